Context: an optimization exercise on an open-source flow, tuned for small area and a short achievable clock period. The choices shown serve that exercise and are no tape-out recipe. In this exercise RTL edits were held to simulation tests only and were not proved equivalent to the original. The runs stand in the order in which they began. Some may have run side by side, so a run need not build on the results above it, and the first need not be the original design. Not every run is shown, and edits may drop behaviour that the tests do not exercise.

$ cat flow/config.mk
export PLATFORM = sky130hd
export DESIGN_NAME = div_top
export DESIGN_NICKNAME = div_top
export VERILOG_FILES = /design/flow/design.v
export SDC_FILE = /design/flow/constraint.sdc
export NUM_CORES = 4
export LEC_CHECK = 0
export CAP_MARGIN = 20
export CORE_MARGIN = 2
export CORE_UTILIZATION = 50
export CTS_CLUSTER_DIAMETER = 50
export CTS_CLUSTER_SIZE = 15
export SLEW_MARGIN = 20
$ cat flow/constraint.sdc
create_clock -name core_clock -period 110.0 [get_ports {clk}]
set_input_delay 22.0000 -clock core_clock [delete_from_list [all_inputs] [get_ports {clk}]]
set_output_delay 22.0000 -clock core_clock [all_outputs]
set_load 0.01 [all_outputs]
$ cat flow/design.v
module div_top
(
    input             clk,
    input      [31:0] x,
    input      [31:0] y,
    output reg [31:0] q,
    output reg [31:0] r
);
reg  [31:0] x_r;
reg  [31:0] y_r;
wire [31:0] q_w;
wire [31:0] r_w;
nrda_div #(.WIDTH(32)) u_div (
    .x(x_r),
    .y(y_r),
    .r(r_w),
    .q(q_w)
);
always @(posedge clk) begin
    x_r <= x;
    y_r <= y;
    q   <= q_w;
    r   <= r_w;
end
endmodule

module nrda_div
#(
    parameter WIDTH=32
)
(
    input [WIDTH-1:0] x,
    input [WIDTH-1:0] y,
    output reg [WIDTH-1:0] r,
    output reg [WIDTH-1:0] q
);
reg [2*WIDTH:0] A; 
reg [2*WIDTH-1:0] D;
integer i;
always @(x or y) begin
    A = x[WIDTH-1] ? {{(WIDTH+1){1'b0}},~x+1'b1} : {{(WIDTH+1){1'b0}},x};
    D = y[WIDTH-1] ? {~y+1'b1,{WIDTH{1'b0}}} : {y,{WIDTH{1'b0}}};
    for(i = 0; i < WIDTH; i = i + 1) begin
        if(A[2*WIDTH]==1'b1) begin
            A = A << 1;
            A = A + D;
        end
        else begin
            A = A << 1;
            A = A - D;
        end
        if(A[2*WIDTH]==1'b1) begin
            A[0] = 1'b0;
        end
        else begin
            A[0] = 1'b1;
        end
    end
    r = A[2*WIDTH-1:WIDTH];
    q = A[WIDTH-1:0];
    if(r[WIDTH-1]==1'b1) begin
        r = y[WIDTH-1] ? (r+(~y+1'b1)) : (r+y);
    end
    r = x[WIDTH-1] ? (~r+1'b1) : r;
    q = x[WIDTH-1]^y[WIDTH-1] ? (~q+1'b1) : q;
end
endmodule
$ cat flow/run.sh
#!/bin/bash
# synth_recipe.tcl (not shown) runs the flow's synth.tcl, then flattens the netlist and writes it again
# the make line also repeats each setting of config.mk as NAME=value (left out here)
make -C /OpenROAD-flow-scripts/flow DESIGN_CONFIG=/design/flow/config.mk WORK_HOME=/design/flow/orfs CLKGATE_MAP_FILE= SYNTH_SCRIPT=/design/flow/synth_recipe.tcl finish
==> flow_metrics.py, run 1 <==
metrics = {
    "sta": {
        "period_share_pct": 97.8,
        "maxSlewViolCount": 0,
        "fin_crit_ps": 107560,
        "setup_violations": 0,
        "worst_pin_slew_ps": 1130,
        "skew_ps": 45.4,
        "hold_viol": 0,
        "fmax_ghz": 0.00930,
        "slew_headroom_pct": 24.2,
        "final.setup.tns_ps": 0,
    },
    "setup_path": {
        "cp_num_buf_inv": 96,
        "cp_common_cell": "buf_4",
        "critPathLaunchType": "flip-flop",
        "r2r.worst_path.cells": 582,
        "endpoint_kind": "flip-flop",
        "worstPathArrival_ps": 108020,
        "crit_path_end": "r[31]",
        "slowest_stage": "or4_1",
        "critPathRequiredTime_ps": 110450,
        "cpPeakStageDelay_ps": 550,
        "regToRegSetupSlack_ps": 2440,
        "cp_max_fo": 19,
        "rr_endpoint": "r[31]",
        "cp_top_family": "compound AO/OA/AOI/OAI gates",
        "r2r-start": "x_r[5]",
        "path_class": "flip-flop to flip-flop",
        "cp-startpoint": "x_r[5]",
        "critical_path_depth": 582,
    },
    "synth": {
        "synthFlopType": "dfxtp_1",
        "synth_edf_count": 0,
        "netlist_area_mm2": 0.0667,
        "synth_seq_area_share_pct": 3.84,
        "syn_inst": 9372,
        "ys_ff_latch": 128,
        "yosys_warnings": 2,
        "synth.distinct_cells": 100,
        "syn_avg_cell_area_um2": 7.11,
        "async_reset_ff_share_pct": 0,
    },
    "global_route": {
        "grt_use_met3_pct": 13.6,
        "grtUsageMet1_pct": 52.0,
        "grt_busiest_layer": "met2",
        "grt_pass1_vias": 87300,
        "grt_util_all_layers_pct": 49.6,
        "antenna_found_initial": 26,
        "grtUsageMet2_pct": 78.1,
        "grt_pass1_wl_mm": 511,
        "grt_max_degree": 40,
        "gr-total-overflow": 0,
    },
    "floorplanning": {
        "top_level_ports": 129,
        "die_area_mm2": 0.136,
        "core_mm2": 0.132,
        "die_x_um": 369,
        "die_h_um": 369,
        "start_util_pct": 50.5,
        "num_rows": 133,
    },
    "finish": {
        "final_core_util_pct": 75.1,
        "drive_gt1_share_pct": 31.8,
        "area_growth_pct": 48.7,
        "most-common-layout-cells": "buf_4 (3511), xnor2_1 (1526), ha_1 (1021), nor2_1 (1008), a21oi_1 (872)",
        "layout_commonest_cell": "buf_4",
        "fin_nets": 13900,
        "stdcell_count": 14500,
    },
    "route": {
        "drtAntennaViolNets": 0,
        "first_pass_iters": 8,
        "drc": 0,
        "vias": 87500,
        "via_per_inst": 6.03,
        "wl_mm": 356,
        "drt-wirelength-per-cell_um": 24.5,
        "drt_iter0_markers": 8682,
    },
    "placement": {
        "dp_hpwl_mm": 271,
        "placedCellCount": 14400,
        "gp_congestion": 1.09,
        "io_buffers": 128,
    },
    "cts": {
        "cts_tree": "done",
        "clkSinkCount": 128,
        "clock_path_buffers": 2,
        "ctsHtreeMaxLevel": 4,
        "cts_buffers": 17,
        "insertion_delay_ps": 600,
        "hold_buffers": 0,
        "cts.clk_slew.worst_paths_ps": 80,
        "cts_root_buf": "clkbuf_16",
    },
    "min_path": {
        "hold_path.startpoint": "x_r[31]",
        "hold_depth": 3,
        "min_to": "r[1]",
        "hold_class": "flip-flop to flip-flop",
    },
    "job": {
        "max-cap-violations": 0,
    },
    "outcome": {
        "status": "no timing/DRC/antenna violations",
    },
}
==> synth_stat cells, drive strengths merged (20+ instances only) <==
cell type | count | share of area, %
a31oi | 85 | 0.80
o41ai | 21 | 0.34
a211oi | 84 | 0.95
a2111oi | 31 | 0.41
dfxtp | 128 | 3.8
clkbuf | 275 | 1.5
o2111ai | 20 | 0.26
mux2i | 96 | 1.4
o31ai | 64 | 0.76
or2 | 38 | 0.36
nand3 | 163 | 1.2
nand2b | 159 | 1.5
ha | 1030 | 19
or3 | 41 | 0.38
a31o | 21 | 0.28
nand2 | 839 | 4.7
o211ai | 41 | 0.46
nor4 | 34 | 0.33
a21boi | 24 | 0.27
inv | 329 | 1.9
nor2 | 1014 | 5.7
and2 | 53 | 0.50
o21bai | 191 | 2.2
nor3 | 127 | 0.96
nand4 | 66 | 0.64
fa | 32 | 0.96
a21o | 356 | 4.0
xnor2 | 1589 | 21
o21a | 186 | 2.1
nor2b | 110 | 1.0
xor2 | 299 | 4.0
buf | 63 | 0.38
or4 | 39 | 0.44
o21ai | 450 | 3.4
a21oi | 941 | 7.1
and3 | 68 | 0.64
==> flip-flops by register name, indices dropped and copies added (netlist names) <==
register / count
q: 32
r: 32
x_r: 32
y_r: 32
==> worst max-delay path by stage <==
stage          cells after the start     to  slack [ps]
3_3_place_gp                     558  r[31]       -2290
2_1_floorplan                    531  r[31]          40
==> final cells by class <==
cell class                      count  area (µm²)
Fill cell                       10500       32900
Inverter                          334        1250
Clock buffer                       17         425
Sequential cell                   128        2570
Timing Repair Buffer             3691       28600
Tap cell                         1755        2200
Multi-Input combinational cell   8572       63900
Antenna cell                       14        35.0
Clock inverter                     15         195
==> cell families after synthesis <==
family / count (synthesis) / synth area share, %
simple gates: 2808 / 19.2
compound gates: 2695 / 25.7
xor+xnor: 1907 / 25.6
fa+ha+maj: 1062 / 20.3
buf+inv: 672 / 3.81
flops: 128 / 3.84
mux: 100 / 1.51
==> through the flow <==
stage / hold WS (ps) / area, µm² / setup slack, ps
6_report: 829 / 99100 / 2440
5_1_grt: 845 / 99100 / -1950
4_1_cts: 815 / 97200 / 6.77
3_5_place_dp: 808 / 95900 / -5430
3_3_place_gp: 785 / 95900 / -2290
2_1_floorplan: 677 / 66700 / 36.2
==> what timing repair did <==
item | in CTS | in global routing
endpoints found under the hold margin | 0 | 0
endpoints found under the setup margin | 64 | 64
cloned | 0 | 3
buffers inserted | 29 | 57
resized for setup | 91 | 308
pin swaps | 35 | 198
==> routing by layer <==
metal,part of all wire (%),up-vias
li1,-,39800
met4,13,16
met2,42,5069
met3,11,2249
met1,34,40400
met5,0.059,-
Power of run 1 is not shown: the default activity estimate is doubtful for this run.
==> inputs of run 2 (changes only) <==
==> flow/design.v (replaced) <==
module div_top
(
    input             clk,
    input      [31:0] x,
    input      [31:0] y,
    output reg [31:0] q,
    output reg [31:0] r
);
reg  [31:0] x_r;
reg  [31:0] y_r;
wire [31:0] q_w;
wire [31:0] r_w;
nrda_div #(.WIDTH(32)) u_div (
    .x(x_r),
    .y(y_r),
    .r(r_w),
    .q(q_w)
);
always @(posedge clk) begin
    x_r <= x;
    y_r <= y;
    q   <= q_w;
    r   <= r_w;
end
endmodule

module nrda_div
#(
    parameter WIDTH=32
)
(
    input [WIDTH-1:0] x,
    input [WIDTH-1:0] y,
    output reg [WIDTH-1:0] r,
    output reg [WIDTH-1:0] q
);
localparam W  = WIDTH;
localparam NS = WIDTH/2;      
localparam RW = WIDTH+1;      
localparam AW = WIDTH+3;      
localparam SW = clog2(WIDTH);
function integer clog2;
    input integer v;
    integer u;
    begin
        clog2 = 0;
        for (u = v - 1; u > 0; u = u >> 1)
            clog2 = clog2 + 1;
    end
endfunction
function [3:0] sel;           
    input [6:0] e;
    input [2:0] di;
    integer m2, m1, m0, mm1, es;
    begin
        case (di)
        3'd0: begin m2 = 12; m1 = 4; m0 = -4;  mm1 = -13; end
        3'd1: begin m2 = 14; m1 = 4; m0 = -6;  mm1 = -15; end
        3'd2: begin m2 = 15; m1 = 4; m0 = -6;  mm1 = -16; end
        3'd3: begin m2 = 16; m1 = 4; m0 = -6;  mm1 = -18; end
        3'd4: begin m2 = 18; m1 = 6; m0 = -8;  mm1 = -20; end
        3'd5: begin m2 = 20; m1 = 6; m0 = -8;  mm1 = -20; end
        3'd6: begin m2 = 20; m1 = 8; m0 = -8;  mm1 = -22; end
        default: begin m2 = 24; m1 = 8; m0 = -8;  mm1 = -24; end
        endcase
        es = e[6] ? {25'h1ffffff, e} : {25'h0, e};
        if (es >= m2)       sel = 4'b1000;
        else if (es >= m1)  sel = 4'b0100;
        else if (es >= m0)  sel = 4'b0000;
        else if (es >= mm1) sel = 4'b0010;
        else                sel = 4'b0001;
    end
endfunction
wire xs = x[W-1];
wire ys = y[W-1];
wire yz = ~|y;
reg  [W-1:0]   yv_ [0:SW];
reg  [2*W-1:0] xv [0:SW];
reg  [SW-1:0]  s;
integer k;
always @(*) begin
    yv_[0] = y;
    xv[0] = {{W{xs}}, x};
    for (k = 0; k < SW; k = k + 1) begin
        s[SW-1-k] = ~|((yv_[k] ^ {W{ys}}) >> (W - (1 << (SW-1-k)))) & ~yz;
        yv_[k+1] = s[SW-1-k] ? yv_[k] << (1 << (SW-1-k)) : yv_[k];
        xv[k+1] = s[SW-1-k] ? xv[k] << (1 << (SW-1-k)) : xv[k];
    end
end
wire [RW-1:0]  yv = {ys, yv_[SW]};        
wire [2*W-1:0] xn = xv[SW];               
wire [RW-1:0]  ya = ys ? ~yv : yv;        
wire [2:0] di = ya[W-1] ? ya[W-2:W-4] : 3'b000;
wire signed [2:0] w0t = xn[2*W-1:2*W-3];   
wire q0p = di[2] ? (w0t >= 3'sd3) : (w0t >= 3'sd2);
wire q0n = di[2] ? (w0t == -3'sd4) : (w0t <= -3'sd3);
wire q0i = ys ? q0n : q0p;                
wire [AW-1:0] D1 = {{(AW-RW){yv[RW-1]}}, yv};
wire [AW-1:0] D2 = {{(AW-RW-1){yv[RW-1]}}, yv, 1'b0};
reg [RW-1:0] S [0:NS];
reg [RW-1:0] C [0:NS];
reg [NS-1:0] dp1, dp2, dn1, dn2;
reg [AW-1:0] A, B, M;
reg [6:0] est;
reg [3:0] qd;
reg inv, one, two;
integer j;
always @(*) begin
    S[0] = {xn[2*W-1], xn[2*W-1:W]};
    C[0] = (q0p | q0n) ? (q0i ? ~yv : yv) : {RW{1'b0}};
    for (j = 1; j <= NS; j = j + 1) begin
        A = {S[j-1], xn[W-2*j+1 -: 2]};
        B = {C[j-1], (j == 1) ? {q0i, q0i} : 2'b00};
        est = A[AW-1:AW-7] + B[AW-1:AW-7];
        qd = sel(est, di);
        inv = ys ? (qd[1] | qd[0]) : (qd[3] | qd[2]);
        one = qd[2] | qd[1];
        two = qd[3] | qd[0];
        dp2[NS-j] = two & inv;  dp1[NS-j] = one & inv;
        dn2[NS-j] = two & ~inv; dn1[NS-j] = one & ~inv;
        M = ({AW{two}} & D2 | {AW{one}} & D1) ^ {AW{inv}};
        S[j] = A ^ B ^ M;
        C[j] = {((A & B) | (A & M) | (B & M)), (inv | ((j == 1) & q0i))};
    end
end
wire [RW-1:0] rf = S[NS] + C[NS];
wire rneg = rf[RW-1];
wire rnz = |rf;
wire corr = xs ? (~rneg & rnz) : rneg;
wire sub = xs ^ ys;                       
wire [RW-1:0] rc = S[NS] + C[NS] + (sub ? ~yv : yv) + sub;
wire [RW-1:0] rr = corr ? rc : rf;
wire [RW-1:0] rs = (rr >> s) | (rr[RW-1] ? ~({RW{1'b1}} >> s) : {RW{1'b0}});
wire [2:0] e0 = {dp2[0], dp1[0]} - {dn2[0], dn1[0]} +
                (corr ? (sub ? 3'd1 : 3'd7) : 3'd0);
reg [W-1:0] P, N;
integer t;
always @(*) begin
    for (t = 1; t < NS; t = t + 1) begin
        P[2*t+1] = dp2[t]; P[2*t] = dp1[t];
        N[2*t+1] = dn2[t]; N[2*t] = dn1[t];
    end
    P[1:0] = e0[2] ? 2'b00 : e0[1:0];
    N[1:0] = e0[2] ? -e0[1:0] : 2'b00;
    if (yz) begin
        P = {{(W-1){1'b0}}, xs};
        N = {{(W-1){1'b0}}, ~xs};
    end
end
always @(*) begin
    r = rs[W-1:0];
    q = P - N;
end
endmodule
==> run 2 against run 1 <==
Synthesized area is 29% lower. Die area fell by 29%. Global-route usage fell by 11 points. Cell area shrank 49%. Clock skew grew 3.9 ps. Flip-flop and latch count unchanged. Routed wire length is 46% lower. Hold slack better by 130 ps. Fmax up 24%. First-iteration DRC count decreased by 44%. Sequential share of layout area grew 2.5 points. Synthesized cell count decreased by 38%. Critical path type unchanged.
==> flow_metrics.py, run 2 <==
metrics = {
    "finish": {
        "most-common-layout-cells": "xnor2_1 (570), fa_1 (499), inv_1 (479), ha_1 (431), nand2_1 (426)",
        "area_growth_pct": 7.44,
        "drive_gt1_share_pct": 6.18,
        "fin_nets": 6696,
        "layout_commonest_cell": "xnor2_1",
    },
    "setup_path": {
        "r2r-start": "y_r[31]",
        "cp_top_family": "compound AO/OA/AOI/OAI gates",
        "endpoint_kind": "flip-flop",
        "cpPeakStageDelay_ps": 920,
        "path_class": "flip-flop to flip-flop",
        "critPathLaunchType": "flip-flop",
        "cp_common_cell": "inv_1",
        "critPathRequiredTime_ps": 110360,
        "slowest_stage": "mux2i_4",
        "worstPathArrival_ps": 87330,
        "cp-startpoint": "y_r[31]",
        "cp_num_buf_inv": 55,
        "cp_max_fo": 52,
    },
    "route": {
        "drtAntennaViolNets": 0,
        "via_per_inst": 6.39,
        "first_pass_iters": 10,
        "drt-wirelength-per-cell_um": 27.3,
        "drc": 0,
        "wl_mm": 190,
        "vias": 44500,
        "drt_iter0_markers": 4879,
    },
    "global_route": {
        "grt_max_degree": 83,
        "grt_pass1_wl_mm": 284,
        "grt_pass1_vias": 43400,
        "gr-total-overflow": 0,
        "antenna_found_initial": 6,
        "grt_util_all_layers_pct": 38.9,
    },
    "cts": {
        "cts_root_buf": "clkbuf_16",
        "cts_resized": 0,
        "postCtsSetupBuffers": 0,
        "hold_buffers": 0,
        "insertion_delay_ps": 540,
        "clock_path_buffers": 2,
        "ctsHtreeMaxLevel": 4,
        "clkSinkCount": 128,
        "cts.clk_slew.worst_paths_ps": 110,
        "cts_tree": "done",
        "cts_buffers": 17,
    },
    "floorplanning": {
        "die_x_um": 311,
        "core_mm2": 0.0932,
        "die_area_mm2": 0.0965,
        "start_util_pct": 50.4,
        "top_level_ports": 129,
        "num_rows": 112,
        "die_h_um": 311,
    },
    "synth": {
        "yosys-top-cells-count": "xnor2_1 (571), fa_1 (499), inv_1 (479)",
        "synth_edf_count": 0,
        "synthFlopType": "dfxtp_1",
        "netlist_area_mm2": 0.0470,
        "async_reset_ff_share_pct": 0,
        "synth.top_cell.area_share_pct": 21.3,
        "ys_top_cells_by_area": "fa_1 (21%), ha_1 (11%), xnor2_1 (11%), dfxtp_1 (5.5%), a22oi_1 (5.0%)",
        "syn_inst": 5814,
        "syn_avg_cell_area_um2": 8.08,
        "yosys.cell_count.top_type": "xnor2_1",
        "synth_seq_area_share_pct": 5.45,
        "synth.distinct_cells": 118,
        "ys_ff_latch": 128,
        "yosys_warnings": 6,
        "synth_top_area_cell": "fa_1",
    },
    "placement": {
        "io_buffers": 128,
        "gp_congestion": 1.02,
        "dp_hpwl_mm": 143,
    },
    "min_path": {
        "hold_path.startpoint": "x_r[31]",
        "hold_class": "flip-flop to flip-flop",
    },
    "sta": {
        "fmax_ghz": 0.0115,
        "slew_headroom_pct": 23.4,
        "setup_violations": 0,
        "maxSlewViolCount": 0,
        "period_share_pct": 79.1,
        "skew_ps": 49.3,
        "fin_crit_ps": 86970,
        "worst_pin_slew_ps": 1150,
        "hold_viol": 0,
        "final.setup.tns_ps": 0,
        "rsz0062_at_grt": "no",
    },
    "job": {
        "max-cap-violations": 0,
    },
    "outcome": {
        "status": "no timing/DRC/antenna violations",
    },
}
run 2: final cells by class:
class | instances | area [µm²]
diodes | 1 | 2.50
clock buffers | 17 | 425
clock inverters | 14 | 195
multi-input cells | 4796 | 41500
well taps | 1254 | 1570
fillers | 8937 | 42700
repair buffers | 271 | 2370
flip-flops and latches | 128 | 2560
inverters | 487 | 1830
run 2: kinds of logic after synthesis:
group	Yosys count	share of synthesized area [%]
xor+xnor	725	13.6
other cells	2	0.0160
flops	128	5.45
mux	200	4.46
compound gates	1652	23.6
buf+inv	925	7.56
fa+ha+maj	930	32.7
simple gates	1252	12.6
run 2: worst paths after layout:
check,slack (ps),cells after the start,to
max,23030,341,q[28]
min reg2reg,960,4,q[0]
min,960,4,q[0]
max reg2reg,23030,341,q[28]
run 2: through the flow:
step                utilization, %  instances  area, µm²  setup slack [ps]  hold WS [ps]
floorplan                        -       5849      47100             32020           841
global placement              53.5       6934      49800             25840           986
detailed placement            53.5       6935      49800             24280           963
CTS                           54.2       6966      50500             24170           943
global route                  54.2       6967      50500             16750          1030
finish                        54.2       6968      50500             23030           958
run 2: worst register-to-register path: cells and delay by family (launching register included):
kind                       cells  cell delay, ps
xor gates and xnor gates      34            9540
muxes                         12            5820
AOI/OAI and AO/OA            110           25770
and+or+nand+nor               67           14050
adders and majority gates     63           21480
DFF                            1             310
buffers and inverters         55            9830
run 2: routing by layer:
layer  up-vias  share of wire (%)  track usage, %
met1     21600                 39            49.6
li1      20000                  -               -
met2      2356                 44            59.8
met4         6                6.7            22.3
met3       548                 10            9.84
met5         -              0.022               0
Power of run 2 is left out: the tool's default activity adds up to more than one toggle a clock period on the data nets, which glitch-free logic cannot reach.
==> inputs of run 3 (changes only) <==
--- a/flow/config.mk
+++ b/flow/config.mk
@@ -8,6 +8,7 @@
 export CAP_MARGIN = 20
 export CORE_MARGIN = 2
-export CORE_UTILIZATION = 50
+export CORE_UTILIZATION = 70
 export CTS_CLUSTER_DIAMETER = 50
 export CTS_CLUSTER_SIZE = 15
+export PLACE_DENSITY = 0.8
 export SLEW_MARGIN = 20
==> run 3 against run 2 <==
Final cell count shrank 5.4%. Utilization grew 21 points. Fmax grew 0.28%. Routed wire length shrank 6.3%. Die area shrank 28%. Hold slack gained 29 ps. Still clean on timing, DRC and antenna. Via count grew 3.8%. Clock skew grew 12 ps. Cell area shrank 1.0%. Count of clock-buffer cells in the layout is the same.
==> flow_metrics.py, run 3 <==
metrics = {
    "min_path": {
        "hold_class": "flip-flop to flip-flop",
        "hold_path.startpoint": "x_r[31]",
        "hold_depth": 4,
        "min_to": "q[0]",
    },
    "finish": {
        "area_growth_pct": 6.31,
        "stdcell_area_mm2": 0.0500,
        "drive_gt1_share_pct": 6.07,
        "fin_nets": 6698,
        "fillCellCount": 5261,
        "layout_commonest_cell": "xnor2_1",
        "most-common-layout-cells": "xnor2_1 (571), fa_1 (499), inv_1 (479), ha_1 (431), nand2_1 (430)",
        "final_core_util_pct": 74.8,
    },
    "global_route": {
        "grt_pass1_vias": 44600,
        "antenna_found_initial": 9,
        "gr-total-overflow": 0,
        "grt_use_met3_pct": 18.6,
        "grt_busiest_layer": "met2",
        "grt_pass1_wl_mm": 269,
        "grtUsageMet2_pct": 73.8,
        "grt_max_degree": 93,
        "grt_util_all_layers_pct": 50.8,
        "grtUsageMet1_pct": 61.6,
    },
    "cts": {
        "cts_resized": 0,
        "cts.clk_slew.worst_paths_ps": 100,
        "clkSinkCount": 128,
        "clock_path_buffers": 2,
        "cts_tree": "done",
        "postCtsSetupBuffers": 0,
        "insertion_delay_ps": 520,
        "ctsHtreeMaxLevel": 4,
        "cts_buffers": 17,
        "cts_root_buf": "clkbuf_16",
        "hold_buffers": 0,
    },
    "route": {
        "wl_mm": 178,
        "vias": 46200,
        "drt-wirelength-per-cell_um": 27.1,
        "drtAntennaViolNets": 0,
        "drt_iter0_markers": 6860,
        "first_pass_iters": 7,
        "drc": 0,
        "via_per_inst": 7.01,
    },
    "synth": {
        "yosys_warnings": 6,
        "synthFlopType": "dfxtp_1",
        "netlist_area_mm2": 0.0470,
        "syn_avg_cell_area_um2": 8.08,
        "synth_top_area_cell": "fa_1",
        "yosys-top-cells-count": "xnor2_1 (571), fa_1 (499), inv_1 (479)",
        "synth.top_cell.area_share_pct": 21.3,
        "synth_edf_count": 0,
        "ys_top_cells_by_area": "fa_1 (21%), ha_1 (11%), xnor2_1 (11%), dfxtp_1 (5.5%), a22oi_1 (5.0%)",
        "async_reset_ff_share_pct": 0,
        "ys_ff_latch": 128,
        "synth_seq_area_share_pct": 5.45,
        "syn_inst": 5814,
        "synth.distinct_cells": 118,
        "yosys.cell_count.top_type": "xnor2_1",
    },
    "sta": {
        "maxSlewViolCount": 0,
        "skew_ps": 61.4,
        "fmax_ghz": 0.0115,
        "whs_ps": 987,
        "hold_viol": 0,
        "rsz0062_at_grt": "no",
        "worst_pin_slew_ps": 1230,
        "period_share_pct": 78.8,
        "slew_headroom_pct": 17.8,
        "fin_crit_ps": 86730,
        "final.setup.tns_ps": 0,
        "setup_violations": 0,
    },
    "setup_path": {
        "path_class": "flip-flop to flip-flop",
        "worstPathArrival_ps": 87070,
        "r2r.worst_path.cells": 335,
        "endpoint_kind": "flip-flop",
        "slowest_stage": "a21oi_2",
        "r2r-start": "y_r[31]",
        "regToRegSetupSlack_ps": 23270,
        "cpPeakStageDelay_ps": 1010,
        "critPathRequiredTime_ps": 110340,
        "cp-startpoint": "y_r[31]",
        "rr_endpoint": "q[28]",
        "critPathLaunchType": "flip-flop",
        "cp_common_cell": "inv_1",
        "cp_max_fo": 81,
    },
    "outcome": {
        "status": "no timing/DRC/antenna violations",
    },
    "placement": {
        "dpl_cell_area_mm2": 0.0493,
        "dp_hpwl_mm": 134,
        "io_buffers": 128,
        "gp_congestion": 1.05,
    },
    "floorplanning": {
        "start_util_pct": 70.4,
        "die_h_um": 263,
        "top_level_ports": 129,
        "die_x_um": 263,
        "num_rows": 95,
        "core_mm2": 0.0668,
        "die_area_mm2": 0.0692,
    },
    "job": {
        "max-cap-violations": 0,
    },
}
run 3: changes by cell type in the layout (fill, tap and decap cells not counted), sizes merged:
cell	change
buf	+1
inv	-1
bufinv	-2
clkinv	+5
clkbuf	+1
diode	+2
clkinvlp	-1
run 3: cell families (layout without fill, tap and decap cells):
family          after synthesis  count (layout)  share of synthesized area (%)
compound gates             1652            1652                           23.6
xor+xnor                    725             725                           13.6
fa+ha+maj                   930             930                           32.7
buf+inv                     925             792                           7.56
flops                       128             128                           5.45
mux                         200             200                           4.46
other cells                   2              40                         0.0160
simple gates               1252            1252                           12.6
run 3: area by class of cell:
cell class,count,area (µm²),share of cell area (%)
multi-input cells,4796,41500,83.0
flip-flops and latches,128,2560,5.13
repair buffers,273,2390,4.77
inverters,487,1830,3.66
well taps,873,1090,2.19
clock buffers,17,425,0.851
clock inverters,15,195,0.391
diodes,3,7.51,0.0150
run 3: per-stage QoR:
stage / instances / setup slack [ps]
after floorplan: 5849 / 32020
after global routing: 6589 / 17540
after detailed placement: 6555 / 25300
after global placement: 6555 / 27660
after CTS: 6587 / 25010
final: 6592 / 23270
run 3: how the worst max path moves through the flow:
stage,endpoint,slack (ps),depth (start not counted)
floorplan,q[31],32020,354
global placement,q[28],27660,333
detailed placement,q[28],25300,328
CTS,q[28],25010,328
global route,q[28],17540,340
finish,q[28],23270,335
run 3: per-layer routing:
metal  routed length, µm  up-vias
met2               72800     3504
met3               26600      962
li1                    -    20000
met5                  45        -
met4               17200        6
met1               61800    21700
run 3: critical path, delay by kind of cell (launching register included):
family,cells,cell delay (ps)
compound gates,109,26640
xor+xnor,34,9540
fa+ha+maj,62,21180
buf+inv,55,10220
flops,1,320
mux,9,4070
simple gates,66,14200
Power of run 3 is left out for the same reason.
==> inputs of run 4 (changes only) <==
==> flow/flow/run.sh (new file) <==
#!/bin/bash
set -euo pipefail
bash standard.sh SETUP_SLACK_MARGIN=40 finish > standard_flow.log 2>&1
==> flow/standard.sh (new file) <==
#!/bin/bash
# synth_recipe.tcl (not shown) runs the flow's synth.tcl, then flattens the netlist and writes it again
# the make line also repeats each setting of config.mk as NAME=value (left out here)
make -C /OpenROAD-flow-scripts/flow DESIGN_CONFIG=/design/flow/config.mk WORK_HOME=/design/flow/orfs CLKGATE_MAP_FILE= SYNTH_SCRIPT=/design/flow/synth_recipe.tcl "${@:-finish}"
--- a/flow/config.mk
+++ b/flow/config.mk
@@ -8,7 +8,6 @@
 export CAP_MARGIN = 20
 export CORE_MARGIN = 2
-export CORE_UTILIZATION = 70
+export CORE_UTILIZATION = 50
 export CTS_CLUSTER_DIAMETER = 50
 export CTS_CLUSTER_SIZE = 15
-export PLACE_DENSITY = 0.8
 export SLEW_MARGIN = 20
removed: flow/run.sh
==> run 4 against run 3 <==
Flip-flop and latch count unchanged. Critical path depth increased by 13. Hold slack better by 2.8 ps. Die area grew 39%. Setup slack better by 18000 ps. First-iteration DRC count down 9.2%. Utilization is 10 points lower. Final cell count rose by 14%. Count of clock-buffer cells in the layout did not move. Synthesized area did not move. Critical endpoint is now q[24]. Highest routed layer unchanged.
==> flow_metrics.py, run 4 <==
metrics = {
    "outcome": {
        "status": "no timing/DRC/antenna violations",
    },
    "cts": {
        "hold_buffers": 0,
        "cts_buffers": 17,
        "insertion_delay_ps": 530,
        "ctsHtreeMaxLevel": 4,
        "clkSinkCount": 128,
        "clock_path_buffers": 2,
        "cts.clk_slew.worst_paths_ps": 110,
        "cts_tree": "done",
        "cts_root_buf": "clkbuf_16",
    },
    "synth": {
        "synthFlopType": "dfxtp_1",
        "ys_ff_latch": 128,
        "yosys-top-cells-count": "xnor2_1 (571), fa_1 (499), inv_1 (479)",
        "syn_inst": 5814,
        "synth_seq_area_share_pct": 5.45,
        "synth.distinct_cells": 118,
        "synth_edf_count": 0,
        "yosys_warnings": 6,
        "synth_top_area_cell": "fa_1",
        "netlist_area_mm2": 0.0470,
        "syn_avg_cell_area_um2": 8.08,
        "async_reset_ff_share_pct": 0,
        "yosys.cell_count.top_type": "xnor2_1",
        "synth.top_cell.area_share_pct": 21.3,
        "ys_top_cells_by_area": "fa_1 (21%), ha_1 (11%), xnor2_1 (11%), dfxtp_1 (5.5%), a22oi_1 (5.0%)",
    },
    "sta": {
        "setup_ws_ps": 41700,
        "slew_headroom_pct": 19.4,
        "hold_viol": 0,
        "skew_ps": 44.7,
        "maxSlewViolCount": 0,
        "final.setup.tns_ps": 0,
        "fin_crit_ps": 68300,
        "fmax_ghz": 0.0146,
        "worst_pin_slew_ps": 1200,
        "rsz0062_at_grt": "yes",
        "setup_violations": 0,
        "period_share_pct": 62.1,
    },
    "floorplanning": {
        "core_mm2": 0.0932,
        "die_x_um": 311,
        "die_h_um": 311,
        "die_area_mm2": 0.0965,
        "num_rows": 112,
        "top_level_ports": 129,
        "start_util_pct": 50.4,
    },
    "setup_path": {
        "cp_max_fo": 18,
        "critPathRequiredTime_ps": 110330,
        "slowest_stage": "fa_2",
        "critPathLaunchType": "flip-flop",
        "cpPeakStageDelay_ps": 590,
        "endpoint_kind": "flip-flop",
        "rr_endpoint": "q[24]",
        "r2r-start": "y_r[31]",
        "regToRegSetupSlack_ps": 41700,
        "cp_common_cell": "inv_1",
        "path_class": "flip-flop to flip-flop",
        "r2r.worst_path.cells": 348,
        "worstPathArrival_ps": 68630,
    },
    "route": {
        "drt_iter0_markers": 6231,
        "first_pass_iters": 8,
        "vias": 48800,
        "wl_mm": 214,
        "drt-wirelength-per-cell_um": 28.6,
        "via_per_inst": 6.52,
        "drtAntennaViolNets": 0,
        "drc": 0,
    },
    "finish": {
        "layout_commonest_cell": "xnor2_1",
        "area_growth_pct": 27.6,
        "stdcell_area_mm2": 0.0600,
        "drive_gt1_share_pct": 21.9,
        "fin_nets": 7208,
        "fillCellCount": 7839,
        "multi_input_area_mm2": 0.0454,
        "most-common-layout-cells": "xnor2_1 (499), buf_4 (495), fa_1 (472), inv_1 (451), nand2_1 (406)",
        "seqCellArea_mm2": 0.00257,
    },
    "global_route": {
        "grt_util_all_layers_pct": 41.9,
        "grt_pass1_wl_mm": 305,
        "grt_pass1_vias": 46200,
        "antenna_found_initial": 11,
        "gr-total-overflow": 0,
        "grt_max_degree": 87,
    },
    "min_path": {
        "min_to": "q[0]",
        "hold_path.startpoint": "x_r[31]",
        "hold_depth": 4,
        "hold_class": "flip-flop to flip-flop",
    },
    "placement": {
        "io_buffers": 128,
        "dpl_cell_area_mm2": 0.0502,
        "gp_congestion": 1.01,
        "dp_hpwl_mm": 142,
        "post-place-ws_ps": 26740,
    },
    "job": {
        "max-cap-violations": 0,
    },
}
run 4: cell counts after synthesis:
Identical to the previous run, type by type.
run 4: how the worst max path moves through the flow:
stage | start | to | slack, ps | cells past startpoint
after detailed placement | y_r[31] | q[30] | 26740 | 341
after floorplan | y_r[31] | q[25] | 40010 | 360
final | y_r[31] | q[24] | 41700 | 348
after global placement | y_r[31] | q[28] | 28070 | 330
after global routing | y_r[31] | q[31] | 38890 | 358
after CTS | y_r[31] | q[25] | 40010 | 351
run 4: routing by layer:
metal	wire length, µm	share of wire [%]	vias up	global-route usage (%)
li1	-	-	21200	-
met1	80300	38	23600	53.7
met2	91100	43	3157	63.0
met3	26200	12	792	11.3
met4	16300	7.6	10	25.6
met5	61	0.029	-	0
run 4: stage by stage:
stage | hold WS, ps | utilization [%] | instances
3_3_place_gp | 982 | 53.8 | 6928
2_1_floorplan | 841 | - | 5849
4_1_cts | 953 | 59.6 | 7220
6_report | 990 | 64.4 | 7487
5_1_grt | 1050 | 64.4 | 7480
3_5_place_dp | 967 | 53.8 | 6929
run 4: critical path, delay by kind of cell, from the launching register on:
kind	cells	cell delay (ps)
AND/OR/NAND/NOR	58	10840
AO/OA/AOI/OAI	118	19300
XOR/XNOR	40	7950
buffers and inverters	62	6440
adder cells (fa/ha/maj)	55	19050
multiplexers	15	4060
flip-flops	1	360
run 4: kinds of logic after synthesis:
| kind of cell | share of synthesized area, % |
|---|---|
| AOI/OAI and AO/OA | 23.6 |
| and+or+nand+nor | 12.6 |
| adders and majority gates | 32.7 |
| buffers and inverters | 7.56 |
| xor gates and xnor gates | 13.6 |
| muxes | 4.46 |
| DFF | 5.45 |
| other | 0.0160 |
run 4: what timing repair did:
action	4_1_cts	5_1_grt
cloned	56	24
pin swaps	126	277
endpoints found under the setup margin	64	64
buffers inserted	203	236
resized for setup	421	439
run 4: area by class of cell:
| cell class | count | area share, % |
|---|---|---|
| sequential | 128 | 4.29 |
| multi-input combinational | 4824 | 75.7 |
| tap | 1254 | 2.62 |
| clock buffer | 17 | 0.709 |
| clock inverter | 15 | 0.323 |
| inverter | 487 | 3.15 |
| timing repair inverter | 2 | 0.0271 |
| timing repair buffer | 753 | 13.1 |
| antenna | 7 | 0.0292 |
Power of run 4 is left out for the same reason.
==> inputs of run 5 (changes only) <==
==> flow/flow/run.sh (replaced) <==
#!/bin/bash
set -euo pipefail
bash standard.sh SETUP_SLACK_MARGIN=50 finish > standard_flow.log 2>&1
==> run 5 against run 4 <==
Fmax rose by 1.5%. Clock skew up 4.0 ps. Count of clock-buffer cells in the layout did not move. Global-route usage up 2.5 points. Critical path depth up 6. Register-to-register slack better by 980 ps. Flip-flop and latch count is the same. Via count rose by 2.8%. Hold slack better by 9.7 ps. Sequential share of layout area down 0.22 points. Utilization is 3.9 points higher.
==> flow_metrics.py, run 5 <==
metrics = {
    "route": {
        "drt_iter0_markers": 6417,
        "wl_mm": 223,
        "drt-wirelength-per-cell_um": 29.0,
        "drtAntennaViolNets": 0,
        "first_pass_iters": 9,
        "vias": 50100,
        "via_per_inst": 6.53,
        "drc": 0,
    },
    "setup_path": {
        "path_class": "flip-flop to flip-flop",
        "rr_endpoint": "q[23]",
        "r2r-start": "y_r[31]",
        "critPathRequiredTime_ps": 110380,
        "endpoint_kind": "flip-flop",
        "cp-startpoint": "y_r[31]",
        "critPathLaunchType": "flip-flop",
        "slowest_stage": "fa_1",
        "worstPathArrival_ps": 67700,
        "r2r.worst_path.cells": 354,
        "regToRegSetupSlack_ps": 42680,
        "cpPeakStageDelay_ps": 640,
        "cp_max_fo": 19,
    },
    "floorplanning": {
        "die_h_um": 311,
        "die_area_mm2": 0.0965,
        "die_x_um": 311,
        "start_util_pct": 50.4,
        "num_rows": 112,
        "top_level_ports": 129,
        "core_mm2": 0.0932,
    },
    "sta": {
        "worst_pin_slew_ps": 1200,
        "rsz0062_at_grt": "yes",
        "skew_ps": 48.6,
        "period_share_pct": 61.2,
        "maxSlewViolCount": 0,
        "fmax_ghz": 0.0149,
        "final.setup.tns_ps": 0,
        "hold_viol": 0,
        "fin_crit_ps": 67320,
        "slew_headroom_pct": 19.6,
        "setup_violations": 0,
    },
    "synth": {
        "synth_edf_count": 0,
        "synth.top_cell.area_share_pct": 21.3,
        "ys_ff_latch": 128,
        "netlist_area_mm2": 0.0470,
        "yosys_warnings": 6,
        "syn_inst": 5814,
        "synth_top_area_cell": "fa_1",
        "syn_avg_cell_area_um2": 8.08,
        "synth.distinct_cells": 118,
        "yosys-top-cells-count": "xnor2_1 (571), fa_1 (499), inv_1 (479)",
        "ys_top_cells_by_area": "fa_1 (21%), ha_1 (11%), xnor2_1 (11%), dfxtp_1 (5.5%), a22oi_1 (5.0%)",
        "async_reset_ff_share_pct": 0,
        "synth_seq_area_share_pct": 5.45,
        "yosys.cell_count.top_type": "xnor2_1",
        "synthFlopType": "dfxtp_1",
    },
    "global_route": {
        "grtUsageMet2_pct": 66.6,
        "grt_use_met3_pct": 14.3,
        "grtUsageMet1_pct": 54.9,
        "antenna_found_initial": 15,
        "grt_util_all_layers_pct": 44.4,
        "gr-total-overflow": 0,
        "grt_busiest_layer": "met2",
        "grt_pass1_vias": 49100,
        "grt_max_degree": 82,
        "grt_pass1_wl_mm": 322,
    },
    "cts": {
        "cts_tree": "done",
        "ctsHtreeMaxLevel": 4,
        "cts_buffers": 17,
        "clkSinkCount": 128,
        "cts_root_buf": "clkbuf_16",
        "insertion_delay_ps": 540,
        "clock_path_buffers": 2,
        "cts.clk_slew.worst_paths_ps": 120,
    },
    "job": {
        "max-cap-violations": 0,
    },
    "finish": {
        "multi_input_area_mm2": 0.0474,
        "most-common-layout-cells": "buf_4 (666), fa_1 (464), xnor2_1 (459), inv_1 (419), nand2_1 (400)",
        "layout_commonest_cell": "buf_4",
        "area_growth_pct": 35.4,
        "seqCellArea_mm2": 0.00259,
        "drive_gt1_share_pct": 28.7,
        "fin_nets": 7407,
        "fillCellCount": 7370,
    },
    "outcome": {
        "status": "no timing/DRC/antenna violations",
    },
    "placement": {
        "gp_congestion": 1.00,
        "io_buffers": 128,
        "dp_hpwl_mm": 144,
    },
    "min_path": {
        "hold_path.startpoint": "x_r[31]",
        "hold_depth": 4,
        "hold_class": "flip-flop to flip-flop",
        "min_to": "q[0]",
    },
}
==> run 5: cell counts after synthesis <==
No cell type changed its count.
==> run 5: what timing repair did <==
item	in CTS	in global routing
gates resized for setup	745	302
setup buffers	463	186
pin swaps	380	390
cloned	66	4
endpoints found under the setup margin	64	64
hold buffers	0	0
==> run 5: how the worst max path moves through the flow <==
| stage | to | slack (ps) | cells after the start |
|---|---|---|---|
| floorplan | q[31] | 43900 | 365 |
| global placement | q[29] | 30510 | 337 |
| detailed placement | q[29] | 29130 | 339 |
| CTS | q[31] | 44100 | 343 |
| global route | q[31] | 40060 | 359 |
| finish | q[23] | 42680 | 354 |
==> run 5: cells by family (layout without fill, tap and decap cells) <==
logic type | Yosys count | count (layout) | share of synthesized area (%)
DFF | 128 | 128 | 5.45
muxes | 200 | 209 | 4.46
other | 2 | 43 | 0.0160
and+or+nand+nor | 1252 | 1258 | 12.6
adders and majority gates | 930 | 930 | 32.7
AOI/OAI and AO/OA | 1652 | 1663 | 23.6
buffers and inverters | 925 | 1475 | 7.56
xor gates and xnor gates | 725 | 725 | 13.6
==> run 5: critical path, delay by kind of cell, from the launching register on <==
family | cells | cell delay, ps
flip-flops | 1 | 400
AO/OA/AOI/OAI | 121 | 19100
multiplexers | 9 | 2800
adder cells (fa/ha/maj) | 56 | 20220
XOR/XNOR | 35 | 6710
buffers and inverters | 77 | 8030
AND/OR/NAND/NOR | 56 | 9800
==> run 5: metal layers <==
layer / vias up / routed length (µm) / part of all wire [%]
met2: 3331 / 95300 / 43
li1: 21600 / - / -
met1: 24300 / 80600 / 36
met4: 18 / 18300 / 8.2
met3: 949 / 28500 / 13
met5: - / 251 / 0.11
==> run 5: cell type report <==
| cell class | instances | area share (%) |
|---|---|---|
| Tap cell | 1254 | 2.47 |
| Clock inverter | 15 | 0.299 |
| Sequential cell | 128 | 4.07 |
| Inverter | 487 | 2.99 |
| Antenna cell | 6 | 0.0236 |
| Timing Repair Buffer | 955 | 14.9 |
| Timing Repair inverter | 1 | 0.0138 |
| Multi-Input combinational cell | 4822 | 74.6 |
| Clock buffer | 17 | 0.669 |
==> run 5: metrics by stage <==
step | utilization (%) | hold WS (ps) | worst slack (ps) | area (µm²) | cells
finish | 68.3 | 999 | 42680 | 63600 | 7685
detailed placement | 54.9 | 1030 | 29130 | 51100 | 6927
global route | 68.3 | 1030 | 40060 | 63600 | 7679
floorplan | - | 840 | 43900 | 49500 | 5849
global placement | 54.8 | 1020 | 30510 | 51100 | 6926
CTS | 64.9 | 1010 | 44100 | 60500 | 7488
Power of run 5 is left out for the same reason.
==> inputs of run 6 (changes only) <==
--- a/flow/design.v
+++ b/flow/design.v
@@ -32,6 +32,6 @@
     input [WIDTH-1:0] x,
     input [WIDTH-1:0] y,
-    output reg [WIDTH-1:0] r,
-    output reg [WIDTH-1:0] q
+    output [WIDTH-1:0] r,
+    output [WIDTH-1:0] q
 );
 localparam W  = WIDTH;
@@ -124,10 +124,26 @@
     end
 end
-wire [RW-1:0] rf = S[NS] + C[NS];
+nrda_div_tail #(.W(W), .NS(NS), .RW(RW), .SW(SW)) u_tail (
+    .xs(xs), .ys(ys), .yz(yz), .S(S[NS]), .C(C[NS]), .yv(yv), .s(s),
+    .dp1(dp1), .dp2(dp2), .dn1(dn1), .dn2(dn2), .r(r), .q(q));
+endmodule
+module nrda_div_tail #(parameter W=32, NS=16, RW=33, SW=5) (
+    input xs,
+    input ys,
+    input yz,
+    input [RW-1:0] S,
+    input [RW-1:0] C,
+    input [RW-1:0] yv,
+    input [SW-1:0] s,
+    input [NS-1:0] dp1, dp2, dn1, dn2,
+    output [W-1:0] r,
+    output [W-1:0] q
+);
+wire [RW-1:0] rf = S + C;
 wire rneg = rf[RW-1];
-wire rnz = |rf;
-wire corr = xs ? (~rneg & rnz) : rneg;
+wire rz = ~|((S ^ C) ^ {S[RW-2:0] | C[RW-2:0], 1'b0});
+wire corr = xs ? ~(rneg | rz) : rneg;
 wire sub = xs ^ ys;                       
-wire [RW-1:0] rc = S[NS] + C[NS] + (sub ? ~yv : yv) + sub;
+wire [RW-1:0] rc = S + C + (sub ? ~yv : yv) + sub;
 wire [RW-1:0] rr = corr ? rc : rf;
 wire [RW-1:0] rs = (rr >> s) | (rr[RW-1] ? ~({RW{1'b1}} >> s) : {RW{1'b0}});
@@ -148,7 +164,5 @@
     end
 end
-always @(*) begin
-    r = rs[W-1:0];
-    q = P - N;
-end
+assign r = rs[W-1:0];
+assign q = P - N;
 endmodule
==> flow/run.sh (new file) <==
#!/bin/bash
# synth_recipe.tcl (not shown) runs the flow's synth.tcl, then flattens the netlist and writes it again
# the make line also repeats each setting of config.mk as NAME=value (left out here)
make -C /OpenROAD-flow-scripts/flow DESIGN_CONFIG=/design/flow/config.mk WORK_HOME=/design/flow/orfs CLKGATE_MAP_FILE= SYNTH_SCRIPT=/design/flow/synth_recipe.tcl finish
--- a/flow/config.mk
+++ b/flow/config.mk
@@ -6,4 +6,5 @@
 export NUM_CORES = 4
 export LEC_CHECK = 0
+export ABC_AREA = 1
 export CAP_MARGIN = 20
 export CORE_MARGIN = 2
@@ -12,2 +13,3 @@
 export CTS_CLUSTER_SIZE = 15
 export SLEW_MARGIN = 20
+export SYNTH_HIERARCHICAL = 1
removed: flow/flow/run.sh
removed: flow/standard.sh
==> run 6 against run 5 <==
Still clean. Count of clock-buffer cells in the layout up 1. Flip-flop and latch count unchanged. Synthesized cell count up 28%. Critical path depth down 21. Cell area down 15%. Utilization down 15 points.
==> flow_metrics.py, run 6 <==
metrics = {
    "outcome": {
        "status": "no timing/DRC/antenna violations",
    },
    "job": {
        "max-cap-violations": 0,
    },
    "global_route": {
        "grt_max_degree": 92,
        "grt_util_all_layers_pct": 37.3,
        "gr-total-overflow": 0,
        "antenna_found_initial": 2,
        "grt_pass1_wl_mm": 293,
        "grt_pass1_vias": 48100,
    },
    "setup_path": {
        "cp_max_fo": 91,
        "rr_endpoint": "q[28]",
        "worstPathArrival_ps": 77200,
        "cp_num_buf_inv": 81,
        "cp-startpoint": "y_r[31]",
        "regToRegSetupSlack_ps": 33150,
        "critPathLaunchType": "flip-flop",
        "path_class": "flip-flop to flip-flop",
        "slowest_stage": "inv_1",
        "cpPeakStageDelay_ps": 790,
        "cp_top_family": "adder cells",
        "cp_common_cell": "inv_1",
        "r2r.worst_path.cells": 333,
        "critPathRequiredTime_ps": 110350,
        "endpoint_kind": "flip-flop",
        "r2r-start": "y_r[31]",
    },
    "synth": {
        "synth.top_cell.area_share_pct": 19.6,
        "async_reset_ff_share_pct": 0,
        "synthFlopType": "dfxtp_1",
        "yosys_warnings": 17,
        "ys_ff_latch": 128,
        "synth_edf_count": 0,
        "ys_top_cells_by_area": "fa_1 (20%), ha_1 (12%), xor2_1 (11%), nand2_1 (11%), inv_1 (9.0%)",
        "synthSimpleGateAreaFrac_pct": 23.8,
        "synth_seq_area_share_pct": 5.02,
        "synth.distinct_cells": 63,
        "synth-compound-area-share_pct": 14.9,
        "netlist_area_mm2": 0.0511,
        "synth_top_area_cell": "fa_1",
        "synthAdderAreaFrac_pct": 31.6,
        "syn_avg_cell_area_um2": 6.88,
        "synthMuxAreaShare_pct": 0.235,
        "syn_inst": 7423,
        "synth_top_family_by_area": "adder cells",
        "yosys.cell_count.top_type": "nand2_1",
        "synthXorXnorAreaFrac_pct": 11.6,
        "yosys-top-cells-count": "nand2_1 (1452), inv_1 (1230), xor2_1 (625)",
    },
    "min_path": {
        "hold_path.startpoint": "x_r[31]",
        "min_to": "q[1]",
        "hold_depth": 4,
        "hold_class": "flip-flop to flip-flop",
    },
    "cts": {
        "insertion_delay_ps": 490,
        "clock_path_buffers": 2,
        "cts_root_buf": "clkbuf_16",
        "cts.clk_slew.worst_paths_ps": 80,
        "cts_tree": "done",
        "cts_buffers": 17,
        "postCtsSetupBuffers": 0,
        "hold_buffers": 0,
        "ctsHtreeMaxLevel": 4,
        "clkSinkCount": 128,
        "cts_resized": 0,
    },
    "sta": {
        "rsz0062_at_grt": "no",
        "fin_crit_ps": 76850,
        "fmax_ghz": 0.0130,
        "maxSlewViolCount": 0,
        "slew_headroom_pct": 17.7,
        "skew_ps": 39.0,
        "worst_pin_slew_ps": 1220,
        "hold_viol": 0,
        "setup_violations": 0,
        "period_share_pct": 69.9,
        "final.setup.tns_ps": 0,
    },
    "placement": {
        "gp_congestion": 1.01,
        "dp_hpwl_mm": 156,
        "io_buffers": 128,
    },
    "route": {
        "drc": 0,
        "drt-wirelength-per-cell_um": 22.5,
        "drt_iter0_markers": 4565,
        "vias": 49500,
        "via_per_inst": 5.69,
        "drtAntennaViolNets": 0,
        "wl_mm": 196,
        "first_pass_iters": 8,
    },
    "finish": {
        "multi_input_area_mm2": 0.0421,
        "n_antenna_cell": 0,
        "seqCellArea_mm2": 0.00257,
        "fin_nets": 8371,
        "layout_commonest_cell": "nand2_1",
        "most-common-layout-cells": "nand2_1 (1450), inv_1 (1224), xor2_1 (625), fa_1 (501), ha_1 (488)",
        "fillCellCount": 10400,
        "area_growth_pct": 5.35,
        "drive_gt1_share_pct": 5.95,
    },
    "floorplanning": {
        "num_rows": 117,
        "start_util_pct": 50.3,
        "die_x_um": 324,
        "top_level_ports": 129,
        "core_mm2": 0.102,
        "die_h_um": 324,
        "die_area_mm2": 0.105,
    },
}
run 6: kinds of logic after synthesis:
family / after synthesis
simple gates: 2685
buf+inv: 1651
compound gates: 1280
fa+ha+maj: 989
xor+xnor: 676
flops: 128
mux: 12
other cells: 2
run 6: tightest hold or removal path, cell delays in order (launching register included):
cell and delay, ps:
dfxtp_1 300, buf_4 220, inv_2 260, nand2_1 110, o21ai_0 160
run 6: worst max-delay path by stage:
stage / to / cells after the start
3_3_place_gp: q[28] / 331
5_1_grt: q[28] / 339
2_1_floorplan: q[31] / 358
4_1_cts: q[28] / 331
3_5_place_dp: q[28] / 332
6_report: q[28] / 333
run 6: cell type report:
| cell class | count | area share, % |
|---|---|---|
| Sequential cell | 128 | 4.77 |
| Multi-Input combinational cell | 5680 | 78.3 |
| Clock buffer | 18 | 0.797 |
| Timing Repair Buffer | 229 | 3.79 |
| Clock inverter | 14 | 0.360 |
| Inverter | 1261 | 8.82 |
| Tap cell | 1368 | 3.18 |
run 6: metrics by stage:
stage	setup WS [ps]	hold WS [ps]	cells	cell area (µm²)	utilization, %
final	33150	1120	8698	53800	53.0
after global routing	27040	1130	8698	53800	53.0
after CTS	34130	1070	8698	53800	53.0
after detailed placement	34270	1070	8666	53200	52.4
after global placement	35330	1100	8666	53200	52.4
after floorplan	46870	656	7459	51200	-
run 6: layer usage:
metal  up-vias  part of all wire, %  track usage [%]
met5         -               0.0046                0
met4         2                  8.3             26.0
met3       542                  6.8             5.07
met2      1992                   46             61.5
met1     23400                   39             44.9
li1      23600                    -                -
Power of run 6 is left out for the same reason.
==> inputs of run 7 (changes only) <==
==> flow/flow/run.sh (new file) <==
#!/bin/bash
set -euo pipefail
bash standard.sh SETUP_SLACK_MARGIN=46 finish > standard_flow.log 2>&1
==> flow/standard.sh (new file) <==
#!/bin/bash
# synth_recipe.tcl (not shown) runs the flow's synth.tcl, then flattens the netlist and writes it again
# the make line also repeats each setting of config.mk as NAME=value (left out here)
make -C /OpenROAD-flow-scripts/flow DESIGN_CONFIG=/design/flow/config.mk WORK_HOME=/design/flow/orfs CLKGATE_MAP_FILE= SYNTH_SCRIPT=/design/flow/synth_recipe.tcl "${@:-finish}"
removed: flow/run.sh
==> run 7 against run 6 <==
Still clean. Flip-flop and latch count did not move. Critical path depth decreased by 2. Fmax up 26%. Non-clock buffer count is 255 higher. Synthesized cell count is the same. Sequential share of layout area down 0.40 points. Synthesized area is the same. Highest routed layer unchanged.
==> flow_metrics.py, run 7 <==
metrics = {
    "floorplanning": {
        "top_level_ports": 129,
        "die_h_um": 324,
        "num_rows": 117,
        "die_area_mm2": 0.105,
        "core_mm2": 0.102,
        "die_x_um": 324,
        "start_util_pct": 50.3,
    },
    "finish": {
        "fin_nets": 8671,
        "area_growth_pct": 15.1,
        "most-common-layout-cells": "nand2_1 (1416), inv_1 (1165), xor2_1 (586), fa_1 (463), ha_1 (435)",
        "layout_commonest_cell": "nand2_1",
        "drive_gt1_share_pct": 13.4,
    },
    "outcome": {
        "status": "no timing/DRC/antenna violations",
    },
    "synth": {
        "ys_top_cells_by_area": "fa_1 (20%), ha_1 (12%), xor2_1 (11%), nand2_1 (11%), inv_1 (9.0%)",
        "async_reset_ff_share_pct": 0,
        "netlist_area_mm2": 0.0511,
        "synth_seq_area_share_pct": 5.02,
        "synth.distinct_cells": 63,
        "syn_inst": 7423,
        "ys_ff_latch": 128,
        "yosys.cell_count.top_type": "nand2_1",
        "synth_edf_count": 0,
        "synth_top_area_cell": "fa_1",
        "yosys-top-cells-count": "nand2_1 (1452), inv_1 (1230), xor2_1 (625)",
        "syn_avg_cell_area_um2": 6.88,
        "synth.top_cell.area_share_pct": 19.6,
        "synthFlopType": "dfxtp_1",
        "yosys_warnings": 17,
    },
    "sta": {
        "period_share_pct": 55.5,
        "slew_headroom_pct": 18.3,
        "fmax_ghz": 0.0164,
        "rsz0062_at_grt": "no",
        "skew_ps": 52.1,
        "hold_viol": 0,
        "final.setup.tns_ps": 0,
        "setup_violations": 0,
        "worst_pin_slew_ps": 1210,
        "maxSlewViolCount": 0,
        "fin_crit_ps": 61090,
    },
    "setup_path": {
        "cp_max_fo": 65,
        "critPathRequiredTime_ps": 110370,
        "endpoint_kind": "flip-flop",
        "slowest_stage": "fa_2",
        "path_class": "flip-flop to flip-flop",
        "critPathLaunchType": "flip-flop",
        "worstPathArrival_ps": 61470,
        "cpPeakStageDelay_ps": 640,
        "cp_common_cell": "nand2_1",
    },
    "job": {
        "max-cap-violations": 0,
    },
    "cts": {
        "cts.clk_slew.worst_paths_ps": 70,
        "clock_path_buffers": 2,
        "cts_root_buf": "clkbuf_16",
        "clkSinkCount": 128,
        "ctsHtreeMaxLevel": 4,
        "cts_tree": "done",
        "cts_buffers": 17,
        "insertion_delay_ps": 510,
    },
    "global_route": {
        "gr-total-overflow": 0,
        "grt_util_all_layers_pct": 38.7,
        "grt_pass1_wl_mm": 304,
        "antenna_found_initial": 4,
        "grt_max_degree": 66,
        "grt_pass1_vias": 49600,
    },
    "route": {
        "drc": 0,
        "drtAntennaViolNets": 0,
        "drt_iter0_markers": 5527,
        "drt-wirelength-per-cell_um": 23.3,
        "via_per_inst": 5.80,
        "wl_mm": 210,
        "vias": 52200,
        "first_pass_iters": 6,
    },
    "placement": {
        "gp_congestion": 1.01,
        "io_buffers": 128,
        "dp_hpwl_mm": 156,
    },
    "min_path": {
        "hold_class": "flip-flop to flip-flop",
    },
}
## run 7: cell count changes in the layout (fill, tap and decap cells not counted), moves of 21 or more
cell | previous run | this run
inv_2 | 25 | 49
clkinvlp_4 | 0 | 26
xor2_1 | 625 | 586
xor2_2 | 0 | 39
ha_1 | 488 | 435
nand2_1 | 1450 | 1416
ha_2 | 0 | 23
buf_4 | 101 | 300
buf_12 | 0 | 30
inv_1 | 1224 | 1165
ha_4 | 0 | 30
nand2_4 | 38 | 59
fa_2 | 0 | 38
fa_1 | 501 | 463
## run 7: worst paths after layout
kind / startpoint / endpoint / slack, ps / depth (start not counted)
worst max register to register: y_r[31] / q[31] / 48910 / 331
worst min register to register: y_r[22] / r[0] / 1110 / 7
worst max-delay path: y_r[31] / q[31] / 48910 / 331
worst min-delay path: y_r[22] / r[0] / 1110 / 7
## run 7: metrics by stage
stage,worst slack (ps),instances,utilization [%],hold slack (ps),area (µm²)
after floorplan,46870,7459,-,656,51200
after global placement,35330,8666,52.4,1100,53200
after detailed placement,34270,8666,52.4,1070,53200
after CTS,46010,8825,54.8,1070,55600
after global routing,45230,8998,57.8,1160,58800
final,48910,9001,57.9,1110,58800
## run 7: worst max-delay path: cells and delay by family (launching register included)
family / cells / cell delay, ps
xor gates and xnor gates: 23 / 3960
DFF: 1 / 370
buffers and inverters: 81 / 11000
AOI/OAI and AO/OA: 66 / 10650
and+or+nand+nor: 99 / 11970
adders and majority gates: 62 / 22780
## run 7: layout make-up
cell class	count	area (µm²)
Sequential cell	128	2570
Antenna cell	3	7.51
Timing Repair Buffer	484	4740
Clock buffer	18	429
Clock inverter	14	194
Inverter	1261	4970
Multi-Input combinational cell	5704	44000
Fill cell	9904	42800
Tap cell	1368	1710
Timing Repair inverter	21	119
## run 7: routing by layer
metal	part of all wire [%]	wire length (µm)	up-vias	track usage, %
met5	0.0062	13	-	0
met4	8.8	18500	2	28.6
met2	45	95200	2551	63.1
met3	8.3	17400	710	6.13
li1	-	-	24200	-
met1	38	78800	24700	46.1
## run 7: logic make-up (layout without fill, tap and decap cells)
family / count (synthesis) / after routing / synth area share [%]
flops: 128 / 128 / 5.02
xor+xnor: 676 / 676 / 11.6
other cells: 2 / 41 / 0.0147
fa+ha+maj: 989 / 989 / 31.6
buf+inv: 1651 / 1798 / 12.9
simple gates: 2685 / 2709 / 23.8
mux: 12 / 12 / 0.235
compound gates: 1280 / 1280 / 14.9
## run 7: repair_timing
| action | in CTS | in global routing |
|---|---|---|
| resized for setup | 173 | 335 |
| setup endpoints to repair | 64 | 64 |
| pin swaps | 27 | 119 |
| hold buffers | 0 | 0 |
| gates cloned | 39 | 24 |
| buffers inserted | 88 | 149 |
Power of run 7 is left out for the same reason.
==> inputs of run 8 (changes only) <==
--- a/flow/design.v
+++ b/flow/design.v
@@ -32,6 +32,6 @@
     input [WIDTH-1:0] x,
     input [WIDTH-1:0] y,
-    output [WIDTH-1:0] r,
-    output [WIDTH-1:0] q
+    output reg [WIDTH-1:0] r,
+    output reg [WIDTH-1:0] q
 );
 localparam W  = WIDTH;
@@ -124,26 +124,10 @@
     end
 end
-nrda_div_tail #(.W(W), .NS(NS), .RW(RW), .SW(SW)) u_tail (
-    .xs(xs), .ys(ys), .yz(yz), .S(S[NS]), .C(C[NS]), .yv(yv), .s(s),
-    .dp1(dp1), .dp2(dp2), .dn1(dn1), .dn2(dn2), .r(r), .q(q));
-endmodule
-module nrda_div_tail #(parameter W=32, NS=16, RW=33, SW=5) (
-    input xs,
-    input ys,
-    input yz,
-    input [RW-1:0] S,
-    input [RW-1:0] C,
-    input [RW-1:0] yv,
-    input [SW-1:0] s,
-    input [NS-1:0] dp1, dp2, dn1, dn2,
-    output [W-1:0] r,
-    output [W-1:0] q
-);
-wire [RW-1:0] rf = S + C;
+wire [RW-1:0] rf = S[NS] + C[NS];
 wire rneg = rf[RW-1];
-wire rz = ~|((S ^ C) ^ {S[RW-2:0] | C[RW-2:0], 1'b0});
-wire corr = xs ? ~(rneg | rz) : rneg;
+wire rnz = |rf;
+wire corr = xs ? (~rneg & rnz) : rneg;
 wire sub = xs ^ ys;                       
-wire [RW-1:0] rc = S + C + (sub ? ~yv : yv) + sub;
+wire [RW-1:0] rc = S[NS] + C[NS] + (sub ? ~yv : yv) + sub;
 wire [RW-1:0] rr = corr ? rc : rf;
 wire [RW-1:0] rs = (rr >> s) | (rr[RW-1] ? ~({RW{1'b1}} >> s) : {RW{1'b0}});
@@ -164,5 +148,7 @@
     end
 end
-assign r = rs[W-1:0];
-assign q = P - N;
+always @(*) begin
+    r = rs[W-1:0];
+    q = P - N;
+end
 endmodule
==> flow/flow/run.sh (replaced) <==
#!/bin/bash
set -euo pipefail
bash standard.sh SETUP_SLACK_MARGIN=30 finish > standard_flow.log 2>&1
--- a/flow/config.mk
+++ b/flow/config.mk
@@ -6,5 +6,4 @@
 export NUM_CORES = 4
 export LEC_CHECK = 0
-export ABC_AREA = 1
 export CAP_MARGIN = 20
 export CORE_MARGIN = 2
@@ -13,3 +12,2 @@
 export CTS_CLUSTER_SIZE = 15
 export SLEW_MARGIN = 20
-export SYNTH_HIERARCHICAL = 1
==> run 8 against run 7 <==
Still clean. Die area fell by 7.9%. Synthesized area down 8.0%. Routed wire length down 5.8%. Cell area fell by 11%. Fmax shrank 19%. Flip-flop and latch count unchanged. Non-clock buffer count down 152. Critical path type unchanged.
==> flow_metrics.py, run 8 <==
metrics = {
    "setup_path": {
        "cp-startpoint": "y_r[4]",
        "regToRegSetupSlack_ps": 34570,
        "r2r.worst_path.cells": 338,
        "critPathRequiredTime_ps": 110370,
        "critPathLaunchType": "flip-flop",
        "rr_endpoint": "q[25]",
        "cp_common_cell": "inv_1",
        "crit_path_end": "q[25]",
        "path_class": "flip-flop to flip-flop",
        "cp_max_fo": 48,
        "r2r-start": "y_r[4]",
        "slowest_stage": "or4_4",
        "endpoint_kind": "flip-flop",
        "worstPathArrival_ps": 75800,
        "cpPeakStageDelay_ps": 660,
    },
    "job": {
        "max-cap-violations": 0,
    },
    "synth": {
        "async_reset_ff_share_pct": 0,
        "netlist_area_mm2": 0.0470,
        "synth.top_cell.area_share_pct": 21.3,
        "synth.distinct_cells": 118,
        "synth_top_family_by_area": "adder cells",
        "yosys.cell_count.top_type": "xnor2_1",
        "synth_seq_area_share_pct": 5.45,
        "synthAdderAreaFrac_pct": 32.7,
        "synth_edf_count": 0,
        "synth-compound-area-share_pct": 23.6,
        "synthSimpleGateAreaFrac_pct": 12.6,
        "yosys_warnings": 6,
        "ys_ff_latch": 128,
        "yosys-top-cells-count": "xnor2_1 (571), fa_1 (499), inv_1 (479)",
        "synthXorXnorAreaFrac_pct": 13.6,
        "synth_top_area_cell": "fa_1",
        "syn_avg_cell_area_um2": 8.08,
        "synthFlopType": "dfxtp_1",
        "ys_top_cells_by_area": "fa_1 (21%), ha_1 (11%), xnor2_1 (11%), dfxtp_1 (5.5%), a22oi_1 (5.0%)",
        "synthMuxAreaShare_pct": 4.46,
        "syn_inst": 5814,
    },
    "finish": {
        "area_growth_pct": 11.1,
        "multi_input_area_mm2": 0.0426,
        "most-common-layout-cells": "xnor2_1 (547), fa_1 (498), inv_1 (477), ha_1 (431), nand2_1 (420)",
        "fillCellCount": 8805,
        "fin_nets": 6774,
        "drive_gt1_share_pct": 9.27,
        "seqCellArea_mm2": 0.00256,
        "layout_commonest_cell": "xnor2_1",
    },
    "floorplanning": {
        "core_mm2": 0.0932,
        "die_x_um": 311,
        "die_area_mm2": 0.0965,
        "num_rows": 112,
        "start_util_pct": 50.4,
        "die_h_um": 311,
        "top_level_ports": 129,
    },
    "sta": {
        "fin_crit_ps": 75430,
        "fmax_ghz": 0.0133,
        "rsz0062_at_grt": "no",
        "period_share_pct": 68.6,
        "slew_headroom_pct": 20.0,
        "worst_pin_slew_ps": 1200,
        "skew_ps": 51.5,
        "hold_viol": 0,
        "setup_violations": 0,
        "final.setup.tns_ps": 0,
        "maxSlewViolCount": 0,
        "whs_ps": 961,
    },
    "cts": {
        "clock_path_buffers": 2,
        "hold_buffers": 0,
        "cts.clk_slew.worst_paths_ps": 120,
        "insertion_delay_ps": 540,
        "cts_tree": "done",
        "cts_buffers": 17,
        "clkSinkCount": 128,
        "ctsHtreeMaxLevel": 4,
        "cts_root_buf": "clkbuf_16",
    },
    "global_route": {
        "grt_pass1_vias": 43900,
        "grt_pass1_wl_mm": 289,
        "grt_max_degree": 83,
        "grt_util_all_layers_pct": 39.6,
        "antenna_found_initial": 7,
        "gr-total-overflow": 0,
    },
    "route": {
        "drt-wirelength-per-cell_um": 28.1,
        "drtAntennaViolNets": 0,
        "first_pass_iters": 7,
        "wl_mm": 198,
        "vias": 45600,
        "drt_iter0_markers": 5283,
        "drc": 0,
        "via_per_inst": 6.47,
    },
    "outcome": {
        "status": "no timing/DRC/antenna violations",
    },
    "placement": {
        "dp_hpwl_mm": 143,
        "gp_congestion": 1.02,
        "io_buffers": 128,
    },
    "min_path": {
        "hold_depth": 4,
        "hold_class": "flip-flop to flip-flop",
    },
}
==> run 8: changes by cell type in the layout (fill, tap and decap cells not counted), sizes merged, moves of 150 or more <==
cell,change
inv,-739
mux2i,+152
xnor2,+523
nand3,-408
nand2,-1186
o21ai,-189
a22oi,+317
xor2,-474
a21oi,+150
o22ai,-252
==> run 8: how the worst min path moves through the flow <==
stage / start / endpoint / slack, ps
floorplan: y_r[30] / r[21] / 840
global placement: y_r[27] / r[21] / 990
detailed placement: x_r[31] / q[0] / 960
CTS: x_r[31] / q[0] / 940
global route: x_r[31] / q[0] / 1040
finish: x_r[31] / q[0] / 960
==> run 8: logic make-up (layout without fill, tap and decap cells) <==
family | after synthesis | in the layout
flip-flops | 128 | 128
buffers and inverters | 925 | 850
multiplexers | 200 | 204
other | 2 | 40
AND/OR/NAND/NOR | 1252 | 1256
XOR/XNOR | 725 | 725
adder cells (fa/ha/maj) | 930 | 930
AO/OA/AOI/OAI | 1652 | 1661
==> run 8: critical path, delay by kind of cell (launching register included) <==
family / cells / cell delay [ps]
mux: 6 / 2090
xor+xnor: 36 / 8500
fa+ha+maj: 56 / 19430
compound gates: 126 / 24260
buf+inv: 58 / 7640
flops: 1 / 460
simple gates: 56 / 12620
==> run 8: metrics by stage <==
stage / cells / area (µm²) / setup WS, ps / util [%]
CTS: 6983 / 50900 / 30020 / 54.6
floorplan: 5849 / 47100 / 32020 / -
global route: 7045 / 52200 / 29820 / 56.0
global placement: 6934 / 49800 / 25840 / 53.5
detailed placement: 6935 / 49800 / 24280 / 53.5
finish: 7048 / 52200 / 34570 / 56.1
==> run 8: routing by layer <==
metal	part of all wire [%]	track usage [%]
met4	7.5	24.0
met3	11	10.7
met2	43	60.1
met1	38	50.3
met5	0.19	0.741
==> run 8: repair_timing <==
action	4_1_cts	5_1_grt
gates cloned	9	9
pin swaps	5	26
setup endpoints to repair	64	64
setup buffers	8	53
resized for setup	61	189
==> run 8: final cells by class <==
| cell class | instances | area share (%) |
|---|---|---|
| Clock buffer | 17 | 0.814 |
| Timing Repair Buffer | 332 | 5.87 |
| Inverter | 487 | 3.53 |
| Tap cell | 1254 | 3.00 |
| Sequential cell | 128 | 4.91 |
| Antenna cell | 3 | 0.0144 |
| Clock inverter | 14 | 0.374 |
| Multi-Input combinational cell | 4813 | 81.5 |
Power of run 8 is left out for the same reason.
==> inputs of run 9 (changes only) <==
--- a/flow/design.v
+++ b/flow/design.v
@@ -32,6 +32,6 @@
     input [WIDTH-1:0] x,
     input [WIDTH-1:0] y,
-    output reg [WIDTH-1:0] r,
-    output reg [WIDTH-1:0] q
+    output [WIDTH-1:0] r,
+    output [WIDTH-1:0] q
 );
 localparam W  = WIDTH;
@@ -124,12 +124,28 @@
     end
 end
-wire [RW-1:0] rf = S[NS] + C[NS];
+nrda_div_tail #(.W(W), .NS(NS), .RW(RW), .SW(SW)) u_tail (
+    .xs(xs), .ys(ys), .yz(yz), .S(S[NS]), .C(C[NS]), .y(y), .s(s),
+    .dp1(dp1), .dp2(dp2), .dn1(dn1), .dn2(dn2), .r(r), .q(q));
+endmodule
+module nrda_div_tail #(parameter W=32, NS=16, RW=33, SW=5) (
+    input xs,
+    input ys,
+    input yz,
+    input [RW-1:0] S,
+    input [RW-1:0] C,
+    input [W-1:0] y,
+    input [SW-1:0] s,
+    input [NS-1:0] dp1, dp2, dn1, dn2,
+    output [W-1:0] r,
+    output [W-1:0] q
+);
+wire [RW-1:0] rf = S + C;
 wire rneg = rf[RW-1];
-wire rnz = |rf;
-wire corr = xs ? (~rneg & rnz) : rneg;
+wire rz = ~|rf;
+wire corr = xs ? ~(rneg | rz) : rneg;
 wire sub = xs ^ ys;                       
-wire [RW-1:0] rc = S[NS] + C[NS] + (sub ? ~yv : yv) + sub;
-wire [RW-1:0] rr = corr ? rc : rf;
-wire [RW-1:0] rs = (rr >> s) | (rr[RW-1] ? ~({RW{1'b1}} >> s) : {RW{1'b0}});
+wire [RW-1:0] rs = (rf >> s) | (rneg ? ~({RW{1'b1}} >> s) : {RW{1'b0}});
+wire [W-1:0] ry = corr ? (sub ? ~y : y) : {W{1'b0}};
+wire [W-1:0] rr = rs[W-1:0] + ry + (corr & sub);
 wire [2:0] e0 = {dp2[0], dp1[0]} - {dn2[0], dn1[0]} +
                 (corr ? (sub ? 3'd1 : 3'd7) : 3'd0);
@@ -148,7 +164,5 @@
     end
 end
-always @(*) begin
-    r = rs[W-1:0];
-    q = P - N;
-end
+assign r = rr;
+assign q = P - N;
 endmodule
==> flow/run.sh (new file) <==
#!/bin/bash
# synth_recipe.tcl (not shown) runs the flow's synth.tcl, then flattens the netlist and writes it again
# the make line also repeats each setting of config.mk as NAME=value (left out here)
make -C /OpenROAD-flow-scripts/flow DESIGN_CONFIG=/design/flow/config.mk WORK_HOME=/design/flow/orfs CLKGATE_MAP_FILE= SYNTH_SCRIPT=/design/flow/synth_recipe.tcl finish
removed: flow/flow/run.sh
removed: flow/standard.sh
==> run 9 against run 8 <==
Sequential share of layout area increased by 0.27 points. Via count decreased by 4.6%. Still clean on timing, DRC and antenna. Global-route usage fell by 2.9 points. Flip-flop and latch count unchanged. Register-to-register slack lost 11000 ps. Clock skew shrank 14 ps. Critical endpoint is now r[31]. Highest routed layer unchanged. First-iteration DRC count is 10% lower. Synthesized area shrank 1.9%. Synthesized cell count decreased by 0.71%. Cell area down 5.2%.
==> flow_metrics.py, run 9 <==
metrics = {
    "setup_path": {
        "r2r-start": "y_r[31]",
        "critPathRequiredTime_ps": 110390,
        "cp-startpoint": "y_r[31]",
        "endpoint_kind": "flip-flop",
        "path_class": "flip-flop to flip-flop",
        "cp_common_cell": "a21oi_1",
        "cp_max_fo": 69,
        "critPathLaunchType": "flip-flop",
        "slowest_stage": "mux2i_4",
        "worstPathArrival_ps": 87050,
        "cpPeakStageDelay_ps": 990,
    },
    "synth": {
        "synth_seq_area_share_pct": 5.56,
        "netlist_area_mm2": 0.0461,
        "synth_top_area_cell": "fa_1",
        "yosys-top-cells-count": "xnor2_1 (634), o22ai_1 (502), inv_1 (500)",
        "synth-compound-area-share_pct": 23.0,
        "synth.distinct_cells": 110,
        "syn_inst": 5773,
        "syn_avg_cell_area_um2": 7.99,
        "ys_ff_latch": 128,
        "synthXorXnorAreaFrac_pct": 13.5,
        "ys_top_cells_by_area": "fa_1 (22%), xnor2_1 (12%), ha_1 (12%), o22ai_1 (6.8%), dfxtp_1 (5.6%)",
        "async_reset_ff_share_pct": 0,
        "synthFlopType": "dfxtp_1",
        "synthSimpleGateAreaFrac_pct": 12.4,
        "yosys_warnings": 11,
        "synthAdderAreaFrac_pct": 33.4,
        "yosys.cell_count.top_type": "xnor2_1",
        "synth_edf_count": 0,
        "synth_top_family_by_area": "adder cells",
        "synth.top_cell.area_share_pct": 21.7,
        "synthMuxAreaShare_pct": 4.38,
    },
    "route": {
        "wl_mm": 175,
        "first_pass_iters": 6,
        "drt_iter0_markers": 4756,
        "drt-wirelength-per-cell_um": 25.5,
        "drtAntennaViolNets": 0,
        "drc": 0,
        "via_per_inst": 6.35,
        "vias": 43500,
    },
    "floorplanning": {
        "die_h_um": 308,
        "num_rows": 111,
        "start_util_pct": 50.4,
        "die_x_um": 308,
        "top_level_ports": 129,
        "core_mm2": 0.0915,
        "die_area_mm2": 0.0947,
    },
    "global_route": {
        "grt_pass1_wl_mm": 264,
        "gr-total-overflow": 0,
        "grt_util_all_layers_pct": 36.7,
        "antenna_found_initial": 5,
        "grt_max_degree": 75,
        "grt_pass1_vias": 42000,
    },
    "placement": {
        "post-place-ws_ps": 23800,
        "gp_congestion": 0.982,
        "dp_hpwl_mm": 131,
        "io_buffers": 128,
    },
    "sta": {
        "period_share_pct": 78.8,
        "setup_violations": 0,
        "slew_headroom_pct": 26.3,
        "worst_pin_slew_ps": 1080,
        "hold_viol": 0,
        "final.setup.tns_ps": 0,
        "maxSlewViolCount": 0,
        "rsz0062_at_grt": "no",
        "fmax_ghz": 0.0115,
        "fin_crit_ps": 86660,
        "setup_ws_ps": 23340,
        "skew_ps": 37.7,
    },
    "min_path": {
        "hold_class": "flip-flop to flip-flop",
        "hold_path.startpoint": "y_r[25]",
    },
    "cts": {
        "clkSinkCount": 128,
        "hold_buffers": 0,
        "cts_root_buf": "clkbuf_16",
        "ctsHtreeMaxLevel": 4,
        "clock_path_buffers": 2,
        "insertion_delay_ps": 530,
        "cts_tree": "done",
        "postCtsSetupBuffers": 0,
        "cts_resized": 0,
        "cts_buffers": 17,
        "cts.clk_slew.worst_paths_ps": 80,
    },
    "finish": {
        "area_growth_pct": 7.34,
        "most-common-layout-cells": "xnor2_1 (634), o22ai_1 (501), fa_1 (499), inv_1 (497), nand2_1 (436)",
        "fin_nets": 6647,
        "layout_commonest_cell": "xnor2_1",
        "drive_gt1_share_pct": 5.90,
    },
    "job": {
        "max-cap-violations": 0,
    },
    "outcome": {
        "status": "no timing/DRC/antenna violations",
    },
}
-- run 9: final timing paths --
| check | cells past startpoint | slack, ps | endpoint |
|---|---|---|---|
| max | 346 | 23340 | r[31] |
| min | 3 | 870 | r[25] |
| max reg2reg | 346 | 23340 | r[31] |
| min reg2reg | 3 | 870 | r[25] |
-- run 9: cell families (layout without fill, tap and decap cells) --
group | Yosys count | in the layout
mux | 194 | 194
compound gates | 1674 | 1674
simple gates | 1199 | 1199
other cells | 2 | 41
xor+xnor | 701 | 701
buf+inv | 945 | 802
flops | 128 | 128
fa+ha+maj | 930 | 930
-- run 9: through the flow --
step | utilization [%] | std cells | hold slack [ps] | area [µm²]
final | 54.1 | 6855 | 868 | 49500
after global routing | 54.1 | 6851 | 920 | 49500
after CTS | 54.1 | 6850 | 870 | 49500
after detailed placement | 53.4 | 6818 | 850 | 48900
after global placement | 53.4 | 6818 | 865 | 48900
after floorplan | - | 5808 | 739 | 46200
-- run 9: layout make-up --
cell class | count | area, µm²
Antenna cell | 4 | 10.0
Clock buffer | 17 | 425
Clock inverter | 15 | 163
Fill cell | 8761 | 42000
Inverter | 514 | 1930
Multi-Input combinational cell | 4735 | 40700
Sequential cell | 128 | 2560
Tap cell | 1186 | 1480
Timing Repair Buffer | 256 | 2250
-- run 9: critical path: cells and delay by family (launching register included) --
kind	cells	cell delay (ps)
buffers and inverters	62	13620
multiplexers	8	3360
XOR/XNOR	36	10950
AND/OR/NAND/NOR	49	9740
flip-flops	1	320
AO/OA/AOI/OAI	133	27770
adder cells (fa/ha/maj)	58	20360
-- run 9: metal layers --
layer / vias to the layer above / GRT usage [%] / wire (µm)
li1: 19900 / - / -
met1: 21100 / 50.0 / 72900
met2: 2140 / 56.5 / 76100
met3: 378 / 6.63 / 17100
met4: 4 / 16.9 / 8820
met5: - / 0 / 33
Power of run 9 is left out for the same reason.
==> inputs of run 10 (changes only) <==
==> flow/flow/run.sh (new file) <==
#!/bin/bash
set -euo pipefail
bash standard.sh SETUP_SLACK_MARGIN=46 finish > standard_flow.log 2>&1
==> flow/standard.sh (new file) <==
#!/bin/bash
# synth_recipe.tcl (not shown) runs the flow's synth.tcl, then flattens the netlist and writes it again
# the make line also repeats each setting of config.mk as NAME=value (left out here)
make -C /OpenROAD-flow-scripts/flow DESIGN_CONFIG=/design/flow/config.mk WORK_HOME=/design/flow/orfs CLKGATE_MAP_FILE= SYNTH_SCRIPT=/design/flow/synth_recipe.tcl "${@:-finish}"
--- a/flow/config.mk
+++ b/flow/config.mk
@@ -6,4 +6,5 @@
 export NUM_CORES = 4
 export LEC_CHECK = 0
+export ABC_AREA = 1
 export CAP_MARGIN = 20
 export CORE_MARGIN = 2
@@ -12,2 +13,3 @@
 export CTS_CLUSTER_SIZE = 15
 export SLEW_MARGIN = 20
+export SYNTH_HIERARCHICAL = 1
removed: flow/run.sh
==> run 10 against run 9 <==
Synthesized cell count grew 21%. Flip-flop and latch count stayed put. Highest routed layer unchanged. Critical path type unchanged. Count of clock-buffer cells in the layout is 1 higher. Global-route usage is 2.5 points higher.
==> flow_metrics.py, run 10 <==
metrics = {
    "cts": {
        "clock_path_buffers": 2,
        "hold_buffers": 0,
        "cts_buffers": 17,
        "cts.clk_slew.worst_paths_ps": 70,
        "insertion_delay_ps": 490,
        "cts_root_buf": "clkbuf_16",
        "clkSinkCount": 128,
        "ctsHtreeMaxLevel": 4,
        "cts_tree": "done",
    },
    "outcome": {
        "status": "no timing/DRC/antenna violations",
    },
    "sta": {
        "skew_ps": 24.4,
        "rsz0062_at_grt": "no",
        "fmax_ghz": 0.0164,
        "worst_pin_slew_ps": 1320,
        "setup_violations": 0,
        "maxSlewViolCount": 0,
        "fin_crit_ps": 60820,
        "hold_viol": 0,
        "final.setup.tns_ps": 0,
        "slew_headroom_pct": 11.3,
        "period_share_pct": 55.3,
    },
    "setup_path": {
        "cp-startpoint": "y_r[13]",
        "r2r-start": "y_r[13]",
        "cp_common_cell": "nand2_1",
        "critical_path_depth": 356,
        "r2r.worst_path.cells": 356,
        "crit_path_end": "q[18]",
        "worstPathArrival_ps": 61190,
        "regToRegSetupSlack_ps": 49180,
        "cp_num_buf_inv": 75,
        "cpPeakStageDelay_ps": 610,
        "path_class": "flip-flop to flip-flop",
        "cp_max_fo": 32,
        "cp_top_family": "adder cells",
        "critPathRequiredTime_ps": 110380,
        "endpoint_kind": "flip-flop",
        "rr_endpoint": "q[18]",
        "critPathLaunchType": "flip-flop",
        "slowest_stage": "fa_2",
    },
    "synth": {
        "synth_seq_area_share_pct": 5.26,
        "synth.top_cell.area_share_pct": 20.6,
        "yosys.cell_count.top_type": "nand2_1",
        "yosys_warnings": 17,
        "synth_top_area_cell": "fa_1",
        "syn_inst": 7002,
        "async_reset_ff_share_pct": 0,
        "ys_top_cells_by_area": "fa_1 (21%), ha_1 (12%), nand2_1 (11%), xor2_1 (10%), inv_1 (8.6%)",
        "synth.distinct_cells": 65,
        "synth_edf_count": 0,
        "syn_avg_cell_area_um2": 6.96,
        "ys_ff_latch": 128,
        "netlist_area_mm2": 0.0487,
        "yosys-top-cells-count": "nand2_1 (1385), inv_1 (1112), xor2_1 (575)",
        "synthFlopType": "dfxtp_1",
    },
    "floorplanning": {
        "num_rows": 114,
        "start_util_pct": 50.4,
        "die_x_um": 316,
        "die_h_um": 316,
        "top_level_ports": 129,
        "core_mm2": 0.0967,
        "die_area_mm2": 0.100,
    },
    "route": {
        "drt_iter0_markers": 5211,
        "drtAntennaViolNets": 0,
        "drt-wirelength-per-cell_um": 23.9,
        "vias": 49400,
        "via_per_inst": 5.83,
        "first_pass_iters": 8,
        "wl_mm": 203,
        "drc": 0,
    },
    "finish": {
        "area_growth_pct": 16.2,
        "fillCellCount": 9304,
        "drive_gt1_share_pct": 14.6,
        "fin_nets": 8211,
        "layout_commonest_cell": "nand2_1",
        "most-common-layout-cells": "nand2_1 (1334), inv_1 (1057), xor2_1 (518), fa_1 (466), o22ai_1 (429)",
    },
    "global_route": {
        "antenna_found_initial": 3,
        "grt_pass1_vias": 46400,
        "gr-total-overflow": 0,
        "grt_util_all_layers_pct": 39.2,
        "grt_max_degree": 92,
        "grt_pass1_wl_mm": 293,
    },
    "min_path": {
        "hold_class": "flip-flop to flip-flop",
    },
    "placement": {
        "dp_hpwl_mm": 149,
        "io_buffers": 128,
        "gp_congestion": 1.03,
    },
    "job": {
        "max-cap-violations": 0,
    },
}
==> run 10: cell types whose count changed in the layout (fill, tap and decap cells not counted), moves of 72 or more <==
cell	change
nand2_1	+898
xnor2_1	-580
inv_1	+560
xor2_1	+459
nand3_1	+217
o21ai_0	+196
a21oi_1	-186
buf_4	+149
mux2i_1	-135
nand2_2	+135
a21o_1	-93
o21bai_1	-74
nand4_1	+73
o22ai_1	-72
==> run 10: logic make-up (layout without fill, tap and decap cells) <==
kind of cell | after synthesis | after routing | synth area share (%)
adders and majority gates | 957 | 957 | 32.3
buffers and inverters | 1523 | 1668 | 12.5
DFF | 128 | 128 | 5.26
xor gates and xnor gates | 636 | 636 | 11.5
and+or+nand+nor | 2385 | 2405 | 21.7
AOI/OAI and AO/OA | 1361 | 1361 | 16.6
muxes | 10 | 10 | 0.205
other | 2 | 40 | 0.0154
==> run 10: timing repair <==
| action | in CTS | in global routing |
|---|---|---|
| cloned | 28 | 27 |
| buffers inserted | 77 | 140 |
| endpoints found under the setup margin | 64 | 64 |
| gates resized for setup | 173 | 421 |
| pin swaps | 32 | 132 |
==> run 10: metal layers <==
layer | up-vias | wire (µm) | GRT usage [%] | share of wire, %
met3 | 624 | 20300 | 7.42 | 10
met2 | 2484 | 86700 | 60.1 | 43
li1 | 23000 | - | - | -
met4 | 6 | 16100 | 23.3 | 7.9
met1 | 23400 | 79900 | 51.4 | 39
met5 | - | 135 | 0.758 | 0.066
==> run 10: cell type report <==
class | instances | area [µm²] | share of cell area [%]
Multi-Input combinational cell | 5406 | 42500 | 75.1
Timing Repair Buffer | 471 | 4780 | 8.45
Inverter | 1153 | 4500 | 7.95
Sequential cell | 128 | 2570 | 4.54
Tap cell | 1276 | 1600 | 2.82
Clock buffer | 18 | 439 | 0.775
Clock inverter | 14 | 148 | 0.261
Timing Repair inverter | 12 | 63.8 | 0.113
Antenna cell | 3 | 7.51 | 0.0133
==> run 10: worst min-delay path by stage <==
stage                 start   end  slack, ps  cells past startpoint
finish               y_r[0]  r[0]        800                      2
global placement     y_r[0]  r[0]        780                      2
CTS                  y_r[0]  r[0]        830                      2
global route         y_r[0]  r[0]        900                      2
floorplan           x_r[31]  q[1]        610                      3
detailed placement   y_r[0]  r[0]        820                      2
==> run 10: worst min-delay path, delay by kind of cell, from the launching register on <==
family	cells	cell delay, ps
DFF	1	340
adders and majority gates	1	230
AOI/OAI and AO/OA	1	200
==> run 10: through the flow <==
stage               instances  hold WS, ps  setup slack [ps]  utilization, %  cell area [µm²]
floorplan                7037          611             46530               -            48900
global placement         8174          785             37790            52.6            50800
detailed placement       8174          819             36490            52.6            50800
CTS                      8311          828             46000            54.9            53100
global route             8478          899             45540            58.6            56600
finish                   8481          800             49180            58.6            56600
Power of run 10 is left out for the same reason.
==> inputs of run 11 (changes only) <==
==> flow/flow/run.sh (replaced) <==
#!/bin/bash
set -euo pipefail
bash standard.sh SETUP_SLACK_MARGIN=40 finish > standard_flow.log 2>&1
==> run 11 against run 10 <==
Global-route usage shrank 1.1 points. Final cell count shrank 2.0%. Register-to-register slack lost 4700 ps. First-iteration DRC count shrank 5.8%. Cell area shrank 6.4%. Routed wire length shrank 3.7%. Still clean. Non-clock buffer count shrank 161.
==> flow_metrics.py, run 11 <==
metrics = {
    "min_path": {
        "hold_path.startpoint": "y_r[0]",
        "hold_class": "flip-flop to flip-flop",
    },
    "synth": {
        "synth_seq_area_share_pct": 5.26,
        "synthSimpleGateAreaFrac_pct": 21.7,
        "synthXorXnorAreaFrac_pct": 11.5,
        "synth.distinct_cells": 65,
        "syn_avg_cell_area_um2": 6.96,
        "yosys-top-cells-count": "nand2_1 (1385), inv_1 (1112), xor2_1 (575)",
        "synth-compound-area-share_pct": 16.6,
        "ys_top_cells_by_area": "fa_1 (21%), ha_1 (12%), nand2_1 (11%), xor2_1 (10%), inv_1 (8.6%)",
        "synthFlopType": "dfxtp_1",
        "ys_ff_latch": 128,
        "netlist_area_mm2": 0.0487,
        "synth_edf_count": 0,
        "syn_inst": 7002,
        "synthAdderAreaFrac_pct": 32.3,
        "synth.top_cell.area_share_pct": 20.6,
        "synth_top_area_cell": "fa_1",
        "yosys.cell_count.top_type": "nand2_1",
        "synth_top_family_by_area": "adder cells",
        "synthMuxAreaShare_pct": 0.205,
        "yosys_warnings": 17,
        "async_reset_ff_share_pct": 0,
    },
    "sta": {
        "whs_ps": 812,
        "final.setup.tns_ps": 0,
        "fmax_ghz": 0.0153,
        "fin_crit_ps": 65530,
        "skew_ps": 25.9,
        "maxSlewViolCount": 0,
        "slew_headroom_pct": 8.42,
        "setup_violations": 0,
        "rsz0062_at_grt": "no",
        "worst_pin_slew_ps": 1360,
        "hold_viol": 0,
        "period_share_pct": 59.6,
    },
    "setup_path": {
        "path_class": "flip-flop to flip-flop",
        "critPathRequiredTime_ps": 110420,
        "cp_num_buf_inv": 82,
        "cp_common_cell": "inv_1",
        "worstPathArrival_ps": 65950,
        "critPathLaunchType": "flip-flop",
        "slowest_stage": "fa_1",
        "r2r.worst_path.cells": 358,
        "cp_max_fo": 52,
        "rr_endpoint": "q[18]",
        "critical_path_depth": 358,
        "cp-startpoint": "y_r[31]",
        "r2r-start": "y_r[31]",
        "endpoint_kind": "flip-flop",
        "cp_top_family": "adder cells",
        "regToRegSetupSlack_ps": 44470,
        "crit_path_end": "q[18]",
        "cpPeakStageDelay_ps": 570,
    },
    "finish": {
        "drive_gt1_share_pct": 8.52,
        "area_growth_pct": 8.80,
        "fin_nets": 8042,
        "stdcell_count": 8311,
        "most-common-layout-cells": "nand2_1 (1373), inv_1 (1082), xor2_1 (559), fa_1 (502), ha_1 (451)",
        "layout_commonest_cell": "nand2_1",
    },
    "placement": {
        "placedCellCount": 8174,
        "gp_congestion": 1.03,
        "io_buffers": 128,
        "dp_hpwl_mm": 149,
    },
    "route": {
        "drt_iter0_markers": 4907,
        "vias": 48200,
        "wl_mm": 196,
        "first_pass_iters": 6,
        "drc": 0,
        "drtAntennaViolNets": 0,
        "via_per_inst": 5.80,
        "drt-wirelength-per-cell_um": 23.5,
    },
    "global_route": {
        "grt_pass1_wl_mm": 285,
        "grt_max_degree": 92,
        "grt_util_all_layers_pct": 38.1,
        "grt_pass1_vias": 45400,
        "gr-total-overflow": 0,
        "antenna_found_initial": 2,
    },
    "floorplanning": {
        "die_x_um": 316,
        "die_area_mm2": 0.100,
        "num_rows": 114,
        "start_util_pct": 50.4,
        "core_mm2": 0.0967,
        "top_level_ports": 129,
        "die_h_um": 316,
    },
    "cts": {
        "ctsHtreeMaxLevel": 4,
        "cts_buffers": 17,
        "insertion_delay_ps": 490,
        "clock_path_buffers": 2,
        "clkSinkCount": 128,
        "cts_root_buf": "clkbuf_16",
        "cts_tree": "done",
        "hold_buffers": 0,
        "cts.clk_slew.worst_paths_ps": 70,
    },
    "job": {
        "max-cap-violations": 0,
    },
    "outcome": {
        "status": "no timing/DRC/antenna violations",
    },
}
run 11: cell counts after synthesis:
Identical to the previous run, type by type.
run 11: cell families (layout without fill, tap and decap cells):
logic type / count (synthesis) / in the layout
xor gates and xnor gates: 636 / 636
adders and majority gates: 957 / 957
and+or+nand+nor: 2385 / 2396
muxes: 10 / 10
AOI/OAI and AO/OA: 1361 / 1361
other: 2 / 39
DFF: 128 / 128
buffers and inverters: 1523 / 1508
run 11: area by class of cell:
type	instances	area (µm²)
multi-input cells	5397	40700
fillers	9745	43700
clock buffers	18	439
repair buffers	310	3000
inverters	1153	4470
repair inverters	13	68.8
clock inverters	14	148
diodes	2	5.00
flip-flops and latches	128	2570
well taps	1276	1600
run 11: worst min-delay path by stage:
stage,end,slack [ps],cells past startpoint
after global placement,r[0],780,2
after global routing,r[0],900,2
after floorplan,q[1],610,3
final,r[0],810,2
after detailed placement,r[0],820,2
after CTS,r[0],830,2
run 11: metal layers:
metal	GRT usage, %	up-vias	wire length, µm
met4	22.1	6	13900
met3	7.10	497	18100
met1	50.4	22800	79500
li1	-	22600	-
met2	58.3	2272	83900
met5	0.758	-	139
run 11: what timing repair did:
| item | in CTS | in global routing |
|---|---|---|
| resized for setup | 26 | 151 |
| gates cloned | 8 | 20 |
| setup endpoints to repair | 64 | 64 |
| pin swaps | 4 | 25 |
| buffers inserted | 8 | 67 |
run 11: stage by stage:
stage               util (%)  setup WS (ps)  area (µm²)
detailed placement      52.6          36490       50800
finish                  54.8          44470       53000
floorplan                  -          46530       48900
CTS                     53.4          40050       51700
global placement        52.6          37790       50800
global route            54.8          39560       53000
run 11: worst min-delay path: stages, from the launching register on:
cell     delay (ps)
dfxtp_1         340
a21oi_1         210
fa_1            230
Power of run 11 is left out for the same reason.
==> inputs of run 12 (changes only) <==
==> flow/flow/run.sh (replaced) <==
#!/bin/bash
set -euo pipefail
bash standard.sh SETUP_SLACK_MARGIN=43 finish > standard_flow.log 2>&1
--- a/flow/config.mk
+++ b/flow/config.mk
@@ -6,5 +6,4 @@
 export NUM_CORES = 4
 export LEC_CHECK = 0
-export ABC_AREA = 1
 export CAP_MARGIN = 20
 export CORE_MARGIN = 2
==> run 12 against run 11 <==
Hold slack about the same. Synthesized area down 2.6%. Critical endpoint is now q[31]. Fmax increased by 0.48%. Setup slack improved by 310 ps. Flip-flop and latch count is the same. Critical path type unchanged. Global-route usage decreased by 0.13 points. Sequential share of layout area is 0.37 points lower. Register-to-register slack improved by 310 ps. First-iteration DRC count increased by 13%. Highest routed layer unchanged. Count of clock-buffer cells in the layout down 1. Cell area up 9.1%.
==> flow_metrics.py, run 12 <==
metrics = {
    "setup_path": {
        "r2r.worst_path.cells": 298,
        "slowest_stage": "or4b_2",
        "worstPathArrival_ps": 65670,
        "path_class": "flip-flop to flip-flop",
        "cp_top_family": "adder cells",
        "critPathLaunchType": "flip-flop",
        "endpoint_kind": "flip-flop",
        "critPathRequiredTime_ps": 110450,
        "cp_common_cell": "inv_1",
        "critical_path_depth": 298,
        "cpPeakStageDelay_ps": 610,
        "cp_num_buf_inv": 52,
        "cp_max_fo": 34,
    },
    "sta": {
        "period_share_pct": 59.3,
        "setup_violations": 0,
        "fin_crit_ps": 65220,
        "rsz0062_at_grt": "no",
        "fmax_ghz": 0.0153,
        "hold_viol": 0,
        "skew_ps": 32.8,
        "worst_pin_slew_ps": 1150,
        "slew_headroom_pct": 22.4,
        "maxSlewViolCount": 0,
        "whs_ps": 812,
        "final.setup.tns_ps": 0,
    },
    "finish": {
        "drive_gt1_share_pct": 18.1,
        "multi_input_area_mm2": 0.0449,
        "fillCellCount": 8197,
        "most-common-layout-cells": "xnor2_1 (544), o22ai_1 (489), fa_1 (478), inv_1 (457), ha_1 (416)",
        "final_core_util_pct": 61.2,
        "seqCellArea_mm2": 0.00258,
        "layout_commonest_cell": "xnor2_1",
        "fin_nets": 7027,
        "area_growth_pct": 21.8,
    },
    "floorplanning": {
        "die_area_mm2": 0.0975,
        "die_h_um": 312,
        "core_mm2": 0.0946,
        "num_rows": 113,
        "top_level_ports": 129,
        "start_util_pct": 50.2,
        "die_x_um": 312,
    },
    "synth": {
        "async_reset_ff_share_pct": 0,
        "synth_top_area_cell": "fa_1",
        "netlist_area_mm2": 0.0475,
        "synth_edf_count": 0,
        "yosys.cell_count.top_type": "xnor2_1",
        "synthFlopType": "dfxtp_1",
        "syn_avg_cell_area_um2": 8.20,
        "syn_inst": 5792,
        "yosys_warnings": 17,
        "ys_ff_latch": 128,
        "synth_seq_area_share_pct": 5.39,
        "synth.distinct_cells": 118,
        "synth.top_cell.area_share_pct": 21.2,
        "ys_top_cells_by_area": "fa_1 (21%), ha_1 (12%), xnor2_1 (11%), o22ai_1 (6.7%), dfxtp_1 (5.4%)",
        "yosys-top-cells-count": "xnor2_1 (598), o22ai_1 (507), fa_1 (502)",
    },
    "global_route": {
        "antenna_found_initial": 3,
        "gr-total-overflow": 0,
        "grt_pass1_vias": 44400,
        "grt_max_degree": 68,
        "grt_pass1_wl_mm": 284,
        "grt_util_all_layers_pct": 38.0,
    },
    "cts": {
        "cts.clk_slew.worst_paths_ps": 80,
        "cts_buffers": 17,
        "clock_path_buffers": 2,
        "cts_tree": "done",
        "cts_root_buf": "clkbuf_16",
        "ctsHtreeMaxLevel": 4,
        "clkSinkCount": 128,
        "insertion_delay_ps": 530,
    },
    "placement": {
        "io_buffers": 128,
        "gp_congestion": 0.992,
        "dp_hpwl_mm": 135,
    },
    "job": {
        "max-cap-violations": 0,
    },
    "route": {
        "drtAntennaViolNets": 0,
        "drt-wirelength-per-cell_um": 26.6,
        "via_per_inst": 6.43,
        "wl_mm": 194,
        "drc": 0,
        "drt_iter0_markers": 5523,
        "first_pass_iters": 8,
        "vias": 46900,
    },
    "min_path": {
        "hold_depth": 3,
        "hold_class": "flip-flop to flip-flop",
    },
    "outcome": {
        "status": "no timing/DRC/antenna violations",
    },
}
==> run 12: final cells by class <==
class,count,area share [%]
Antenna cell,2,0.00865
Clock buffer,17,0.735
Clock inverter,15,0.249
Inverter,487,3.37
Multi-Input combinational cell,4810,77.6
Sequential cell,128,4.47
Tap cell,1265,2.74
Timing Repair Buffer,555,10.7
Timing Repair inverter,6,0.0952
==> run 12: what timing repair did <==
| item | in CTS | in global routing |
|---|---|---|
| cloned | 42 | 16 |
| setup endpoints to repair | 64 | 64 |
| pin swaps | 69 | 146 |
| hold buffers | 0 | 0 |
| setup buffers | 122 | 151 |
| resized for setup | 383 | 351 |
==> run 12: worst reg2reg max path: cells and delay by family, from the launching register on <==
kind | cells | cell delay [ps]
AOI/OAI and AO/OA | 99 | 18190
xor gates and xnor gates | 32 | 5870
adders and majority gates | 57 | 21330
buffers and inverters | 52 | 6420
DFF | 1 | 390
muxes | 7 | 1740
and+or+nand+nor | 51 | 11260
==> run 12: stage by stage <==
step | std cells | cell area, µm² | setup WS, ps
final | 7285 | 57900 | 44780
after global routing | 7283 | 57900 | 42020
after CTS | 7116 | 54800 | 43030
after detailed placement | 6920 | 50300 | 30940
after global placement | 6920 | 50300 | 32310
after floorplan | 5827 | 47900 | 43020
==> run 12: logic make-up after synthesis <==
family                     share of synthesized area (%)
other                                             0.0158
DFF                                                 5.39
AOI/OAI and AO/OA                                   21.1
and+or+nand+nor                                     13.0
muxes                                               7.00
adders and majority gates                           33.2
xor gates and xnor gates                            13.0
buffers and inverters                               7.33
==> run 12: final timing paths <==
kind | startpoint | to | slack [ps]
worst max register to register | y_r[27] | q[31] | 44780
worst min-delay path | x_r[31] | q[1] | 810
worst max-delay path | y_r[27] | q[31] | 44780
worst min register to register | x_r[31] | q[1] | 810
==> run 12: routing by layer <==
layer  up-vias  global-route usage [%]  wire (µm)
met4         2                    14.4      10200
met3       549                    9.15      20600
met5         -                       0         12
met1     22900                    50.9      77400
li1      20800                       -          -
met2      2642                    59.3      85800
Power of run 12 is left out for the same reason.
==> inputs of run 13 (changes only) <==
--- a/flow/config.mk
+++ b/flow/config.mk
@@ -6,4 +6,5 @@
 export NUM_CORES = 4
 export LEC_CHECK = 0
+export ABC_AREA = 1
 export CAP_MARGIN = 20
 export CORE_MARGIN = 2
==> run 13 against run 12 <==
Count of clock-buffer cells in the layout increased by 1. Hold slack got worse by 4.9 ps. Global-route usage increased by 0.54 points. Still clean on timing, DRC and antenna. Largest cell class unchanged. Die area increased by 2.6%. Via count increased by 3.9%.
==> flow_metrics.py, run 13 <==
metrics = {
    "sta": {
        "hold_viol": 0,
        "worst_pin_slew_ps": 1260,
        "fmax_ghz": 0.0159,
        "period_share_pct": 57.3,
        "fin_crit_ps": 63020,
        "setup_violations": 0,
        "whs_ps": 808,
        "rsz0062_at_grt": "no",
        "slew_headroom_pct": 14.8,
        "final.setup.tns_ps": 0,
        "maxSlewViolCount": 0,
        "skew_ps": 25.6,
    },
    "cts": {
        "ctsHtreeMaxLevel": 4,
        "cts_buffers": 17,
        "hold_buffers": 0,
        "clkSinkCount": 128,
        "cts_tree": "done",
        "clock_path_buffers": 2,
        "cts.clk_slew.worst_paths_ps": 70,
        "insertion_delay_ps": 490,
        "cts_root_buf": "clkbuf_16",
    },
    "finish": {
        "most-common-layout-cells": "nand2_1 (1365), inv_1 (1080), xor2_1 (550), fa_1 (492), o22ai_1 (443)",
        "stdcell_area_mm2": 0.0541,
        "fin_nets": 8095,
        "fillCellCount": 9600,
        "area_growth_pct": 11.0,
        "layout_commonest_cell": "nand2_1",
        "drive_gt1_share_pct": 10.2,
        "stdcell_count": 8364,
    },
    "synth": {
        "synth_top_family_by_area": "adder cells",
        "netlist_area_mm2": 0.0487,
        "yosys.cell_count.top_type": "nand2_1",
        "synth.distinct_cells": 65,
        "synthSimpleGateAreaFrac_pct": 21.7,
        "yosys-top-cells-count": "nand2_1 (1385), inv_1 (1112), xor2_1 (575)",
        "synthFlopType": "dfxtp_1",
        "ys_ff_latch": 128,
        "synthMuxAreaShare_pct": 0.205,
        "synth_seq_area_share_pct": 5.26,
        "syn_inst": 7002,
        "synth.top_cell.area_share_pct": 20.6,
        "yosys_warnings": 17,
        "synth-compound-area-share_pct": 16.6,
        "synthXorXnorAreaFrac_pct": 11.5,
        "synthAdderAreaFrac_pct": 32.3,
        "synth_top_area_cell": "fa_1",
        "ys_top_cells_by_area": "fa_1 (21%), ha_1 (12%), nand2_1 (11%), xor2_1 (10%), inv_1 (8.6%)",
        "synth_edf_count": 0,
        "async_reset_ff_share_pct": 0,
        "syn_avg_cell_area_um2": 6.96,
    },
    "placement": {
        "dp_hpwl_mm": 149,
        "placedCellCount": 8174,
        "dpl_cell_area_mm2": 0.0508,
        "gp_congestion": 1.03,
        "io_buffers": 128,
    },
    "setup_path": {
        "regToRegSetupSlack_ps": 46980,
        "critPathRequiredTime_ps": 110370,
        "critPathLaunchType": "flip-flop",
        "r2r-start": "y_r[31]",
        "endpoint_kind": "flip-flop",
        "path_class": "flip-flop to flip-flop",
        "r2r.worst_path.cells": 346,
        "cpPeakStageDelay_ps": 620,
        "slowest_stage": "fa_1",
        "cp_common_cell": "nand2_1",
        "cp_max_fo": 52,
        "rr_endpoint": "q[18]",
        "worstPathArrival_ps": 63390,
    },
    "floorplanning": {
        "die_x_um": 316,
        "num_rows": 114,
        "die_h_um": 316,
        "die_area_mm2": 0.100,
        "start_util_pct": 50.4,
        "core_mm2": 0.0967,
        "top_level_ports": 129,
    },
    "min_path": {
        "hold_depth": 2,
        "hold_path.startpoint": "y_r[0]",
        "hold_class": "flip-flop to flip-flop",
        "min_to": "r[0]",
    },
    "route": {
        "drc": 0,
        "drt_iter0_markers": 4888,
        "drt-wirelength-per-cell_um": 23.6,
        "drtAntennaViolNets": 0,
        "first_pass_iters": 7,
        "via_per_inst": 5.82,
        "wl_mm": 198,
        "vias": 48700,
    },
    "global_route": {
        "antenna_found_initial": 3,
        "grt_max_degree": 92,
        "grt_pass1_vias": 45900,
        "grt_pass1_wl_mm": 288,
        "grt_util_all_layers_pct": 38.5,
        "gr-total-overflow": 0,
    },
    "job": {
        "max-cap-violations": 0,
    },
    "outcome": {
        "status": "no timing/DRC/antenna violations",
    },
}
run 13: changes by cell type in the layout (fill, tap and decap cells not counted), moves of 72 or more:
cell and change:
nor2b_1 -84, a21oi_1 -72, nand2_2 +105, buf_4 -133, nand2b_1 -99, nand3_1 +218
a21o_1 -94, mux2i_1 -162, xor2_1 +487, nand2_1 +1026, xnor2_1 -489, o21ai_0 +248
inv_1 +623
run 13: metrics by stage:
stage               util [%]  setup WS, ps
global route            55.9         42690
CTS                     54.0         43010
detailed placement      52.6         36490
global placement        52.6         37790
finish                  55.9         46980
floorplan                  -         46530
run 13: worst max path at each step:
stage | from | to
floorplan | y_r[31] | q[19]
global placement | y_r[31] | q[31]
detailed placement | y_r[31] | q[31]
CTS | y_r[31] | q[31]
global route | y_r[28] | q[19]
finish | y_r[31] | q[18]
run 13: area by class of cell:
cell class	count	area [µm²]	area share, %
Sequential cell	128	2570	4.75
Antenna cell	2	5.00	0.00925
Timing Repair Buffer	361	3590	6.63
Clock inverter	14	148	0.273
Clock buffer	18	439	0.812
Tap cell	1276	1600	2.95
Inverter	1153	4480	8.29
Timing Repair inverter	12	63.8	0.118
Multi-Input combinational cell	5400	41200	76.2
run 13: cell families (layout without fill, tap and decap cells):
family          Yosys count  in the layout
buf+inv                1523           1558
flops                   128            128
xor+xnor                636            636
fa+ha+maj               957            957
simple gates           2385           2399
other cells               2             39
compound gates         1361           1361
mux                      10             10
run 13: critical path: cells and delay by family (launching register included):
| family | cells | cell delay (ps) |
|---|---|---|
| xor gates and xnor gates | 29 | 5930 |
| adders and majority gates | 60 | 22420 |
| AOI/OAI and AO/OA | 51 | 8200 |
| and+or+nand+nor | 130 | 16370 |
| DFF | 1 | 370 |
| buffers and inverters | 76 | 9470 |
run 13: routing by layer:
layer | up-vias | part of all wire, % | GRT usage, % | wire length [µm]
li1 | 22700 | - | - | -
met1 | 23100 | 40 | 50.8 | 79900
met2 | 2309 | 43 | 59.1 | 85300
met3 | 524 | 9.2 | 7.18 | 18300
met4 | 4 | 7.1 | 22.2 | 14000
met5 | - | 0.065 | 0.758 | 128
run 13: what timing repair did:
action                                  in CTS  in global routing
gates cloned                                16                 19
endpoints found under the setup margin      64                 64
pin swaps                                    9                 48
buffers inserted                            35                 86
resized for setup                           78                214
Power of run 13 is left out for the same reason.
==> inputs of run 14 (changes only) <==
==> flow/flow/run.sh (replaced) <==
#!/bin/bash
set -euo pipefail
bash standard.sh SETUP_SLACK_MARGIN=43 SKIP_GATE_CLONING=1 SKIP_PIN_SWAP=1 finish > standard_flow.log 2>&1
==> run 14 against run 13 <==
Flip-flop and latch count is the same. Register-to-register slack worse by 140 ps. Count of clock-buffer cells in the layout stayed put. Final cell count decreased by 0.18%. First-iteration DRC count rose by 2.0%. Clock skew barely moved. Fmax is 0.23% lower. Routed wire length is 1.6% lower. Synthesized area is the same. Utilization fell by 0.19 points. Hold slack worse by 9.6 ps. Die area unchanged.
==> flow_metrics.py, run 14 <==
metrics = {
    "sta": {
        "fin_crit_ps": 63160,
        "period_share_pct": 57.4,
        "final.setup.tns_ps": 0,
        "slew_headroom_pct": 14.1,
        "maxSlewViolCount": 0,
        "rsz0062_at_grt": "no",
        "setup_violations": 0,
        "hold_viol": 0,
        "skew_ps": 25.8,
        "worst_pin_slew_ps": 1270,
        "fmax_ghz": 0.0158,
    },
    "setup_path": {
        "critPathLaunchType": "flip-flop",
        "endpoint_kind": "flip-flop",
        "regToRegSetupSlack_ps": 46840,
        "cp_num_buf_inv": 83,
        "r2r-start": "y_r[31]",
        "path_class": "flip-flop to flip-flop",
        "critPathRequiredTime_ps": 110370,
        "cp_common_cell": "inv_1",
        "slowest_stage": "fa_1",
        "cp_max_fo": 34,
        "cpPeakStageDelay_ps": 650,
        "rr_endpoint": "q[18]",
        "cp_top_family": "adder cells",
        "worstPathArrival_ps": 63530,
        "r2r.worst_path.cells": 350,
    },
    "min_path": {
        "hold_path.startpoint": "y_r[0]",
        "hold_depth": 2,
        "min_to": "r[0]",
        "hold_class": "flip-flop to flip-flop",
    },
    "floorplanning": {
        "die_x_um": 316,
        "start_util_pct": 50.4,
        "top_level_ports": 129,
        "die_h_um": 316,
        "num_rows": 114,
        "die_area_mm2": 0.100,
        "core_mm2": 0.0967,
    },
    "global_route": {
        "antenna_found_initial": 4,
        "grt_max_degree": 92,
        "grt_pass1_vias": 45700,
        "gr-total-overflow": 0,
        "grt_pass1_wl_mm": 286,
        "grt_util_all_layers_pct": 38.2,
    },
    "finish": {
        "n_antenna_cell": 0,
        "seqCellArea_mm2": 0.00257,
        "area_growth_pct": 10.6,
        "most-common-layout-cells": "nand2_1 (1369), inv_1 (1083), xor2_1 (557), fa_1 (493), o22ai_1 (446)",
        "multi_input_area_mm2": 0.0409,
        "fin_nets": 8082,
        "layout_commonest_cell": "nand2_1",
        "fillCellCount": 9641,
        "drive_gt1_share_pct": 9.90,
    },
    "cts": {
        "cts_root_buf": "clkbuf_16",
        "ctsHtreeMaxLevel": 4,
        "cts_buffers": 17,
        "clock_path_buffers": 2,
        "clkSinkCount": 128,
        "insertion_delay_ps": 490,
        "cts.clk_slew.worst_paths_ps": 70,
        "cts_tree": "done",
    },
    "route": {
        "vias": 48300,
        "drt-wirelength-per-cell_um": 23.3,
        "via_per_inst": 5.78,
        "first_pass_iters": 8,
        "drtAntennaViolNets": 0,
        "wl_mm": 194,
        "drt_iter0_markers": 4984,
        "drc": 0,
    },
    "synth": {
        "yosys-top-cells-count": "nand2_1 (1385), inv_1 (1112), xor2_1 (575)",
        "synthXorXnorAreaFrac_pct": 11.5,
        "synthMuxAreaShare_pct": 0.205,
        "synthFlopType": "dfxtp_1",
        "syn_inst": 7002,
        "netlist_area_mm2": 0.0487,
        "synth-compound-area-share_pct": 16.6,
        "async_reset_ff_share_pct": 0,
        "synth_top_area_cell": "fa_1",
        "synth_seq_area_share_pct": 5.26,
        "synth.top_cell.area_share_pct": 20.6,
        "ys_top_cells_by_area": "fa_1 (21%), ha_1 (12%), nand2_1 (11%), xor2_1 (10%), inv_1 (8.6%)",
        "synthSimpleGateAreaFrac_pct": 21.7,
        "syn_avg_cell_area_um2": 6.96,
        "yosys_warnings": 17,
        "synthAdderAreaFrac_pct": 32.3,
        "synth.distinct_cells": 65,
        "ys_ff_latch": 128,
        "synth_top_family_by_area": "adder cells",
        "synth_edf_count": 0,
        "yosys.cell_count.top_type": "nand2_1",
    },
    "placement": {
        "io_buffers": 128,
        "dp_hpwl_mm": 149,
        "gp_congestion": 1.03,
    },
    "job": {
        "max-cap-violations": 0,
    },
    "outcome": {
        "status": "no timing/DRC/antenna violations",
    },
}
-- run 14: changes by cell type in the layout (fill, tap and decap cells not counted), moves of 9 or more --
cell,before,now
nand2_4,50,36
buf_8,4,16
clkinvlp_2,11,0
clkbuf_16,26,17
buf_6,8,19
buf_4,185,176
-- run 14: worst min-delay path: stages, from the launching register on --
cell     delay (ps)
dfxtp_1         340
a21oi_1         200
fa_1            220
-- run 14: final cells by class --
type                       instances  area share (%)
multi-input combinational       5386            75.9
inverter                        1153            8.27
timing repair buffer             374            7.04
sequential                       128            4.77
tap                             1276            2.96
clock buffer                      18           0.814
clock inverter                    14           0.274
-- run 14: how the worst max path moves through the flow --
stage             from     to  slack [ps]  depth (start not counted)
2_1_floorplan  y_r[31]  q[19]       46530                        367
3_3_place_gp   y_r[31]  q[31]       37790                        343
3_5_place_dp   y_r[31]  q[31]       36490                        340
4_1_cts        y_r[30]  q[31]       43030                        366
5_1_grt        y_r[30]  q[19]       42750                        365
6_report       y_r[31]  q[18]       46840                        350
-- run 14: metal layers --
metal / up-vias / wire length, µm / global-route usage (%)
met1: 22900 / 78900 / 50.3
met2: 2166 / 83900 / 58.5
met4: 10 / 13700 / 22.0
li1: 22700 / - / -
met5: - / 170 / 0.758
met3: 491 / 17800 / 7.36
-- run 14: repair_timing --
item	in CTS	in global routing
buffers inserted	37	106
hold buffers	0	0
gates resized for setup	62	201
endpoints found under the hold margin	0	0
setup endpoints to repair	64	64
pin swaps	0	0
-- run 14: logic make-up after synthesis --
logic type / after synthesis
AND/OR/NAND/NOR: 2385
buffers and inverters: 1523
AO/OA/AOI/OAI: 1361
adder cells (fa/ha/maj): 957
XOR/XNOR: 636
flip-flops: 128
multiplexers: 10
other: 2
-- run 14: through the flow --
stage	std cells	worst slack (ps)	hold slack [ps]	util (%)	instance area, µm²
floorplan	7037	46530	611	-	48900
global placement	8174	37790	785	52.6	50800
detailed placement	8174	36490	819	52.6	50800
CTS	8243	43030	828	53.9	52100
global route	8349	42750	899	55.8	53900
finish	8349	46840	798	55.8	53900
Power of run 14 is left out for the same reason.
==> inputs of run 15 (changes only) <==
--- a/flow/config.mk
+++ b/flow/config.mk
@@ -14,2 +14,3 @@
 export SLEW_MARGIN = 20
 export SYNTH_HIERARCHICAL = 1
+export TNS_END_PERCENT = 0
==> run 15 against run 14 <==
Register-to-register slack is essentially flat. Flip-flop and latch count is the same. Highest routed layer unchanged. Via count is the same.
==> flow_metrics.py, run 15 <==
metrics = {
    "finish": {
        "layout_commonest_cell": "nand2_1",
        "drive_gt1_share_pct": 9.90,
        "fin_nets": 8082,
        "area_growth_pct": 10.6,
        "fillCellCount": 9641,
        "final_core_util_pct": 55.8,
        "most-common-layout-cells": "nand2_1 (1369), inv_1 (1083), xor2_1 (557), fa_1 (493), o22ai_1 (446)",
        "n_antenna_cell": 0,
        "stdcell_area_mm2": 0.0539,
    },
    "setup_path": {
        "endpoint_kind": "flip-flop",
        "worstPathArrival_ps": 63530,
        "cp_num_buf_inv": 83,
        "critPathLaunchType": "flip-flop",
        "cp_common_cell": "inv_1",
        "crit_path_end": "q[18]",
        "rr_endpoint": "q[18]",
        "r2r.worst_path.cells": 350,
        "regToRegSetupSlack_ps": 46840,
        "slowest_stage": "fa_1",
        "r2r-start": "y_r[31]",
        "cpPeakStageDelay_ps": 650,
        "critical_path_depth": 350,
        "cp-startpoint": "y_r[31]",
        "cp_top_family": "adder cells",
        "cp_max_fo": 34,
        "critPathRequiredTime_ps": 110370,
        "path_class": "flip-flop to flip-flop",
    },
    "job": {
        "max-cap-violations": 0,
    },
    "synth": {
        "ys_top_cells_by_area": "fa_1 (21%), ha_1 (12%), nand2_1 (11%), xor2_1 (10%), inv_1 (8.6%)",
        "synth_top_area_cell": "fa_1",
        "yosys-top-cells-count": "nand2_1 (1385), inv_1 (1112), xor2_1 (575)",
        "synth_edf_count": 0,
        "synth.distinct_cells": 65,
        "yosys.cell_count.top_type": "nand2_1",
        "synth.top_cell.area_share_pct": 20.6,
        "synth_seq_area_share_pct": 5.26,
        "yosys_warnings": 17,
        "netlist_area_mm2": 0.0487,
        "synthFlopType": "dfxtp_1",
        "syn_inst": 7002,
        "async_reset_ff_share_pct": 0,
        "syn_avg_cell_area_um2": 6.96,
        "ys_ff_latch": 128,
    },
    "global_route": {
        "grt_max_degree": 92,
        "grt_util_all_layers_pct": 38.2,
        "antenna_found_initial": 4,
        "grt_pass1_vias": 45700,
        "gr-total-overflow": 0,
        "grt_pass1_wl_mm": 286,
    },
    "sta": {
        "rsz0062_at_grt": "no",
        "period_share_pct": 57.4,
        "setup_violations": 0,
        "maxSlewViolCount": 0,
        "skew_ps": 25.8,
        "worst_pin_slew_ps": 1270,
        "hold_viol": 0,
        "slew_headroom_pct": 14.1,
        "fin_crit_ps": 63160,
        "setup_ws_ps": 46840,
        "final.setup.tns_ps": 0,
        "fmax_ghz": 0.0158,
    },
    "placement": {
        "gp_congestion": 1.03,
        "io_buffers": 128,
        "dp_hpwl_mm": 149,
        "post-place-ws_ps": 36490,
        "dpl_cell_area_mm2": 0.0508,
    },
    "floorplanning": {
        "num_rows": 114,
        "die_h_um": 316,
        "top_level_ports": 129,
        "die_x_um": 316,
        "die_area_mm2": 0.100,
        "start_util_pct": 50.4,
        "core_mm2": 0.0967,
    },
    "route": {
        "first_pass_iters": 8,
        "wl_mm": 194,
        "vias": 48300,
        "drt_iter0_markers": 4984,
        "drc": 0,
        "drtAntennaViolNets": 0,
        "via_per_inst": 5.78,
        "drt-wirelength-per-cell_um": 23.3,
    },
    "cts": {
        "clkSinkCount": 128,
        "cts.clk_slew.worst_paths_ps": 70,
        "clock_path_buffers": 2,
        "hold_buffers": 0,
        "insertion_delay_ps": 490,
        "ctsHtreeMaxLevel": 4,
        "cts_root_buf": "clkbuf_16",
        "cts_tree": "done",
        "cts_buffers": 17,
    },
    "min_path": {
        "hold_class": "flip-flop to flip-flop",
    },
    "outcome": {
        "status": "no timing/DRC/antenna violations",
    },
}
-- run 15: what timing repair did --
| item | in CTS | in global routing |
|---|---|---|
| setup buffers | 37 | 106 |
| setup endpoints to repair | 64 | 64 |
| cloned | 0 | 0 |
| resized for setup | 62 | 201 |
-- run 15: area by class of cell --
type,count,area (µm²),area share (%)
multi-input combinational,5386,40900,75.9
sequential,128,2570,4.77
clock inverter,14,148,0.274
clock buffer,18,439,0.814
inverter,1153,4460,8.27
tap,1276,1600,2.96
timing repair buffer,374,3790,7.04
-- run 15: stage by stage --
step	hold slack, ps	cells
floorplan	611	7037
global placement	785	8174
detailed placement	819	8174
CTS	828	8243
global route	899	8349
finish	798	8349
-- run 15: per-layer routing --
metal  part of all wire [%]  global-route usage (%)  vias up
li1                       -                       -    22700
met1                     41                    50.3    22900
met2                     43                    58.5     2166
met3                    9.2                    7.36      491
met4                    7.1                    22.0       10
met5                  0.087                   0.758        -
-- run 15: worst min path at each step --
stage	depth (start not counted)	slack (ps)	endpoint	startpoint
floorplan	3	610	q[1]	x_r[31]
global placement	2	780	r[0]	y_r[0]
detailed placement	2	820	r[0]	y_r[0]
CTS	2	830	r[0]	y_r[0]
global route	2	900	r[0]	y_r[0]
finish	2	800	r[0]	y_r[0]
-- run 15: kinds of logic after synthesis --
group	Yosys count	share of synthesized area (%)
adders and majority gates	957	32.3
and+or+nand+nor	2385	21.7
muxes	10	0.205
xor gates and xnor gates	636	11.5
DFF	128	5.26
other	2	0.0154
buffers and inverters	1523	12.5
AOI/OAI and AO/OA	1361	16.6
-- run 15: worst reg2reg max path, delay by kind of cell, from the launching register on --
kind            cells  cell delay [ps]
buf+inv            83            10390
simple gates      122            14710
fa+ha+maj          59            22320
xor+xnor           28             5770
compound gates     58             9470
flops               1              370
Power of run 15 is left out for the same reason.
==> inputs of run 16 (changes only) <==
==> flow/flow/run.sh (replaced) <==
#!/bin/bash
set -euo pipefail
bash standard.sh SETUP_SLACK_MARGIN=46 SKIP_GATE_CLONING=1 SKIP_PIN_SWAP=1 finish > standard_flow.log 2>&1
==> run 16 against run 15 <==
Utilization increased by 1.6 points. Global-route usage increased by 0.42 points. Clock skew increased by 1.4 ps. Register-to-register slack improved by 2600 ps. Setup slack improved by 2600 ps. Cell area increased by 2.9%. Synthesized area unchanged. Final cell count increased by 0.98%. Hold slack improved by 6.3 ps. Count of clock-buffer cells in the layout unchanged. Via count increased by 1.2%. Synthesized cell count unchanged.
==> flow_metrics.py, run 16 <==
metrics = {
    "route": {
        "vias": 48900,
        "drtAntennaViolNets": 0,
        "drt_iter0_markers": 4868,
        "wl_mm": 197,
        "via_per_inst": 5.79,
        "drc": 0,
        "drt-wirelength-per-cell_um": 23.4,
        "first_pass_iters": 7,
    },
    "global_route": {
        "grt_util_all_layers_pct": 38.6,
        "gr-total-overflow": 0,
        "grt_max_degree": 92,
        "grt_pass1_wl_mm": 289,
        "grt_pass1_vias": 46100,
        "antenna_found_initial": 1,
    },
    "floorplanning": {
        "die_x_um": 316,
        "die_h_um": 316,
        "num_rows": 114,
        "die_area_mm2": 0.100,
        "top_level_ports": 129,
        "core_mm2": 0.0967,
        "start_util_pct": 50.4,
    },
    "setup_path": {
        "critPathLaunchType": "flip-flop",
        "cpPeakStageDelay_ps": 620,
        "path_class": "flip-flop to flip-flop",
        "endpoint_kind": "flip-flop",
        "slowest_stage": "fa_2",
        "critPathRequiredTime_ps": 110370,
        "worstPathArrival_ps": 60940,
        "cp_common_cell": "nand2_1",
        "cp_max_fo": 72,
    },
    "synth": {
        "yosys-top-cells-count": "nand2_1 (1385), inv_1 (1112), xor2_1 (575)",
        "synth.top_cell.area_share_pct": 20.6,
        "synthFlopType": "dfxtp_1",
        "async_reset_ff_share_pct": 0,
        "synth_top_area_cell": "fa_1",
        "netlist_area_mm2": 0.0487,
        "synth.distinct_cells": 65,
        "yosys_warnings": 17,
        "ys_ff_latch": 128,
        "ys_top_cells_by_area": "fa_1 (21%), ha_1 (12%), nand2_1 (11%), xor2_1 (10%), inv_1 (8.6%)",
        "synth_edf_count": 0,
        "yosys.cell_count.top_type": "nand2_1",
        "synth_seq_area_share_pct": 5.26,
        "syn_avg_cell_area_um2": 6.96,
        "syn_inst": 7002,
    },
    "finish": {
        "layout_commonest_cell": "nand2_1",
        "drive_gt1_share_pct": 12.9,
        "fin_nets": 8162,
        "stdcell_area_mm2": 0.0555,
        "fillCellCount": 9448,
        "most-common-layout-cells": "nand2_1 (1355), inv_1 (1063), xor2_1 (541), fa_1 (469), o22ai_1 (436)",
        "area_growth_pct": 13.8,
    },
    "cts": {
        "cts.clk_slew.worst_paths_ps": 70,
        "cts_tree": "done",
        "insertion_delay_ps": 490,
        "clkSinkCount": 128,
        "ctsHtreeMaxLevel": 4,
        "clock_path_buffers": 2,
        "cts_buffers": 17,
        "cts_root_buf": "clkbuf_16",
    },
    "sta": {
        "rsz0062_at_grt": "no",
        "fin_crit_ps": 60570,
        "period_share_pct": 55.1,
        "whs_ps": 804,
        "maxSlewViolCount": 0,
        "fmax_ghz": 0.0165,
        "slew_headroom_pct": 13.6,
        "worst_pin_slew_ps": 1280,
        "hold_viol": 0,
        "final.setup.tns_ps": 0,
        "skew_ps": 27.2,
        "setup_violations": 0,
        "setup_ws_ps": 49430,
    },
    "placement": {
        "gp_congestion": 1.03,
        "io_buffers": 128,
        "dp_hpwl_mm": 149,
        "dpl_cell_area_mm2": 0.0508,
        "post-place-ws_ps": 36490,
    },
    "min_path": {
        "hold_class": "flip-flop to flip-flop",
    },
    "job": {
        "max-cap-violations": 0,
    },
    "outcome": {
        "status": "no timing/DRC/antenna violations",
    },
}
==> run 16: cell counts after synthesis <==
Identical to the previous run, type by type.
==> run 16: layout make-up <==
class	count	area, µm²	area share, %
Antenna cell	2	5.00	0.00902
Clock buffer	18	439	0.792
Clock inverter	14	148	0.266
Inverter	1153	4480	8.08
Multi-Input combinational cell	5386	41700	75.2
Sequential cell	128	2570	4.64
Tap cell	1276	1600	2.88
Timing Repair Buffer	454	4530	8.16
==> run 16: kinds of logic after synthesis <==
kind of cell             after synthesis  share of synthesized area [%]
other                                  2                         0.0154
flip-flops                           128                           5.26
multiplexers                          10                          0.205
AND/OR/NAND/NOR                     2385                           21.7
AO/OA/AOI/OAI                       1361                           16.6
adder cells (fa/ha/maj)              957                           32.3
XOR/XNOR                             636                           11.5
buffers and inverters               1523                           12.5
==> run 16: through the flow <==
stage | utilization (%) | std cells
global route | 57.3 | 8429
finish | 57.4 | 8431
floorplan | - | 7037
detailed placement | 52.6 | 8174
CTS | 54.8 | 8283
global placement | 52.6 | 8174
==> run 16: metal layers <==
layer	GRT usage (%)	share of wire, %	up-vias
met4	22.4	7.3	4
met1	50.5	40	23100
met5	0.758	0.057	-
met2	59.2	43	2308
li1	-	-	22900
met3	7.74	9.5	540
==> run 16: final timing paths <==
check	slack, ps	cells past startpoint	from	end
min	800	2	y_r[0]	r[0]
max reg2reg	49430	352	y_r[30]	q[18]
min reg2reg	800	2	y_r[0]	r[0]
max	49430	352	y_r[30]	q[18]
==> run 16: repair_timing <==
action / in CTS / in global routing
hold buffers: 0 / 0
buffers inserted: 77 / 146
resized for setup: 169 / 309
setup endpoints to repair: 64 / 64
==> run 16: worst max-delay path, delay by kind of cell (launching register included) <==
kind,cells,cell delay (ps)
buf+inv,81,9100
xor+xnor,25,4430
compound gates,63,10430
simple gates,121,12900
flops,1,390
fa+ha+maj,62,23040
Power of run 16 is left out for the same reason.
==> inputs of run 17 (changes only) <==
==> flow/flow/run.sh (replaced) <==
#!/bin/bash
set -euo pipefail
bash standard.sh SETUP_SLACK_MARGIN=43 SKIP_GATE_CLONING=1 SKIP_PIN_SWAP=1 finish > standard_flow.log 2>&1
--- a/flow/config.mk
+++ b/flow/config.mk
@@ -9,8 +9,8 @@
 export CAP_MARGIN = 20
 export CORE_MARGIN = 2
-export CORE_UTILIZATION = 50
+export CORE_UTILIZATION = 65
 export CTS_CLUSTER_DIAMETER = 50
 export CTS_CLUSTER_SIZE = 15
+export PLACE_DENSITY = 0.75
 export SLEW_MARGIN = 20
 export SYNTH_HIERARCHICAL = 1
-export TNS_END_PERCENT = 0
==> run 17 against run 16 <==
Critical path type unchanged. Utilization grew 15 points. Clock skew grew 7.0 ps. Non-clock buffer count shrank 59. Flip-flop and latch count is the same. Die area shrank 23%. Final cell count shrank 4.3%. Still clean. Register-to-register slack lost 3400 ps. Fmax shrank 5.2%.
==> flow_metrics.py, run 17 <==
metrics = {
    "placement": {
        "post-place-ws_ps": 34320,
        "dp_hpwl_mm": 133,
        "placedCellCount": 7844,
        "io_buffers": 128,
        "gp_congestion": 1.05,
    },
    "setup_path": {
        "critPathRequiredTime_ps": 110430,
        "cpPeakStageDelay_ps": 560,
        "worstPathArrival_ps": 64350,
        "critPathLaunchType": "flip-flop",
        "slowest_stage": "fa_1",
        "endpoint_kind": "flip-flop",
        "path_class": "flip-flop to flip-flop",
        "cp_max_fo": 67,
        "cp_common_cell": "inv_1",
    },
    "route": {
        "wl_mm": 182,
        "via_per_inst": 6.21,
        "drtAntennaViolNets": 0,
        "first_pass_iters": 7,
        "vias": 50100,
        "drt_iter0_markers": 6318,
        "drt-wirelength-per-cell_um": 22.6,
        "drc": 0,
    },
    "synth": {
        "synth.top_cell.area_share_pct": 20.6,
        "synth_edf_count": 0,
        "ys_ff_latch": 128,
        "async_reset_ff_share_pct": 0,
        "yosys.cell_count.top_type": "nand2_1",
        "synth.distinct_cells": 65,
        "synth_seq_area_share_pct": 5.26,
        "syn_inst": 7002,
        "synth_top_area_cell": "fa_1",
        "syn_avg_cell_area_um2": 6.96,
        "ys_top_cells_by_area": "fa_1 (21%), ha_1 (12%), nand2_1 (11%), xor2_1 (10%), inv_1 (8.6%)",
        "yosys_warnings": 17,
        "synthFlopType": "dfxtp_1",
        "netlist_area_mm2": 0.0487,
        "yosys-top-cells-count": "nand2_1 (1385), inv_1 (1112), xor2_1 (575)",
    },
    "global_route": {
        "grt_pass1_vias": 47200,
        "gr-total-overflow": 0,
        "grt_util_all_layers_pct": 45.4,
        "antenna_found_initial": 4,
        "grt_pass1_wl_mm": 271,
        "grt_max_degree": 92,
    },
    "finish": {
        "fillCellCount": 6284,
        "layout_commonest_cell": "nand2_1",
        "area_growth_pct": 9.80,
        "stdcell_count": 8066,
        "drive_gt1_share_pct": 9.61,
        "most-common-layout-cells": "nand2_1 (1368), inv_1 (1079), xor2_1 (560), fa_1 (501), o22ai_1 (448)",
        "fin_nets": 8103,
    },
    "sta": {
        "final.setup.tns_ps": 0,
        "setup_ws_ps": 46080,
        "fin_crit_ps": 63920,
        "worst_pin_slew_ps": 1310,
        "hold_viol": 0,
        "maxSlewViolCount": 0,
        "period_share_pct": 58.1,
        "skew_ps": 34.2,
        "fmax_ghz": 0.0156,
        "rsz0062_at_grt": "yes",
        "setup_violations": 0,
        "slew_headroom_pct": 11.9,
    },
    "cts": {
        "clkSinkCount": 128,
        "cts_root_buf": "clkbuf_16",
        "clock_path_buffers": 2,
        "hold_buffers": 0,
        "ctsHtreeMaxLevel": 4,
        "insertion_delay_ps": 510,
        "cts_tree": "done",
        "cts.clk_slew.worst_paths_ps": 80,
        "cts_buffers": 17,
    },
    "floorplanning": {
        "start_util_pct": 65.6,
        "num_rows": 100,
        "die_area_mm2": 0.0772,
        "die_x_um": 278,
        "top_level_ports": 129,
        "core_mm2": 0.0743,
        "die_h_um": 278,
    },
    "min_path": {
        "hold_class": "flip-flop to flip-flop",
    },
    "outcome": {
        "status": "no timing/DRC/antenna violations",
    },
    "job": {
        "max-cap-violations": 0,
    },
}
[run 17: cell count changes in the layout (fill, tap and decap cells not counted), moves of 15 or more]
| cell | before | now |
|---|---|---|
| a21oi_2 | 30 | 15 |
| buf_12 | 37 | 22 |
| buf_4 | 234 | 190 |
| fa_1 | 469 | 501 |
| fa_2 | 33 | 1 |
| ha_1 | 410 | 447 |
| ha_4 | 29 | 1 |
| inv_1 | 1063 | 1079 |
| inv_2 | 48 | 29 |
| nand2_2 | 132 | 117 |
| xor2_1 | 541 | 560 |
| xor2_2 | 35 | 19 |
[run 17: area by class of cell]
cell class              count  area [µm²]  share of cell area, %
multi-input cells        5386       40700                   76.1
inverters                1153        4500                   8.40
repair buffers            395        3890                   7.27
flip-flops and latches    128        2570                   4.80
well taps                 969        1210                   2.26
clock buffers              18         439                  0.820
clock inverters            14         193                  0.360
diodes                      3        7.51                 0.0140
[run 17: worst paths after layout]
kind | startpoint | to | slack, ps | cells past startpoint
setup / recovery | y_r[30] | q[31] | 46080 | 352
hold reg to reg | y_r[0] | r[0] | 730 | 2
setup reg to reg | y_r[30] | q[31] | 46080 | 352
hold / removal | y_r[0] | r[0] | 730 | 2
[run 17: what timing repair did]
action,CTS,global route
gates resized for setup,104,113
setup endpoints to repair,64,64
buffers inserted,50,135
[run 17: worst max-delay path: cells and delay by family, from the launching register on]
kind	cells	cell delay, ps
compound gates	56	10140
fa+ha+maj	63	23160
buf+inv	83	10520
flops	1	420
xor+xnor	25	4530
simple gates	125	14850
[run 17: kinds of logic (layout without fill, tap and decap cells)]
family | count (synthesis) | count (layout) | share of synthesized area, %
adders and majority gates | 957 | 957 | 32.3
AOI/OAI and AO/OA | 1361 | 1361 | 16.6
xor gates and xnor gates | 636 | 636 | 11.5
buffers and inverters | 1523 | 1580 | 12.5
other | 2 | 40 | 0.0154
muxes | 10 | 10 | 0.205
DFF | 128 | 128 | 5.26
and+or+nand+nor | 2385 | 2385 | 21.7
[run 17: per-layer routing]
| layer | GRT usage, % | routed length, µm |
|---|---|---|
| met4 | 35.2 | 17600 |
| met5 | 0 | 23 |
| met3 | 10.6 | 20200 |
| met1 | 55.0 | 66300 |
| met2 | 69.9 | 77800 |
[run 17: through the flow]
stage	area [µm²]	hold WS, ps	util (%)
after floorplan	48900	611	-
after global placement	50300	720	67.6
after detailed placement	50300	714	67.6
after CTS	51900	737	69.8
after global routing	53500	792	72.0
final	53500	734	72.0
Power of run 17 is left out for the same reason.
==> inputs of run 18 (changes only) <==
==> flow/flow/run.sh (replaced) <==
#!/bin/bash
set -euo pipefail
bash standard.sh SETUP_SLACK_MARGIN=49 SKIP_GATE_CLONING=1 SKIP_PIN_SWAP=1 finish > standard_flow.log 2>&1
--- a/flow/config.mk
+++ b/flow/config.mk
@@ -9,8 +9,7 @@
 export CAP_MARGIN = 20
 export CORE_MARGIN = 2
-export CORE_UTILIZATION = 65
+export CORE_UTILIZATION = 50
 export CTS_CLUSTER_DIAMETER = 50
 export CTS_CLUSTER_SIZE = 15
-export PLACE_DENSITY = 0.75
 export SLEW_MARGIN = 20
 export SYNTH_HIERARCHICAL = 1
==> run 18 against run 17 <==
Global-route usage down 6.5 points. Utilization down 11 points. Non-clock buffer count up 274. Now fails the layout checks on capacitance limit, slew limit. Register-to-register slack better by 5100 ps. Cell area up 10%. Synthesized cell count unchanged. Clock skew down 1.2 ps. Synthesized area unchanged. Fmax up 8.7%. Highest routed layer unchanged. Largest cell class unchanged.
==> flow_metrics.py, run 18 <==
metrics = {
    "route": {
        "drtAntennaViolNets": 0,
        "wl_mm": 203,
        "drt_iter0_markers": 5636,
        "vias": 50700,
        "first_pass_iters": 7,
        "via_per_inst": 5.86,
        "drc": 0,
        "drt-wirelength-per-cell_um": 23.5,
    },
    "finish": {
        "most-common-layout-cells": "nand2_1 (1314), inv_1 (1018), xor2_1 (511), fa_1 (448), buf_4 (407)",
        "layout_commonest_cell": "nand2_1",
        "fillCellCount": 8951,
        "area_growth_pct": 20.9,
        "fin_nets": 8377,
        "stdcell_area_mm2": 0.0589,
        "drive_gt1_share_pct": 19.1,
    },
    "synth": {
        "synth_edf_count": 0,
        "netlist_area_mm2": 0.0487,
        "synthMuxAreaShare_pct": 0.205,
        "yosys_warnings": 17,
        "synthXorXnorAreaFrac_pct": 11.5,
        "syn_avg_cell_area_um2": 6.96,
        "synth.top_cell.area_share_pct": 20.6,
        "ys_top_cells_by_area": "fa_1 (21%), ha_1 (12%), nand2_1 (11%), xor2_1 (10%), inv_1 (8.6%)",
        "synthAdderAreaFrac_pct": 32.3,
        "synth_top_family_by_area": "adder cells",
        "synth_top_area_cell": "fa_1",
        "yosys.cell_count.top_type": "nand2_1",
        "ys_ff_latch": 128,
        "synth.distinct_cells": 65,
        "yosys-top-cells-count": "nand2_1 (1385), inv_1 (1112), xor2_1 (575)",
        "synth_seq_area_share_pct": 5.26,
        "synthSimpleGateAreaFrac_pct": 21.7,
        "async_reset_ff_share_pct": 0,
        "synth-compound-area-share_pct": 16.6,
        "syn_inst": 7002,
        "synthFlopType": "dfxtp_1",
    },
    "cts": {
        "hold_buffers": 0,
        "cts_root_buf": "clkbuf_16",
        "clkSinkCount": 128,
        "clock_path_buffers": 2,
        "cts_buffers": 17,
        "ctsHtreeMaxLevel": 4,
        "insertion_delay_ps": 500,
        "cts.clk_slew.worst_paths_ps": 70,
        "cts_tree": "done",
    },
    "setup_path": {
        "slowest_stage": "fa_2",
        "cp_max_fo": 15,
        "cp_common_cell": "nand2_1",
        "cp-startpoint": "y_r[13]",
        "endpoint_kind": "flip-flop",
        "critPathLaunchType": "flip-flop",
        "r2r.worst_path.cells": 344,
        "path_class": "flip-flop to flip-flop",
        "cpPeakStageDelay_ps": 660,
        "critPathRequiredTime_ps": 110370,
        "worstPathArrival_ps": 59170,
        "r2r-start": "y_r[13]",
    },
    "global_route": {
        "grt_max_degree": 86,
        "antenna_found_initial": 4,
        "grt_pass1_wl_mm": 292,
        "gr-total-overflow": 0,
        "grt_util_all_layers_pct": 38.9,
        "grt_pass1_vias": 47200,
    },
    "placement": {
        "gp_congestion": 1.03,
        "dpl_cell_area_mm2": 0.0508,
        "io_buffers": 128,
        "dp_hpwl_mm": 147,
    },
    "min_path": {
        "hold_depth": 3,
        "hold_path.startpoint": "y_r[20]",
        "hold_class": "flip-flop to flip-flop",
    },
    "floorplanning": {
        "start_util_pct": 50.4,
        "die_x_um": 316,
        "num_rows": 114,
        "core_mm2": 0.0967,
        "top_level_ports": 129,
        "die_area_mm2": 0.100,
        "die_h_um": 316,
    },
    "outcome": {
        "failed_checks": "capacitance limit, slew limit",
        "status": "failed layout checks",
    },
    "sta": {
        "final.setup.tns_ps": 0,
        "skew_ps": 33.1,
        "fmax_ghz": 0.0170,
        "slew_headroom_pct": -0.965,
        "hold_viol": 0,
        "maxSlewViolCount": 16,
        "rsz0062_at_grt": "no",
        "setup_violations": 0,
        "worst_pin_slew_ps": 1510,
        "period_share_pct": 53.5,
        "fin_crit_ps": 58800,
    },
    "job": {
        "max-cap-violations": 1,
    },
}
[run 18: cell counts after synthesis]
No cell type changed its count.
[run 18: final timing paths]
check	end	slack [ps]
setup / recovery	q[15]	51200
hold / removal	r[20]	870
setup reg to reg	q[15]	51200
hold reg to reg	r[20]	870
[run 18: worst max-delay path: cells and delay by family, from the launching register on]
family,cells,cell delay [ps]
adders and majority gates,58,21500
DFF,1,410
buffers and inverters,81,9090
xor gates and xnor gates,24,4290
AOI/OAI and AO/OA,65,10070
and+or+nand+nor,116,13130
[run 18: cells by family after synthesis]
| kind of cell | count (synthesis) |
|---|---|
| simple gates | 2385 |
| buf+inv | 1523 |
| compound gates | 1361 |
| fa+ha+maj | 957 |
| xor+xnor | 636 |
| flops | 128 |
| mux | 10 |
| other cells | 2 |
[run 18: cell type report]
class | instances | area, µm² | share of cell area [%]
repair buffers | 669 | 6470 | 11.0
well taps | 1276 | 1600 | 2.71
multi-input cells | 5386 | 43100 | 73.2
diodes | 3 | 7.51 | 0.0127
flip-flops and latches | 128 | 2580 | 4.37
clock buffers | 17 | 425 | 0.722
inverters | 1153 | 4550 | 7.72
clock inverters | 14 | 180 | 0.306
[run 18: metrics by stage]
stage / worst slack [ps] / util, % / cells / hold WS (ps)
5_1_grt: 48010 / 60.9 / 8643 / 904
2_1_floorplan: 49110 / - / 7037 / 611
3_3_place_gp: 35610 / 52.5 / 8161 / 861
4_1_cts: 49000 / 56.2 / 8386 / 862
3_5_place_dp: 34350 / 52.5 / 8161 / 852
6_report: 51200 / 60.9 / 8646 / 867
[run 18: what timing repair did]
action | 4_1_cts | 5_1_grt
setup endpoints to repair | 64 | 64
gates resized for setup | 264 | 596
setup buffers | 194 | 257
endpoints found under the hold margin | 0 | 0
[run 18: layer usage]
| metal | vias to the layer above | share of wire (%) | wire length, µm | track usage (%) |
|---|---|---|---|---|
| li1 | 23300 | - | - | - |
| met2 | 2623 | 43 | 87200 | 60.3 |
| met1 | 24100 | 39 | 79400 | 50.7 |
| met5 | - | 0.016 | 32 | 0 |
| met3 | 683 | 9.7 | 19600 | 7.40 |
| met4 | 6 | 8.3 | 16900 | 22.8 |
Power of run 18 is left out for the same reason.
==> inputs of run 19 (changes only) <==
--- a/flow/design.v
+++ b/flow/design.v
@@ -96,6 +96,6 @@
 wire q0n = di[2] ? (w0t == -3'sd4) : (w0t <= -3'sd3);
 wire q0i = ys ? q0n : q0p;                
-wire [AW-1:0] D1 = {{(AW-RW){yv[RW-1]}}, yv};
-wire [AW-1:0] D2 = {{(AW-RW-1){yv[RW-1]}}, yv, 1'b0};
+wire [AW-1:0] D1 = {{(AW-RW){1'b0}}, ya};
+wire [AW-1:0] D2 = {{(AW-RW-1){1'b0}}, ya, ys};
 reg [RW-1:0] S [0:NS];
 reg [RW-1:0] C [0:NS];
@@ -104,9 +104,9 @@
 reg [6:0] est;
 reg [3:0] qd;
-reg inv, one, two;
+reg inv, one, two, cin;
 integer j;
 always @(*) begin
     S[0] = {xn[2*W-1], xn[2*W-1:W]};
-    C[0] = (q0p | q0n) ? (q0i ? ~yv : yv) : {RW{1'b0}};
+    C[0] = q0p ? ~ya : (q0n ? ya : {RW{1'b0}});
     for (j = 1; j <= NS; j = j + 1) begin
         A = {S[j-1], xn[W-2*j+1 -: 2]};
@@ -114,12 +114,13 @@
         est = A[AW-1:AW-7] + B[AW-1:AW-7];
         qd = sel(est, di);
-        inv = ys ? (qd[1] | qd[0]) : (qd[3] | qd[2]);
+        inv = qd[3] | qd[2];              
         one = qd[2] | qd[1];
         two = qd[3] | qd[0];
-        dp2[NS-j] = two & inv;  dp1[NS-j] = one & inv;
-        dn2[NS-j] = two & ~inv; dn1[NS-j] = one & ~inv;
+        cin = (one | two) & (inv ^ ys);   
+        dp2[NS-j] = two & cin;  dp1[NS-j] = one & cin;
+        dn2[NS-j] = two & ~cin; dn1[NS-j] = one & ~cin;
         M = ({AW{two}} & D2 | {AW{one}} & D1) ^ {AW{inv}};
         S[j] = A ^ B ^ M;
-        C[j] = {((A & B) | (A & M) | (B & M)), (inv | ((j == 1) & q0i))};
+        C[j] = {((A & B) | (A & M) | (B & M)), (cin | ((j == 1) & q0i))};
     end
 end
==> flow/flow/run.sh (replaced) <==
#!/bin/bash
set -euo pipefail
bash standard.sh SETUP_SLACK_MARGIN=46 SKIP_GATE_CLONING=1 SKIP_PIN_SWAP=1 finish > standard_flow.log 2>&1
==> run 19 against run 18 <==
Now clean on timing, DRC and antenna. Die area decreased by 0.42%. Non-clock buffer count decreased by 271. Clock skew decreased by 19 ps. Setup slack got worse by 1700 ps. Register-to-register slack got worse by 1700 ps. Critical path depth increased by 18. Via count decreased by 5.7%. Critical path type unchanged. Largest cell class unchanged.
==> flow_metrics.py, run 19 <==
metrics = {
    "finish": {
        "drive_gt1_share_pct": 11.1,
        "most-common-layout-cells": "nand2_1 (1409), inv_1 (1004), xor2_1 (559), fa_1 (481), o22ai_1 (452)",
        "layout_commonest_cell": "nand2_1",
        "area_growth_pct": 13.3,
        "fin_nets": 8089,
    },
    "setup_path": {
        "path_class": "flip-flop to flip-flop",
        "cpPeakStageDelay_ps": 620,
        "endpoint_kind": "flip-flop",
        "worstPathArrival_ps": 60890,
        "cp_max_fo": 35,
        "cp_common_cell": "nand2_1",
        "critPathRequiredTime_ps": 110370,
        "critPathLaunchType": "flip-flop",
        "slowest_stage": "fa_1",
    },
    "placement": {
        "post-place-ws_ps": 35800,
        "io_buffers": 128,
        "gp_congestion": 0.952,
        "dp_hpwl_mm": 136,
    },
    "route": {
        "first_pass_iters": 7,
        "drt_iter0_markers": 4288,
        "via_per_inst": 5.72,
        "drt-wirelength-per-cell_um": 21.1,
        "drc": 0,
        "drtAntennaViolNets": 0,
        "wl_mm": 176,
        "vias": 47800,
    },
    "cts": {
        "clkSinkCount": 128,
        "cts_root_buf": "clkbuf_16",
        "cts.clk_slew.worst_paths_ps": 70,
        "insertion_delay_ps": 450,
        "cts_tree": "done",
        "clock_path_buffers": 2,
        "cts_buffers": 17,
        "ctsHtreeMaxLevel": 4,
    },
    "sta": {
        "slew_headroom_pct": 26.7,
        "setup_violations": 0,
        "fin_crit_ps": 60530,
        "worst_pin_slew_ps": 1090,
        "fmax_ghz": 0.0165,
        "hold_viol": 0,
        "setup_ws_ps": 49470,
        "final.setup.tns_ps": 0,
        "skew_ps": 14.0,
        "rsz0062_at_grt": "no",
        "period_share_pct": 55.0,
        "maxSlewViolCount": 0,
    },
    "global_route": {
        "grt_util_all_layers_pct": 33.5,
        "grt_pass1_vias": 44900,
        "grt_pass1_wl_mm": 261,
        "gr-total-overflow": 0,
        "antenna_found_initial": 3,
        "grt_max_degree": 73,
    },
    "floorplanning": {
        "top_level_ports": 129,
        "die_area_mm2": 0.0996,
        "die_x_um": 316,
        "die_h_um": 316,
        "core_mm2": 0.0964,
        "start_util_pct": 50.3,
        "num_rows": 114,
    },
    "synth": {
        "synth_top_area_cell": "fa_1",
        "synth.distinct_cells": 66,
        "synth_edf_count": 0,
        "yosys_warnings": 17,
        "synth.top_cell.area_share_pct": 20.7,
        "yosys.cell_count.top_type": "nand2_1",
        "ys_ff_latch": 128,
        "netlist_area_mm2": 0.0485,
        "ys_top_cells_by_area": "fa_1 (21%), ha_1 (12%), nand2_1 (11%), xor2_1 (11%), inv_1 (7.9%)",
        "syn_avg_cell_area_um2": 6.94,
        "synth_seq_area_share_pct": 5.28,
        "yosys-top-cells-count": "nand2_1 (1441), inv_1 (1028), xor2_1 (605)",
        "async_reset_ff_share_pct": 0,
        "syn_inst": 6993,
        "synthFlopType": "dfxtp_1",
    },
    "min_path": {
        "hold_class": "flip-flop to flip-flop",
    },
    "outcome": {
        "status": "no timing/DRC/antenna violations",
    },
    "job": {
        "max-cap-violations": 0,
    },
}
[run 19: cell count changes after synthesis, sizes merged, moves of 9 or more]
cell    change
clkinv     +15
xor2       +28
buf        +55
inv        -85
clkbuf     -49
a21oi      +48
o22ai      +14
xnor2      -19
o21ai      -13
nand3      +41
nor2        -9
nand4      -47
[run 19: logic make-up (layout without fill, tap and decap cells)]
family | count (synthesis) | in the layout | synth area share [%]
buffers and inverters | 1461 | 1513 | 12.0
other | 2 | 38 | 0.0155
xor gates and xnor gates | 645 | 645 | 11.7
adders and majority gates | 957 | 957 | 32.4
AOI/OAI and AO/OA | 1414 | 1414 | 17.3
muxes | 13 | 13 | 0.268
DFF | 128 | 128 | 5.28
and+or+nand+nor | 2373 | 2373 | 21.0
[run 19: timing repair]
| item | in CTS | in global routing |
|---|---|---|
| setup buffers | 38 | 138 |
| gates resized for setup | 131 | 308 |
| hold buffers | 0 | 0 |
| endpoints found under the setup margin | 64 | 64 |
[run 19: final cells by class]
| type | instances | area (µm²) |
|---|---|---|
| multi-input combinational | 5439 | 41800 |
| fill | 9429 | 41400 |
| inverter | 1083 | 4320 |
| timing repair buffer | 398 | 4150 |
| sequential | 128 | 2570 |
| tap | 1276 | 1600 |
| clock buffer | 17 | 425 |
| clock inverter | 15 | 189 |
| antenna | 1 | 2.50 |
[run 19: routing by layer]
layer	vias up	share of wire, %	global-route usage (%)
met3	350	6.6	3.59
met5	-	0.0085	0
met2	1780	46	54.7
met4	4	4.2	11.6
met1	22800	43	46.2
li1	22800	-	-
[run 19: final timing paths]
| kind | start | endpoint | slack, ps | cells after the start |
|---|---|---|---|---|
| setup / recovery | y_r[31] | q[29] | 49470 | 362 |
| hold / removal | y_r[1] | r[1] | 920 | 3 |
| setup reg to reg | y_r[31] | q[29] | 49470 | 362 |
| hold reg to reg | y_r[1] | r[1] | 920 | 3 |
[run 19: worst max-delay path: cells and delay by family (launching register included)]
kind | cells | cell delay, ps
adder cells (fa/ha/maj) | 57 | 20950
AND/OR/NAND/NOR | 143 | 14530
AO/OA/AOI/OAI | 71 | 10630
buffers and inverters | 64 | 8340
XOR/XNOR | 27 | 5270
flip-flops | 1 | 420
[run 19: stage by stage]
| step | std cells | utilization (%) | hold WS, ps | instance area [µm²] |
|---|---|---|---|---|
| floorplan | 7028 | - | 635 | 48700 |
| global placement | 8148 | 52.7 | 862 | 50900 |
| detailed placement | 8148 | 52.7 | 885 | 50900 |
| CTS | 8218 | 54.3 | 917 | 52400 |
| global route | 8356 | 57.1 | 944 | 55000 |
| finish | 8357 | 57.1 | 917 | 55000 |
Power of run 19 is left out for the same reason.
==> inputs of run 20 (changes only) <==
==> flow/flow/run.sh (replaced) <==
#!/bin/bash
set -euo pipefail
bash standard.sh SETUP_SLACK_MARGIN=47 SKIP_GATE_CLONING=1 SKIP_PIN_SWAP=1 finish > standard_flow.log 2>&1
==> run 20 against run 19 <==
Still clean on timing, DRC and antenna. Largest cell class unchanged. Register-to-register slack better by 680 ps. Utilization is 0.67 points higher. Die area stayed put. Critical endpoint is now q[27]. Count of clock-buffer cells in the layout stayed put. Synthesized area stayed put. Final cell count is 0.59% higher.
==> flow_metrics.py, run 20 <==
metrics = {
    "outcome": {
        "status": "no timing/DRC/antenna violations",
    },
    "setup_path": {
        "cp-startpoint": "y_r[31]",
        "critical_path_depth": 360,
        "critPathLaunchType": "flip-flop",
        "cp_max_fo": 35,
        "worstPathArrival_ps": 60170,
        "r2r.worst_path.cells": 360,
        "cp_common_cell": "nand2_1",
        "cpPeakStageDelay_ps": 610,
        "crit_path_end": "q[27]",
        "r2r-start": "y_r[31]",
        "slowest_stage": "fa_2",
        "critPathRequiredTime_ps": 110320,
        "endpoint_kind": "flip-flop",
        "rr_endpoint": "q[27]",
        "cp_top_family": "adder cells",
        "regToRegSetupSlack_ps": 50150,
        "cp_num_buf_inv": 65,
        "path_class": "flip-flop to flip-flop",
    },
    "global_route": {
        "grt_max_degree": 73,
        "antenna_found_initial": 4,
        "grt_pass1_wl_mm": 263,
        "grt_busiest_layer": "met2",
        "grt_use_met3_pct": 3.57,
        "grt_util_all_layers_pct": 33.8,
        "grtUsageMet1_pct": 46.5,
        "grt_pass1_vias": 45100,
        "grtUsageMet2_pct": 55.2,
        "gr-total-overflow": 0,
    },
    "synth": {
        "yosys-top-cells-count": "nand2_1 (1441), inv_1 (1028), xor2_1 (605)",
        "ys_top_cells_by_area": "fa_1 (21%), ha_1 (12%), nand2_1 (11%), xor2_1 (11%), inv_1 (7.9%)",
        "syn_avg_cell_area_um2": 6.94,
        "ys_ff_latch": 128,
        "synth.top_cell.area_share_pct": 20.7,
        "synth_edf_count": 0,
        "async_reset_ff_share_pct": 0,
        "synth.distinct_cells": 66,
        "synth_seq_area_share_pct": 5.28,
        "netlist_area_mm2": 0.0485,
        "syn_inst": 6993,
        "yosys.cell_count.top_type": "nand2_1",
        "synth_top_area_cell": "fa_1",
        "yosys_warnings": 17,
        "synthFlopType": "dfxtp_1",
    },
    "cts": {
        "cts_root_buf": "clkbuf_16",
        "cts.clk_slew.worst_paths_ps": 60,
        "clock_path_buffers": 2,
        "cts_tree": "done",
        "cts_buffers": 17,
        "clkSinkCount": 128,
        "insertion_delay_ps": 450,
        "ctsHtreeMaxLevel": 4,
    },
    "sta": {
        "worst_pin_slew_ps": 1050,
        "maxSlewViolCount": 0,
        "skew_ps": 14.2,
        "fin_crit_ps": 59850,
        "setup_violations": 0,
        "period_share_pct": 54.4,
        "final.setup.tns_ps": 0,
        "fmax_ghz": 0.0167,
        "rsz0062_at_grt": "no",
        "slew_headroom_pct": 30.1,
        "hold_viol": 0,
        "setup_ws_ps": 50150,
    },
    "floorplanning": {
        "top_level_ports": 129,
        "start_util_pct": 50.3,
        "die_h_um": 316,
        "core_mm2": 0.0964,
        "num_rows": 114,
        "die_x_um": 316,
        "die_area_mm2": 0.0996,
    },
    "route": {
        "drtAntennaViolNets": 0,
        "drt_iter0_markers": 4479,
        "drc": 0,
        "via_per_inst": 5.74,
        "wl_mm": 178,
        "drt-wirelength-per-cell_um": 21.2,
        "first_pass_iters": 6,
        "vias": 48200,
    },
    "job": {
        "max-cap-violations": 0,
    },
    "finish": {
        "area_growth_pct": 14.7,
        "stdcell_area_mm2": 0.0557,
        "fin_nets": 8138,
        "most-common-layout-cells": "nand2_1 (1399), inv_1 (996), xor2_1 (556), fa_1 (474), o22ai_1 (449)",
        "layout_commonest_cell": "nand2_1",
        "drive_gt1_share_pct": 12.5,
    },
    "placement": {
        "io_buffers": 128,
        "post-place-ws_ps": 35800,
        "dpl_cell_area_mm2": 0.0509,
        "dp_hpwl_mm": 136,
        "gp_congestion": 0.952,
    },
    "min_path": {
        "hold_class": "flip-flop to flip-flop",
    },
}
## run 20: repair_timing
item                       in CTS  in global routing
setup endpoints to repair      64                 64
gates cloned                    0                  0
gates resized for setup       165                356
hold buffers                    0                  0
buffers inserted               63                162
## run 20: worst reg2reg max path, delay by kind of cell (launching register included)
family,cells,cell delay [ps]
adders and majority gates,55,20040
and+or+nand+nor,141,15460
xor gates and xnor gates,29,5730
DFF,1,370
AOI/OAI and AO/OA,70,10000
buffers and inverters,65,8110
## run 20: cell families (layout without fill, tap and decap cells)
| group | Yosys count | after routing | share of synthesized area (%) |
|---|---|---|---|
| AND/OR/NAND/NOR | 2373 | 2373 | 21.0 |
| buffers and inverters | 1461 | 1562 | 12.0 |
| AO/OA/AOI/OAI | 1414 | 1414 | 17.3 |
| adder cells (fa/ha/maj) | 957 | 957 | 32.4 |
| XOR/XNOR | 645 | 645 | 11.7 |
| flip-flops | 128 | 128 | 5.28 |
| multiplexers | 13 | 13 | 0.268 |
| other | 2 | 38 | 0.0155 |
## run 20: per-stage QoR
step | hold slack [ps] | instances | util (%)
floorplan | 635 | 7028 | -
global placement | 862 | 8148 | 52.7
detailed placement | 885 | 8148 | 52.7
CTS | 917 | 8243 | 54.8
global route | 946 | 8405 | 57.7
finish | 920 | 8406 | 57.7
## run 20: how the worst min path moves through the flow
stage | from | endpoint | cells past startpoint
floorplan | x_r[31] | q[1] | 3
global placement | y_r[1] | r[1] | 3
detailed placement | y_r[1] | r[1] | 3
CTS | y_r[7] | r[7] | 3
global route | y_r[9] | r[9] | 3
finish | y_r[7] | r[7] | 3
## run 20: area by class of cell
cell class                 instances  area, µm²
antenna                            1       2.50
sequential                       128       2570
timing repair buffer             447       4590
clock buffer                      17        425
clock inverter                    15        189
fill                            9337      40800
multi-input combinational       5439      42000
tap                             1276       1600
inverter                        1083       4250
## run 20: per-layer routing
| metal | vias up | wire [µm] |
|---|---|---|
| met5 | - | 26 |
| met4 | 4 | 7420 |
| met3 | 359 | 12500 |
| met2 | 1860 | 82000 |
| met1 | 23100 | 76200 |
| li1 | 22900 | - |
Power of run 20 is left out for the same reason.
==> inputs of run 21 (changes only) <==
==> flow/flow/run.sh (replaced) <==
#!/bin/bash
set -euo pipefail
bash standard.sh SETUP_SLACK_MARGIN=48 SKIP_GATE_CLONING=1 SKIP_PIN_SWAP=1 finish > standard_flow.log 2>&1
==> run 21 against run 20 <==
Cell area increased by 0.87%. Hold slack got worse by 14 ps. Synthesized area unchanged. Highest routed layer unchanged. Utilization increased by 0.50 points. First-iteration DRC count decreased by 3.6%. Flip-flop and latch count unchanged. Largest cell class unchanged. Non-clock buffer count decreased by 3.
==> flow_metrics.py, run 21 <==
metrics = {
    "outcome": {
        "status": "no timing/DRC/antenna violations",
    },
    "global_route": {
        "gr-total-overflow": 0,
        "antenna_found_initial": 4,
        "grt_max_degree": 73,
        "grt_pass1_wl_mm": 263,
        "grt_util_all_layers_pct": 33.9,
        "grt_pass1_vias": 45200,
    },
    "route": {
        "first_pass_iters": 9,
        "drtAntennaViolNets": 0,
        "drt_iter0_markers": 4318,
        "drc": 0,
        "drt-wirelength-per-cell_um": 21.3,
        "via_per_inst": 5.75,
        "vias": 48300,
        "wl_mm": 179,
    },
    "synth": {
        "yosys-top-cells-count": "nand2_1 (1441), inv_1 (1028), xor2_1 (605)",
        "syn_avg_cell_area_um2": 6.94,
        "synth.distinct_cells": 66,
        "ys_ff_latch": 128,
        "yosys_warnings": 17,
        "synth_top_area_cell": "fa_1",
        "synth_edf_count": 0,
        "async_reset_ff_share_pct": 0,
        "synthFlopType": "dfxtp_1",
        "ys_top_cells_by_area": "fa_1 (21%), ha_1 (12%), nand2_1 (11%), xor2_1 (11%), inv_1 (7.9%)",
        "synth.top_cell.area_share_pct": 20.7,
        "yosys.cell_count.top_type": "nand2_1",
        "syn_inst": 6993,
        "netlist_area_mm2": 0.0485,
        "synth_seq_area_share_pct": 5.28,
    },
    "placement": {
        "dp_hpwl_mm": 136,
        "io_buffers": 128,
        "gp_congestion": 0.952,
    },
    "setup_path": {
        "worstPathArrival_ps": 59350,
        "cp_common_cell": "nand2_1",
        "cp_max_fo": 35,
        "cp_num_buf_inv": 64,
        "critPathLaunchType": "flip-flop",
        "path_class": "flip-flop to flip-flop",
        "critPathRequiredTime_ps": 110320,
        "endpoint_kind": "flip-flop",
        "cp_top_family": "adder cells",
        "slowest_stage": "fa_1",
        "cpPeakStageDelay_ps": 630,
    },
    "finish": {
        "drive_gt1_share_pct": 13.5,
        "area_growth_pct": 15.7,
        "multi_input_area_mm2": 0.0425,
        "most-common-layout-cells": "nand2_1 (1392), inv_1 (988), xor2_1 (550), fa_1 (466), o22ai_1 (437)",
        "layout_commonest_cell": "nand2_1",
        "seqCellArea_mm2": 0.00258,
        "fin_nets": 8135,
        "fillCellCount": 9267,
        "final_core_util_pct": 58.2,
    },
    "cts": {
        "cts_buffers": 17,
        "cts.clk_slew.worst_paths_ps": 70,
        "clkSinkCount": 128,
        "cts_tree": "done",
        "clock_path_buffers": 2,
        "cts_root_buf": "clkbuf_16",
        "insertion_delay_ps": 450,
        "ctsHtreeMaxLevel": 4,
    },
    "sta": {
        "final.setup.tns_ps": 0,
        "rsz0062_at_grt": "no",
        "slew_headroom_pct": 30.5,
        "period_share_pct": 53.7,
        "maxSlewViolCount": 0,
        "setup_violations": 0,
        "fin_crit_ps": 59030,
        "hold_viol": 0,
        "skew_ps": 15.2,
        "worst_pin_slew_ps": 1040,
        "fmax_ghz": 0.0169,
    },
    "min_path": {
        "hold_class": "flip-flop to flip-flop",
    },
    "floorplanning": {
        "start_util_pct": 50.3,
        "die_x_um": 316,
        "die_h_um": 316,
        "top_level_ports": 129,
        "num_rows": 114,
        "core_mm2": 0.0964,
        "die_area_mm2": 0.0996,
    },
    "job": {
        "max-cap-violations": 0,
    },
}
run 21: cell counts after synthesis:
Identical to the previous run, type by type.
run 21: what timing repair did:
action,in CTS,in global routing
setup buffers,75,147
endpoints found under the setup margin,64,64
hold buffers,0,0
gates resized for setup,198,419
run 21: tightest hold or removal path: stages, from the launching register on:
cell and delay (ps):
dfxtp_1 380, a21oi_1 240, fa_1 240
run 21: cell type report:
class                      count  area share (%)
tap                         1276            2.84
timing repair buffer         444            8.24
inverter                    1083            7.58
antenna                        1         0.00446
multi-input combinational   5439            75.6
sequential                   128            4.59
clock buffer                  17           0.758
clock inverter                15           0.337
run 21: per-stage QoR:
step | setup WS, ps | std cells | hold WS (ps) | cell area (µm²)
after floorplan | 48830 | 7028 | 635 | 48700
after global placement | 36650 | 8148 | 862 | 50900
after detailed placement | 35800 | 8148 | 885 | 50900
after CTS | 48010 | 8255 | 917 | 53100
after global routing | 47350 | 8402 | 940 | 56100
final | 50970 | 8403 | 907 | 56100
run 21: kinds of logic after synthesis:
| logic type | count (synthesis) | share of synthesized area (%) |
|---|---|---|
| AOI/OAI and AO/OA | 1414 | 17.3 |
| xor gates and xnor gates | 645 | 11.7 |
| adders and majority gates | 957 | 32.4 |
| buffers and inverters | 1461 | 12.0 |
| DFF | 128 | 5.28 |
| muxes | 13 | 0.268 |
| other | 2 | 0.0155 |
| and+or+nand+nor | 2373 | 21.0 |
run 21: path summary, 6_finish.rpt:
path              startpoint  depth (start not counted)  slack (ps)  endpoint
hold reg to reg       y_r[0]                          2         910      r[0]
hold / removal        y_r[0]                          2         910      r[0]
setup reg to reg     y_r[30]                        364       50970     q[27]
setup / recovery     y_r[30]                        364       50970     q[27]
run 21: per-layer routing:
| metal | global-route usage [%] | vias to the layer above | part of all wire (%) |
|---|---|---|---|
| li1 | - | 22900 | - |
| met2 | 55.3 | 1942 | 46 |
| met5 | 0 | - | 0.010 |
| met3 | 3.57 | 368 | 6.9 |
| met1 | 46.7 | 23100 | 43 |
| met4 | 11.8 | 2 | 4.4 |
Power of run 21 is left out for the same reason.
==> inputs of run 22 (changes only) <==
==> flow/flow/run.sh (replaced) <==
#!/bin/bash
set -euo pipefail
bash standard.sh SETUP_SLACK_MARGIN=50 SKIP_GATE_CLONING=1 SKIP_PIN_SWAP=1 finish > standard_flow.log 2>&1
--- a/flow/config.mk
+++ b/flow/config.mk
@@ -7,9 +7,9 @@
 export LEC_CHECK = 0
 export ABC_AREA = 1
-export CAP_MARGIN = 20
+export CAP_MARGIN = 35
 export CORE_MARGIN = 2
 export CORE_UTILIZATION = 50
 export CTS_CLUSTER_DIAMETER = 50
 export CTS_CLUSTER_SIZE = 15
-export SLEW_MARGIN = 20
+export SLEW_MARGIN = 35
 export SYNTH_HIERARCHICAL = 1
==> run 22 against run 21 <==
Still clean. Register-to-register slack better by 1300 ps. First-iteration DRC count rose by 8.2%. Highest routed layer unchanged. Hold slack got worse by 59 ps. Flip-flop and latch count unchanged. Non-clock buffer count rose by 73. Via count up 1.1%. Global-route usage increased by 0.36 points. Final cell count is 0.86% higher. Clock skew rose by 8.6 ps. Sequential share of layout area shrank 0.14 points.
==> flow_metrics.py, run 22 <==
metrics = {
    "global_route": {
        "grt_pass1_vias": 45500,
        "antenna_found_initial": 1,
        "gr-total-overflow": 0,
        "grt_max_degree": 77,
        "grt_pass1_wl_mm": 266,
        "grt_util_all_layers_pct": 34.2,
    },
    "floorplanning": {
        "die_x_um": 316,
        "num_rows": 114,
        "start_util_pct": 50.3,
        "die_h_um": 316,
        "top_level_ports": 129,
        "core_mm2": 0.0964,
        "die_area_mm2": 0.0996,
    },
    "route": {
        "drc": 0,
        "vias": 48900,
        "wl_mm": 181,
        "drt-wirelength-per-cell_um": 21.4,
        "drt_iter0_markers": 4671,
        "first_pass_iters": 6,
        "via_per_inst": 5.77,
        "drtAntennaViolNets": 0,
    },
    "sta": {
        "setup_violations": 0,
        "slew_headroom_pct": 39.1,
        "maxSlewViolCount": 0,
        "final.setup.tns_ps": 0,
        "rsz0062_at_grt": "no",
        "hold_viol": 0,
        "period_share_pct": 52.4,
        "skew_ps": 23.8,
        "fin_crit_ps": 57690,
        "fmax_ghz": 0.0173,
        "whs_ps": 847,
        "worst_pin_slew_ps": 904,
    },
    "cts": {
        "insertion_delay_ps": 460,
        "cts_tree": "done",
        "cts_buffers": 17,
        "cts.clk_slew.worst_paths_ps": 70,
        "cts_root_buf": "clkbuf_16",
        "clkSinkCount": 128,
        "clock_path_buffers": 2,
        "ctsHtreeMaxLevel": 4,
    },
    "setup_path": {
        "endpoint_kind": "flip-flop",
        "cpPeakStageDelay_ps": 570,
        "regToRegSetupSlack_ps": 52310,
        "cp-startpoint": "y_r[31]",
        "worstPathArrival_ps": 58040,
        "cp_max_fo": 28,
        "crit_path_end": "q[29]",
        "critPathRequiredTime_ps": 110350,
        "slowest_stage": "fa_2",
        "critPathLaunchType": "flip-flop",
        "cp_common_cell": "nand2_1",
        "path_class": "flip-flop to flip-flop",
        "critical_path_depth": 357,
        "cp_top_family": "adder cells",
        "r2r.worst_path.cells": 357,
        "r2r-start": "y_r[31]",
        "rr_endpoint": "q[29]",
        "cp_num_buf_inv": 62,
    },
    "placement": {
        "dp_hpwl_mm": 136,
        "io_buffers": 128,
        "gp_congestion": 0.978,
    },
    "synth": {
        "ys_ff_latch": 128,
        "yosys.cell_count.top_type": "nand2_1",
        "yosys_warnings": 17,
        "synth_top_area_cell": "fa_1",
        "syn_avg_cell_area_um2": 6.94,
        "synthFlopType": "dfxtp_1",
        "async_reset_ff_share_pct": 0,
        "synth.top_cell.area_share_pct": 20.7,
        "synth_edf_count": 0,
        "synth.distinct_cells": 66,
        "ys_top_cells_by_area": "fa_1 (21%), ha_1 (12%), nand2_1 (11%), xor2_1 (11%), inv_1 (7.9%)",
        "yosys-top-cells-count": "nand2_1 (1441), inv_1 (1028), xor2_1 (605)",
        "netlist_area_mm2": 0.0485,
        "synth_seq_area_share_pct": 5.28,
        "syn_inst": 6993,
    },
    "finish": {
        "fin_nets": 8208,
        "most-common-layout-cells": "nand2_1 (1363), inv_1 (972), xor2_1 (539), fa_1 (454), o22ai_1 (421)",
        "n_antenna_cell": 0,
        "area_growth_pct": 19.1,
        "drive_gt1_share_pct": 16.8,
        "layout_commonest_cell": "nand2_1",
    },
    "job": {
        "max-cap-violations": 0,
    },
    "min_path": {
        "hold_class": "flip-flop to flip-flop",
    },
    "outcome": {
        "status": "no timing/DRC/antenna violations",
    },
}
-- run 22: worst register-to-register path, delay by kind of cell (launching register included) --
family | cells | cell delay, ps
AO/OA/AOI/OAI | 71 | 11010
AND/OR/NAND/NOR | 143 | 13910
XOR/XNOR | 30 | 5900
flip-flops | 1 | 390
adder cells (fa/ha/maj) | 51 | 19180
buffers and inverters | 62 | 7110
-- run 22: cell families (layout without fill, tap and decap cells) --
group | count (synthesis) | count (layout) | share of synthesized area [%]
flip-flops | 128 | 128 | 5.28
AND/OR/NAND/NOR | 2373 | 2373 | 21.0
other | 2 | 37 | 0.0155
XOR/XNOR | 645 | 645 | 11.7
multiplexers | 13 | 13 | 0.268
AO/OA/AOI/OAI | 1414 | 1414 | 17.3
adder cells (fa/ha/maj) | 957 | 957 | 32.4
buffers and inverters | 1461 | 1632 | 12.0
-- run 22: area by class of cell --
cell class                 count  area [µm²]
clock buffer                  17         425
clock inverter                15         188
fill                        9021       38600
inverter                    1083        4260
multi-input combinational   5439       43500
sequential                   128        2570
tap                         1276        1600
timing repair buffer         517        5280
-- run 22: what timing repair did --
action	in CTS	in global routing
endpoints found under the setup margin	64	64
setup buffers	125	165
hold buffers	0	0
cloned	0	0
resized for setup	312	544
-- run 22: stage by stage --
stage | setup slack, ps | utilization (%) | cell area, µm² | cells
floorplan | 50060 | - | 48700 | 7028
global placement | 35860 | 52.7 | 50800 | 8145
finish | 52310 | 60.0 | 57800 | 8475
CTS | 50020 | 56.2 | 54200 | 8310
global route | 49010 | 60.0 | 57800 | 8475
detailed placement | 37830 | 52.9 | 51000 | 8153
-- run 22: metal layers --
metal | track usage [%] | wire length [µm] | up-vias
li1 | - | - | 23000
met1 | 47.3 | 77400 | 23500
met2 | 56.7 | 85000 | 1952
met3 | 3.10 | 11800 | 379
met4 | 10.6 | 7060 | 2
met5 | 0 | 8 | -
-- run 22: worst min path at each step --
stage,start,end,slack (ps),cells after the start
2_1_floorplan,x_r[31],q[1],630,3
3_3_place_gp,y_r[0],r[0],840,2
3_5_place_dp,y_r[0],r[0],830,2
4_1_cts,y_r[0],r[0],850,2
5_1_grt,y_r[1],r[1],910,3
6_report,y_r[0],r[0],850,2
Power of run 22 is left out for the same reason.
==> inputs of run 23 (changes only) <==
==> flow/flow/run.sh (replaced) <==
#!/bin/bash
set -euo pipefail
bash standard.sh SETUP_SLACK_MARGIN=53 SKIP_GATE_CLONING=1 SKIP_PIN_SWAP=1 finish > standard_flow.log 2>&1
==> run 23 against run 22 <==
Still clean. Setup slack gained 260 ps. Utilization increased by 5.7 points. Clock skew down 5.6 ps. Sequential share of layout area shrank 0.38 points. First-iteration DRC count grew 4.5%. Critical path depth is 9 lower. Cell area increased by 9.6%. Synthesized area is the same. Via count rose by 5.0%. Flip-flop and latch count unchanged. Fmax is 0.46% higher. Final cell count increased by 3.6%.
==> flow_metrics.py, run 23 <==
metrics = {
    "outcome": {
        "status": "no timing/DRC/antenna violations",
    },
    "synth": {
        "syn_avg_cell_area_um2": 6.94,
        "synth_top_family_by_area": "adder cells",
        "yosys.cell_count.top_type": "nand2_1",
        "synthAdderAreaFrac_pct": 32.4,
        "ys_ff_latch": 128,
        "synthSimpleGateAreaFrac_pct": 21.0,
        "synthXorXnorAreaFrac_pct": 11.7,
        "synth.top_cell.area_share_pct": 20.7,
        "yosys-top-cells-count": "nand2_1 (1441), inv_1 (1028), xor2_1 (605)",
        "synth-compound-area-share_pct": 17.3,
        "yosys_warnings": 17,
        "ys_top_cells_by_area": "fa_1 (21%), ha_1 (12%), nand2_1 (11%), xor2_1 (11%), inv_1 (7.9%)",
        "synth_seq_area_share_pct": 5.28,
        "synthMuxAreaShare_pct": 0.268,
        "synth.distinct_cells": 66,
        "synthFlopType": "dfxtp_1",
        "synth_edf_count": 0,
        "netlist_area_mm2": 0.0485,
        "synth_top_area_cell": "fa_1",
        "syn_inst": 6993,
        "async_reset_ff_share_pct": 0,
    },
    "placement": {
        "dpl_cell_area_mm2": 0.0510,
        "io_buffers": 128,
        "dp_hpwl_mm": 135,
        "placedCellCount": 8150,
        "gp_congestion": 0.959,
    },
    "finish": {
        "fin_nets": 8510,
        "layout_commonest_cell": "nand2_1",
        "n_antenna_cell": 0,
        "area_growth_pct": 30.5,
        "stdcell_count": 8777,
        "most-common-layout-cells": "nand2_1 (1246), inv_1 (941), xor2_1 (522), buf_4 (514), fa_1 (452)",
        "drive_gt1_share_pct": 25.8,
        "stdcell_area_mm2": 0.0634,
    },
    "cts": {
        "cts_buffers": 17,
        "cts.clk_slew.worst_paths_ps": 70,
        "cts_tree": "done",
        "hold_buffers": 0,
        "insertion_delay_ps": 450,
        "clock_path_buffers": 2,
        "ctsHtreeMaxLevel": 4,
        "cts_root_buf": "clkbuf_16",
        "clkSinkCount": 128,
    },
    "floorplanning": {
        "top_level_ports": 129,
        "die_area_mm2": 0.0996,
        "die_h_um": 316,
        "core_mm2": 0.0964,
        "die_x_um": 316,
        "start_util_pct": 50.3,
        "num_rows": 114,
    },
    "sta": {
        "fin_crit_ps": 57430,
        "slew_headroom_pct": 36.5,
        "skew_ps": 18.2,
        "hold_viol": 0,
        "final.setup.tns_ps": 0,
        "rsz0062_at_grt": "yes",
        "maxSlewViolCount": 0,
        "setup_violations": 0,
        "worst_pin_slew_ps": 942,
        "fmax_ghz": 0.0174,
        "period_share_pct": 52.2,
    },
    "setup_path": {
        "cp_common_cell": "buf_4",
        "worstPathArrival_ps": 57760,
        "cp-startpoint": "y_r[31]",
        "regToRegSetupSlack_ps": 52570,
        "slowest_stage": "fa_2",
        "endpoint_kind": "flip-flop",
        "cp_top_family": "adder cells",
        "r2r-start": "y_r[31]",
        "critPathLaunchType": "flip-flop",
        "critPathRequiredTime_ps": 110330,
        "cp_max_fo": 31,
        "path_class": "flip-flop to flip-flop",
        "cp_num_buf_inv": 90,
        "cpPeakStageDelay_ps": 710,
    },
    "route": {
        "drtAntennaViolNets": 0,
        "first_pass_iters": 6,
        "via_per_inst": 5.85,
        "drc": 0,
        "drt-wirelength-per-cell_um": 22.0,
        "vias": 51300,
        "wl_mm": 194,
        "drt_iter0_markers": 4883,
    },
    "global_route": {
        "grt_util_all_layers_pct": 35.5,
        "grt_pass1_wl_mm": 276,
        "grt_max_degree": 72,
        "gr-total-overflow": 0,
        "grt_pass1_vias": 47300,
        "antenna_found_initial": 2,
    },
    "min_path": {
        "hold_class": "flip-flop to flip-flop",
        "hold_path.startpoint": "y_r[0]",
    },
    "job": {
        "max-cap-violations": 0,
    },
}
[run 23: changes by cell type in the layout (fill, tap and decap cells not counted), moves of 34 or more]
cell,previous run,this run
nand2_2,122,204
buf_4,278,514
ha_1,384,325
nand3_1,303,258
ha_4,54,115
a21oi_1,191,143
buf_6,27,61
a21oi_2,62,99
nand2_1,1363,1246
[run 23: routing by layer]
layer | up-vias | routed length [µm] | track usage, %
met5 | - | 0 | 0
met4 | 0 | 10700 | 14.3
met3 | 590 | 14900 | 4.37
met2 | 2395 | 89400 | 57.7
met1 | 24700 | 78600 | 48.0
li1 | 23600 | - | -
[run 23: worst paths after layout]
| path | endpoint | cells past startpoint |
|---|---|---|
| worst max-delay path | q[15] | 348 |
| worst min-delay path | r[0] | 2 |
| worst max register to register | q[15] | 348 |
| worst min register to register | r[0] | 2 |
[run 23: per-stage QoR]
step	setup WS (ps)	hold slack [ps]	util [%]
detailed placement	37180	821	52.9
finish	52570	800	65.7
global placement	35930	830	52.8
floorplan	53000	635	-
CTS	53010	842	58.9
global route	50280	830	65.7
[run 23: cell type report]
type | instances | area, µm²
well taps | 1276 | 1600
repair buffers | 819 | 7970
clock inverters | 12 | 126
fillers | 8154 | 33100
clock buffers | 20 | 447
flip-flops and latches | 128 | 2580
multi-input cells | 5439 | 46300
inverters | 1083 | 4320
[run 23: timing repair]
item	4_1_cts	5_1_grt
setup endpoints to repair	64	64
resized for setup	589	925
buffers inserted	275	320
[run 23: cell families after synthesis]
family          count (synthesis)
mux                            13
other cells                     2
compound gates               1414
fa+ha+maj                     957
flops                         128
xor+xnor                      645
buf+inv                      1461
simple gates                 2373
[run 23: worst register-to-register path: cells and delay by family (launching register included)]
family                     cells  cell delay (ps)
adders and majority gates     50            18500
and+or+nand+nor              117            13170
buffers and inverters         90            10570
AOI/OAI and AO/OA             64             9330
xor gates and xnor gates      27             5320
DFF                            1              340
Power of run 23 is left out for the same reason.

what the ideal ports hide:
Ports are ideal in the flow. The routed layouts listed here were re-timed in OpenROAD.
Step 1, drivers: a clkbuf_16 drives clk and a buf_2 each remaining input, both assumed.
Step 2 also shifts input and output timing later by t, the mid clock arrival at the registers, as if the neighbouring blocks saw the same clock.
Three values: no drivers, after step 1, after step 2; two values: the first two.
| run | shift t [ns] | setup slack, ns | worst hold slack (ns) | worst setup path at the end | slew at the worst register clock pin (ns) |
|---|---|---|---|---|---|
| run 1 | 0.665 | 2.437 / 2.437 / 2.437 | 0.829 / 0.829 / 0.829 | register to register | 0.12 / 0.11 |
| run 2 | 0.580 | 23.033 / 23.033 / 23.033 | 0.958 / 0.958 / 0.958 | register to register | 0.11 / 0.11 |
| run 3 | 0.554 | 23.274 / 23.274 / 23.274 | 0.987 / 0.987 / 0.987 | register to register | 0.13 / 0.13 |
| run 4 | 0.573 | 41.702 / 41.702 / 41.702 | 0.990 / 0.990 / 0.990 | register to register | 0.12 / 0.12 |
| run 5 | 0.588 | 42.681 / 42.681 / 42.681 | 0.999 / 0.999 / 0.999 | register to register | 0.12 / 0.12 |
| run 6 | 0.540 | 33.154 / 33.154 / 33.154 | 1.116 / 1.116 / 1.116 | register to register | 0.10 / 0.10 |
| run 7 | 0.551 | 48.907 / 48.907 / 48.907 | 1.110 / 1.110 / 1.110 | register to register | 0.11 / 0.11 |
| run 8 | 0.582 | 34.570 / 34.570 / 34.570 | 0.961 / 0.961 / 0.961 | register to register | 0.12 / 0.12 |
| run 9 | 0.574 | 23.344 / 23.344 / 23.344 | 0.868 / 0.868 / 0.868 | register to register | 0.11 / 0.11 |
| run 10 | 0.556 | 49.181 / 49.181 / 49.181 | 0.800 / 0.800 / 0.800 | register to register | 0.09 / 0.09 |
| run 11 | 0.554 | 44.468 / 44.468 / 44.468 | 0.812 / 0.812 / 0.812 | register to register | 0.09 / 0.09 |
| run 12 | 0.585 | 44.778 / 44.778 / 44.778 | 0.812 / 0.812 / 0.812 | register to register | 0.09 / 0.09 |
| run 13 | 0.557 | 46.983 / 46.983 / 46.983 | 0.808 / 0.808 / 0.808 | register to register | 0.09 / 0.09 |
| run 14 | 0.551 | 46.840 / 46.840 / 46.840 | 0.798 / 0.798 / 0.798 | register to register | 0.09 / 0.09 |
| run 15 | 0.551 | 46.840 / 46.840 / 46.840 | 0.798 / 0.798 / 0.798 | register to register | 0.09 / 0.09 |
| run 16 | 0.558 | 49.434 / 49.434 / 49.434 | 0.804 / 0.804 / 0.804 | register to register | 0.09 / 0.09 |
| run 17 | 0.571 | 46.083 / 46.083 / 46.083 | 0.734 / 0.734 / 0.734 | register to register | 0.10 / 0.10 |
| run 18 | 0.554 | 51.201 / 51.201 / 51.201 | 0.867 / 0.867 / 0.867 | register to register | 0.09 / 0.09 |
| run 19 | 0.496 | 49.474 / 49.474 / 49.474 | 0.917 / 0.917 / 0.917 | register to register | 0.07 / 0.07 |
| run 20 | 0.496 | 50.151 / 50.151 / 50.151 | 0.920 / 0.920 / 0.920 | register to register | 0.07 / 0.07 |
| run 21 | 0.496 | 50.973 / 50.973 / 50.973 | 0.907 / 0.907 / 0.907 | register to register | 0.07 / 0.07 |
| run 22 | 0.509 | 52.311 / 52.311 / 52.311 | 0.847 / 0.847 / 0.847 | register to register | 0.08 / 0.08 |
| run 23 | 0.500 | 52.573 / 52.573 / 52.573 | 0.800 / 0.800 / 0.800 | register to register | 0.08 / 0.08 |
